This design comes from an exercise in tuning for small area on the open sky130 flow, not from production work.
RTL that was checked went through simulation tests only; none was proved equivalent to the original.
Order is by start time. A run may have started before the one above it ended, and the first run may already hold edits.
The series may have gaps, and a smaller design here may also do less where the tests do not look.
The RTL of runs 3 to 5 was laid out without a check of its function.
The clock cells of runs 8 to 17 come from the design's own scripts or RTL, not from TritonCTS.
The clock input has no modelled driver; a real chip could not lean on it and would need a root buffer or a full tree.

===== design/flow/design.v =====
module steering(
					PCLK,
					PENABLE,
					PSEL,
					PRESETN,
					PWRITE,
					PREADY,
					PSLVERR,
					PADDR,
					PWDATA,
					PRDATA,
                    SERVOMOTOR1,
                    SERVOMOTOR2,
                    SERVOMOTORPWM,
                    SAMPLEINT);
input PCLK,PENABLE, PSEL, PRESETN, PWRITE;
input wire [31:0] PWDATA;
input [7:0] PADDR;
output [31:0] PRDATA;
output PREADY, PSLVERR;
output reg SERVOMOTOR1, SERVOMOTOR2;
output SERVOMOTORPWM;
output SAMPLEINT;
reg active;
reg signed [10:0] des_pos, act_pos;
parameter Pterm = 10;
parameter Dterm = 55;
wire BUS_WRITE_EN, BUS_READ_EN;
assign BUS_WRITE_EN = (PENABLE && PWRITE && PSEL);
assign BUS_READ_EN = (!PWRITE && PSEL);  
assign PREADY = 1'b1;
assign PSLVERR = 1'b0;
assign PRDATA = 32'd0;
reg signed [31:0] E0, E1, E2, E3, E4;
reg signed [31:0] motor_power;
reg signed [31:0] PID;
wire clk1k_tick;
clk_div cd(PCLK, PRESETN, clk1k_tick, SAMPLEINT);
always @(posedge PCLK)
begin
    if (!PRESETN)
    begin
        active <= 0;
        des_pos <= 512;
        act_pos <= 0;
    end
    else if (BUS_WRITE_EN)
        begin
        if (PWDATA[20] == 1)
        begin
            act_pos[10] <= 0;
            act_pos[9:0] <= PWDATA[9:0];
        end
        else if (active)
        begin
            des_pos[10] <= 0;
            des_pos[9:0] <= PWDATA[9:0];
        end
        if (PWDATA[22] == 1)
        begin
            active <= 1;
        end
        if (PWDATA[23] == 1)
        begin
            active <= 0;
        end
    end
end
always @(posedge PCLK)
begin
    if (!PRESETN)
    begin
        E0 <= 0;
        E1 <= 0;
        E2 <= 0;
        E3 <= 0;
        E4 <= 0;
        PID <= 0;
        motor_power <= 0;
        SERVOMOTOR1 <= 0;
        SERVOMOTOR2 <= 0;
    end
    else if (clk1k_tick)
    begin
        E4 <= E3;
        E3 <= E2;
        E2 <= E1;
        E1 <= E0;
        E0 <= $signed(des_pos - act_pos);
        PID <= Dterm*(E0*4 - E1 - E2 - E3 - E4) + (Pterm*E0);
        if (PID[31] == 1 & active)
        begin
            SERVOMOTOR1 <= 1;
            SERVOMOTOR2 <= 0;
            motor_power <= -PID;
        end
        else if (PID[31] == 0 & active)
        begin
            SERVOMOTOR1 <= 0;
            SERVOMOTOR2 <= 1;
            motor_power <= PID;
        end
        else
        begin
            SERVOMOTOR1 <= 0;
            SERVOMOTOR2 <= 0;
            motor_power <= 0;
        end
    end
end
pwmsteer ps(motor_power, SERVOMOTORPWM, PCLK, PRESETN);
endmodule
module pwmsteer(input wire [31:0] power, output reg pwm_out, input clk, input rstn);
    reg [18:0] counter;
    reg [31:0] pulse;
    always @(posedge clk)
    begin
        if (!rstn)
        begin
            pulse <= 0;
            counter <= 0;
            pwm_out <= 0;
        end
        else
        begin
            if (power > 255)
            begin
                pulse <= 200000;
            end
            else
            begin
                pulse <= 784*power;  
            end
            if (counter >= 200000)  
            begin
                counter <= 0;
            end
            else
            begin
                counter <= counter + 1;
            end
            if (counter <= pulse)
            begin
                pwm_out <= 1;
            end
            else
            begin
                pwm_out <= 0;
            end
        end
    end
endmodule
module clk_div(input clk, input rstn, output tick, output reg interrupt);
    reg [31:0] count;
    reg sclk;
    assign tick = (count == 0);
    always @(posedge clk)
    begin
        if (!rstn)
        begin
            count <= 0;
            sclk <= 0;
            interrupt <= 0;
        end
        else
        begin
            if (count >= 100000)
            begin
                count <= 0;
            end
            else
            begin
                count <= count + 1;
            end
            if (count <= 50000)
            begin
                sclk <= 1;
                interrupt <= 1;
            end
            else
            begin
                sclk <= 0;
                interrupt <= 0;
            end
        end
    end
endmodule

===== design/flow/run.sh =====
#!/bin/bash
# synth_recipe.tcl (not shown) runs the flow's synth.tcl, then flattens the netlist and writes it again
# the make line also repeats each setting of config.mk as NAME=value (left out here)
make -C /OpenROAD-flow-scripts/flow DESIGN_CONFIG=/design/flow/config.mk WORK_HOME=/design/flow/orfs CLKGATE_MAP_FILE= SYNTH_SCRIPT=/design/flow/synth_recipe.tcl finish

===== design/flow/config.mk =====
export PLATFORM = sky130hd
export DESIGN_NAME = steering
export DESIGN_NICKNAME = steering
export VERILOG_FILES = /design/flow/design.v
export SDC_FILE = /design/flow/constraint.sdc
export NUM_CORES = 4
export LEC_CHECK = 0
export CAP_MARGIN = 20
export CORE_MARGIN = 2
export CORE_UTILIZATION = 40
export SLEW_MARGIN = 20

===== design/flow/constraint.sdc =====
create_clock -name core_clock -period 10.0 [get_ports {PCLK}]
set_input_delay 2.0000 -clock core_clock [delete_from_list [all_inputs] [get_ports {PCLK}]]
set_output_delay 2.0000 -clock core_clock [all_outputs]
set_load 0.01 [all_outputs]

==> impl_metrics.ini, run 1 <==
[synth]
netlist_instances = 2103
seq_area_frac_synth_pct = 25.6
synth_top_area_cell = sky130_fd_sc_hd__dfxtp_1
synth_edf_count = 0
yosys_warnings = 3
postSynth.asyncResetShare_pct = 0
synth-seq-cells = 223
synth.cells.most_frequent = sky130_fd_sc_hd__inv_1, sky130_fd_sc_hd__dfxtp_1, sky130_fd_sc_hd__nand2_1
synth_area_um2 = 17400
synthMostInstantiatedCell = sky130_fd_sc_hd__inv_1
post_synth_num_cell_types = 71
synth.avg_cell_area_um2 = 8.29
area_share_of_the_largest_cell_type_after_synthesis_pct = 25.6
synth.top_cells.by_area = sky130_fd_sc_hd__dfxtp_1, sky130_fd_sc_hd__ha_1, sky130_fd_sc_hd__fa_1, sky130_fd_sc_hd__inv_1, sky130_fd_sc_hd__nand2_1
synth_top_flop_cell = sky130_fd_sc_hd__dfxtp_1

[route]
detailedRoute.firstPassIterationCount = 5
routed-via-count = 13000
antenna_left = 0
drt_first_iter_violations = 556
detail_route.wirelength_mm = 34.2
wl_per_cell_um = 12.6
via_per_inst = 4.77
drt_drc_violations_left = 0

[worst_hold_path]
timing.hold.worst.class = flop to flop
hp_start = motor_power[28]$_SDFFE_PN0N_

[floorplan]
fp.dieW_um = 213
boundaryPins = 83
floorplan.initialDensity_pct = 40.5
floorplan.core_area_um2 = 43100
chipHeight_um = 213
dieArea_um2 = 45200
fp-row-count = 76

[clocking]
tritoncts_clock_tree = yes
path_clk_slew_ns = 0.06
ctsResizeCount = 0
cts.path.max_buffers = 3
cts_setup_buffers = 0
clkLatencyLatePin_ns = 0.56
cts_htree_levels = 1
numCtsBuffers = 26
cts_num_sinks = 223
cts_hold_buffers = 0
ctsRootBufferMaster = sky130_fd_sc_hd__clkbuf_16

[finish]
final_layout_size_suffix_gt1_share_pct = 3.84
postLayoutCellArea_um2 = 19100
nets = 2478
area.growth.synth_to_final_pct = 9.79
filler_cell_count = 4260
num_antenna_cells = 0

[placed_design]
dp_hpwl_mm = 26.6
dp_slack_ns = 1.73
finalWeightedCongestion = 0.826
placed_area_um2 = 18200
port_buffers = 21

[global_route]
grt_start_max_net_pins = 92
antenna_violations_before_repair = 0
grt_first_pass_wirelength_mm = 58.8
first_global_vias = 12600
grt_usage_pct = 15.5
grt_remaining_overflow = 0

[worst_setup_path]
most_common_cell_type_on_the_critical_path = sky130_fd_sc_hd__inv_1
worst_path_max_delay_cell = sky130_fd_sc_hd__fa_1
critical_path_arrival_ns = 8.75
worst-path-max-fanout = 5
timing.critical_path.from = E1[1]$_SDFFE_PN0N_
timing.critical_path.required_ns = 10.48
startpoint_type = flop
timing_worst_setup_path_type = flop to flop
timing.critical_path.to_type = flop
r2r-start = E1[1]$_SDFFE_PN0N_
crit_path_max_incr_delay_ns = 0.54

[timing]
rsz0062_at_grt = false
min_period_over_period_pct = 82.7
drv_slew = 0
fmax_ghz = 0.121
timing_worst_slew_pin_value_ns = 0.996
layout_setup_ws_ns = 1.73
clock_skew_ns = 0.0211
layout_min_cycle_time_ns = 8.27
holdWs_ns = 0.450
setup_tns_ns = 0
hold_viol = 0
setup_viol_count_final = 0
relSlewSlack_pct = 33.6

[run_status]
status = timing/DRC/antenna clean

[run]
max_cap_violations = 0
-- routing by layer --
layer | vias up | global-route usage [%] | share of wire (%)
met5 | - | 0 | 0
met2 | 125 | 27.0 | 47
li1 | 6738 | - | -
met3 | 40 | 2.03 | 2.6
met4 | 0 | 3.83 | 2.1
met1 | 6077 | 20.4 | 48
-- critical path: cells and delay by family (launching register included) --
family | cells | cell delay (ns)
adders and majority gates | 9 | 4.10
xor gates and xnor gates | 1 | 0.20
DFF | 1 | 0.35
and+or+nand+nor | 3 | 0.58
AOI/OAI and AO/OA | 11 | 2.57
buffers and inverters | 7 | 0.38
-- stage by stage --
step | utilization, % | cells
5_1_grt | 44.4 | 2720
2_1_floorplan | - | 2151
3_3_place_gp | 42.1 | 2671
6_report | 44.4 | 2720
4_1_cts | 44.4 | 2720
3_5_place_dp | 42.1 | 2672
-- flip-flops by register name, indices dropped and copies added, names as in the netlist, 11 cells and up --
signal	count
ps.pulse	28
E0	11
E4	11
PID	32
cd.count	32
motor_power	32
E3	11
E1	11
ps.counter	19
E2	11
-- area by class of cell --
| type | count | area [um2] | share of cell area [%] |
|---|---|---|---|
| Inverter | 377 | 1420 | 7.41 |
| Timing Repair Buffer | 29 | 274 | 1.43 |
| Clock inverter | 15 | 253 | 1.32 |
| Clock buffer | 33 | 727 | 3.80 |
| Multi-Input combinational cell | 1458 | 11300 | 58.9 |
| Sequential cell | 223 | 4460 | 23.3 |
| Tap cell | 585 | 732 | 3.83 |
-- cells by family after synthesis --
| group | after synthesis | synth area share [%] |
|---|---|---|
| and+or+nand+nor | 597 | 15.9 |
| muxes | 12 | 0.697 |
| xor gates and xnor gates | 130 | 6.53 |
| adders and majority gates | 318 | 27.7 |
| AOI/OAI and AO/OA | 351 | 12.6 |
| buffers and inverters | 470 | 10.9 |
| DFF | 223 | 25.6 |
| other | 2 | 0.0431 |
-- final timing paths --
kind	slack [ns]	end	depth (start not counted)
hold / removal	0.45	motor_power[28]$_SDFFE_PN0N_	2
setup / recovery	1.73	PID[27]$_SDFFE_PN0N_	31
setup reg to reg	1.73	PID[27]$_SDFFE_PN0N_	31
hold reg to reg	0.45	motor_power[28]$_SDFFE_PN0N_	2
-- cells in the final DEF (no fill, tap or decap), types with 12 or more instances in the layout --
master                            count
sky130_fd_sc_hd__ha_1               204
sky130_fd_sc_hd__o21a_1              23
sky130_fd_sc_hd__inv_1              376
sky130_fd_sc_hd__a21oi_1            164
sky130_fd_sc_hd__dfxtp_1            223
sky130_fd_sc_hd__conb_1              50
sky130_fd_sc_hd__o21ai_0             51
sky130_fd_sc_hd__clkdlybuf4s50_1     21
sky130_fd_sc_hd__and3_1              20
sky130_fd_sc_hd__nand2b_1            24
sky130_fd_sc_hd__nand3_1             48
sky130_fd_sc_hd__nor4_1              12
sky130_fd_sc_hd__nand4_1             14
sky130_fd_sc_hd__clkbuf_16           26
sky130_fd_sc_hd__xnor2_1             72
sky130_fd_sc_hd__nand2_1            221
sky130_fd_sc_hd__a21o_1              24
sky130_fd_sc_hd__nor2b_1             18
sky130_fd_sc_hd__nor3_1              22
sky130_fd_sc_hd__nor2_1             163
sky130_fd_sc_hd__xor2_1              58
sky130_fd_sc_hd__a211oi_1            14
sky130_fd_sc_hd__fa_1               114
Power of run 1 is not shown: the default activity estimate is doubtful for this run.
==> run 2: changes to the inputs <==
==> design/flow/design.v (replaced) <==
module steering(
                    PCLK,
                    PENABLE,
                    PSEL,
                    PRESETN,
                    PWRITE,
                    PREADY,
                    PSLVERR,
                    PADDR,
                    PWDATA,
                    PRDATA,
                    SERVOMOTOR1,
                    SERVOMOTOR2,
                    SERVOMOTORPWM,
                    SAMPLEINT);
input PCLK, PENABLE, PSEL, PRESETN, PWRITE;
input wire [31:0] PWDATA;
input [7:0] PADDR;
output [31:0] PRDATA;
output PREADY, PSLVERR;
output reg SERVOMOTOR1, SERVOMOTOR2;
output SERVOMOTORPWM;
output SAMPLEINT;
assign PREADY = 1'b1;
assign PSLVERR = 1'b0;
assign PRDATA = 32'd0;
wire we = PENABLE & PWRITE & PSEL;
reg active;
reg [9:0] des_pos, act_pos;
always @(posedge PCLK)
begin
    if (!PRESETN)
    begin
        active <= 1'b0;
        des_pos <= 10'd512;
        act_pos <= 10'd0;
    end
    else if (we)
    begin
        if (PWDATA[20])
            act_pos <= PWDATA[9:0];
        else if (active)
            des_pos <= PWDATA[9:0];
        if (PWDATA[23])
            active <= 1'b0;
        else if (PWDATA[22])
            active <= 1'b1;
    end
end
localparam [16:0] S_0      = 17'hce3b;
localparam [16:0] S_50001  = 17'h05ab;
localparam [16:0] S_99990  = 17'hec59;
localparam [16:0] S_100000 = 17'h1671d;
reg [16:0] dc;
reg tick;
reg sint;
reg comp;
wire wrap = (dc == S_100000);
always @(posedge PCLK)
begin
    if (!PRESETN)
    begin
        dc <= S_0;
        tick <= 1'b1;
        sint <= 1'b0;
    end
    else
    begin
        dc <= {dc[15:0], dc[16] ^ dc[13] ^ wrap};
        tick <= wrap;
        if (tick)
            sint <= 1'b1;
        else if (dc == S_50001)
            sint <= 1'b0;
    end
end
assign SAMPLEINT = sint;
always @(posedge PCLK)
    comp <= (dc == S_99990) | (comp & ~tick);
reg [2:0] ns;
always @(posedge PCLK)
begin
    if (!PRESETN)
        ns <= 3'd0;
    else if (tick & ~&ns)
        ns <= ns + 3'd1;
end
reg [65:0] R;
wire [10:0] d = {1'b0, des_pos} - {1'b0, act_pos};
wire e0 = R[55] & comp & (ns >= 3'd2);
wire e1 = R[44] & comp & (ns >= 3'd3);
wire e2 = R[33] & comp & (ns >= 3'd4);
wire e3 = R[22] & comp & (ns >= 3'd5);
wire e4 = R[11] & comp & (ns >= 3'd6);
wire [2:0] pc = e1 + e2 + e3 + e4;
wire signed [9:0] up = (e0 ? 10'sd230 : 10'sd0) - $signed({7'd0, pc}) * 10'sd55;
wire signed [9:0] u = tick ? -up : up;    
reg signed [8:0] A;
wire signed [9:0] S = A + u;
always @(posedge PCLK)
    A <= {S[9] & comp, S[8:1]};    
always @(posedge PCLK)
begin
    R <= {R[0], R[65:1]};
    if (comp)
        R[10] <= S[0];
    if (tick)
        R[10:0] <= d;
end
wire neg = S[9];
wire [11:0] hi = {S[9:0], R[10], R[9]};
wire inr = (&hi) | ~(|hi);            
wire [7:0] x = R[8:1];
wire [7:0] xn = (x ^ {8{neg}}) + {7'd0, neg};
wire [8:0] magv = inr ? {neg & ~(|x), xn} : 9'd256;
reg [8:0] mag;
always @(posedge PCLK)
begin
    if (!PRESETN)
    begin
        mag <= 9'd0;
        SERVOMOTOR1 <= 1'b0;
        SERVOMOTOR2 <= 1'b0;
    end
    else if (tick)
    begin
        mag <= active ? magv : 9'd0;
        SERVOMOTOR1 <= active & neg;
        SERVOMOTOR2 <= active & ~neg;
    end
end
reg [9:0] r;
reg [8:0] c;
reg Y, pwm;
wire pend = c[8] & r[6] & r[4];           
wire rend = r[9] & r[8] & (&r[3:0]);      
always @(posedge PCLK)
begin
    if (!PRESETN)
    begin
        r <= 10'd1;
        c <= 9'd1;
        Y <= 1'b1;
        pwm <= 1'b0;
    end
    else
    begin
        if (pend)
        begin
            r <= 10'd0;
            c <= 9'd0;
        end
        else
        begin
            r <= rend ? 10'd0 : r + 10'd1;
            if (r == 10'd0)
                c <= c + 9'd1;
        end
        Y <= (c <= mag);
        pwm <= Y;
    end
end
assign SERVOMOTORPWM = pwm;
endmodule
==> run 2 against run 1 <==
  * Still clean on timing, DRC and antenna
  * Count of clock-buffer cells in the layout down 16
  * Final area down 58%
  * Area after synthesis down 59%
  * Worst hold slack got worse by 0.12 ns
  * First-iteration DRC count fell by 62%
  * Setup slack got worse by 0.18 ns
  * Non-clock buffer count fell by 4
  * Routed wire length down 64%
  * Clock skew fell by 0.0054 ns
  * Critical endpoint is now mag[6]$_SDFFE_PN0P_
  * Largest cell class unchanged
==> impl_metrics.ini, run 2 <==
[placed_design]
finalWeightedCongestion = 0.803
dp_hpwl_mm = 8.79
port_buffers = 21
placed_area_um2 = 7470

[finish]
num_antenna_cells = 0
layout_commonest_cell = sky130_fd_sc_hd__dfxtp_1
postLayoutCellArea_um2 = 8100
max_flop_register = R
final_layout_size_suffix_gt1_share_pct = 6.94
area.growth.synth_to_final_pct = 13.2
nets = 886
number_of_flip_flops_in_the_largest_register = 66
most-common-layout-cells = sky130_fd_sc_hd__dfxtp_1, sky130_fd_sc_hd__nand2_1, sky130_fd_sc_hd__inv_1
reg_top3 = R (66), dc (17)
post_layout_utilization_of_the_core_pct = 46.5
filler_cell_count = 1681

[synth]
netlist_instances = 756
postSynth.asyncResetShare_pct = 0
synthMostInstantiatedCell = sky130_fd_sc_hd__dfxtp_1
yosys_warnings = 1
synth.cells.most_frequent = sky130_fd_sc_hd__dfxtp_1, sky130_fd_sc_hd__nand2_1, sky130_fd_sc_hd__inv_1
area_share_of_the_largest_cell_type_after_synthesis_pct = 42.3
seq_area_frac_synth_pct = 42.3
synth_area_um2 = 7150
synth.top_cells.by_area = sky130_fd_sc_hd__dfxtp_1, sky130_fd_sc_hd__ha_1, sky130_fd_sc_hd__nand2_1, sky130_fd_sc_hd__buf_4, sky130_fd_sc_hd__xnor2_1
synth_top_flop_cell = sky130_fd_sc_hd__dfxtp_1
synth_top_area_cell = sky130_fd_sc_hd__dfxtp_1
synth-seq-cells = 151
synth_edf_count = 0
post_synth_num_cell_types = 67
synth.avg_cell_area_um2 = 9.46

[floorplan]
dieArea_um2 = 19000
fp.dieW_um = 138
floorplan.core_area_um2 = 17400
floorplan.initialDensity_pct = 41.1
fp-row-count = 48
boundaryPins = 83
chipHeight_um = 138

[clocking]
ctsResizeCount = 0
cts_num_sinks = 151
path_clk_slew_ns = 0.07
cts_setup_buffers = 0
clkLatencyLatePin_ns = 0.43
cts_hold_buffers = 0
cts.path.max_buffers = 2
tritoncts_clock_tree = yes
ctsRootBufferMaster = sky130_fd_sc_hd__clkbuf_16
cts_htree_levels = 4
numCtsBuffers = 17

[run_status]
status = timing/DRC/antenna clean

[worst_setup_path]
most_common_cell_type_on_the_critical_path = sky130_fd_sc_hd__ha_1
worst_path_max_delay_cell = sky130_fd_sc_hd__fa_1
timing.critical_path.to_type = flop
worst-path-max-fanout = 18
startpoint_type = flop
crit_path_max_incr_delay_ns = 0.60
timing.critical_path.required_ns = 10.31
timing_worst_setup_path_type = flop to flop
critical_path_arrival_ns = 8.75

[timing]
drv_slew = 0
min_period_over_period_pct = 84.5
timing_worst_slew_pin_value_ns = 0.833
relSlewSlack_pct = 43.9
fmax_ghz = 0.118
setup_tns_ns = 0
setup_viol_count_final = 0
holdWs_ns = 0.325
clock_skew_ns = 0.0157
rsz0062_at_grt = false
hold_viol = 0
layout_min_cycle_time_ns = 8.45

[worst_hold_path]
timing.hold.worst.class = flop to flop

[global_route]
grt_start_max_net_pins = 54
antenna_violations_before_repair = 0
grt_usage_pct = 13.9
grt_first_pass_wirelength_mm = 20.8
grt_remaining_overflow = 0
first_global_vias = 4521

[route]
detail_route.wirelength_mm = 12.3
antenna_left = 0
drt_first_iter_violations = 209
detailedRoute.firstPassIterationCount = 4
wl_per_cell_um = 12.1
routed-via-count = 4834
drt_drc_violations_left = 0
via_per_inst = 4.75

[run]
max_cap_violations = 0
-- run 2: changes by cell type in the layout (fill, tap and decap cells not counted), sizes merged, moves of 44 or more --
| cell | change |
|---|---|
| xnor2 | -44 |
| a21oi | -154 |
| ha | -148 |
| dfxtp | -72 |
| nor2 | -120 |
| inv | -313 |
| fa | -109 |
| nand2 | -148 |
-- run 2: cell families after synthesis --
family | count (synthesis) | synth area share, %
xor+xnor | 47 | 5.96
mux | 14 | 1.99
compound gates | 115 | 12.2
fa+ha+maj | 61 | 11.2
buf+inv | 111 | 7.61
simple gates | 255 | 18.7
other cells | 2 | 0.105
flops | 151 | 42.3
-- run 2: cell type report --
class | instances | area [um2] | share of cell area [%]
Clock buffer | 17 | 425 | 5.25
Clock inverter | 15 | 194 | 2.39
Inverter | 59 | 221 | 2.73
Multi-Input combinational cell | 526 | 3710 | 45.8
Sequential cell | 151 | 3020 | 37.3
Tap cell | 225 | 282 | 3.48
Timing Repair Buffer | 25 | 244 | 3.01
-- run 2: worst max-delay path, delay by kind of cell (launching register included) --
family	cells	cell delay (ns)
adders and majority gates	9	3.46
and+or+nand+nor	8	1.75
AOI/OAI and AO/OA	8	1.38
xor gates and xnor gates	4	1.11
DFF	1	0.44
buffers and inverters	3	0.17
-- run 2: through the flow --
stage	cells	setup WS [ns]
floorplan	788	2.42
global placement	985	1.57
detailed placement	985	1.51
CTS	1017	1.48
global route	1018	0.789
finish	1018	1.55
-- run 2: layer usage --
layer / wire length (um) / track usage [%]
met4: 155 / 4.93
met2: 5530 / 22.2
met1: 6210 / 18.0
met5: 0 / 0
met3: 393 / 3.97
-- run 2: worst paths after layout --
check	end	slack, ns	startpoint	cells after the start
min	R[24]$_DFF_P_	0.33	R[25]$_DFF_P_	0
max	mag[6]$_SDFFE_PN0P_	1.55	ns[1]$_SDFFE_PN0P_	32
max reg2reg	mag[6]$_SDFFE_PN0P_	1.55	ns[1]$_SDFFE_PN0P_	32
min reg2reg	R[24]$_DFF_P_	0.33	R[25]$_DFF_P_	0
Power of run 2 is not shown: the default activity estimate is doubtful for this run.
==> run 3: changes to the inputs <==
--- a/design/flow/design.v
+++ b/design/flow/design.v
@@ -94,10 +94,10 @@
 wire e4 = R[11] & comp & (ns >= 3'd6);
 wire [2:0] pc = e1 + e2 + e3 + e4;
-wire signed [9:0] up = (e0 ? 10'sd230 : 10'sd0) - $signed({7'd0, pc}) * 10'sd55;
-wire signed [9:0] u = tick ? -up : up;    
-reg signed [8:0] A;
-wire signed [9:0] S = A + u;
+wire signed [7:0] up = (e0 ? 8'sd46 : 8'sd0) - $signed({5'd0, pc}) * 8'sd11;
+wire signed [7:0] u = tick ? -up : up;    
+reg signed [6:0] A;
+wire signed [7:0] S = A + u;
 always @(posedge PCLK)
-    A <= {S[9] & comp, S[8:1]};    
+    A <= {S[7] & comp, S[6:1]};    
 always @(posedge PCLK)
 begin
@@ -108,16 +108,15 @@
         R[10:0] <= d;
 end
-wire neg = S[9];
-wire [11:0] hi = {S[9:0], R[10], R[9]};
-wire inr = (&hi) | ~(|hi);            
-wire [7:0] x = R[8:1];
-wire [7:0] xn = (x ^ {8{neg}}) + {7'd0, neg};
-wire [8:0] magv = inr ? {neg & ~(|x), xn} : 9'd256;
-reg [8:0] mag;
+wire neg = S[7];
+wire [11:0] hi = {S[7:0], R[10:7]};
+wire [5:0] x = R[6:1];
+wire inr = ((&hi) & (|x)) | ~(|hi);    
+wire [5:0] magv = inr ? (x ^ {6{neg}}) + {5'd0, neg} : 6'd63;
+reg [5:0] mag;
 always @(posedge PCLK)
 begin
     if (!PRESETN)
     begin
-        mag <= 9'd0;
+        mag <= 6'd0;
         SERVOMOTOR1 <= 1'b0;
         SERVOMOTOR2 <= 1'b0;
@@ -125,20 +124,20 @@
     else if (tick)
     begin
-        mag <= active ? magv : 9'd0;
+        mag <= active ? magv : 6'd0;
         SERVOMOTOR1 <= active & neg;
         SERVOMOTOR2 <= active & ~neg;
     end
 end
-reg [9:0] r;
-reg [8:0] c;
+reg [11:0] r;
+reg [5:0] c;
 reg Y, pwm;
-wire pend = c[8] & r[6] & r[4];           
-wire rend = r[9] & r[8] & (&r[3:0]);      
+wire pend = c[5] & c[4] & c[2] & r[6] & r[4];             
+wire rend = (&r[11:8]) & r[6] & (&r[3:0]);               
 always @(posedge PCLK)
 begin
     if (!PRESETN)
     begin
-        r <= 10'd1;
-        c <= 9'd1;
+        r <= 12'd1;
+        c <= 6'd1;
         Y <= 1'b1;
         pwm <= 1'b0;
@@ -148,12 +147,12 @@
         if (pend)
         begin
-            r <= 10'd0;
-            c <= 9'd0;
+            r <= 12'd0;
+            c <= 6'd0;
         end
         else
         begin
-            r <= rend ? 10'd0 : r + 10'd1;
-            if (r == 10'd0)
-                c <= c + 9'd1;
+            r <= rend ? 12'd0 : r + 12'd1;
+            if (r == 12'd0)
+                c <= c + 6'd1;
         end
         Y <= (c <= mag);
--- a/design/flow/config.mk
+++ b/design/flow/config.mk
@@ -6,4 +6,5 @@
 export NUM_CORES = 4
 export LEC_CHECK = 0
+export ABC_AREA = 1
 export CAP_MARGIN = 20
 export CORE_MARGIN = 2
==> run 3 against run 2 <==
  * Still clean
  * Final area shrank 9.3%
  * First-iteration DRC count is 3.8% lower
  * Count of clock-buffer cells in the layout grew 3
  * Maximum frequency rose by 34%
  * Global-route usage is essentially flat
  * Flip-flop and latch count is 6 lower
  * Via count decreased by 5.8%
  * Critical endpoint is now mag[2]$_SDFFE_PN0P_
  * Highest routed layer unchanged
==> impl_metrics.ini, run 3 <==
[clocking]
ctsRootBufferMaster = sky130_fd_sc_hd__clkbuf_16
cts_num_sinks = 145
cts_setup_buffers = 0
cts_hold_buffers = 0
numCtsBuffers = 17
clkLatencyLatePin_ns = 0.42
tritoncts_clock_tree = yes
path_clk_slew_ns = 0.06
ctsResizeCount = 0
cts_htree_levels = 4
cts.path.max_buffers = 2

[worst_setup_path]
critical_path.top_delay_family = adder cells
worst-path-buf-inv = 3
startpoint_type = flop
worst-path-max-fanout = 7
timing_worst_setup_path_type = flop to flop
critical_path_arrival_ns = 6.57
timing.critical_path.required_ns = 10.28
worst_path_max_delay_cell = sky130_fd_sc_hd__fa_1
most_common_cell_type_on_the_critical_path = sky130_fd_sc_hd__ha_1
timing.critical_path.to_type = flop
crit_path_max_incr_delay_ns = 0.55

[synth]
post_synth_num_cell_types = 45
synth_top_area_cell = sky130_fd_sc_hd__dfxtp_1
synth-seq-cells = 145
synth_area_um2 = 6530
seq_area_frac_synth_pct = 44.5
postSynth.asyncResetShare_pct = 0
netlist_instances = 769
yosys_warnings = 1
synth.cells.most_frequent = sky130_fd_sc_hd__dfxtp_1, sky130_fd_sc_hd__inv_1, sky130_fd_sc_hd__nand2_1
synthMostInstantiatedCell = sky130_fd_sc_hd__dfxtp_1
synth_edf_count = 0
synth.avg_cell_area_um2 = 8.49
synth_top_flop_cell = sky130_fd_sc_hd__dfxtp_1
area_share_of_the_largest_cell_type_after_synthesis_pct = 44.5
synth.top_cells.by_area = sky130_fd_sc_hd__dfxtp_1, sky130_fd_sc_hd__ha_1, sky130_fd_sc_hd__inv_1, sky130_fd_sc_hd__nand2_1, sky130_fd_sc_hd__buf_4

[timing]
layout_min_cycle_time_ns = 6.29
min_period_over_period_pct = 62.9
clock_skew_ns = 0.00787
relSlewSlack_pct = 44.2
timing_worst_slew_pin_value_ns = 0.830
setup_tns_ns = 0
fmax_ghz = 0.159
holdWs_ns = 0.321
drv_slew = 0
hold_viol = 0
setup_viol_count_final = 0
rsz0062_at_grt = false

[worst_hold_path]
timing.hold.worst.class = flop to flop

[run]
max_cap_violations = 0

[placed_design]
dp_hpwl_mm = 8.05
finalWeightedCongestion = 0.822
port_buffers = 21

[route]
drt_drc_violations_left = 0
antenna_left = 0
drt_first_iter_violations = 201
detailedRoute.firstPassIterationCount = 5
detail_route.wirelength_mm = 11.0
via_per_inst = 4.46
routed-via-count = 4552
wl_per_cell_um = 10.8

[global_route]
grt_start_max_net_pins = 43
first_global_vias = 4449
grt_first_pass_wirelength_mm = 19.9
grt_remaining_overflow = 0
grt_usage_pct = 13.9
antenna_violations_before_repair = 0

[finish]
max_flop_register = R
filler_cell_count = 1569
nets = 894
reg_top3 = R (66), dc (17), r (12)
number_of_flip_flops_in_the_largest_register = 66
layout_commonest_cell = sky130_fd_sc_hd__dfxtp_1
final_layout_size_suffix_gt1_share_pct = 9.81
most-common-layout-cells = sky130_fd_sc_hd__dfxtp_1, sky130_fd_sc_hd__inv_1, sky130_fd_sc_hd__nand2_1
area.growth.synth_to_final_pct = 12.6
num_antenna_cells = 0

[floorplan]
floorplan.core_area_um2 = 15900
chipHeight_um = 132
fp.dieW_um = 132
boundaryPins = 83
dieArea_um2 = 17400
fp-row-count = 46
floorplan.initialDensity_pct = 40.9

[run_status]
status = timing/DRC/antenna clean
## run 3: final timing paths
path / cells after the start / from / end / slack (ns)
worst max-delay path: 29 / ns[1]$_SDFFE_PN0P_ / mag[2]$_SDFFE_PN0P_ / 3.71
worst min-delay path: 0 / R[0]$_DFF_P_ / R[65]$_DFF_P_ / 0.32
worst max register to register: 29 / ns[1]$_SDFFE_PN0P_ / mag[2]$_SDFFE_PN0P_ / 3.71
worst min register to register: 0 / R[0]$_DFF_P_ / R[65]$_DFF_P_ / 0.32
## run 3: final cells by class
cell class | instances | area (um2) | area share, %
Multi-Input combinational cell | 484 | 2950 | 40.1
Tap cell | 216 | 270 | 3.68
Timing Repair Buffer | 24 | 233 | 3.17
Inverter | 126 | 473 | 6.44
Clock buffer | 20 | 457 | 6.22
Clock inverter | 6 | 63.8 | 0.869
Sequential cell | 145 | 2900 | 39.5
## run 3: cells by family after synthesis
kind of cell	synth area share (%)
buffers and inverters	12.2
AND/OR/NAND/NOR	19.9
other	0.115
XOR/XNOR	3.49
AO/OA/AOI/OAI	9.55
flip-flops	44.5
adder cells (fa/ha/maj)	10.2
## run 3: through the flow
stage	setup slack (ns)	area [um2]	util, %	cells
detailed placement	3.71	6830	42.8	995
CTS	3.64	7350	46.1	1021
global placement	3.72	6830	42.8	995
finish	3.71	7350	46.1	1021
floorplan	4.22	6650	-	801
global route	3.30	7350	46.1	1021
## run 3: metal layers
layer | GRT usage (%) | wire length, um
met3 | 3.92 | 310
met2 | 22.0 | 4870
met5 | 0 | 0
met1 | 18.3 | 5680
met4 | 4.89 | 157
Power of run 3 is not shown: the default activity estimate is doubtful for this run.
==> run 4: changes to the inputs <==
--- a/design/flow/design.v
+++ b/design/flow/design.v
@@ -78,19 +78,14 @@
 always @(posedge PCLK)
     comp <= (dc == S_99990) | (comp & ~tick);
-reg [2:0] ns;
-always @(posedge PCLK)
-begin
-    if (!PRESETN)
-        ns <= 3'd0;
-    else if (tick & ~&ns)
-        ns <= ns + 3'd1;
-end
+reg [11:0] r;
+reg [5:0] c;
+reg Y, pwm;
 reg [65:0] R;
 wire [10:0] d = {1'b0, des_pos} - {1'b0, act_pos};
-wire e0 = R[55] & comp & (ns >= 3'd2);
-wire e1 = R[44] & comp & (ns >= 3'd3);
-wire e2 = R[33] & comp & (ns >= 3'd4);
-wire e3 = R[22] & comp & (ns >= 3'd5);
-wire e4 = R[11] & comp & (ns >= 3'd6);
+wire e0 = R[55] & comp;
+wire e1 = R[44] & comp;
+wire e2 = R[33] & comp;
+wire e3 = R[22] & comp;
+wire e4 = R[11] & comp;
 wire [2:0] pc = e1 + e2 + e3 + e4;
 wire signed [7:0] up = (e0 ? 8'sd46 : 8'sd0) - $signed({5'd0, pc}) * 8'sd11;
@@ -100,4 +95,7 @@
 always @(posedge PCLK)
     A <= {S[7] & comp, S[6:1]};    
+reg clr;
+always @(posedge PCLK)
+    clr <= ~PRESETN | (clr & ~(r == 12'd56));
 always @(posedge PCLK)
 begin
@@ -105,4 +103,6 @@
     if (comp)
         R[10] <= S[0];
+    if (clr)
+        R[10] <= 1'b0;
     if (tick)
         R[10:0] <= d;
@@ -129,7 +129,4 @@
     end
 end
-reg [11:0] r;
-reg [5:0] c;
-reg Y, pwm;
 wire pend = c[5] & c[4] & c[2] & r[6] & r[4];             
 wire rend = (&r[11:8]) & r[6] & (&r[3:0]);               
--- a/design/flow/config.mk
+++ b/design/flow/config.mk
@@ -9,4 +9,5 @@
 export CAP_MARGIN = 20
 export CORE_MARGIN = 2
-export CORE_UTILIZATION = 40
+export CORE_UTILIZATION = 70
+export CTS_BUF_LIST = sky130_fd_sc_hd__clkbuf_8
 export SLEW_MARGIN = 20
==> run 4 against run 3 <==
  * Final cell count shrank 11%
  * Clock skew grew 0.011 ns
  * Non-clock buffer count shrank 2
  * Via count grew 1.5%
  * Maximum frequency grew 6.8%
  * Critical path depth grew 1
  * First-iteration DRC count shrank 12%
  * Area after synthesis shrank 4.1%
  * Routed wire length shrank 0.81%
  * Register-to-register slack gained 0.40 ns
==> impl_metrics.ini, run 4 <==
[synth]
post_synth_num_cell_types = 43
synth.avg_cell_area_um2 = 8.23
synth.top_cells.by_area = sky130_fd_sc_hd__dfxtp_1, sky130_fd_sc_hd__ha_1, sky130_fd_sc_hd__inv_1, sky130_fd_sc_hd__nand2_1, sky130_fd_sc_hd__buf_4
yosys_warnings = 1
synthMostInstantiatedCell = sky130_fd_sc_hd__dfxtp_1
netlist_instances = 761
area_share_of_the_largest_cell_type_after_synthesis_pct = 45.7
postSynth.asyncResetShare_pct = 0
synth_top_flop_cell = sky130_fd_sc_hd__dfxtp_1
synth_top_area_cell = sky130_fd_sc_hd__dfxtp_1
synth_edf_count = 0
synth.cells.most_frequent = sky130_fd_sc_hd__dfxtp_1, sky130_fd_sc_hd__inv_1, sky130_fd_sc_hd__nand2_1
seq_area_frac_synth_pct = 45.7
synth_area_um2 = 6260
synth-seq-cells = 143

[route]
routed-via-count = 4620
antenna_left = 0
detailedRoute.firstPassIterationCount = 5
via_per_inst = 5.09
drt_drc_violations_left = 0
detail_route.wirelength_mm = 10.9
wl_per_cell_um = 12.0
drt_first_iter_violations = 177

[worst_setup_path]
most_common_cell_type_on_the_critical_path = sky130_fd_sc_hd__ha_1
worst-path-buf-inv = 4
timing_worst_setup_path_type = flop to flop
worst_path_max_delay_cell = sky130_fd_sc_hd__fa_1
critical_path.top_delay_family = adder cells
timing.critical_path.from = comp$_DFF_P_
cp_num_cells = 30
startpoint_type = flop
critical_path_arrival_ns = 6.18
crit_path_max_incr_delay_ns = 0.54
timing.critical_path.required_ns = 10.29
worst-path-max-fanout = 12
timing.critical_path.to_type = flop
r2r-start = comp$_DFF_P_
worst-r2r-cell-count = 30

[global_route]
grt_usage_pct = 23.3
antenna_violations_before_repair = 0
grt_remaining_overflow = 0
first_global_vias = 4500
grt_first_pass_wirelength_mm = 18.6
grt_start_max_net_pins = 44

[timing]
min_period_over_period_pct = 58.9
relSlewSlack_pct = 40.7
fmax_ghz = 0.170
timing_worst_slew_pin_value_ns = 0.883
setup_viol_count_final = 0
setup_tns_ns = 0
hold_viol = 0
clock_skew_ns = 0.0192
layout_min_cycle_time_ns = 5.89
drv_slew = 0
rsz0062_at_grt = false

[finish]
number_of_flip_flops_in_the_largest_register = 66
most-common-layout-cells = sky130_fd_sc_hd__dfxtp_1, sky130_fd_sc_hd__inv_1, sky130_fd_sc_hd__nand2_1
num_antenna_cells = 0
reg_top3 = R (66), dc (17), r (12)
area.growth.synth_to_final_pct = 7.86
filler_cell_count = 644
layout_commonest_cell = sky130_fd_sc_hd__dfxtp_1
nets = 878
max_flop_register = R
final_layout_size_suffix_gt1_share_pct = 6.88

[clocking]
numCtsBuffers = 17
cts_hold_buffers = 0
cts_htree_levels = 4
cts_setup_buffers = 0
tritoncts_clock_tree = yes
path_clk_slew_ns = 0.09
cts_num_sinks = 143
cts.path.max_buffers = 2
ctsResizeCount = 0
ctsRootBufferMaster = sky130_fd_sc_hd__clkbuf_8
clkLatencyLatePin_ns = 0.43

[placed_design]
port_buffers = 21
finalWeightedCongestion = 0.876
dp_hpwl_mm = 7.97

[run_status]
status = timing/DRC/antenna clean

[worst_hold_path]
hp_start = R[29]$_DFF_P_
timing.hold.worst.class = flop to flop
worstHoldPathCells = 0

[floorplan]
floorplan.core_area_um2 = 8680
floorplan.initialDensity_pct = 72.1
fp-row-count = 34
boundaryPins = 83
dieArea_um2 = 9720
chipHeight_um = 98.6
fp.dieW_um = 98.6

[run]
max_cap_violations = 0
[run 4: cell types whose count changed in the layout (fill, tap and decap cells not counted), sizes merged, moves of 3 or more]
cell / previous run / this run
clkbuf: 20 / 17
ha: 47 / 43
inv: 125 / 138
nand3: 37 / 43
nand4: 9 / 14
nor3: 14 / 11
nor3b: 5 / 2
o31ai: 5 / 1
xnor2: 11 / 6
[run 4: cell type report]
cell class	count	area, um2	area share, %
Sequential cell	143	2860	42.4
Multi-Input combinational cell	473	2690	39.8
Inverter	129	489	7.25
Clock buffer	17	234	3.47
Timing Repair Buffer	22	218	3.22
Tap cell	108	135	2.00
Clock inverter	15	123	1.82
[run 4: cells by family (layout without fill, tap and decap cells)]
logic type,Yosys count,after routing,share of synthesized area [%]
AOI/OAI and AO/OA,110,110,9.31
and+or+nand+nor,263,263,19.1
xor gates and xnor gates,19,19,2.66
DFF,143,143,45.7
adders and majority gates,47,47,9.87
other,2,34,0.120
buffers and inverters,177,183,13.2
[run 4: metrics by stage]
| step | cell area [um2] | instances | utilization, % | setup WS, ns | hold slack, ns |
|---|---|---|---|---|---|
| 2_1_floorplan | 6380 | 793 | - | 4.82 | 0.310 |
| 3_3_place_gp | 6390 | 875 | 73.7 | 4.36 | 0.310 |
| 3_5_place_dp | 6390 | 875 | 73.7 | 4.12 | 0.312 |
| 4_1_cts | 6750 | 907 | 77.8 | 4.11 | 0.324 |
| 5_1_grt | 6750 | 907 | 77.8 | 3.61 | 0.326 |
| 6_report | 6750 | 907 | 77.8 | 4.11 | 0.321 |
[run 4: worst reg2reg max path: cells and delay by family, from the launching register on]
kind	cells	cell delay, ns
flip-flops	1	0.52
XOR/XNOR	1	0.09
adder cells (fa/ha/maj)	9	2.94
AND/OR/NAND/NOR	10	1.11
buffers and inverters	4	0.27
AO/OA/AOI/OAI	6	0.86
[run 4: worst paths after layout]
path	end	slack [ns]
max reg2reg	mag[4]$_SDFFE_PN0P_	4.11
min reg2reg	R[28]$_DFF_P_	0.32
max	mag[4]$_SDFFE_PN0P_	4.11
min	R[28]$_DFF_P_	0.32
[run 4: routing by layer]
| layer | up-vias | wire length, um | global-route usage [%] |
|---|---|---|---|
| met3 | 14 | 362 | 4.40 |
| met4 | 0 | 153 | 8.85 |
| li1 | 2416 | - | - |
| met2 | 97 | 5460 | 42.5 |
| met1 | 2093 | 4950 | 27.1 |
| met5 | - | 0 | 0 |
Power of run 4 is not shown: the default activity estimate is doubtful for this run.
==> run 5: changes to the inputs <==
--- a/design/flow/design.v
+++ b/design/flow/design.v
@@ -82,5 +82,9 @@
 reg Y, pwm;
 reg [65:0] R;
-wire [10:0] d = {1'b0, des_pos} - {1'b0, act_pos};
+wire [10:0] dcy;
+wire [9:0] nact = ~act_pos;
+assign dcy[0] = 1'b1;
+assign dcy[10:1] = (des_pos & nact) | (dcy[9:0] & (des_pos ^ nact));
+wire [10:0] d = {~dcy[10], des_pos ^ nact ^ dcy[9:0]};
 wire e0 = R[55] & comp;
 wire e1 = R[44] & comp;
@@ -88,9 +92,40 @@
 wire e3 = R[22] & comp;
 wire e4 = R[11] & comp;
-wire [2:0] pc = e1 + e2 + e3 + e4;
-wire signed [7:0] up = (e0 ? 8'sd46 : 8'sd0) - $signed({5'd0, pc}) * 8'sd11;
-wire signed [7:0] u = tick ? -up : up;    
-reg signed [6:0] A;
-wire signed [7:0] S = A + u;
+wire h1s = e1 ^ e2, h1c = e1 & e2;
+wire h2s = e3 ^ e4, h2c = e3 & e4;
+wire [2:0] pc = {h1c & h2c, (h1c ^ h2c) | (h1s & h2s), h1s ^ h2s};
+reg [7:0] u;
+always @(*)
+begin
+    case ({tick, e0, pc})
+        5'b00000: u = 8'd0;
+        5'b00001: u = -8'd11;
+        5'b00010: u = -8'd22;
+        5'b00011: u = -8'd33;
+        5'b00100: u = -8'd44;
+        5'b01000: u = 8'd46;
+        5'b01001: u = 8'd35;
+        5'b01010: u = 8'd24;
+        5'b01011: u = 8'd13;
+        5'b01100: u = 8'd2;
+        5'b10000: u = 8'd0;
+        5'b10001: u = 8'd11;
+        5'b10010: u = 8'd22;
+        5'b10011: u = 8'd33;
+        5'b10100: u = 8'd44;
+        5'b11000: u = -8'd46;
+        5'b11001: u = -8'd35;
+        5'b11010: u = -8'd24;
+        5'b11011: u = -8'd13;
+        5'b11100: u = -8'd2;
+        default: u = 8'd0;
+    endcase
+end
+reg [6:0] A;
+wire [7:0] Ax = {A[6], A};
+wire [8:0] scy;
+assign scy[0] = 1'b0;
+assign scy[8:1] = (Ax & u) | (scy[7:0] & (Ax ^ u));
+wire [7:0] S = Ax ^ u ^ scy[7:0];
 always @(posedge PCLK)
     A <= {S[7] & comp, S[6:1]};    
@@ -112,5 +147,9 @@
 wire [5:0] x = R[6:1];
 wire inr = ((&hi) & (|x)) | ~(|hi);    
-wire [5:0] magv = inr ? (x ^ {6{neg}}) + {5'd0, neg} : 6'd63;
+wire [5:0] xi = x ^ {6{neg}};
+wire [6:0] ncy;
+assign ncy[0] = neg;
+assign ncy[6:1] = xi & ncy[5:0];
+wire [5:0] magv = inr ? (xi ^ ncy[5:0]) : 6'd63;
 reg [5:0] mag;
 always @(posedge PCLK)
@@ -131,4 +170,16 @@
 wire pend = c[5] & c[4] & c[2] & r[6] & r[4];             
 wire rend = (&r[11:8]) & r[6] & (&r[3:0]);               
+wire [12:0] rcy;
+assign rcy[0] = 1'b1;
+assign rcy[12:1] = r & rcy[11:0];
+wire [11:0] rinc = r ^ rcy[11:0];
+wire [6:0] ccy;
+assign ccy[0] = 1'b1;
+assign ccy[6:1] = c & ccy[5:0];
+wire [5:0] cinc = c ^ ccy[5:0];
+wire [6:0] cley;
+wire [5:0] nc = ~c;
+assign cley[0] = 1'b1;
+assign cley[6:1] = (mag & nc) | (cley[5:0] & (mag ^ nc));
 always @(posedge PCLK)
 begin
@@ -149,9 +200,9 @@
         else
         begin
-            r <= rend ? 12'd0 : r + 12'd1;
+            r <= rend ? 12'd0 : rinc;
             if (r == 12'd0)
-                c <= c + 6'd1;
+                c <= cinc;
         end
-        Y <= (c <= mag);
+        Y <= cley[6];
         pwm <= Y;
     end
==> run 5 against run 4 <==
  * Still clean on timing, DRC and antenna
  * Die area decreased by 8.6%
  * Final area decreased by 7.1%
  * Clock skew decreased by 0.0059 ns
  * Non-clock buffer count unchanged
  * Highest routed layer unchanged
==> impl_metrics.ini, run 5 <==
[clocking]
cts_htree_levels = 4
path_clk_slew_ns = 0.08
cts.path.max_buffers = 2
numCtsBuffers = 17
cts_hold_buffers = 0
ctsRootBufferMaster = sky130_fd_sc_hd__clkbuf_8
cts_num_sinks = 143
ctsResizeCount = 0
cts_setup_buffers = 0
tritoncts_clock_tree = yes
clkLatencyLatePin_ns = 0.44

[placed_design]
dp_hpwl_mm = 6.60
finalWeightedCongestion = 0.865
dp_slack_ns = 3.62
port_buffers = 21

[finish]
ff_latch_area_um2 = 2860
filler_cell_count = 524
nets = 750
most-common-layout-cells = sky130_fd_sc_hd__dfxtp_1, sky130_fd_sc_hd__nand2_1, sky130_fd_sc_hd__inv_1
number_of_flip_flops_in_the_largest_register = 66
multiInputGateArea_um2 = 2260
max_flop_register = R
layout_commonest_cell = sky130_fd_sc_hd__dfxtp_1
final_layout_size_suffix_gt1_share_pct = 6.91
reg_top3 = R (66), dc (17), r (12)
num_antenna_cells = 0
area.growth.synth_to_final_pct = 10.1

[synth]
postSynth.asyncResetShare_pct = 0
seq_area_frac_synth_pct = 50.2
synth.avg_cell_area_um2 = 9.09
synth-seq-cells = 143
synth_edf_count = 0
synth_top_area_cell = sky130_fd_sc_hd__dfxtp_1
synth_top_flop_cell = sky130_fd_sc_hd__dfxtp_1
synth_area_um2 = 5700
synth.top_cells.by_area = sky130_fd_sc_hd__dfxtp_1, sky130_fd_sc_hd__ha_1, sky130_fd_sc_hd__nand2_1, sky130_fd_sc_hd__inv_1, sky130_fd_sc_hd__fa_1
synth.cells.most_frequent = sky130_fd_sc_hd__dfxtp_1, sky130_fd_sc_hd__nand2_1, sky130_fd_sc_hd__inv_1
netlist_instances = 627
yosys_warnings = 1
post_synth_num_cell_types = 39
synthMostInstantiatedCell = sky130_fd_sc_hd__dfxtp_1
area_share_of_the_largest_cell_type_after_synthesis_pct = 50.2

[route]
via_per_inst = 5.11
detail_route.wirelength_mm = 10.0
wl_per_cell_um = 13.1
drt_first_iter_violations = 137
routed-via-count = 3927
drt_drc_violations_left = 0
detailedRoute.firstPassIterationCount = 7
antenna_left = 0

[timing]
hold_viol = 0
relSlewSlack_pct = 39.1
layout_min_cycle_time_ns = 6.45
timing_worst_slew_pin_value_ns = 0.908
layout_setup_ws_ns = 3.55
setup_viol_count_final = 0
holdWs_ns = 0.327
min_period_over_period_pct = 64.5
fmax_ghz = 0.155
rsz0062_at_grt = false
clock_skew_ns = 0.0132
setup_tns_ns = 0
drv_slew = 0

[worst_setup_path]
worst-path-max-fanout = 10
startpoint_type = flop
timing.critical_path.to_type = flop
crit_path_max_incr_delay_ns = 0.54
timing_worst_setup_path_type = flop to flop
timing.critical_path.required_ns = 10.31
worst_path_max_delay_cell = sky130_fd_sc_hd__dfxtp_1
r2r-start = comp$_DFF_P_
most_common_cell_type_on_the_critical_path = sky130_fd_sc_hd__ha_1
r2r_slack_ns = 3.55
timing.critical_path.from = comp$_DFF_P_
critical_path_arrival_ns = 6.76

[global_route]
antenna_violations_before_repair = 0
grt_remaining_overflow = 0
grt_start_max_net_pins = 41
grt_usage_pct = 24.9
first_global_vias = 3858
grt_first_pass_wirelength_mm = 17.0

[run]
max_cap_violations = 0

[floorplan]
floorplan.core_area_um2 = 7810
floorplan.initialDensity_pct = 73.0
chipHeight_um = 94.2
fp-row-count = 32
boundaryPins = 83
dieArea_um2 = 8880
fp.dieW_um = 94.2

[worst_hold_path]
hp_start = R[43]$_DFF_P_
timing.hold.worst.class = flop to flop

[run_status]
status = timing/DRC/antenna clean
## run 5: critical path: cells and delay by family, from the launching register on
kind            cells  cell delay (ns)
fa+ha+maj          14             4.09
simple gates        5             0.70
xor+xnor            1             0.16
buf+inv             4             0.27
compound gates      4             0.54
flops               1             0.54
## run 5: cell families after synthesis
group	count (synthesis)	share of synthesized area, %
fa+ha+maj	52	13.4
xor+xnor	9	1.38
other cells	2	0.132
flops	143	50.2
simple gates	194	14.3
buf+inv	141	12.2
compound gates	86	8.32
## run 5: stage by stage
step	cells	util [%]	instance area, um2
2_1_floorplan	659	-	5820
5_1_grt	768	80.3	6270
3_5_place_dp	736	74.6	5830
6_report	768	80.3	6270
3_3_place_gp	736	74.6	5830
4_1_cts	768	80.3	6270
## run 5: final cells by class
class,instances,share of cell area [%]
Clock inverter,15,3.35
Inverter,94,5.71
Timing Repair Buffer,22,3.47
Clock buffer,17,3.73
Sequential cell,143,45.7
Multi-Input combinational cell,375,36.1
Tap cell,102,2.04
## run 5: worst paths after layout
kind                         end  cells past startpoint
max          mag[5]$_SDFFE_PN0P_                     28
min                R[42]$_DFF_P_                      0
max reg2reg  mag[5]$_SDFFE_PN0P_                     28
min reg2reg        R[42]$_DFF_P_                      0
## run 5: per-layer routing
metal,global-route usage (%),vias up,part of all wire (%)
li1,-,1949,-
met1,29.5,1804,42
met2,42.0,150,49
met3,7.14,24,6.5
met4,11.2,0,2.2
met5,0,-,0
Power of run 5 is not shown: the default activity estimate is doubtful for this run.
==> run 6: changes to the inputs <==
--- a/design/flow/design.v
+++ b/design/flow/design.v
@@ -132,5 +132,5 @@
 reg clr;
 always @(posedge PCLK)
-    clr <= ~PRESETN | (clr & ~(r == 12'd56));
+    clr <= ~PRESETN | (clr & ~(r == 12'hf3b));    
 always @(posedge PCLK)
 begin
@@ -145,33 +145,26 @@
 wire neg = S[7];
 wire [11:0] hi = {S[7:0], R[10:7]};
+wire hz = ~(|hi);                      
+wire ho = &hi;                         
 wire [5:0] x = R[6:1];
-wire inr = ((&hi) & (|x)) | ~(|hi);    
-wire [5:0] xi = x ^ {6{neg}};
-wire [6:0] ncy;
-assign ncy[0] = neg;
-assign ncy[6:1] = xi & ncy[5:0];
-wire [5:0] magv = inr ? (xi ^ ncy[5:0]) : 6'd63;
-reg [5:0] mag;
-always @(posedge PCLK)
-begin
-    if (!PRESETN)
-    begin
-        mag <= 6'd0;
-        SERVOMOTOR1 <= 1'b0;
-        SERVOMOTOR2 <= 1'b0;
-    end
-    else if (tick)
-    begin
-        mag <= active ? magv : 6'd0;
-        SERVOMOTOR1 <= active & neg;
-        SERVOMOTOR2 <= active & ~neg;
-    end
-end
-wire pend = c[5] & c[4] & c[2] & r[6] & r[4];             
-wire rend = (&r[11:8]) & r[6] & (&r[3:0]);               
-wire [12:0] rcy;
-assign rcy[0] = 1'b1;
-assign rcy[12:1] = r & rcy[11:0];
-wire [11:0] rinc = r ^ rcy[11:0];
+wire acte = active & PRESETN;
+reg [5:0] m;
+reg mc;
+always @(posedge PCLK)
+begin
+    if (tick | ~PRESETN)
+    begin
+        m <= {6{~acte}} | ({6{hz}} & ~x) | ({6{ho}} & x);
+        mc <= ~acte | hz;
+        SERVOMOTOR1 <= acte & neg;
+        SERVOMOTOR2 <= acte & ~neg;
+    end
+end
+localparam [11:0] R_0    = 12'h807;
+localparam [11:0] R_79   = 12'h5cd;
+localparam [11:0] R_3919 = 12'h403;
+wire rend = (r == R_3919);
+wire pend = c[5] & c[4] & c[1] & c[0] & (r == R_79);    
+wire cz = c[5] & c[4] & c[3];                           
 wire [6:0] ccy;
 assign ccy[0] = 1'b1;
@@ -179,13 +172,12 @@
 wire [5:0] cinc = c ^ ccy[5:0];
 wire [6:0] cley;
-wire [5:0] nc = ~c;
-assign cley[0] = 1'b1;
-assign cley[6:1] = (mag & nc) | (cley[5:0] & (mag ^ nc));
+assign cley[0] = mc;
+assign cley[6:1] = (m & c) | (cley[5:0] & (m ^ c));
 always @(posedge PCLK)
 begin
     if (!PRESETN)
     begin
-        r <= 12'd1;
-        c <= 6'd1;
+        r <= R_0;
+        c <= 6'd0;
         Y <= 1'b1;
         pwm <= 1'b0;
@@ -195,14 +187,14 @@
         if (pend)
         begin
-            r <= 12'd0;
-            c <= 6'd0;
+            r <= R_3919;
+            c <= 6'd63;
         end
         else
         begin
-            r <= rend ? 12'd0 : rinc;
-            if (r == 12'd0)
+            r <= {r[10:0], r[11] ^ r[4] ^ r[1] ^ r[0] ^ rend};
+            if (rend)
                 c <= cinc;
         end
-        Y <= cley[6];
+        Y <= cz | ~cley[6];
         pwm <= Y;
     end
==> run 6 against run 5 <==
  * Still clean
  * Critical path depth decreased by 8
  * Via count decreased by 6.9%
  * Non-clock buffer count unchanged
  * Maximum frequency increased by 3.9%
  * Clock skew decreased by 0.0024 ns
  * Setup slack improved by 0.24 ns
  * Worst hold slack about the same
  * Critical path type unchanged
  * Critical endpoint is now m[5]$_DFFE_PP_
==> impl_metrics.ini, run 6 <==
[synth]
synth_top_area_cell = sky130_fd_sc_hd__dfxtp_1
post_synth_num_cell_types = 42
synth_edf_count = 9
netlist_instances = 577
area_share_of_the_largest_cell_type_after_synthesis_pct = 49.1
synth.top_cells.by_area = sky130_fd_sc_hd__dfxtp_1, sky130_fd_sc_hd__fa_1, sky130_fd_sc_hd__nand2_1, sky130_fd_sc_hd__inv_1, sky130_fd_sc_hd__ha_1
synth.cells.most_frequent = sky130_fd_sc_hd__dfxtp_1, sky130_fd_sc_hd__nand2_1, sky130_fd_sc_hd__inv_1
seq_area_frac_synth_pct = 54.0
yosys_warnings = 1
synth_area_um2 = 5500
synthMostInstantiatedCell = sky130_fd_sc_hd__dfxtp_1
synth.avg_cell_area_um2 = 9.54
synth_top_flop_cell = sky130_fd_sc_hd__dfxtp_1
synth-seq-cells = 144
postSynth.asyncResetShare_pct = 0

[floorplan]
floorplan.initialDensity_pct = 71.6
floorplan.core_area_um2 = 7690
fp.dieW_um = 92.7
chipHeight_um = 92.7
fp-row-count = 32
dieArea_um2 = 8590
boundaryPins = 83

[route]
antenna_left = 0
drt_first_iter_violations = 224
wl_per_cell_um = 12.7
drt_drc_violations_left = 0
routed-via-count = 3656
detail_route.wirelength_mm = 9.15
via_per_inst = 5.08
detailedRoute.firstPassIterationCount = 5

[finish]
ff_latch_area_um2 = 2970
area.growth.synth_to_final_pct = 9.43
final_layout_size_suffix_gt1_share_pct = 7.94
final-instance-count-excl-fill = 719
multiInputGateArea_um2 = 2010
layout_commonest_cell = sky130_fd_sc_hd__dfxtp_1
most-common-layout-cells = sky130_fd_sc_hd__dfxtp_1, sky130_fd_sc_hd__nand2_1, sky130_fd_sc_hd__inv_1
num_antenna_cells = 0
reg_top3 = R (66), dc (17), r (12)
number_of_flip_flops_in_the_largest_register = 66
nets = 687
filler_cell_count = 526
max_flop_register = R

[worst_hold_path]
timing.hold.worst.class = flop to flop

[worst_setup_path]
cp_cell_sequence = nand2_1 > inv_1 > ha_1 > ha_1 > nor2_1 > ha_1 > o21ai_0 > o21ai_0 > o22ai_1 > fa_1 > inv_1 > fa_1 > fa_1 > fa_1 > fa_1 > fa_1 > inv_1 > nor4_1 > nand4_1 > o211ai_1
timing.critical_path.required_ns = 10.25
critical_path_arrival_ns = 6.46
worst-path-buf-inv = 3
worst-path-max-fanout = 8
startpoint_type = flop
most_common_cell_type_on_the_critical_path = sky130_fd_sc_hd__fa_1
timing_worst_setup_path_type = flop to flop
critical_path.top_delay_family = adder cells
worst_path_max_delay_cell = sky130_fd_sc_hd__fa_1
crit_path_max_incr_delay_ns = 0.58
timing.critical_path.to_type = flop

[global_route]
gr-usage-met3_pct = 6.59
grt_remaining_overflow = 0
grt_start_max_net_pins = 48
grt_first_pass_wirelength_mm = 15.5
first_global_vias = 3490
groute.layer.met2.usage_pct = 37.3
antenna_violations_before_repair = 0
grt_util_met1_pct = 30.6
grt_usage_pct = 23.4
grt.busiest_layer = met2

[timing]
relSlewSlack_pct = 46.0
layout_min_cycle_time_ns = 6.21
setup_viol_count_final = 0
setup_tns_ns = 0
rsz0062_at_grt = false
layout_setup_ws_ns = 3.79
drv_slew = 0
min_period_over_period_pct = 62.1
fmax_ghz = 0.161
timing_worst_slew_pin_value_ns = 0.809
clock_skew_ns = 0.0108
hold_viol = 0

[clocking]
ctsRootBufferMaster = sky130_fd_sc_hd__clkbuf_8
clkLatencyLatePin_ns = 0.44
cts_htree_levels = 4
cts.path.max_buffers = 2
cts_hold_buffers = 0
numCtsBuffers = 17
tritoncts_clock_tree = yes
cts_setup_buffers = 0
cts_num_sinks = 144
path_clk_slew_ns = 0.08
ctsResizeCount = 0

[placed_design]
dp_slack_ns = 3.93
port_buffers = 21
dp_hpwl_mm = 6.31
placed_insts = 687
finalWeightedCongestion = 0.827

[run]
max_cap_violations = 0

[run_status]
status = timing/DRC/antenna clean
-- run 6: metal layers --
layer | share of wire (%) | vias to the layer above
li1 | - | 1839
met1 | 46 | 1691
met2 | 47 | 114
met3 | 5.4 | 12
met4 | 1.8 | 0
met5 | 0 | -
-- run 6: logic make-up after synthesis --
kind of cell,Yosys count,share of synthesized area (%)
fa+ha+maj,38,10.8
compound gates,83,8.41
other cells,2,0.136
xor+xnor,1,0.159
simple gates,175,14.7
flops,144,54.0
buf+inv,134,11.7
-- run 6: per-stage QoR --
| step | utilization, % | hold slack [ns] | cell area [um2] |
|---|---|---|---|
| 2_1_floorplan | - | 0.310 | 5620 |
| 3_3_place_gp | 73.7 | 0.311 | 5670 |
| 3_5_place_dp | 73.7 | 0.312 | 5670 |
| 4_1_cts | 78.4 | 0.326 | 6020 |
| 5_1_grt | 78.4 | 0.332 | 6020 |
| 6_report | 78.4 | 0.327 | 6020 |
-- run 6: layout make-up --
type / instances / area share [%]
clock buffer: 17 / 3.88
clock inverter: 15 / 2.01
inverter: 88 / 5.71
multi-input combinational: 331 / 33.3
sequential: 144 / 49.4
tap: 102 / 2.12
timing repair buffer: 22 / 3.61
-- run 6: final timing paths --
kind                               startpoint              to  slack (ns)  depth (start not counted)
worst max register to register   comp$_DFF_P_  m[5]$_DFFE_PP_        3.79                         20
worst min-delay path            R[41]$_DFF_P_   R[40]$_DFF_P_        0.33                          0
worst min register to register  R[41]$_DFF_P_   R[40]$_DFF_P_        0.33                          0
worst max-delay path             comp$_DFF_P_  m[5]$_DFFE_PP_        3.79                         20
-- run 6: worst reg2reg max path, stage by stage (launching register included) --
cell,delay (ns)
sky130_fd_sc_hd__dfxtp_1,0.55
sky130_fd_sc_hd__nand2_1,0.11
sky130_fd_sc_hd__inv_1,0.07
sky130_fd_sc_hd__ha_1,0.23
sky130_fd_sc_hd__ha_1,0.20
sky130_fd_sc_hd__nor2_1,0.42
sky130_fd_sc_hd__ha_1,0.34
sky130_fd_sc_hd__o21ai_0,0.23
sky130_fd_sc_hd__o21ai_0,0.13
sky130_fd_sc_hd__o22ai_1,0.17
sky130_fd_sc_hd__fa_1,0.21
sky130_fd_sc_hd__inv_1,0.05
sky130_fd_sc_hd__fa_1,0.42
sky130_fd_sc_hd__fa_1,0.44
sky130_fd_sc_hd__fa_1,0.43
sky130_fd_sc_hd__fa_1,0.48
sky130_fd_sc_hd__fa_1,0.58
sky130_fd_sc_hd__inv_1,0.07
sky130_fd_sc_hd__nor4_1,0.27
sky130_fd_sc_hd__nand4_1,0.32
sky130_fd_sc_hd__o211ai_1,0.32
Power of run 6 is not shown: the default activity estimate is doubtful for this run.
==> run 7: changes to the inputs <==
==> design/flow/flow/run.sh (new file) <==
#!/bin/bash
# Standard ORFS layout (standard.sh) with three knobs changed:
# no dummy loads in the clock tree, buf_1 as the port buffer, and one tie cell per
# constant value instead of one per constant port. Each tool's output goes to the
# ORFS logs under orfs/logs; make's own output goes to flow_make.log.
set -euo pipefail
bash standard.sh \
  "CTS_ARGS=-sink_clustering_enable -repair_clock_nets -dont_use_dummy_load -buf_list sky130_fd_sc_hd__clkbuf_8" \
  "BUFFER_PORTS_ARGS=-buffer_cell sky130_fd_sc_hd__buf_1" \
  "SKIP_REPAIR_TIE_FANOUT=1" \
  finish > flow_make.log 2>&1
==> design/flow/standard.sh (new file) <==
#!/bin/bash
# synth_recipe.tcl (not shown) runs the flow's synth.tcl, then flattens the netlist and writes it again
# the make line also repeats each setting of config.mk as NAME=value (left out here)
make -C /OpenROAD-flow-scripts/flow DESIGN_CONFIG=/design/flow/config.mk WORK_HOME=/design/flow/orfs CLKGATE_MAP_FILE= SYNTH_SCRIPT=/design/flow/synth_recipe.tcl "${@:-finish}"
removed: design/flow/run.sh
==> run 7 against run 6 <==
  * Die area did not move
  * Routed wire length down 2.2%
  * Count of clock-buffer cells in the layout is the same
  * Synthesized cell count did not move
  * Flip-flop and latch count stayed put
  * Register-to-register slack improved by 0.095 ns
  * Clock skew rose by 0.014 ns
  * Final cell count down 6.5%
  * Critical endpoint unchanged
  * Highest routed layer unchanged
==> impl_metrics.ini, run 7 <==
[finish]
final-instance-count-excl-fill = 672
number_of_flip_flops_in_the_largest_register = 66
filler_cell_count = 583
num_antenna_cells = 0
most-common-layout-cells = sky130_fd_sc_hd__dfxtp_1, sky130_fd_sc_hd__nand2_1, sky130_fd_sc_hd__inv_1
area.growth.synth_to_final_pct = 2.66
final_layout_size_suffix_gt1_share_pct = 6.14
reg_top3 = R (66), dc (17), r (12)
max_flop_register = R
layout_commonest_cell = sky130_fd_sc_hd__dfxtp_1
nets = 655

[clocking]
numCtsBuffers = 17
clkLatencyLatePin_ns = 0.42
ctsRootBufferMaster = sky130_fd_sc_hd__clkbuf_8
path_clk_slew_ns = 0.08
cts_num_sinks = 144
tritoncts_clock_tree = yes
cts.path.max_buffers = 2
ctsResizeCount = 0
cts_setup_buffers = 0
cts_htree_levels = 4
cts_hold_buffers = 0

[timing]
holdWs_ns = 0.305
clock_skew_ns = 0.0253
setup_tns_ns = 0
drv_slew = 0
fmax_ghz = 0.164
hold_viol = 0
min_period_over_period_pct = 61.1
setup_viol_count_final = 0
relSlewSlack_pct = 44.0
layout_min_cycle_time_ns = 6.11
rsz0062_at_grt = false
timing_worst_slew_pin_value_ns = 0.839

[placed_design]
placed_insts = 655
dp_hpwl_mm = 6.29
port_buffers = 21
finalWeightedCongestion = 0.841

[global_route]
first_global_vias = 3395
grt_start_max_net_pins = 48
grt_remaining_overflow = 0
grt.busiest_layer = met2
grt_usage_pct = 22.7
grt_util_met1_pct = 28.5
antenna_violations_before_repair = 0
gr-usage-met3_pct = 6.35
groute.layer.met2.usage_pct = 38.1
grt_first_pass_wirelength_mm = 15.2

[worst_setup_path]
timing.critical_path.to_type = flop
startpoint_type = flop
worst-path-max-fanout = 8
timing_worst_setup_path_type = flop to flop
timing.rr.end = m[5]$_DFFE_PP_
critical_path_arrival_ns = 6.34
r2r_slack_ns = 3.89
timing.critical_path.required_ns = 10.23
r2r-start = comp$_DFF_P_
worst-r2r-cell-count = 20

[synth]
synth.cells.most_frequent = sky130_fd_sc_hd__dfxtp_1, sky130_fd_sc_hd__nand2_1, sky130_fd_sc_hd__inv_1
synth_edf_count = 9
synth.top_cells.by_area = sky130_fd_sc_hd__dfxtp_1, sky130_fd_sc_hd__fa_1, sky130_fd_sc_hd__nand2_1, sky130_fd_sc_hd__inv_1, sky130_fd_sc_hd__ha_1
yosys_warnings = 1
synth-seq-cells = 144
post_synth_num_cell_types = 42
seq_area_frac_synth_pct = 54.0
synth_top_area_cell = sky130_fd_sc_hd__dfxtp_1
synth_area_um2 = 5500
synthMostInstantiatedCell = sky130_fd_sc_hd__dfxtp_1
area_share_of_the_largest_cell_type_after_synthesis_pct = 49.1
postSynth.asyncResetShare_pct = 0
synth_top_flop_cell = sky130_fd_sc_hd__dfxtp_1
netlist_instances = 577
synth.avg_cell_area_um2 = 9.54

[route]
antenna_left = 0
wl_per_cell_um = 13.3
detail_route.wirelength_mm = 8.95
detailedRoute.firstPassIterationCount = 5
routed-via-count = 3514
drt_drc_violations_left = 0
via_per_inst = 5.23
drt_first_iter_violations = 121

[run]
max_cap_violations = 0

[floorplan]
floorplan.core_area_um2 = 7690
dieArea_um2 = 8590
boundaryPins = 83
fp.dieW_um = 92.7
floorplan.initialDensity_pct = 71.6
chipHeight_um = 92.7
fp-row-count = 32

[worst_hold_path]
hp_start = R[31]$_DFF_P_
worstHoldPathCells = 0
timing.hold.worst.class = flop to flop
holdPathEnd = R[30]$_DFF_P_

[run_status]
status = timing/DRC/antenna clean
==> run 7: cell types whose count changed in the layout (fill, tap and decap cells not counted), sizes merged <==
cell	previous run	this run
clkdlybuf4s50	21	0
clkinv	9	5
buf	1	22
conb	34	2
inv	93	83
clkinvlp	1	0
==> run 7: worst max-delay path by stage <==
stage | startpoint | endpoint | slack (ns) | cells after the start
after global placement | comp$_DFF_P_ | m[5]$_DFFE_PP_ | 4.09 | 20
after global routing | comp$_DFF_P_ | m[5]$_DFFE_PP_ | 3.44 | 20
after detailed placement | comp$_DFF_P_ | m[5]$_DFFE_PP_ | 3.94 | 20
after CTS | comp$_DFF_P_ | m[5]$_DFFE_PP_ | 3.89 | 20
final | comp$_DFF_P_ | m[5]$_DFFE_PP_ | 3.89 | 20
after floorplan | comp$_DFF_P_ | m[0]$_DFFE_PP_ | 4.75 | 21
==> run 7: per-layer routing <==
metal  wire [um]  vias up
met5           0        -
met1        4090     1649
met2        4410       67
li1            -     1792
met3         371        6
met4          69        0
==> run 7: critical path, stage by stage, from the launching register on <==
cell and delay, ns:
sky130_fd_sc_hd__dfxtp_1 0.54, sky130_fd_sc_hd__nand2_1 0.09, sky130_fd_sc_hd__inv_1 0.07, sky130_fd_sc_hd__ha_1 0.22
sky130_fd_sc_hd__ha_1 0.19, sky130_fd_sc_hd__nor2_1 0.39, sky130_fd_sc_hd__ha_1 0.33, sky130_fd_sc_hd__o21ai_0 0.26
sky130_fd_sc_hd__o21ai_0 0.14, sky130_fd_sc_hd__o22ai_1 0.16, sky130_fd_sc_hd__fa_1 0.20, sky130_fd_sc_hd__inv_1 0.05
sky130_fd_sc_hd__fa_1 0.43, sky130_fd_sc_hd__fa_1 0.43, sky130_fd_sc_hd__fa_1 0.44, sky130_fd_sc_hd__fa_1 0.48
sky130_fd_sc_hd__fa_1 0.57, sky130_fd_sc_hd__inv_1 0.06, sky130_fd_sc_hd__nor4_1 0.24, sky130_fd_sc_hd__nand4_1 0.32
sky130_fd_sc_hd__o211ai_1 0.32
==> run 7: stage by stage <==
step	cell area [um2]	setup slack, ns	utilization (%)
final	5650	3.89	73.5
after global placement	5420	4.09	70.5
after detailed placement	5420	3.94	70.5
after global routing	5650	3.44	73.5
after CTS	5650	3.89	73.5
after floorplan	5500	4.75	-
==> run 7: area by class of cell <==
type | instances | area (um2) | share of cell area [%]
flip-flops and latches | 144 | 2970 | 52.6
multi-input cells | 299 | 1890 | 33.4
inverters | 88 | 344 | 6.09
clock buffers | 17 | 234 | 4.14
well taps | 102 | 128 | 2.26
repair buffers | 22 | 86.3 | 1.53
==> run 7: cells by family after synthesis <==
kind of cell    share of synthesized area (%)
simple gates                             14.7
flops                                    54.0
buf+inv                                  11.7
compound gates                           8.41
fa+ha+maj                                10.8
other cells                             0.136
xor+xnor                                0.159
Power of run 7 is not shown: the default activity estimate is doubtful for this run.
==> run 8: changes to the inputs <==
==> design/flow/flow/run.sh (replaced) <==
#!/bin/bash
# Standard ORFS layout (standard.sh) with these changes:
#  - buf_1 as the port buffer, and one tie cell per constant value instead of one per port;
#  - the clock tree is built by flow/mycts.tcl (one root buffer, six leaf buffers over
#    balanced k-means clusters of the flip-flops) instead of TritonCTS's H-tree.
# Each step's output goes to a log of its own: ORFS's logs under orfs/logs, make's output
# to flow_make_*.log and the clock tree step to cts_stage.log.
set -euo pipefail
here=$(pwd)
knobs=("BUFFER_PORTS_ARGS=-buffer_cell sky130_fd_sc_hd__buf_1" "SKIP_REPAIR_TIE_FANOUT=1")
bash standard.sh "${knobs[@]}" place > flow_make_place.log 2>&1
res=$here/orfs/results/$FLOW_PLATFORM/steering/base
logs=$here/orfs/logs/$FLOW_PLATFORM/steering/base
RES_DIR=$res MYCTS_DIR=$here/flow MYCTS_NLEAF=6 MYCTS_LEAF=sky130_fd_sc_hd__buf_12 \
  MYCTS_ROOT=sky130_fd_sc_hd__clkbuf_8 \
  openroad -no_init -exit $here/flow/cts_stage.tcl > cts_stage.log 2>&1
cp cts_stage.log $logs/4_1_cts.log
cp $res/4_1_cts.odb $res/4_cts.odb
touch $res/4_cts.sdc
bash standard.sh "${knobs[@]}" finish > flow_make_finish.log 2>&1
==> design/flow/flow/cts_stage.tcl (new file) <==
# Replaces ORFS's clock tree step: reads the placed design, builds the clock tree with
# mycts.tcl, legalizes the new buffers and writes what ORFS's CTS step writes.
set R $::env(RES_DIR)
read_liberty $::env(FLOW_HOME)/platforms/sky130hd/lib/sky130_fd_sc_hd__tt_025C_1v80.lib
read_db $R/3_place.odb
read_sdc $R/3_place.sdc
source $::env(FLOW_HOME)/platforms/sky130hd/setRC.tcl
source $::env(MYCTS_DIR)/mycts.tcl
set_propagated_clock [all_clocks]
detailed_placement
check_placement -verbose
estimate_parasitics -placement
report_clock_skew
report_worst_slack -min
report_worst_slack -max
set worst 0
foreach pin [get_pins -hierarchical */CLK] { set s [get_property $pin slew_max]; if {$s > $worst} {set worst $s} }
puts "worst flip-flop clock pin slew (placement estimate): $worst"
write_db $R/4_1_cts.odb
write_sdc -no_timestamp $R/4_cts.sdc
==> design/flow/flow/mycts.tcl (new file) <==
# Clock tree built by hand: one root clock buffer next to the clock port's sinks' centre,
# driving NLEAF leaf clock buffers, each at the centre of a k-means cluster of flip-flops.
proc env_or { name default } { if { [info exists ::env($name)] && $::env($name) ne "" } { return $::env($name) } { return $default } }
set nleaf [env_or MYCTS_NLEAF 5]
set leafcell [env_or MYCTS_LEAF sky130_fd_sc_hd__clkbuf_8]
set rootcell [env_or MYCTS_ROOT sky130_fd_sc_hd__clkbuf_8]
set block [ord::get_db_block]
set db [ord::get_db]
set clk [$block findNet PCLK]
set sinks {}
foreach it [$clk getITerms] {
  set inst [$it getInst]
  set bb [$inst getBBox]
  set x [expr {([$bb xMin] + [$bb xMax]) / 2.0}]
  set y [expr {([$bb yMin] + [$bb yMax]) / 2.0}]
  lappend sinks [list $it $x $y]
}
set n [llength $sinks]
puts "mycts: $n sinks, $nleaf leaves"
set sorted [lsort -real -index 1 $sinks]
set cx {}; set cy {}
for {set k 0} {$k < $nleaf} {incr k} {
  set s [lindex $sorted [expr {int(($k + 0.5) * $n / $nleaf)}]]
  lappend cx [lindex $s 1]; lappend cy [lindex $s 2]
}
set cap [expr {int(ceil(double($n) / $nleaf))}]
for {set iter 0} {$iter < 30} {incr iter} {
  # capacity-limited assignment: closest (sink, centre) pairs first, at most cap sinks a centre
  set pairs {}
  set i 0
  foreach s $sinks {
    for {set k 0} {$k < $nleaf} {incr k} {
      lappend pairs [list [expr {abs([lindex $s 1] - [lindex $cx $k]) + abs([lindex $s 2] - [lindex $cy $k])}] $i $k]
    }
    incr i
  }
  set pairs [lsort -real -index 0 $pairs]
  for {set k 0} {$k < $nleaf} {incr k} { set sx($k) 0.0; set sy($k) 0.0; set cnt($k) 0 }
  array unset asg
  set left $n
  foreach p $pairs {
    set i [lindex $p 1]; set k [lindex $p 2]
    if {[info exists asg($i)] || $cnt($k) >= $cap} continue
    set asg($i) $k
    incr cnt($k)
    set s [lindex $sinks $i]
    set sx($k) [expr {$sx($k) + [lindex $s 1]}]
    set sy($k) [expr {$sy($k) + [lindex $s 2]}]
    incr left -1
    if {$left == 0} break
  }
  set cx {}; set cy {}
  for {set k 0} {$k < $nleaf} {incr k} {
    lappend cx [expr {$sx($k) / $cnt($k)}]; lappend cy [expr {$sy($k) / $cnt($k)}]
  }
}
set assign {}
for {set i 0} {$i < $n} {incr i} { lappend assign $asg($i) }
for {set k 0} {$k < $nleaf} {incr k} { puts "mycts: leaf $k: $cnt($k) sinks" }
set leafm [$db findMaster $leafcell]
set rootm [$db findMaster $rootcell]
# root buffer at the mean of the leaf centres
set rx 0.0; set ry 0.0
for {set k 0} {$k < $nleaf} {incr k} { set rx [expr {$rx + [lindex $cx $k]}]; set ry [expr {$ry + [lindex $cy $k]}] }
set rx [expr {int($rx / $nleaf)}]; set ry [expr {int($ry / $nleaf)}]
set root [odb::dbInst_create $block $rootm clkbuf_root]
$root setLocation $rx $ry
$root setPlacementStatus PLACED
set rootnet [odb::dbNet_create $block clknet_root]
$rootnet setSigType CLOCK
[$root findITerm A] connect $clk
[$root findITerm X] connect $rootnet
for {set k 0} {$k < $nleaf} {incr k} {
  set b [odb::dbInst_create $block $leafm clkbuf_leaf_$k]
  $b setLocation [expr {int([lindex $cx $k])}] [expr {int([lindex $cy $k])}]
  $b setPlacementStatus PLACED
  set ln [odb::dbNet_create $block clknet_leaf_$k]
  $ln setSigType CLOCK
  [$b findITerm A] connect $rootnet
  [$b findITerm X] connect $ln
  set leafnet($k) $ln
}
set i 0
foreach s $sinks {
  set it [lindex $s 0]
  set k [lindex $assign $i]
  $it disconnect
  $it connect $leafnet($k)
  incr i
}
$clk setSigType CLOCK
==> run 8 against run 7 <==
  * Largest cell class unchanged
  * Maximum frequency is 0.76% lower
  * Synthesized cell count stayed put
  * Sequential share of layout area is 0.95 points higher
  * Critical path depth stayed put
  * Clock skew is 0.0079 ns lower
  * Core utilization is 1.3 points lower
  * Register-to-register slack worse by 0.05 ns
  * Setup slack worse by 0.047 ns
  * Final area is 1.8% lower
  * Global-route usage is 1.7 points lower
  * Die area stayed put
  * Worst hold slack better by 0.011 ns
==> impl_metrics.ini, run 8 <==
[timing]
rsz0062_at_grt = false
timing_worst_slew_pin_value_ns = 0.841
setup_tns_ns = 0
relSlewSlack_pct = 43.8
fmax_ghz = 0.162
hold_viol = 0
layout_min_cycle_time_ns = 6.16
min_period_over_period_pct = 61.6
clock_skew_ns = 0.0174
drv_slew = 0
setup_viol_count_final = 0

[placed_design]
finalWeightedCongestion = 0.841
port_buffers = 21
dp_hpwl_mm = 6.29

[finish]
reg_top3 = R (66), dc (17), r (12)
filler_cell_count = 602
multiInputGateArea_um2 = 1890
number_of_flip_flops_in_the_largest_register = 66
most-common-layout-cells = sky130_fd_sc_hd__dfxtp_1, sky130_fd_sc_hd__nand2_1, sky130_fd_sc_hd__inv_1
num_antenna_cells = 0
max_flop_register = R
ff_latch_area_um2 = 2970
final_layout_size_suffix_gt1_share_pct = 4.46
area.growth.synth_to_final_pct = 0.841
layout_commonest_cell = sky130_fd_sc_hd__dfxtp_1
nets = 645

[synth]
area_share_of_the_largest_cell_type_after_synthesis_pct = 49.1
synth.cells.most_frequent = sky130_fd_sc_hd__dfxtp_1, sky130_fd_sc_hd__nand2_1, sky130_fd_sc_hd__inv_1
postSynth.asyncResetShare_pct = 0
yosys_warnings = 1
synth_top_area_cell = sky130_fd_sc_hd__dfxtp_1
synthMostInstantiatedCell = sky130_fd_sc_hd__dfxtp_1
synth_top_flop_cell = sky130_fd_sc_hd__dfxtp_1
synth_edf_count = 9
synth.top_cells.by_area = sky130_fd_sc_hd__dfxtp_1, sky130_fd_sc_hd__fa_1, sky130_fd_sc_hd__nand2_1, sky130_fd_sc_hd__inv_1, sky130_fd_sc_hd__ha_1
synth-seq-cells = 144
netlist_instances = 577
post_synth_num_cell_types = 42
seq_area_frac_synth_pct = 54.0
synth.avg_cell_area_um2 = 9.54
synth_area_um2 = 5500

[worst_setup_path]
critical_path_arrival_ns = 6.36
r2r_slack_ns = 3.84
worst-path-max-fanout = 8
worst-path-buf-inv = 3
most_common_cell_type_on_the_critical_path = sky130_fd_sc_hd__fa_1
worst_path_max_delay_cell = sky130_fd_sc_hd__fa_1
crit_path_max_incr_delay_ns = 0.57
timing.rr.end = m[5]$_DFFE_PP_
critical_path.top_delay_family = adder cells
worst-r2r-cell-count = 20
timing_worst_setup_path_type = flop to flop
timing.critical_path.required_ns = 10.20
cp_cell_sequence = nand2_1 > inv_1 > ha_1 > ha_1 > nor2_1 > ha_1 > o21ai_0 > o21ai_0 > o22ai_1 > fa_1 > inv_1 > fa_1 > fa_1 > fa_1 > fa_1 > fa_1 > inv_1 > nor4_1 > nand4_1 > o211ai_1
timing.critical_path.to_type = flop
startpoint_type = flop
r2r-start = comp$_DFF_P_

[route]
wl_per_cell_um = 13.3
via_per_inst = 5.22
drt_drc_violations_left = 0
detail_route.wirelength_mm = 8.79
detailedRoute.firstPassIterationCount = 4
antenna_left = 0
routed-via-count = 3455
drt_first_iter_violations = 131

[global_route]
first_global_vias = 3330
antenna_violations_before_repair = 0
grt_start_max_net_pins = 48
grt_usage_pct = 21.0
grt_first_pass_wirelength_mm = 15.1
grt_remaining_overflow = 0

[worst_hold_path]
timing.hold.worst.class = flop to flop
holdPathEnd = R[36]$_DFF_P_
worstHoldPathCells = 0
hp_start = R[37]$_DFF_P_

[floorplan]
fp-row-count = 32
dieArea_um2 = 8590
fp.dieW_um = 92.7
chipHeight_um = 92.7
boundaryPins = 83
floorplan.core_area_um2 = 7690
floorplan.initialDensity_pct = 71.6

[clocking]
path_clk_slew_ns = 0.10
clkLatencyLatePin_ns = 0.38

[run_status]
status = timing/DRC/antenna clean

[run]
max_cap_violations = 0
==> run 8: stage by stage <==
stage	hold WS [ns]	std cells	setup slack [ns]	utilization [%]	instance area, um2
floorplan	0.310	577	4.75	-	5500
global placement	0.312	655	4.09	70.5	5420
finish	0.316	662	3.84	72.2	5550
global route	0.325	662	3.44	72.2	5550
detailed placement	0.312	655	3.94	70.5	5420
==> run 8: worst register-to-register path, delay by kind of cell (launching register included) <==
kind            cells  cell delay [ns]
fa+ha+maj           9             3.29
compound gates      4             0.90
buf+inv             3             0.18
simple gates        4             1.05
flops               1             0.56
==> run 8: cell type report <==
cell class,instances,area share (%)
plain buffers,7,2.41
multi-input cells,299,34.0
repair buffers,22,1.56
well taps,102,2.30
flip-flops and latches,144,53.6
inverters,88,6.20
==> run 8: worst max path at each step <==
stage / start / endpoint / slack (ns) / cells past startpoint
after floorplan: comp$_DFF_P_ / m[0]$_DFFE_PP_ / 4.75 / 21
after global placement: comp$_DFF_P_ / m[5]$_DFFE_PP_ / 4.09 / 20
after detailed placement: comp$_DFF_P_ / m[5]$_DFFE_PP_ / 3.94 / 20
after global routing: comp$_DFF_P_ / m[5]$_DFFE_PP_ / 3.44 / 20
final: comp$_DFF_P_ / m[5]$_DFFE_PP_ / 3.84 / 20
==> run 8: layer usage <==
layer	up-vias	wire, um	track usage (%)
met5	-	0	0
met1	1604	4170	29.5
met2	72	4140	36.4
li1	1770	-	-
met3	9	378	2.28
met4	0	101	3.19
==> run 8: cell families (layout without fill, tap and decap cells) <==
logic type	Yosys count	count (layout)	synth area share (%)
buffers and inverters	134	117	11.7
and+or+nand+nor	175	175	14.7
other	2	2	0.136
adders and majority gates	38	38	10.8
xor gates and xnor gates	1	1	0.159
DFF	144	144	54.0
AOI/OAI and AO/OA	83	83	8.41
Power of run 8 is not shown: the default activity estimate is doubtful for this run.
==> run 9: changes to the inputs <==
--- a/design/flow/design.v
+++ b/design/flow/design.v
@@ -92,32 +92,31 @@
 wire e3 = R[22] & comp;
 wire e4 = R[11] & comp;
-wire h1s = e1 ^ e2, h1c = e1 & e2;
-wire h2s = e3 ^ e4, h2c = e3 & e4;
-wire [2:0] pc = {h1c & h2c, (h1c ^ h2c) | (h1s & h2s), h1s ^ h2s};
+wire o12 = e1 | e2, a12 = e1 & e2, o34 = e3 | e4, a34 = e3 & e4;
+wire [3:0] th = {a12 & a34, (a12 & o34) | (a34 & o12), a12 | a34 | (o12 & o34), o12 | o34};
 reg [7:0] u;
 always @(*)
 begin
-    case ({tick, e0, pc})
-        5'b00000: u = 8'd0;
-        5'b00001: u = -8'd11;
-        5'b00010: u = -8'd22;
-        5'b00011: u = -8'd33;
-        5'b00100: u = -8'd44;
-        5'b01000: u = 8'd46;
-        5'b01001: u = 8'd35;
-        5'b01010: u = 8'd24;
-        5'b01011: u = 8'd13;
-        5'b01100: u = 8'd2;
-        5'b10000: u = 8'd0;
-        5'b10001: u = 8'd11;
-        5'b10010: u = 8'd22;
-        5'b10011: u = 8'd33;
-        5'b10100: u = 8'd44;
-        5'b11000: u = -8'd46;
-        5'b11001: u = -8'd35;
-        5'b11010: u = -8'd24;
-        5'b11011: u = -8'd13;
-        5'b11100: u = -8'd2;
-        default: u = 8'd0;
+    case ({tick, e0, th})
+        6'b000000: u = 8'h00;
+        6'b000001: u = 8'hf5;
+        6'b000011: u = 8'hea;
+        6'b000111: u = 8'hdf;
+        6'b001111: u = 8'hd4;
+        6'b010000: u = 8'h2e;
+        6'b010001: u = 8'h23;
+        6'b010011: u = 8'h18;
+        6'b010111: u = 8'h0d;
+        6'b011111: u = 8'h02;
+        6'b100000: u = 8'h00;
+        6'b100001: u = 8'h0b;
+        6'b100011: u = 8'h16;
+        6'b100111: u = 8'h21;
+        6'b101111: u = 8'h2c;
+        6'b110000: u = 8'hd2;
+        6'b110001: u = 8'hdd;
+        6'b110011: u = 8'he8;
+        6'b110111: u = 8'hf3;
+        6'b111111: u = 8'hfe;
+        default: u = 8'h00;
     endcase
 end
--- a/design/flow/flow/cts_stage.tcl
+++ b/design/flow/flow/cts_stage.tcl
@@ -6,4 +6,21 @@
 read_sdc $R/3_place.sdc
 source $::env(FLOW_HOME)/platforms/sky130hd/setRC.tcl
+# Synthesis sized some gates up for fanout; take every combinational gate back to its
+# smallest drive strength and let repair_design size up only what the slew and
+# capacitance limits need.
+set db [ord::get_db]
+set nsw 0
+foreach inst [[ord::get_db_block] getInsts] {
+  set mname [[$inst getMaster] getName]
+  if {![regexp {^sky130_fd_sc_hd__([a-z0-9]+)_([0-9]+)$} $mname -> base drive]} continue
+  if {$drive <= 1} continue
+  if {[regexp {^(df|edf|sdf|sedf|dl|buf|clkbuf|clkdly|dly|conb|tap|fill|decap)} $base]} continue
+  foreach d {1 0} {
+    set nm [$db findMaster sky130_fd_sc_hd__${base}_$d]
+    if {$nm ne "NULL"} { $inst swapMaster $nm; incr nsw; break }
+  }
+}
+puts "downsized $nsw gates"
+repair_design -slew_margin 20 -cap_margin 20
 source $::env(MYCTS_DIR)/mycts.tcl
 set_propagated_clock [all_clocks]
==> run 9 against run 8 <==
  * Final cell count rose by 1.5%
  * Global-route usage is essentially flat
  * Setup slack gained 0.87 ns
  * Area after synthesis shrank 1.7%
  * Register-to-register slack gained 0.87 ns
  * Flip-flop and latch count unchanged
  * Clock skew is 0.0058 ns lower
  * Core utilization is 1.1 points lower
  * Maximum frequency is 16% higher
  * Die area decreased by 1.6%
  * Worst hold slack improved by 0.0073 ns
  * Largest cell class unchanged
  * Highest routed layer unchanged
==> impl_metrics.ini, run 9 <==
[global_route]
grt_usage_pct = 21.0
grt_first_pass_wirelength_mm = 14.9
antenna_violations_before_repair = 0
grt_remaining_overflow = 0
grt_start_max_net_pins = 48
first_global_vias = 3272

[clocking]
path_clk_slew_ns = 0.10
clkLatencyLatePin_ns = 0.38

[worst_setup_path]
critical_path_arrival_ns = 5.50
timing_worst_setup_path_type = flop to flop
timing.critical_path.required_ns = 10.21
worst-path-max-fanout = 7
timing.critical_path.to_type = flop
startpoint_type = flop

[synth]
yosys_warnings = 1
seq_area_frac_synth_pct = 54.9
synthMostInstantiatedCell = sky130_fd_sc_hd__dfxtp_1
synth.top_cells.by_area = sky130_fd_sc_hd__dfxtp_1, sky130_fd_sc_hd__nand2_1, sky130_fd_sc_hd__fa_1, sky130_fd_sc_hd__inv_1, sky130_fd_sc_hd__edfxtp_1
postSynth.asyncResetShare_pct = 0
synth.cells.most_frequent = sky130_fd_sc_hd__dfxtp_1, sky130_fd_sc_hd__nand2_1, sky130_fd_sc_hd__inv_1
synth_top_flop_cell = sky130_fd_sc_hd__dfxtp_1
synth_top_area_cell = sky130_fd_sc_hd__dfxtp_1
synth_area_um2 = 5410
netlist_instances = 585
post_synth_num_cell_types = 39
synth.avg_cell_area_um2 = 9.25
synth_edf_count = 9
synth-seq-cells = 144
area_share_of_the_largest_cell_type_after_synthesis_pct = 50.0

[placed_design]
dp_slack_ns = 4.92
finalWeightedCongestion = 0.920
dp_hpwl_mm = 6.11
port_buffers = 21
placed_insts = 665

[route]
wl_per_cell_um = 12.8
drt_drc_violations_left = 0
detail_route.wirelength_mm = 8.57
via_per_inst = 5.19
drt_first_iter_violations = 189
routed-via-count = 3488
detailedRoute.firstPassIterationCount = 5
antenna_left = 0

[finish]
number_of_flip_flops_in_the_largest_register = 66
layout_commonest_cell = sky130_fd_sc_hd__dfxtp_1
reg_top3 = R (66), dc (17), r (12)
max_flop_register = R
area.growth.synth_to_final_pct = 0.0231
nets = 647
final_layout_size_suffix_gt1_share_pct = 1.40
post_layout_utilization_of_the_core_pct = 71.1
final-instance-count-excl-fill = 672
most-common-layout-cells = sky130_fd_sc_hd__dfxtp_1, sky130_fd_sc_hd__nand2_1, sky130_fd_sc_hd__inv_1
num_antenna_cells = 0

[timing]
fmax_ghz = 0.189
setup_tns_ns = 0
clock_skew_ns = 0.0116
drv_slew = 0
hold_viol = 0
timing_worst_slew_pin_value_ns = 0.867
rsz0062_at_grt = false
min_period_over_period_pct = 52.9
layout_min_cycle_time_ns = 5.29
relSlewSlack_pct = 41.8
layout_setup_ws_ns = 4.71
setup_viol_count_final = 0

[floorplan]
dieArea_um2 = 8450
floorplan.initialDensity_pct = 71.1
fp.dieW_um = 91.9
chipHeight_um = 91.9
fp-row-count = 32
floorplan.core_area_um2 = 7610
boundaryPins = 83

[run_status]
status = timing/DRC/antenna clean

[worst_hold_path]
timing.hold.worst.class = flop to flop

[run]
max_cap_violations = 0
## run 9: changes by cell type after synthesis, sizes merged, moves of 4 or more
cell / before / now
nand4: 17 / 13
nor2: 46 / 50
nand2: 84 / 109
nand3: 8 / 12
inv: 83 / 79
ha: 22 / 15
## run 9: path summary, 6_finish.rpt
path | startpoint | end | slack (ns) | depth (start not counted)
worst max-delay path | comp$_DFF_P_ | m[2]$_DFFE_PP_ | 4.71 | 25
worst min-delay path | R[18]$_DFF_P_ | R[17]$_DFF_P_ | 0.32 | 0
worst max register to register | comp$_DFF_P_ | m[2]$_DFFE_PP_ | 4.71 | 25
worst min register to register | R[18]$_DFF_P_ | R[17]$_DFF_P_ | 0.32 | 0
## run 9: stage by stage
stage,hold WS (ns),cell area [um2]
floorplan,0.310,5410
global placement,0.311,5330
detailed placement,0.312,5330
global route,0.333,5410
finish,0.323,5410
## run 9: per-layer routing
layer	part of all wire, %	GRT usage, %	wire length (um)	up-vias
met5	0	0	0	-
met4	1.3	2.49	115	0
met3	4.4	1.89	373	8
met2	47	36.2	4000	87
met1	48	30.1	4080	1609
li1	-	-	-	1784
## run 9: kinds of logic after synthesis
group / Yosys count / share of synthesized area [%]
XOR/XNOR: 2 / 0.324
buffers and inverters: 126 / 11.2
other: 2 / 0.139
AO/OA/AOI/OAI: 78 / 7.82
AND/OR/NAND/NOR: 203 / 16.6
adder cells (fa/ha/maj): 30 / 9.02
flip-flops: 144 / 54.9
## run 9: final cells by class
class	instances	area, um2
well taps	102	128
repair buffers	22	86.3
fillers	600	2200
inverters	82	308
plain buffers	7	134
multi-input cells	315	1780
flip-flops and latches	144	2970
## run 9: worst max-delay path, stage by stage, from the launching register on
cell and delay (ns):
sky130_fd_sc_hd__dfxtp_1 0.38, sky130_fd_sc_hd__inv_1 0.12, sky130_fd_sc_hd__o21ai_1 0.22, sky130_fd_sc_hd__nand2_1 0.08, sky130_fd_sc_hd__o21ai_0 0.08, sky130_fd_sc_hd__nor2_1 0.11, sky130_fd_sc_hd__inv_1 0.10, sky130_fd_sc_hd__ha_1 0.23
sky130_fd_sc_hd__nand2_1 0.19, sky130_fd_sc_hd__nand2_1 0.11, sky130_fd_sc_hd__nand2_1 0.05, sky130_fd_sc_hd__inv_1 0.10, sky130_fd_sc_hd__a21oi_1 0.08, sky130_fd_sc_hd__nor2_1 0.15, sky130_fd_sc_hd__fa_1 0.19, sky130_fd_sc_hd__inv_1 0.05
sky130_fd_sc_hd__fa_1 0.41, sky130_fd_sc_hd__fa_1 0.43, sky130_fd_sc_hd__fa_1 0.44, sky130_fd_sc_hd__fa_1 0.41, sky130_fd_sc_hd__inv_1 0.08, sky130_fd_sc_hd__fa_1 0.27, sky130_fd_sc_hd__inv_1 0.08, sky130_fd_sc_hd__nor4_1 0.26
sky130_fd_sc_hd__nand4_1 0.27, sky130_fd_sc_hd__o21ai_0 0.27
Power of run 9 is not shown: the default activity estimate is doubtful for this run.
==> run 10: changes to the inputs <==
==> design/flow/flow/run.sh (replaced) <==
#!/bin/bash
# Standard ORFS layout (standard.sh) with these changes:
#  - after the floorplan, flow/rmp_stage.tcl re-maps the combinational logic for area
#    with OpenROAD's restructure (registers untouched) and merges the tie cells;
#  - buf_1 as the port buffer, and one tie cell per constant value instead of one per port;
#  - the clock tree is built by flow/mycts.tcl (one root buffer, six leaf buffers over
#    balanced k-means clusters of the flip-flops) instead of TritonCTS's H-tree, after
#    taking gates back to their smallest drive strength (repair_design then sizes up
#    what the slew and capacitance limits need).
# Each step's output goes to a log of its own: ORFS's logs under orfs/logs, make's output
# to flow_make_*.log, the restructure step to rmp_stage.log (ABC's to rmp_work/abc.log)
# and the clock tree step to cts_stage.log.
set -euo pipefail
here=$(pwd)
knobs=("BUFFER_PORTS_ARGS=-buffer_cell sky130_fd_sc_hd__buf_1" "SKIP_REPAIR_TIE_FANOUT=1")
res=$here/orfs/results/$FLOW_PLATFORM/steering/base
logs=$here/orfs/logs/$FLOW_PLATFORM/steering/base
bash standard.sh "${knobs[@]}" floorplan > flow_make_floorplan.log 2>&1
python3 $here/flow/filter_lib.py $FLOW_HOME/platforms/sky130hd/lib/sky130_fd_sc_hd__tt_025C_1v80.lib \
  $here/rmp_lib.lib > filter_lib.log 2>&1
RES_DIR=$res RMP_LIB=$here/rmp_lib.lib RMP_WORK=$here/rmp_work \
  openroad -no_init -exit $here/flow/rmp_stage.tcl > rmp_stage.log 2>&1
bash standard.sh "${knobs[@]}" place > flow_make_place.log 2>&1
RES_DIR=$res MYCTS_DIR=$here/flow MYCTS_NLEAF=6 MYCTS_LEAF=sky130_fd_sc_hd__buf_12 \
  MYCTS_ROOT=sky130_fd_sc_hd__clkbuf_8 \
  openroad -no_init -exit $here/flow/cts_stage.tcl > cts_stage.log 2>&1
cp cts_stage.log $logs/4_1_cts.log
cp $res/4_1_cts.odb $res/4_cts.odb
touch $res/4_cts.sdc
bash standard.sh "${knobs[@]}" finish > flow_make_finish.log 2>&1
==> design/flow/flow/filter_lib.py (new file) <==
# Copies a Liberty file without the cells the platform marks don't-use (probe_p_8,
# probec_p_8 and the lpflow_ cells), for the area restructuring step's own ABC run.
import re, sys
src, dst = sys.argv[1], sys.argv[2]
text = open(src).read()
out = []
i = 0
pat = re.compile(r'\n\s*cell\s*\(\s*"?([A-Za-z0-9_]+)"?\s*\)\s*\{')
while True:
    m = pat.search(text, i)
    if not m:
        out.append(text[i:])
        break
    name = m.group(1)
    start = m.start()
    depth = 0
    j = m.end() - 1
    while True:
        c = text[j]
        if c == '{':
            depth += 1
        elif c == '}':
            depth -= 1
            if depth == 0:
                break
        j += 1
    drop = re.search(r'__(probe_p_8|probec_p_8|lpflow_)', name) is not None
    out.append(text[i:start])
    if not drop:
        out.append(text[start:j + 1])
    i = j + 1
open(dst, 'w').write(''.join(out))
==> design/flow/flow/rmp_stage.tcl (new file) <==
# Area recovery on the floorplanned netlist: OpenROAD's restructure (ABC) re-maps the
# combinational logic for area; registers are left as synthesis made them. Then the
# tie cells it makes are merged into one, and the result replaces 2_floorplan.odb.
set R $::env(RES_DIR)
read_liberty $::env(FLOW_HOME)/platforms/sky130hd/lib/sky130_fd_sc_hd__tt_025C_1v80.lib
read_db $R/2_floorplan.odb
read_sdc $R/2_floorplan.sdc
source $::env(FLOW_HOME)/platforms/sky130hd/setRC.tcl
proc comb_area {} {
  set a 0.0
  foreach inst [[ord::get_db_block] getInsts] {
    set m [$inst getMaster]
    if {[string match "*tapvpwrvgnd*" [$m getName]]} continue
    set a [expr {$a + [$m getWidth] * [$m getHeight] / 1e6}]
  }
  return $a
}
puts "cell area before restructure: [comb_area]"
report_worst_slack -max
file mkdir $::env(RMP_WORK)
restructure -target area -liberty_file $::env(RMP_LIB) \
  -tielo_port sky130_fd_sc_hd__conb_1/LO -tiehi_port sky130_fd_sc_hd__conb_1/HI \
  -work_dir $::env(RMP_WORK) -abc_logfile $::env(RMP_WORK)/abc.log
puts "cell area after restructure: [comb_area]"
# merge the tie cells into one
set block [ord::get_db_block]
set keep ""
foreach inst [$block getInsts] {
  if {[[$inst getMaster] getName] ne "sky130_fd_sc_hd__conb_1"} continue
  if {$keep eq ""} { set keep $inst; continue }
  foreach pin {LO HI} {
    set it [$inst findITerm $pin]
    set n [$it getNet]
    if {$n eq "NULL"} continue
    set kit [$keep findITerm $pin]
    set kn [$kit getNet]
    if {$kn eq "NULL"} {
      $it disconnect
      $kit connect $n
      continue
    }
    foreach lt [$n getITerms] { if {$lt ne $it} { $lt disconnect; $lt connect $kn } }
    foreach bt [$n getBTerms] { $bt connect $kn }
    $it disconnect
    odb::dbNet_destroy $n
  }
  odb::dbInst_destroy $inst
}
set nt 0
foreach inst [$block getInsts] { if {[[$inst getMaster] getName] eq "sky130_fd_sc_hd__conb_1"} { incr nt } }
puts "tie cells: $nt"
puts "cell area after merging ties: [comb_area]"
report_worst_slack -max
report_worst_slack -min
write_db $R/2_floorplan.odb
==> run 10 against run 9 <==
  * Still clean on timing, DRC and antenna
  * Die area is the same
  * Core utilization shrank 3.5 points
  * Critical path depth fell by 2
  * Register-to-register slack better by 0.45 ns
  * Final area decreased by 4.9%
  * Maximum frequency is 9.3% higher
==> impl_metrics.ini, run 10 <==
[run_status]
status = timing/DRC/antenna clean

[placed_design]
port_buffers = 21
finalWeightedCongestion = 0.820
dp_hpwl_mm = 5.86

[worst_setup_path]
timing.critical_path.to_type = flop
cp_cell_sequence = nand3_1 > nor3_1 > nor2_1 > clkinv_1 > o21ai_0 > o22ai_1 > nor2_1 > o21ai_0 > nor2_1 > o21ai_0 > nor2_1 > o21ai_0 > nor2_1 > o21ai_0 > nor2_1 > nor2_1 > a21oi_1 > nor2_1 > a21oi_1 > nor2_1 > a21oi_1 > or4_1 > o221ai_1
worst-path-max-fanout = 7
critical_path_arrival_ns = 5.05
critical_path.top_delay_family = simple AND/OR/NAND/NOR gates
worst-path-buf-inv = 1
timing_worst_setup_path_type = flop to flop
timing.critical_path.required_ns = 10.21
startpoint_type = flop
most_common_cell_type_on_the_critical_path = sky130_fd_sc_hd__nor2_1
crit_path_max_incr_delay_ns = 0.64
worst_path_max_delay_cell = sky130_fd_sc_hd__or4_1

[synth]
synth.avg_cell_area_um2 = 9.25
synth_top_flop_cell = sky130_fd_sc_hd__dfxtp_1
post_synth_num_cell_types = 39
synthMostInstantiatedCell = sky130_fd_sc_hd__dfxtp_1
synth_edf_count = 9
area_share_of_the_largest_cell_type_after_synthesis_pct = 50.0
synth.cells.most_frequent = sky130_fd_sc_hd__dfxtp_1, sky130_fd_sc_hd__nand2_1, sky130_fd_sc_hd__inv_1
postSynth.asyncResetShare_pct = 0
synth-seq-cells = 144
synth_area_um2 = 5410
yosys_warnings = 1
netlist_instances = 585
synth_top_area_cell = sky130_fd_sc_hd__dfxtp_1
synth.top_cells.by_area = sky130_fd_sc_hd__dfxtp_1, sky130_fd_sc_hd__nand2_1, sky130_fd_sc_hd__fa_1, sky130_fd_sc_hd__inv_1, sky130_fd_sc_hd__edfxtp_1
seq_area_frac_synth_pct = 54.9

[floorplan]
fp.dieW_um = 91.9
chipHeight_um = 91.9
floorplan.core_area_um2 = 7610
floorplan.initialDensity_pct = 71.1
fp-row-count = 32
boundaryPins = 83
dieArea_um2 = 8450

[global_route]
grt_start_max_net_pins = 35
antenna_violations_before_repair = 0
first_global_vias = 3229
grt_usage_pct = 20.2
grt_first_pass_wirelength_mm = 14.5
grt_remaining_overflow = 0

[finish]
max_flop_register = R
filler_cell_count = 630
layout_commonest_cell = sky130_fd_sc_hd__dfxtp_1
num_antenna_cells = 0
number_of_flip_flops_in_the_largest_register = 66
most-common-layout-cells = sky130_fd_sc_hd__dfxtp_1, sky130_fd_sc_hd__nor2_1, sky130_fd_sc_hd__clkinv_1
reg_top3 = R (66), dc (17), r (12)
final_layout_size_suffix_gt1_share_pct = 1.87
area.growth.synth_to_final_pct = -4.90
nets = 584

[run]
max_cap_violations = 0

[worst_hold_path]
timing.hold.worst.class = flop to flop

[timing]
rsz0062_at_grt = false
drv_slew = 0
setup_viol_count_final = 0
fmax_ghz = 0.207
setup_tns_ns = 0
clock_skew_ns = 0.0134
layout_min_cycle_time_ns = 4.84
timing_worst_slew_pin_value_ns = 0.990
hold_viol = 0
min_period_over_period_pct = 48.4
relSlewSlack_pct = 33.6

[route]
via_per_inst = 5.49
drt_drc_violations_left = 0
routed-via-count = 3505
detail_route.wirelength_mm = 8.49
wl_per_cell_um = 13.3
detailedRoute.firstPassIterationCount = 5
drt_first_iter_violations = 141
antenna_left = 0

[clocking]
clkLatencyLatePin_ns = 0.38
path_clk_slew_ns = 0.10
## run 10: path summary, 6_finish.rpt
kind                            cells after the start             end           from  slack, ns
worst min-delay path                                0   R[24]$_DFF_P_  R[25]$_DFF_P_       0.32
worst max-delay path                               23  m[3]$_DFFE_PP_   comp$_DFF_P_       5.16
worst min register to register                      0   R[24]$_DFF_P_  R[25]$_DFF_P_       0.32
worst max register to register                     23  m[3]$_DFFE_PP_   comp$_DFF_P_       5.16
## run 10: layer usage
metal	routed length (um)	GRT usage [%]	share of wire, %
met5	0	0	0
met4	127	3.73	1.5
met3	333	1.56	3.9
met2	3880	35.0	46
met1	4150	28.2	49
## run 10: area by class of cell
type / instances / area, um2 / share of cell area [%]
Sequential cell: 144 / 2970 / 57.8
Timing Repair Buffer: 24 / 101 / 1.97
Inverter: 62 / 233 / 4.52
Multi-Input combinational cell: 299 / 1580 / 30.6
Tap cell: 102 / 128 / 2.48
Buffer: 7 / 134 / 2.60
## run 10: cells by family after synthesis
| kind of cell | share of synthesized area (%) |
|---|---|
| buffers and inverters | 11.2 |
| and+or+nand+nor | 16.6 |
| adders and majority gates | 9.02 |
| DFF | 54.9 |
| other | 0.139 |
| AOI/OAI and AO/OA | 7.82 |
| xor gates and xnor gates | 0.324 |
## run 10: metrics by stage
| step | hold slack (ns) | instances | util [%] | worst slack, ns | instance area [um2] |
|---|---|---|---|---|---|
| 6_report | 0.324 | 638 | 67.6 | 5.16 | 5140 |
| 5_1_grt | 0.335 | 638 | 67.6 | 4.44 | 5140 |
| 3_5_place_dp | 0.312 | 631 | 65.9 | 5.25 | 5010 |
| 3_3_place_gp | 0.311 | 631 | 65.9 | 5.36 | 5010 |
| 2_1_floorplan | 0.310 | 585 | - | 5.50 | 5410 |
Power of run 10 is not shown: the default activity estimate is doubtful for this run.
==> run 11: changes to the inputs <==
--- a/design/flow/config.mk
+++ b/design/flow/config.mk
@@ -9,5 +9,4 @@
 export CAP_MARGIN = 20
 export CORE_MARGIN = 2
-export CORE_UTILIZATION = 70
-export CTS_BUF_LIST = sky130_fd_sc_hd__clkbuf_8
+export CORE_UTILIZATION = 80
 export SLEW_MARGIN = 20
==> run 11 against run 10 <==
  * Flip-flop and latch count unchanged
  * Final area down 0.61%
  * Sequential share of layout area up 0.35 points
  * Setup slack worse by 0.36 ns
  * Register-to-register slack worse by 0.36 ns
  * Via count up 2.8%
  * Synthesized cell count unchanged
  * Global-route usage up 3.9 points
  * Final cell count down 3.9%
  * Core utilization up 12 points
  * Area after synthesis unchanged
  * Critical endpoint is now m[1]$_DFFE_PP_
  * Highest routed layer unchanged
==> impl_metrics.ini, run 11 <==
[run_status]
status = timing/DRC/antenna clean

[route]
wl_per_cell_um = 14.7
drt_first_iter_violations = 187
detail_route.wirelength_mm = 8.98
antenna_left = 0
via_per_inst = 5.88
routed-via-count = 3603
detailedRoute.firstPassIterationCount = 5
drt_drc_violations_left = 0

[floorplan]
chipHeight_um = 86.2
boundaryPins = 83
floorplan.initialDensity_pct = 83.8
fp-row-count = 29
fp.dieW_um = 86.2
dieArea_um2 = 7440
floorplan.core_area_um2 = 6460

[synth]
synth_top_area_cell = sky130_fd_sc_hd__dfxtp_1
synth_area_um2 = 5410
synthMostInstantiatedCell = sky130_fd_sc_hd__dfxtp_1
multiplexer_share_of_the_synthesized_area_pct = 0
synth-seq-cells = 144
synth.cells.most_frequent = sky130_fd_sc_hd__dfxtp_1, sky130_fd_sc_hd__nand2_1, sky130_fd_sc_hd__inv_1
netlist_instances = 585
synth-adder-area-share_pct = 9.02
synth-compound-area-share_pct = 7.82
area_share_of_the_largest_cell_type_after_synthesis_pct = 50.0
synth_simple_gate_area_share_pct = 16.6
yosys_warnings = 1
synth.avg_cell_area_um2 = 9.25
post_synth_num_cell_types = 39
postSynth.asyncResetShare_pct = 0
synth_top_flop_cell = sky130_fd_sc_hd__dfxtp_1
synth.top_cells.by_area = sky130_fd_sc_hd__dfxtp_1, sky130_fd_sc_hd__nand2_1, sky130_fd_sc_hd__fa_1, sky130_fd_sc_hd__inv_1, sky130_fd_sc_hd__edfxtp_1
synth_edf_count = 9
synth_top_family_by_area = simple AND/OR/NAND/NOR gates
seq_area_frac_synth_pct = 54.9
yosys.area_share.xor_xnor_pct = 0.324

[worst_setup_path]
critical_path_arrival_ns = 5.40
r2r-start = tick$_SDFF_PN1_
critical_path.top_delay_family = compound AO/OA/AOI/OAI gates
timing.critical_path.to_type = flop
timing_worst_setup_path_type = flop to flop
critical_path.endpoint = m[1]$_DFFE_PP_
timing.rr.end = m[1]$_DFFE_PP_
worst_path_max_delay_cell = sky130_fd_sc_hd__dfxtp_1
worst-path-max-fanout = 20
cp_num_cells = 20
worst-path-buf-inv = 2
startpoint_type = flop
cp_cell_sequence = clkinv_1 > o21ai_0 > o22ai_1 > nand2_1 > o21ai_0 > nor2_1 > o21ai_0 > nor2_1 > o21ai_0 > nor2_1 > o21ai_0 > nor2_1 > nor2_1 > a21oi_1 > nor2_1 > o21ai_0 > clkinv_1 > nor4_1 > nand3_1 > o221ai_1
timing.critical_path.from = tick$_SDFF_PN1_
crit_path_max_incr_delay_ns = 0.75
worst-r2r-cell-count = 20
timing.critical_path.required_ns = 10.21
r2r_slack_ns = 4.80

[finish]
final_layout_size_suffix_gt1_share_pct = 1.87
max_flop_register = R
num_antenna_cells = 0
filler_cell_count = 434
multiInputGateArea_um2 = 1580
ff_latch_area_um2 = 2970
area.growth.synth_to_final_pct = -5.48
most-common-layout-cells = sky130_fd_sc_hd__dfxtp_1, sky130_fd_sc_hd__nor2_1, sky130_fd_sc_hd__clkinv_1
layout_commonest_cell = sky130_fd_sc_hd__dfxtp_1
nets = 584
number_of_flip_flops_in_the_largest_register = 66
reg_top3 = R (66), dc (17), r (12)

[timing]
rsz0062_at_grt = false
setup_viol_count_final = 0
clock_skew_ns = 0.00802
hold_viol = 0
relSlewSlack_pct = 42.1
drv_slew = 0
fmax_ghz = 0.192
timing_worst_slew_pin_value_ns = 0.861
layout_min_cycle_time_ns = 5.20
min_period_over_period_pct = 52.0
setup_tns_ns = 0

[worst_hold_path]
timing.hold.worst.class = flop to flop
worstHoldPathCells = 0

[placed_design]
finalWeightedCongestion = 0.851
dp_hpwl_mm = 6.08
port_buffers = 21

[clocking]
clkLatencyLatePin_ns = 0.37
path_clk_slew_ns = 0.09

[run]
max_cap_violations = 0

[global_route]
grt_usage_pct = 24.1
first_global_vias = 3380
grt_remaining_overflow = 0
antenna_violations_before_repair = 0
grt_start_max_net_pins = 34
grt_first_pass_wirelength_mm = 14.9
## run 11: layout make-up
class,count,share of cell area (%)
inverters,62,4.55
plain buffers,7,2.62
flip-flops and latches,144,58.1
repair buffers,24,1.98
multi-input cells,299,30.8
well taps,77,1.88
## run 11: worst min path at each step
| stage | from | endpoint | slack (ns) |
|---|---|---|---|
| 2_1_floorplan | R[12]$_DFF_P_ | R[11]$_DFF_P_ | 0.31 |
| 3_3_place_gp | R[47]$_DFF_P_ | R[46]$_DFF_P_ | 0.31 |
| 3_5_place_dp | R[20]$_DFF_P_ | R[19]$_DFF_P_ | 0.31 |
| 5_1_grt | R[46]$_DFF_P_ | R[45]$_DFF_P_ | 0.34 |
| 6_report | R[56]$_DFF_P_ | R[55]$_DFF_P_ | 0.33 |
## run 11: logic make-up after synthesis
group	count (synthesis)
adder cells (fa/ha/maj)	30
AND/OR/NAND/NOR	203
XOR/XNOR	2
other	2
AO/OA/AOI/OAI	78
buffers and inverters	126
flip-flops	144
## run 11: worst reg2reg max path: cells and delay by family (launching register included)
kind / cells / cell delay (ns)
flops: 1 / 0.75
buf+inv: 2 / 0.88
compound gates: 9 / 1.91
simple gates: 9 / 1.49
## run 11: metal layers
| metal | share of wire, % | GRT usage (%) |
|---|---|---|
| met1 | 43 | 31.1 |
| met2 | 50 | 45.0 |
| met3 | 5.6 | 2.00 |
| met4 | 1.4 | 4.12 |
| met5 | 0 | 0 |
## run 11: per-stage QoR
step           hold WS, ns  cell area [um2]  utilization (%)  setup slack (ns)  std cells
2_1_floorplan        0.310             5410                -              5.50        585
3_3_place_gp         0.312             4980             77.1              5.13        606
3_5_place_dp         0.312             4980             77.1              4.92        606
5_1_grt              0.339             5110             79.2              4.17        613
6_report             0.334             5110             79.2              4.80        613
Power of run 11 is not shown: the default activity estimate is doubtful for this run.
==> run 12: changes to the inputs <==
--- a/design/flow/config.mk
+++ b/design/flow/config.mk
@@ -9,4 +9,4 @@
 export CAP_MARGIN = 20
 export CORE_MARGIN = 2
-export CORE_UTILIZATION = 80
+export CORE_UTILIZATION = 85
 export SLEW_MARGIN = 20
==> run 12 against run 11 <==
  * Setup slack improved by 0.15 ns
  * Area after synthesis stayed put
  * Critical path depth unchanged
  * Die area decreased by 5.6%
  * Largest cell class unchanged
  * Routed wire length grew 2.7%
  * Clock skew increased by 0.0069 ns
  * Final area did not move
  * Maximum frequency grew 2.9%
  * Critical endpoint is now m[5]$_DFFE_PP_
==> impl_metrics.ini, run 12 <==
[worst_setup_path]
timing.critical_path.from = tick$_SDFF_PN1_
startpoint_type = flop
timing.critical_path.to_type = flop
critical_path_arrival_ns = 5.25
worst-r2r-cell-count = 20
r2r-start = tick$_SDFF_PN1_
worst_path_max_delay_cell = sky130_fd_sc_hd__dfxtp_1
timing_worst_setup_path_type = flop to flop
worst-path-max-fanout = 20
critical_path.top_delay_family = compound AO/OA/AOI/OAI gates
timing.critical_path.required_ns = 10.20
crit_path_max_incr_delay_ns = 0.72
timing.rr.end = m[5]$_DFFE_PP_
r2r_slack_ns = 4.95
worst-path-buf-inv = 2
cp_cell_sequence = clkinv_1 > o21ai_0 > o22ai_1 > nand2_1 > o21ai_0 > nor2_1 > o21ai_0 > nor2_1 > o21ai_0 > nor2_1 > o21ai_0 > nor2_1 > nor2_1 > a21oi_1 > nor2_1 > o21ai_0 > clkinv_1 > nor4_1 > nand3_1 > o221ai_1

[floorplan]
boundaryPins = 83
fp.dieW_um = 83.8
dieArea_um2 = 7020
fp-row-count = 29
floorplan.initialDensity_pct = 86.7
floorplan.core_area_um2 = 6240
chipHeight_um = 83.8

[synth]
synth_top_area_cell = sky130_fd_sc_hd__dfxtp_1
netlist_instances = 585
synth.cells.most_frequent = sky130_fd_sc_hd__dfxtp_1, sky130_fd_sc_hd__nand2_1, sky130_fd_sc_hd__inv_1
synth_edf_count = 9
seq_area_frac_synth_pct = 54.9
area_share_of_the_largest_cell_type_after_synthesis_pct = 50.0
synth.top_cells.by_area = sky130_fd_sc_hd__dfxtp_1, sky130_fd_sc_hd__nand2_1, sky130_fd_sc_hd__fa_1, sky130_fd_sc_hd__inv_1, sky130_fd_sc_hd__edfxtp_1
synthMostInstantiatedCell = sky130_fd_sc_hd__dfxtp_1
post_synth_num_cell_types = 39
yosys_warnings = 1
synth.avg_cell_area_um2 = 9.25
postSynth.asyncResetShare_pct = 0
synth-seq-cells = 144
synth_area_um2 = 5410
synth_top_flop_cell = sky130_fd_sc_hd__dfxtp_1

[timing]
layout_min_cycle_time_ns = 5.05
drv_slew = 0
rsz0062_at_grt = false
hold_viol = 0
setup_viol_count_final = 0
timing_worst_slew_pin_value_ns = 0.942
min_period_over_period_pct = 50.5
holdWs_ns = 0.317
fmax_ghz = 0.198
setup_tns_ns = 0
clock_skew_ns = 0.0149
relSlewSlack_pct = 36.6

[finish]
nets = 584
most-common-layout-cells = sky130_fd_sc_hd__dfxtp_1, sky130_fd_sc_hd__nor2_1, sky130_fd_sc_hd__clkinv_1
multiInputGateArea_um2 = 1580
max_flop_register = R
number_of_flip_flops_in_the_largest_register = 66
filler_cell_count = 392
final-instance-count-excl-fill = 613
area.growth.synth_to_final_pct = -5.48
reg_top3 = R (66), dc (17), r (12)
post_layout_utilization_of_the_core_pct = 81.9
num_antenna_cells = 0
layout_commonest_cell = sky130_fd_sc_hd__dfxtp_1
ff_latch_area_um2 = 2970
final_layout_size_suffix_gt1_share_pct = 1.87

[global_route]
grt_first_pass_wirelength_mm = 15.6
first_global_vias = 3452
antenna_violations_before_repair = 0
grt_remaining_overflow = 0
grt_usage_pct = 26.5
grt_start_max_net_pins = 34

[route]
detailedRoute.firstPassIterationCount = 5
detail_route.wirelength_mm = 9.22
routed-via-count = 3640
drt_drc_violations_left = 0
wl_per_cell_um = 15.0
drt_first_iter_violations = 252
antenna_left = 0
via_per_inst = 5.94

[placed_design]
port_buffers = 21
placed_insts = 606
finalWeightedCongestion = 0.866
dp_hpwl_mm = 6.33

[run_status]
status = timing/DRC/antenna clean

[worst_hold_path]
worstHoldPathCells = 0
hp_start = R[60]$_DFF_P_
holdPathEnd = R[59]$_DFF_P_
timing.hold.worst.class = flop to flop

[clocking]
path_clk_slew_ns = 0.10
clkLatencyLatePin_ns = 0.38

[run]
max_cap_violations = 0
-- run 12: cell counts in the layout (fill, tap and decap cells not counted) --
No cell type changed its count.
-- run 12: kinds of logic after synthesis --
group / share of synthesized area [%]
buf+inv: 11.2
other cells: 0.139
fa+ha+maj: 9.02
flops: 54.9
simple gates: 16.6
xor+xnor: 0.324
compound gates: 7.82
-- run 12: how the worst max path moves through the flow --
stage | to | slack (ns) | depth (start not counted)
finish | m[5]$_DFFE_PP_ | 4.95 | 20
global route | m[5]$_DFFE_PP_ | 4.21 | 20
detailed placement | m[4]$_DFFE_PP_ | 5.14 | 20
floorplan | m[3]$_DFFE_PP_ | 5.50 | 24
global placement | m[5]$_DFFE_PP_ | 5.25 | 20
-- run 12: final cells by class --
class | instances | share of cell area (%)
timing repair buffer | 24 | 1.98
buffer | 7 | 2.62
inverter | 62 | 4.55
tap | 77 | 1.88
sequential | 144 | 58.1
multi-input combinational | 299 | 30.8
-- run 12: per-layer routing --
| layer | wire, um | track usage, % | up-vias |
|---|---|---|---|
| met2 | 4650 | 48.1 | 104 |
| met3 | 434 | 2.37 | 13 |
| met5 | 0 | 0 | - |
| met1 | 4010 | 35.4 | 1691 |
| li1 | - | - | 1832 |
| met4 | 134 | 4.11 | 0 |
-- run 12: metrics by stage --
stage | setup WS [ns] | instance area, um2
after detailed placement | 5.14 | 4980
after global placement | 5.25 | 4980
after global routing | 4.21 | 5110
after floorplan | 5.50 | 5410
final | 4.95 | 5110
Power of run 12 is not shown: the default activity estimate is doubtful for this run.
==> run 13: changes to the inputs <==
--- a/design/flow/config.mk
+++ b/design/flow/config.mk
@@ -9,4 +9,5 @@
 export CAP_MARGIN = 20
 export CORE_MARGIN = 2
-export CORE_UTILIZATION = 85
+export CORE_UTILIZATION = 70
+export GPL_TIMING_DRIVEN = 0
 export SLEW_MARGIN = 20
==> run 13 against run 12 <==
  * Critical endpoint unchanged
  * Critical path type unchanged
  * Register-to-register slack about the same
  * Area after synthesis unchanged
  * Core utilization is 15 points lower
  * Synthesized cell count stayed put
  * Flip-flop and latch count unchanged
  * Still clean on timing, DRC and antenna
  * Final cell count is 3.8% higher
  * Highest routed layer unchanged
  * Sequential share of layout area fell by 0.14 points
==> impl_metrics.ini, run 13 <==
[synth]
synth_top_family_by_area = simple AND/OR/NAND/NOR gates
synth_edf_count = 9
synth_top_flop_cell = sky130_fd_sc_hd__dfxtp_1
post_synth_num_cell_types = 39
synth.cells.most_frequent = sky130_fd_sc_hd__dfxtp_1, sky130_fd_sc_hd__nand2_1, sky130_fd_sc_hd__inv_1
synth.top_cells.by_area = sky130_fd_sc_hd__dfxtp_1, sky130_fd_sc_hd__nand2_1, sky130_fd_sc_hd__fa_1, sky130_fd_sc_hd__inv_1, sky130_fd_sc_hd__edfxtp_1
synth_area_um2 = 5410
synth-seq-cells = 144
synth.avg_cell_area_um2 = 9.25
multiplexer_share_of_the_synthesized_area_pct = 0
synth-adder-area-share_pct = 9.02
netlist_instances = 585
seq_area_frac_synth_pct = 54.9
synth_simple_gate_area_share_pct = 16.6
yosys.area_share.xor_xnor_pct = 0.324
yosys_warnings = 1
area_share_of_the_largest_cell_type_after_synthesis_pct = 50.0
synth_top_area_cell = sky130_fd_sc_hd__dfxtp_1
synth-compound-area-share_pct = 7.82
postSynth.asyncResetShare_pct = 0
synthMostInstantiatedCell = sky130_fd_sc_hd__dfxtp_1

[clocking]
path_clk_slew_ns = 0.10
clkLatencyLatePin_ns = 0.37

[finish]
max_flop_register = R
area.growth.synth_to_final_pct = -5.25
number_of_flip_flops_in_the_largest_register = 66
postLayoutCellArea_um2 = 5130
filler_cell_count = 641
num_antenna_cells = 0
final_layout_size_suffix_gt1_share_pct = 1.31
reg_top3 = R (66), dc (17), r (12)
most-common-layout-cells = sky130_fd_sc_hd__dfxtp_1, sky130_fd_sc_hd__nor2_1, sky130_fd_sc_hd__clkinv_1
nets = 582
layout_commonest_cell = sky130_fd_sc_hd__dfxtp_1

[global_route]
grt_remaining_overflow = 0
grt_start_max_net_pins = 35
grt_usage_pct = 20.1
first_global_vias = 3288
antenna_violations_before_repair = 0
grt_first_pass_wirelength_mm = 14.4

[worst_hold_path]
worstHoldPathCells = 0
timing.hold.worst.class = flop to flop

[route]
via_per_inst = 5.56
drt_first_iter_violations = 171
detailroute.wirelength.met3_um = 329
detailedRoute.firstPassIterationCount = 4
routedLengthMet1_mm = 4.05
top_routing_layer_in_use = met4
antenna_left = 0
wl_per_cell_um = 13.3
met2WireLength_mm = 3.95
routed-via-count = 3534
drt_drc_violations_left = 0
detail_route.wirelength_mm = 8.46

[timing]
fmax_ghz = 0.198
rsz0062_at_grt = false
drv_slew = 0
relSlewSlack_pct = 30.2
timing_worst_slew_pin_value_ns = 1.04
clock_skew_ns = 0.00835
hold_viol = 0
setup_tns_ns = 0
layout_min_cycle_time_ns = 5.06
setup_viol_count_final = 0
min_period_over_period_pct = 50.6

[floorplan]
fp.dieW_um = 91.9
floorplan.core_area_um2 = 7610
dieArea_um2 = 8450
boundaryPins = 83
fp-row-count = 32
floorplan.initialDensity_pct = 71.1
chipHeight_um = 91.9

[worst_setup_path]
critical_path_arrival_ns = 5.27
timing_worst_setup_path_type = flop to flop
critical_path.top_delay_family = compound AO/OA/AOI/OAI gates
crit_path_max_incr_delay_ns = 0.73
timing.critical_path.to_type = flop
startpoint_type = flop
worst-path-max-fanout = 20
worst-path-buf-inv = 2
worst-r2r-cell-count = 20
cp_cell_sequence = clkinv_1 > o21ai_0 > o22ai_1 > nand2_1 > o21ai_0 > nor2_1 > o21ai_0 > nor2_1 > o21ai_0 > nor2_1 > o21ai_0 > nor2_1 > nor2_1 > a21oi_1 > nor2_1 > o21ai_0 > clkinv_1 > nor4_1 > nand3_1 > o221ai_1
worst_path_max_delay_cell = sky130_fd_sc_hd__dfxtp_1
timing.critical_path.required_ns = 10.20
cp_num_cells = 20

[placed_design]
placed_area_um2 = 4990
finalWeightedCongestion = 0.825
port_buffers = 21
dp_hpwl_mm = 5.85

[run_status]
status = timing/DRC/antenna clean

[run]
max_cap_violations = 0
==> run 13: cell counts after synthesis <==
No cell type changed its count.
==> run 13: logic make-up (layout without fill, tap and decap cells) <==
group | Yosys count | in the layout
AOI/OAI and AO/OA | 78 | 141
xor gates and xnor gates | 2 | 0
adders and majority gates | 30 | 0
buffers and inverters | 126 | 91
DFF | 144 | 144
other | 2 | 1
and+or+nand+nor | 203 | 157
==> run 13: through the flow <==
| step | utilization, % | hold slack [ns] | setup WS (ns) | instances |
|---|---|---|---|---|
| floorplan | - | 0.310 | 5.50 | 585 |
| global placement | 65.6 | 0.311 | 4.96 | 629 |
| detailed placement | 65.6 | 0.312 | 4.92 | 629 |
| global route | 67.4 | 0.326 | 4.28 | 636 |
| finish | 67.4 | 0.325 | 4.94 | 636 |
==> run 13: final cells by class <==
cell class	instances	area [um2]	area share [%]
Tap cell	102	128	2.49
Timing Repair Buffer	21	78.8	1.54
Buffer	8	138	2.68
Inverter	62	233	4.54
Sequential cell	144	2970	58.0
Multi-Input combinational cell	299	1580	30.8
==> run 13: routing by layer <==
layer	GRT usage, %	up-vias
li1	-	1836
met1	27.5	1613
met2	35.4	74
met3	1.97	11
met4	3.36	0
met5	0	-
==> run 13: worst paths after layout <==
| path | from | end | slack (ns) |
|---|---|---|---|
| worst max-delay path | tick$_SDFF_PN1_ | m[5]$_DFFE_PP_ | 4.94 |
| worst min-delay path | R[56]$_DFF_P_ | R[55]$_DFF_P_ | 0.33 |
| worst max register to register | tick$_SDFF_PN1_ | m[5]$_DFFE_PP_ | 4.94 |
| worst min register to register | R[56]$_DFF_P_ | R[55]$_DFF_P_ | 0.33 |
Power of run 13 is not shown: the default activity estimate is doubtful for this run.
==> run 14: changes to the inputs <==
--- a/design/flow/flow/run.sh
+++ b/design/flow/flow/run.sh
@@ -4,11 +4,4 @@
 #    with OpenROAD's restructure (registers untouched) and merges the tie cells;
 #  - buf_1 as the port buffer, and one tie cell per constant value instead of one per port;
-#  - the clock tree is built by flow/mycts.tcl (one root buffer, six leaf buffers over
-#    balanced k-means clusters of the flip-flops) instead of TritonCTS's H-tree, after
-#    taking gates back to their smallest drive strength (repair_design then sizes up
-#    what the slew and capacitance limits need).
-# Each step's output goes to a log of its own: ORFS's logs under orfs/logs, make's output
-# to flow_make_*.log, the restructure step to rmp_stage.log (ABC's to rmp_work/abc.log)
-# and the clock tree step to cts_stage.log.
 set -euo pipefail
 here=$(pwd)
==> run 14 against run 13 <==
  * Still clean on timing, DRC and antenna
  * Die area stayed put
  * Via count did not move
  * Clock skew is the same
  * Worst hold slack is the same
  * Global-route usage did not move
  * Final area unchanged
  * Synthesized cell count unchanged
  * Critical path depth unchanged
  * Sequential share of layout area did not move
  * Critical endpoint unchanged
  * Largest cell class unchanged
==> impl_metrics.ini, run 14 <==
[run_status]
status = timing/DRC/antenna clean

[finish]
max_flop_register = R
area.growth.synth_to_final_pct = -5.25
final_layout_size_suffix_gt1_share_pct = 1.31
reg_top3 = R (66), dc (17), r (12)
postLayoutCellArea_um2 = 5130
most-common-layout-cells = sky130_fd_sc_hd__dfxtp_1, sky130_fd_sc_hd__nor2_1, sky130_fd_sc_hd__clkinv_1
number_of_flip_flops_in_the_largest_register = 66
num_antenna_cells = 0
layout_commonest_cell = sky130_fd_sc_hd__dfxtp_1
nets = 582

[route]
drt_first_iter_violations = 171
detailedRoute.firstPassIterationCount = 4
via_per_inst = 5.56
detail_route.wirelength_mm = 8.46
routed-via-count = 3534
antenna_left = 0
wl_per_cell_um = 13.3
drt_drc_violations_left = 0

[worst_hold_path]
worstHoldPathCells = 0
timing.hold.worst.class = flop to flop

[placed_design]
dp_hpwl_mm = 5.85
placed_area_um2 = 4990
dp_slack_ns = 4.92
port_buffers = 21
finalWeightedCongestion = 0.825

[global_route]
gr-usage-met3_pct = 1.97
antenna_violations_before_repair = 0
groute.layer.met2.usage_pct = 35.4
grt_remaining_overflow = 0
grt.busiest_layer = met2
grt_first_pass_wirelength_mm = 14.4
grt_usage_pct = 20.1
grt_util_met1_pct = 27.5
first_global_vias = 3288
grt_start_max_net_pins = 35

[worst_setup_path]
timing.critical_path.to_type = flop
worst_path_max_delay_cell = sky130_fd_sc_hd__dfxtp_1
startpoint_type = flop
timing_worst_setup_path_type = flop to flop
cp_cell_sequence = clkinv_1 > o21ai_0 > o22ai_1 > nand2_1 > o21ai_0 > nor2_1 > o21ai_0 > nor2_1 > o21ai_0 > nor2_1 > o21ai_0 > nor2_1 > nor2_1 > a21oi_1 > nor2_1 > o21ai_0 > clkinv_1 > nor4_1 > nand3_1 > o221ai_1
critical_path.top_delay_family = compound AO/OA/AOI/OAI gates
worst-r2r-cell-count = 20
cp_num_cells = 20
worst-path-max-fanout = 20
crit_path_max_incr_delay_ns = 0.73
r2r_slack_ns = 4.94
worst-path-buf-inv = 2
critical_path_arrival_ns = 5.27
timing.critical_path.required_ns = 10.20

[floorplan]
floorplan.core_area_um2 = 7610
dieArea_um2 = 8450
fp.dieW_um = 91.9
chipHeight_um = 91.9
fp-row-count = 32
floorplan.initialDensity_pct = 71.1
boundaryPins = 83

[timing]
layout_setup_ws_ns = 4.94
fmax_ghz = 0.198
clock_skew_ns = 0.00835
relSlewSlack_pct = 30.2
setup_viol_count_final = 0
hold_viol = 0
setup_tns_ns = 0
layout_min_cycle_time_ns = 5.06
rsz0062_at_grt = false
timing_worst_slew_pin_value_ns = 1.04
drv_slew = 0
min_period_over_period_pct = 50.6
holdWs_ns = 0.325

[synth]
synth_top_area_cell = sky130_fd_sc_hd__dfxtp_1
seq_area_frac_synth_pct = 54.9
synth_edf_count = 9
post_synth_num_cell_types = 39
synth_top_flop_cell = sky130_fd_sc_hd__dfxtp_1
area_share_of_the_largest_cell_type_after_synthesis_pct = 50.0
synth-seq-cells = 144
synthMostInstantiatedCell = sky130_fd_sc_hd__dfxtp_1
synth_area_um2 = 5410
postSynth.asyncResetShare_pct = 0
netlist_instances = 585
yosys_warnings = 1
synth.avg_cell_area_um2 = 9.25
synth.cells.most_frequent = sky130_fd_sc_hd__dfxtp_1, sky130_fd_sc_hd__nand2_1, sky130_fd_sc_hd__inv_1
synth.top_cells.by_area = sky130_fd_sc_hd__dfxtp_1, sky130_fd_sc_hd__nand2_1, sky130_fd_sc_hd__fa_1, sky130_fd_sc_hd__inv_1, sky130_fd_sc_hd__edfxtp_1

[run]
max_cap_violations = 0

[clocking]
clkLatencyLatePin_ns = 0.37
path_clk_slew_ns = 0.10
-- run 14: worst register-to-register path: stages (launching register included) --
cell                       delay (ns)
sky130_fd_sc_hd__dfxtp_1         0.73
sky130_fd_sc_hd__clkinv_1        0.65
sky130_fd_sc_hd__o21ai_0         0.33
sky130_fd_sc_hd__o22ai_1         0.17
sky130_fd_sc_hd__nand2_1         0.10
sky130_fd_sc_hd__o21ai_0         0.13
sky130_fd_sc_hd__nor2_1          0.15
sky130_fd_sc_hd__o21ai_0         0.15
sky130_fd_sc_hd__nor2_1          0.17
sky130_fd_sc_hd__o21ai_0         0.14
sky130_fd_sc_hd__nor2_1          0.15
sky130_fd_sc_hd__o21ai_0         0.14
sky130_fd_sc_hd__nor2_1          0.17
sky130_fd_sc_hd__nor2_1          0.05
sky130_fd_sc_hd__a21oi_1         0.22
sky130_fd_sc_hd__nor2_1          0.08
sky130_fd_sc_hd__o21ai_0         0.40
sky130_fd_sc_hd__clkinv_1        0.17
sky130_fd_sc_hd__nor4_1          0.30
sky130_fd_sc_hd__nand3_1         0.24
sky130_fd_sc_hd__o221ai_1        0.26
-- run 14: worst paths after layout --
path	startpoint	end
worst max-delay path	tick$_SDFF_PN1_	m[5]$_DFFE_PP_
worst min-delay path	R[56]$_DFF_P_	R[55]$_DFF_P_
worst max register to register	tick$_SDFF_PN1_	m[5]$_DFFE_PP_
worst min register to register	R[56]$_DFF_P_	R[55]$_DFF_P_
-- run 14: kinds of logic (layout without fill, tap and decap cells) --
logic type | after synthesis | count (layout) | share of synthesized area (%)
AOI/OAI and AO/OA | 78 | 141 | 7.82
xor gates and xnor gates | 2 | 0 | 0.324
adders and majority gates | 30 | 0 | 9.02
buffers and inverters | 126 | 91 | 11.2
DFF | 144 | 144 | 54.9
other | 2 | 1 | 0.139
and+or+nand+nor | 203 | 157 | 16.6
-- run 14: per-stage QoR --
step | util, % | cells
3_3_place_gp | 65.6 | 629
2_1_floorplan | - | 585
6_report | 67.4 | 636
5_1_grt | 67.4 | 636
3_5_place_dp | 65.6 | 629
-- run 14: metal layers --
metal | part of all wire [%] | vias up
met5 | 0 | -
met4 | 1.5 | 0
met3 | 3.9 | 11
met1 | 48 | 1613
li1 | - | 1836
met2 | 47 | 74
-- run 14: area by class of cell --
| class | count | area (um2) |
|---|---|---|
| inverters | 62 | 233 |
| flip-flops and latches | 144 | 2970 |
| repair buffers | 21 | 78.8 |
| multi-input cells | 299 | 1580 |
| plain buffers | 8 | 138 |
| well taps | 102 | 128 |
| fillers | 641 | 2480 |
Power of run 14 is not shown: the default activity estimate is doubtful for this run.
==> run 15: changes to the inputs <==
--- a/design/flow/design.v
+++ b/design/flow/design.v
@@ -131,5 +131,5 @@
 reg clr;
 always @(posedge PCLK)
-    clr <= ~PRESETN | (clr & ~(r == 12'hf3b));    
+    clr <= ~PRESETN | (clr & ~(r[10] & r[9] & r[5] & r[4]));    
 always @(posedge PCLK)
 begin
--- a/design/flow/flow/run.sh
+++ b/design/flow/flow/run.sh
@@ -15,5 +15,5 @@
   openroad -no_init -exit $here/flow/rmp_stage.tcl > rmp_stage.log 2>&1
 bash standard.sh "${knobs[@]}" place > flow_make_place.log 2>&1
-RES_DIR=$res MYCTS_DIR=$here/flow MYCTS_NLEAF=6 MYCTS_LEAF=sky130_fd_sc_hd__buf_12 \
+RES_DIR=$res MYCTS_DIR=$here/flow MYCTS_NLEAF=7 MYCTS_LEAF=sky130_fd_sc_hd__buf_8 \
   MYCTS_ROOT=sky130_fd_sc_hd__clkbuf_8 \
   openroad -no_init -exit $here/flow/cts_stage.tcl > cts_stage.log 2>&1
==> run 15 against run 14 <==
  * Maximum frequency rose by 3.9%
  * Global-route usage rose by 0.15 points
  * Setup slack improved by 0.19 ns
  * Register-to-register slack improved by 0.19 ns
  * Area after synthesis rose by 0.16%
  * Critical path depth fell by 2
  * Final cell count fell by 0.31%
  * Clock skew rose by 0.0032 ns
  * Sequential share of layout area rose by 0.27 points
  * Via count fell by 2.2%
  * Final area fell by 0.46%
==> impl_metrics.ini, run 15 <==
[finish]
max_flop_register = R
multiInputGateArea_um2 = 1570
final_layout_size_suffix_gt1_share_pct = 2.07
filler_cell_count = 620
final-instance-count-excl-fill = 634
reg_top3 = R (66), dc (17), r (12)
nets = 580
most-common-layout-cells = sky130_fd_sc_hd__dfxtp_1, sky130_fd_sc_hd__nor2_1, sky130_fd_sc_hd__clkinv_1
num_antenna_cells = 0
postLayoutCellArea_um2 = 5100
number_of_flip_flops_in_the_largest_register = 66
ff_latch_area_um2 = 2970
layout_commonest_cell = sky130_fd_sc_hd__dfxtp_1
area.growth.synth_to_final_pct = -5.84

[global_route]
first_global_vias = 3192
grt_usage_pct = 20.3
antenna_violations_before_repair = 0
grt_first_pass_wirelength_mm = 14.4
grt_start_max_net_pins = 35
grt_remaining_overflow = 0

[worst_hold_path]
timing.hold.worst.class = flop to flop

[route]
via_per_inst = 5.45
drt_drc_violations_left = 0
detail_route.wirelength_mm = 8.44
wl_per_cell_um = 13.3
antenna_left = 0
detailedRoute.firstPassIterationCount = 4
drt_first_iter_violations = 146
routed-via-count = 3458

[worst_setup_path]
critical_path_arrival_ns = 5.06
startpoint_type = flop
worst_path_max_delay_cell = sky130_fd_sc_hd__dfxtp_1
timing.critical_path.required_ns = 10.19
crit_path_max_incr_delay_ns = 0.69
timing.critical_path.to_type = flop
timing_worst_setup_path_type = flop to flop
worst-path-max-fanout = 20
cp_cell_sequence = clkinv_1 > or2_0 > o21ai_0 > nor2_1 > o21ai_0 > nor2_1 > o21ai_0 > nor2_1 > o21ai_0 > nor2_1 > nor2_1 > a21oi_1 > nor2_1 > a21oi_1 > nor2_1 > a21oi_1 > or4_1 > o221ai_1
most_common_cell_type_on_the_critical_path = sky130_fd_sc_hd__nor2_1
r2r_slack_ns = 5.13

[synth]
yosys_warnings = 1
synth.avg_cell_area_um2 = 9.14
synth.cells.most_frequent = sky130_fd_sc_hd__dfxtp_1, sky130_fd_sc_hd__nand2_1, sky130_fd_sc_hd__inv_1
synth_top_flop_cell = sky130_fd_sc_hd__dfxtp_1
area_share_of_the_largest_cell_type_after_synthesis_pct = 49.9
synth_edf_count = 9
synthMostInstantiatedCell = sky130_fd_sc_hd__dfxtp_1
synth_area_um2 = 5420
synth.top_cells.by_area = sky130_fd_sc_hd__dfxtp_1, sky130_fd_sc_hd__nand2_1, sky130_fd_sc_hd__inv_1, sky130_fd_sc_hd__fa_1, sky130_fd_sc_hd__edfxtp_1
synth-seq-cells = 144
postSynth.asyncResetShare_pct = 0
synth_top_area_cell = sky130_fd_sc_hd__dfxtp_1
netlist_instances = 593
post_synth_num_cell_types = 32
seq_area_frac_synth_pct = 54.9

[placed_design]
placed_insts = 625
port_buffers = 21
finalWeightedCongestion = 0.801
dp_hpwl_mm = 5.82
placed_area_um2 = 4980

[clocking]
clkLatencyLatePin_ns = 0.37
path_clk_slew_ns = 0.11

[floorplan]
floorplan.initialDensity_pct = 71.2
boundaryPins = 83
dieArea_um2 = 8460
fp.dieW_um = 92.0
floorplan.core_area_um2 = 7610
fp-row-count = 32
chipHeight_um = 92.0

[timing]
drv_slew = 0
clock_skew_ns = 0.0116
min_period_over_period_pct = 48.7
setup_viol_count_final = 0
setup_tns_ns = 0
layout_min_cycle_time_ns = 4.87
timing_worst_slew_pin_value_ns = 0.908
fmax_ghz = 0.205
rsz0062_at_grt = false
relSlewSlack_pct = 38.9
hold_viol = 0

[run]
max_cap_violations = 0

[run_status]
status = timing/DRC/antenna clean
run 15: worst paths after layout:
path,depth (start not counted),start,end
setup / recovery,18,tick$_SDFF_PN1_,m[5]$_DFFE_PP_
hold / removal,0,R[43]$_DFF_P_,R[42]$_DFF_P_
setup reg to reg,18,tick$_SDFF_PN1_,m[5]$_DFFE_PP_
hold reg to reg,0,R[43]$_DFF_P_,R[42]$_DFF_P_
run 15: cells by family (layout without fill, tap and decap cells):
logic type	Yosys count	in the layout	synth area share [%]
buffers and inverters	135	91	11.8
and+or+nand+nor	200	155	16.1
xor gates and xnor gates	2	0	0.323
AOI/OAI and AO/OA	80	141	7.83
other	2	1	0.139
adders and majority gates	30	0	9.00
DFF	144	144	54.9
run 15: per-layer routing:
layer,share of wire [%],GRT usage (%)
met3,4.4,1.81
met1,47,28.1
met4,2.1,3.98
met2,46,35.0
met5,0,0
run 15: stage by stage:
stage	setup WS, ns	hold WS (ns)	util [%]
finish	5.13	0.328	67.1
detailed placement	4.73	0.312	65.4
global route	4.51	0.342	67.1
global placement	4.69	0.311	65.4
floorplan	5.51	0.310	-
run 15: cell type report:
type,instances,area share [%]
tap,102,2.50
timing repair buffer,22,1.67
buffer,9,2.40
sequential,144,58.3
multi-input combinational,297,30.8
inverter,60,4.41
run 15: worst max-delay path: cells and delay by family (launching register included):
| kind | cells | cell delay, ns |
|---|---|---|
| AOI/OAI and AO/OA | 8 | 1.58 |
| DFF | 1 | 0.69 |
| buffers and inverters | 1 | 0.60 |
| and+or+nand+nor | 9 | 1.81 |
Power of run 15 is not shown: the default activity estimate is doubtful for this run.
==> run 16: changes to the inputs <==
--- a/design/flow/design.v
+++ b/design/flow/design.v
@@ -149,5 +149,4 @@
 wire acte = active & PRESETN;
 reg [5:0] m;
-reg mc;
 always @(posedge PCLK)
 begin
@@ -155,9 +154,9 @@
     begin
         m <= {6{~acte}} | ({6{hz}} & ~x) | ({6{ho}} & x);
-        mc <= ~acte | hz;
         SERVOMOTOR1 <= acte & neg;
         SERVOMOTOR2 <= acte & ~neg;
     end
 end
+wire mc = ~SERVOMOTOR1;
 localparam [11:0] R_0    = 12'h807;
 localparam [11:0] R_79   = 12'h5cd;
==> run 16 against run 15 <==
  * Area after synthesis down 1.2%
  * Critical path depth up 4
  * Worst hold slack lost 0.0081 ns
  * Maximum frequency is 11% lower
  * First-iteration DRC count increased by 21%
  * Via count down 1.9%
==> impl_metrics.ini, run 16 <==
[timing]
timing_worst_slew_pin_value_ns = 0.988
fmax_ghz = 0.183
relSlewSlack_pct = 32.4
drv_slew = 0
clock_skew_ns = 0.0143
setup_viol_count_final = 0
setup_tns_ns = 0
min_period_over_period_pct = 54.5
layout_min_cycle_time_ns = 5.45
rsz0062_at_grt = false
hold_viol = 0

[global_route]
grt_remaining_overflow = 0
grt_usage_pct = 19.7
grt_start_max_net_pins = 36
grt_first_pass_wirelength_mm = 14.1
antenna_violations_before_repair = 0
first_global_vias = 3132

[finish]
nets = 570
final_layout_size_suffix_gt1_share_pct = 1.72
most-common-layout-cells = sky130_fd_sc_hd__dfxtp_1, sky130_fd_sc_hd__nor2_1, sky130_fd_sc_hd__clkinv_1
number_of_flip_flops_in_the_largest_register = 66
filler_cell_count = 569
max_flop_register = R
area.growth.synth_to_final_pct = -5.66
layout_commonest_cell = sky130_fd_sc_hd__dfxtp_1
reg_top3 = R (66), dc (17), r (12)
num_antenna_cells = 0

[route]
wl_per_cell_um = 13.0
detailedRoute.firstPassIterationCount = 4
drt_drc_violations_left = 0
via_per_inst = 5.46
detail_route.wirelength_mm = 8.10
drt_first_iter_violations = 177
routed-via-count = 3392
antenna_left = 0

[worst_setup_path]
timing.critical_path.required_ns = 10.20
timing_worst_setup_path_type = flop to flop
r2r-start = comp$_DFF_P_
timing.critical_path.to_type = flop
worst-r2r-cell-count = 22
timing.rr.end = m[1]$_DFFE_PP_
startpoint_type = flop
worst-path-max-fanout = 6
critical_path.endpoint = m[1]$_DFFE_PP_
timing.critical_path.from = comp$_DFF_P_
r2r_slack_ns = 4.55
critical_path_arrival_ns = 5.65

[clocking]
path_clk_slew_ns = 0.11
clkLatencyLatePin_ns = 0.37

[synth]
synth_area_um2 = 5350
area_share_of_the_largest_cell_type_after_synthesis_pct = 50.5
yosys_warnings = 1
synth_top_flop_cell = sky130_fd_sc_hd__dfxtp_1
synth-seq-cells = 143
synth_top_area_cell = sky130_fd_sc_hd__dfxtp_1
postSynth.asyncResetShare_pct = 0
post_synth_num_cell_types = 33
synthMostInstantiatedCell = sky130_fd_sc_hd__dfxtp_1
netlist_instances = 580
synth.avg_cell_area_um2 = 9.23
synth.cells.most_frequent = sky130_fd_sc_hd__dfxtp_1, sky130_fd_sc_hd__nand2_1, sky130_fd_sc_hd__inv_1
synth_edf_count = 8
synth.top_cells.by_area = sky130_fd_sc_hd__dfxtp_1, sky130_fd_sc_hd__nand2_1, sky130_fd_sc_hd__inv_1, sky130_fd_sc_hd__fa_1, sky130_fd_sc_hd__buf_4
seq_area_frac_synth_pct = 55.0

[placed_design]
finalWeightedCongestion = 0.810
port_buffers = 21
dp_hpwl_mm = 5.71

[run_status]
status = timing/DRC/antenna clean

[worst_hold_path]
hp_start = R[51]$_DFF_P_
timing.hold.worst.class = flop to flop

[run]
max_cap_violations = 0

[floorplan]
fp-row-count = 31
dieArea_um2 = 8360
floorplan.initialDensity_pct = 73.0
fp.dieW_um = 91.4
boundaryPins = 83
chipHeight_um = 91.4
floorplan.core_area_um2 = 7330
## run 16: changes by cell type in the layout (fill, tap and decap cells not counted), moves of 3 or more
cell | previous run | this run
sky130_fd_sc_hd__nand2_1 | 35 | 42
sky130_fd_sc_hd__or2_0 | 6 | 9
sky130_fd_sc_hd__a21oi_1 | 27 | 20
sky130_fd_sc_hd__or4_1 | 8 | 5
sky130_fd_sc_hd__clkinv_1 | 59 | 52
sky130_fd_sc_hd__o22ai_1 | 35 | 28
## run 16: area by class of cell
class	count	area, um2	share of cell area [%]
Multi-Input combinational cell	297	1590	31.4
Timing Repair Buffer	21	78.8	1.56
Inverter	52	195	3.87
Tap cell	99	124	2.45
Buffer	9	123	2.43
Sequential cell	143	2940	58.3
## run 16: worst min-delay path by stage
stage,end,slack [ns],cells after the start
after floorplan,R[11]$_DFF_P_,0.31,0
after global placement,R[48]$_DFF_P_,0.31,0
after detailed placement,R[23]$_DFF_P_,0.31,0
after global routing,R[50]$_DFF_P_,0.33,0
final,R[50]$_DFF_P_,0.32,0
## run 16: logic make-up (layout without fill, tap and decap cells)
group	count (synthesis)	after routing	share of synthesized area, %
buffers and inverters	130	82	11.6
and+or+nand+nor	192	162	15.7
AOI/OAI and AO/OA	81	133	8.18
xor gates and xnor gates	2	1	0.327
DFF	143	143	55.0
other	2	1	0.140
adders and majority gates	30	0	9.12
## run 16: worst max-delay path: stages (launching register included)
cell                        delay (ns)
sky130_fd_sc_hd__dfxtp_1          0.47
sky130_fd_sc_hd__clkinv_1         0.19
sky130_fd_sc_hd__a2111oi_0        0.79
sky130_fd_sc_hd__nor2_1           0.25
sky130_fd_sc_hd__and2_0           0.24
sky130_fd_sc_hd__nor2_1           0.15
sky130_fd_sc_hd__nor2_1           0.08
sky130_fd_sc_hd__nand2_1          0.14
sky130_fd_sc_hd__nand2_1          0.08
sky130_fd_sc_hd__a21oi_1          0.18
sky130_fd_sc_hd__nor2b_1          0.17
sky130_fd_sc_hd__o21bai_1         0.16
sky130_fd_sc_hd__nor2_1           0.05
sky130_fd_sc_hd__o21ai_0          0.21
sky130_fd_sc_hd__nor2b_1          0.20
sky130_fd_sc_hd__o21bai_1         0.17
sky130_fd_sc_hd__nor2_1           0.09
sky130_fd_sc_hd__o21ai_0          0.26
sky130_fd_sc_hd__nor2_1           0.08
sky130_fd_sc_hd__o21ai_0          0.41
sky130_fd_sc_hd__nand4_1          0.13
sky130_fd_sc_hd__or4_1            0.53
sky130_fd_sc_hd__o221ai_1         0.24
## run 16: metrics by stage
stage | hold WS (ns) | cells | area (um2) | util (%) | setup slack (ns)
after floorplan | 0.310 | 580 | 5350 | - | 5.51
after global placement | 0.309 | 613 | 4920 | 67.2 | 4.73
after detailed placement | 0.312 | 613 | 4920 | 67.2 | 4.58
after global routing | 0.334 | 621 | 5050 | 68.9 | 3.75
final | 0.320 | 621 | 5050 | 68.9 | 4.55
## run 16: per-layer routing
metal | vias up | share of wire (%) | track usage, %
met3 | 7 | 3.3 | 1.66
met1 | 1529 | 49 | 26.9
met5 | - | 0 | 0
met2 | 70 | 46 | 34.9
met4 | 0 | 1.4 | 2.78
li1 | 1786 | - | -
Power of run 16 is not shown: the default activity estimate is doubtful for this run.
==> run 17: changes to the inputs <==
--- a/design/flow/design.v
+++ b/design/flow/design.v
@@ -56,5 +56,5 @@
 reg sint;
 reg comp;
-wire wrap = (dc == S_100000);
+wire wrap;
 always @(posedge PCLK)
 begin
@@ -71,5 +71,5 @@
         if (tick)
             sint <= 1'b1;
-        else if (dc == S_50001)
+        else if ((dc & 17'h0b3ff) == 17'h001ab)    
             sint <= 1'b0;
     end
@@ -77,5 +77,6 @@
 assign SAMPLEINT = sint;
 always @(posedge PCLK)
-    comp <= (dc == S_99990) | (comp & ~tick);
+    comp <= (~sint & ((dc & 17'h0d77f) == 17'h0c459)) | (comp & ~tick);    
+assign wrap = comp & dc[13] & dc[4];
 reg [11:0] r;
 reg [5:0] c;
@@ -163,5 +164,5 @@
 localparam [11:0] R_3919 = 12'h403;
 wire rend = (r == R_3919);
-wire pend = c[5] & c[4] & c[1] & c[0] & (r == R_79);    
+wire pend = c[5] & c[4] & c[1] & c[0] & r[8] & r[3] & r[2] & r[0] & ~r[4];
 wire cz = c[5] & c[4] & c[3];                           
 wire [6:0] ccy;
==> run 17 against run 16 <==
  * Routed wire length down 0.51%
  * Setup slack better by 0.33 ns
  * Critical endpoint is now m[0]$_DFFE_PP_
  * Critical path depth down 2
==> impl_metrics.ini, run 17 <==
[run_status]
status = timing/DRC/antenna clean

[timing]
setup_tns_ns = 0
setup_viol_count_final = 0
layout_min_cycle_time_ns = 5.12
hold_viol = 0
relSlewSlack_pct = 25.8
layout_setup_ws_ns = 4.88
rsz0062_at_grt = false
fmax_ghz = 0.195
min_period_over_period_pct = 51.2
clock_skew_ns = 0.0142
timing_worst_slew_pin_value_ns = 1.10
drv_slew = 0

[floorplan]
fp-row-count = 31
boundaryPins = 83
fp.dieW_um = 91.2
chipHeight_um = 91.2
floorplan.initialDensity_pct = 72.7
dieArea_um2 = 8320
floorplan.core_area_um2 = 7330

[worst_setup_path]
critical_path_arrival_ns = 5.32
timing.critical_path.from = comp$_DFF_P_
worst-path-max-fanout = 6
r2r-start = comp$_DFF_P_
worst-r2r-cell-count = 20
startpoint_type = flop
timing.critical_path.required_ns = 10.20
timing_worst_setup_path_type = flop to flop
r2r_slack_ns = 4.88
timing.rr.end = m[0]$_DFFE_PP_
timing.critical_path.to_type = flop

[synth]
synthMostInstantiatedCell = sky130_fd_sc_hd__dfxtp_1
postSynth.asyncResetShare_pct = 0
synth_edf_count = 8
synth_area_um2 = 5330
synth_top_flop_cell = sky130_fd_sc_hd__dfxtp_1
synth.cells.most_frequent = sky130_fd_sc_hd__dfxtp_1, sky130_fd_sc_hd__nand2_1, sky130_fd_sc_hd__inv_1
post_synth_num_cell_types = 40
synth.top_cells.by_area = sky130_fd_sc_hd__dfxtp_1, sky130_fd_sc_hd__fa_1, sky130_fd_sc_hd__nand2_1, sky130_fd_sc_hd__inv_1, sky130_fd_sc_hd__buf_4
synth_top_area_cell = sky130_fd_sc_hd__dfxtp_1
seq_area_frac_synth_pct = 55.2
synth.avg_cell_area_um2 = 9.46
netlist_instances = 563
yosys_warnings = 1
synth-seq-cells = 143
area_share_of_the_largest_cell_type_after_synthesis_pct = 50.7

[finish]
post_layout_utilization_of_the_core_pct = 68.4
final-instance-count-excl-fill = 613
area.growth.synth_to_final_pct = -5.82
most-common-layout-cells = sky130_fd_sc_hd__dfxtp_1, sky130_fd_sc_hd__nor2_1, sky130_fd_sc_hd__o21ai_0
num_antenna_cells = 0
max_flop_register = R
layout_commonest_cell = sky130_fd_sc_hd__dfxtp_1
reg_top3 = R (66), dc (17), r (12)
final_layout_size_suffix_gt1_share_pct = 1.75
filler_cell_count = 597
number_of_flip_flops_in_the_largest_register = 66
nets = 562

[global_route]
antenna_violations_before_repair = 0
grt_usage_pct = 19.1
grt_first_pass_wirelength_mm = 13.6
grt_remaining_overflow = 0
first_global_vias = 3049
grt_start_max_net_pins = 40

[placed_design]
dp_slack_ns = 4.91
finalWeightedCongestion = 0.788
port_buffers = 21
placed_insts = 604
dp_hpwl_mm = 5.58

[route]
detailroute.wirelength.met3_um = 361
routedLengthMet1_mm = 3.98
routed-via-count = 3369
drt_first_iter_violations = 143
drt_drc_violations_left = 0
antenna_left = 0
met2WireLength_mm = 3.61
detailedRoute.firstPassIterationCount = 6
detail_route.wirelength_mm = 8.06
wl_per_cell_um = 13.2
via_per_inst = 5.50
top_routing_layer_in_use = met4

[run]
max_cap_violations = 0

[worst_hold_path]
hp_start = R[32]$_DFF_P_
timing.hold.worst.class = flop to flop
worstHoldPathCells = 0
holdPathEnd = R[31]$_DFF_P_

[clocking]
path_clk_slew_ns = 0.11
clkLatencyLatePin_ns = 0.37
[run 17: cell types whose count changed after synthesis, moves of 5 or more]
| cell | before | now |
|---|---|---|
| sky130_fd_sc_hd__inv_1 | 81 | 75 |
| sky130_fd_sc_hd__a21oi_1 | 18 | 24 |
| sky130_fd_sc_hd__o21ai_0 | 49 | 44 |
| sky130_fd_sc_hd__nand2_1 | 94 | 79 |
[run 17: worst max path at each step]
stage	slack, ns	to	cells after the start
after floorplan	5.28	m[0]$_DFFE_PP_	24
after global placement	5.04	m[0]$_DFFE_PP_	20
after detailed placement	4.91	m[0]$_DFFE_PP_	20
after global routing	4.15	m[0]$_DFFE_PP_	20
final	4.88	m[0]$_DFFE_PP_	20
[run 17: metal layers]
metal / GRT usage [%] / up-vias
li1: - / 1757
met2: 32.7 / 70
met4: 2.78 / 0
met3: 1.58 / 11
met1: 27.1 / 1531
met5: 0 / -
[run 17: stage by stage]
stage / hold WS (ns) / area, um2
after detailed placement: 0.312 / 4870
after global routing: 0.335 / 5020
after floorplan: 0.310 / 5330
after global placement: 0.309 / 4870
final: 0.329 / 5020
[run 17: worst max-delay path: stages, from the launching register on]
cell,delay [ns]
sky130_fd_sc_hd__dfxtp_1,0.50
sky130_fd_sc_hd__clkinv_1,0.28
sky130_fd_sc_hd__o221ai_1,0.40
sky130_fd_sc_hd__clkinv_1,0.22
sky130_fd_sc_hd__nor3_1,0.30
sky130_fd_sc_hd__o32a_1,0.25
sky130_fd_sc_hd__nand2_1,0.08
sky130_fd_sc_hd__a21oi_1,0.22
sky130_fd_sc_hd__nor2_1,0.05
sky130_fd_sc_hd__o21ai_0,0.28
sky130_fd_sc_hd__nor2_1,0.07
sky130_fd_sc_hd__o21ai_0,0.20
sky130_fd_sc_hd__nor2b_1,0.19
sky130_fd_sc_hd__o21bai_1,0.16
sky130_fd_sc_hd__nor2_1,0.09
sky130_fd_sc_hd__o21ai_0,0.26
sky130_fd_sc_hd__o21ai_0,0.16
sky130_fd_sc_hd__o21ai_0,0.34
sky130_fd_sc_hd__nand4_1,0.13
sky130_fd_sc_hd__or4_1,0.53
sky130_fd_sc_hd__o221ai_1,0.25
[run 17: cells by family after synthesis]
kind of cell               after synthesis  share of synthesized area (%)
AOI/OAI and AO/OA                       87                           8.97
other                                    2                          0.141
DFF                                    143                           55.2
buffers and inverters                  125                           11.4
and+or+nand+nor                        173                           14.6
adders and majority gates               30                           9.16
xor gates and xnor gates                 3                          0.493
[run 17: area by class of cell]
| cell class | count | area, um2 | area share (%) |
|---|---|---|---|
| well taps | 99 | 124 | 2.47 |
| repair buffers | 22 | 106 | 2.12 |
| plain buffers | 9 | 123 | 2.44 |
| inverters | 46 | 173 | 3.44 |
| flip-flops and latches | 143 | 2940 | 58.7 |
| multi-input cells | 294 | 1550 | 30.9 |
Power of run 17 is not shown: the default activity estimate is doubtful for this run.

==> static timing again, ports no longer ideal <==
In the flow no input, the clock included, has a driving cell. The finished layouts below were timed again as built, in two steps. Step 1 (the two cells are an assumption about what drives the block):
set clk [get_ports {PCLK}]
set_driving_cell -lib_cell sky130_fd_sc_hd__clkbuf_16 $clk
set_driving_cell -lib_cell sky130_fd_sc_hd__buf_2 [delete_from_list [all_inputs] $clk]
Step 2 moves the port delays by t, midway between the first and last clock arrival at a register: inputs arrive t later, outputs are due t later. That takes back most of the time a late clock gives input paths. Three values: no drivers, after step 1, after step 2; two values: the first two.
run | shift t [ns] | setup slack, ns | worst slew at a driven data input, ns
run 1 | 0.597 | 1.735 / 1.735 / 1.735 | 0.06
run 2 | 0.466 | 1.554 / 1.554 / 1.554 | 0.03
run 3 | 0.453 | 3.710 / 3.710 / 3.710 | 0.04
run 4 | 0.455 | 4.109 / 4.109 / 4.109 | 0.04
run 5 | 0.468 | 3.550 / 3.550 / 3.550 | 0.03
run 6 | 0.468 | 3.794 / 3.794 / 3.794 | 0.03
run 7 | 0.437 | 3.889 / 3.889 / 3.889 | 0.03
run 8 | 0.403 | 3.842 / 3.842 / 3.842 | 0.03
run 9 | 0.400 | 4.711 / 4.711 / 4.711 | 0.04
run 10 | 0.404 | 5.161 / 5.161 / 5.161 | 0.03
run 11 | 0.395 | 4.803 / 4.803 / 4.803 | 0.03
run 12 | 0.403 | 4.951 / 4.951 / 4.951 | 0.04
run 13 | 0.396 | 4.938 / 4.938 / 4.938 | 0.03
run 14 | 0.396 | 4.938 / 4.938 / 4.938 | 0.03
run 15 | 0.397 | 5.130 / 5.130 / 5.130 | 0.03
run 16 | 0.400 | 4.545 / 4.545 / 4.545 | 0.05
run 17 | 0.390 | 4.877 / 4.877 / 4.877 | 0.04
After both steps every run listed still meets setup and hold.
